What follows belongs to an exercise in optimizing a design on an open flow for a short achievable clock period and few clock cycles per item; a production flow would make more cautious choices.
In this exercise RTL edits were held to simulation tests only and were not proved equivalent to the original.
Runs are listed by start time; runs that overlapped did not see each other's results, and the first one shown may already differ from the original design.
Some runs may be left out. An edit can pass the tests and still lose a function that they never use.
Power is estimated from default activity; no workload was simulated.

--- run.sh ---
#!/bin/bash
# synth_recipe.tcl (not shown) runs the flow's synth.tcl, then flattens the netlist and writes it again
# the make line also repeats each setting of config.mk as NAME=value (left out here)
make -C /OpenROAD-flow-scripts/flow DESIGN_CONFIG=/design/flow/config.mk WORK_HOME=/design/flow/orfs CLKGATE_MAP_FILE= SYNTH_SCRIPT=/design/flow/synth_recipe.tcl finish
--- config.mk ---
export PLATFORM = sky130hd
export DESIGN_NAME = divider_top
export DESIGN_NICKNAME = divider_top
export VERILOG_FILES = /design/flow/design.v
export SDC_FILE = /design/flow/constraint.sdc
export NUM_CORES = 4
export LEC_CHECK = 0
export CAP_MARGIN = 20
export CORE_MARGIN = 2
export CORE_UTILIZATION = 50
export CTS_BUF_LIST = sky130_fd_sc_hd__clkbuf_8 sky130_fd_sc_hd__clkbuf_16
export SLEW_MARGIN = 20
--- constraint.sdc ---
create_clock -name core_clock -period 170.0 [get_ports {clk}]
set_input_delay 34.0000 -clock core_clock [delete_from_list [all_inputs] [get_ports {clk}]]
set_output_delay 34.0000 -clock core_clock [all_outputs]
set_load 0.01 [all_outputs]
--- design.v ---
module divider (input wire [31:0] dividend, divisor, output reg [31:0] quotient);
  reg [32:0] temp;
  integer i;
  always @ (*) begin
    quotient = 0;
    temp = 0;
    for (i=31; i>=0; i=i-1) begin
      temp = {temp[31:0], dividend[i]};
      if (temp >= {1'b0, divisor}) begin
        temp = temp - {1'b0, divisor};
        quotient[i] = 1'b1;
      end else
        quotient[i] = 1'b0;
    end
  end
endmodule
module divider_top (
  input  wire        clk,
  input  wire        rst,
  input  wire        start,
  input  wire [31:0] dividend,
  input  wire [31:0] divisor,
  output wire        ready,
  output reg         done,
  output reg  [31:0] quotient
);
  reg [31:0] dividend_r;
  reg [31:0] divisor_r;
  reg        valid_r;
  wire [31:0] q;
  always @(posedge clk) begin
    if (rst) begin
      valid_r <= 1'b0;
      done    <= 1'b0;
    end else begin
      valid_r <= start;
      done    <= valid_r;
    end
  end
  always @(posedge clk) begin
    if (start) begin
      dividend_r <= dividend;
      divisor_r  <= divisor;
    end
    if (valid_r)
      quotient <= q;
  end
  divider u_div (.dividend(dividend_r), .divisor(divisor_r), .quotient(q));
  assign ready = 1'b1;
endmodule
==> impl_metrics.csv, run 1 <==
group,metric,value,unit
status,status,"no timing/DRC/antenna violations",
timing,fin_crit_sh,90.6,%
detailed_routing,ant_nets,0,
critical_path,cp-startpoint,"divisor_r[7]",
timing,period_needed,153.97,ns
synth,synth_warnings,2,
timing,tightestPinTransition,1.27,ns
finish,final-instance-count-excl-fill,10100,
hold_path,worstHoldEndpoint,"quotient[31]",
synth,yosysUniqueCellTypes,120,
critical_path,crit_family,"compound AO/OA/AOI/OAI gates",
global_route,antenna_found_initial,3,
power,switching_share,53.4,%
global_route,overflow,0,
floorplanning,start_util,50.2,%
floorplanning,dieArea,125000,um^2
synth,synth_area_leaders,"ha_1, mux2_2, o21ai_0",
placement,io_buffers,99,
hold_path,hp-class,"reg2reg",
placement,dp.cells,10000,
power,p_seq_share,1.8,%
critical_path,worst_path_largest_cell_delay,0.68,ns
power,p_seq,0.0000360,W
synth,ys_ff_latch,98,
detailed_routing,num_vias,64700,
detailed_routing,drt_pre_antenna_iters,8,
clock_tree,clockBufferDepth,2,
power,peakVddDrop,149,uV
critical_path,worstSetupStartpointType,"flip-flop",
power,top_power_group,"combinational logic",
clock_tree,insertion_delay,0.50,ns
clock_tree,cts_hold_buffers,0,
timing,setup_viol_count_final,0,
placement,gp_congestion,0.988,
critical_path,r2r-start,"divisor_r[7]",
finish,syn2layout_area_growth,6.73,%
timing,hold_ws,1.03,ns
timing,hold_viol,0,
finish,nNetsFinal,9553,
detailed_routing,viasPerCell,6.40,
job,maxCapViolations,0,
global_route,grt_pass1_wl,359000,um
timing,slew_viol_final,0,
critical_path,cp.required,170.22,ns
synth,ys_seq_area_share,4.79,%
power,powerDensity,30.1,nW/um^2
power,intPower,0.000915,W
power,p_clk_share,1.5,%
finish,drive_above_1_share,11.2,%
critical_path,endpoint,"quotient[0]",
synth,synth_edf_count,96,
clock_tree,numCtsBuffers,9,
clock_tree,htreeDepth,3,
critical_path,cp-end-kind,"flip-flop",
power,combPwrFrac,96.7,%
critical_path,cp_num_buf_inv,59,
finish,multi_input_area,55400,um^2
timing,skew,0.0551,ns
floorplanning,fp.dieW,353,um
synth,synth_top_area_cell,"ha_1",
hold_path,whs_path_depth,3,
floorplanning,rows,128,
timing,maxSlewHeadroom,15.6,%
detailed_routing,drc,0,
global_route,grt_start_max_net_pins,75,
synth,synth_nets,9496,
placement,dpl_cell_area,63900,um^2
critical_path,worstSetupPathType,"reg2reg",
finish,nFillCells,12100,
clock_tree,cts.sink_count,98,
hold_path,hp-start,"divisor_r[19]",
synth,postSynthCellCount,8406,
global_route,first_global_vias,59600,
critical_path,crit_cells,940,
timing,fmax,6.49,MHz
critical_path,critPathArrivalTime,154.20,ns
synth,avgSynthCellArea,7.25,um^2
critical_path,rr_endpoint,"quotient[0]",
detailed_routing,drt_wl_total,242000,um
power,switchingPower,0.00105,W
synth,async_flop_share,0,%
power,comb_power,0.00190,W
critical_path,rrSetupSlack,16.03,ns
synth,synth_ff_type,"edfxtp_1",
clock_tree,path_clk_slew,0.09,ns
placement,place_hpwl,190000,um
clock_tree,cts_tree,"yes",
critical_path,r2r.worst_path.cells,737,
power,power.leakage,31.0,nW
finish,register_area,2920,um^2
finish,final_util,53.6,%
synth,synth_top_area_share,20.4,%
floorplanning,die_h,353,um
global_route,grt_usage,36.9,%
floorplanning,core-area,121000,um^2
power,powerClk,0.0000286,W
detailed_routing,drt-initial-drc-count,6206,
critical_path,cp_max_fo,50,
clock_tree,cts_root_buf,"clkbuf_16",
detailed_routing,wl_per_cell,24.0,um
floorplanning,ioPinCount,101,
synth,syn-cell-area,61000,um^2
critical_path,cp_slowest_cell,"edfxtp_1",
finish,fin_area,65100,um^2
critical_path,cpMostUsedCell,"o21ai_0",
[cells in the mapped netlist (all sizes together), types with 13 or more instances]
| cell | count |
|---|---|
| buf | 76 |
| and3 | 70 |
| nand2b | 111 |
| o31ai | 39 |
| inv | 619 |
| a221oi | 17 |
| or3 | 52 |
| ha | 993 |
| a21boi | 252 |
| o2111ai | 14 |
| o41ai | 14 |
| nor4 | 70 |
| fa | 30 |
| a221o | 23 |
| edfxtp | 96 |
| mux2 | 587 |
| a211o | 16 |
| o21ai | 757 |
| or2 | 44 |
| o21a | 116 |
| o221ai | 37 |
| and2 | 43 |
| nand4 | 194 |
| nand3 | 161 |
| a21o | 290 |
| a2111oi | 38 |
| mux2i | 130 |
| a21oi | 590 |
| a31oi | 60 |
| xnor2 | 374 |
| clkbuf | 102 |
| nor2 | 846 |
| o21bai | 57 |
| a211oi | 54 |
| nor2b | 127 |
| a31o | 18 |
| o211ai | 48 |
| and4 | 16 |
| o31a | 18 |
| xor2 | 192 |
| o311ai | 13 |
| nor3 | 144 |
| nand2 | 699 |
[cell usage in the layout, fill, tap and decap left out, types with 31 or more instances in the layout]
cell	n
ha_1	992
nor2_1	834
o21ai_0	711
nand2_1	696
a21oi_1	574
inv_1	567
mux2_2	549
xnor2_1	374
a21o_1	288
a21boi_0	247
nand4_1	194
xor2_1	192
nand3_1	161
nor3_1	142
nor2b_1	126
mux2i_1	125
o21a_1	114
nand2b_1	110
buf_4	110
clkdlybuf4s50_1	98
edfxtp_1	96
and3_1	69
nor4_1	63
a31oi_1	57
o21bai_1	56
a211oi_1	50
or3_1	49
o211ai_1	47
or2_2	41
inv_2	40
and2_1	39
o221ai_1	36
o21ai_1	34
o31ai_1	34
a2111oi_0	31
[registers in the layout, indices dropped and copies added (netlist names)]
signal	cells
valid_r	1
dividend_r	32
quotient	32
done	1
divisor_r	32
[cell families (layout without fill, tap and decap cells)]
kind of cell | Yosys count | count (layout) | share of synthesized area [%]
xor+xnor | 566 | 566 | 8.13
compound gates | 2578 | 2579 | 27.2
mux | 717 | 717 | 13.1
other cells | 1 | 4 | 0.00615
fa+ha+maj | 1023 | 1023 | 21.4
simple gates | 2625 | 2628 | 20.3
flops | 98 | 98 | 4.79
buf+inv | 798 | 856 | 5.05
[metal layers]
| layer | wire length [um] | track usage, % | up-vias | part of all wire, % |
|---|---|---|---|---|
| met5 | 0 | 0 | - | 0 |
| met4 | 9230 | 12.5 | 0 | 3.8 |
| met3 | 19400 | 4.49 | 413 | 8.0 |
| met2 | 105000 | 58.6 | 2589 | 43 |
| met1 | 109000 | 51.3 | 30500 | 45 |
| li1 | - | - | 31200 | - |
[repair_timing]
action / in CTS / in global routing
endpoints found under the setup margin: 0 / 3
buffers inserted: 0 / 42
hold endpoints to repair: 0 / 0
resized for setup: 0 / 143
[layout make-up]
type / instances / share of cell area, %
diodes: 3 / 0.0115
flip-flops and latches: 98 / 4.49
clock buffers: 9 / 0.346
multi-input cells: 7514 / 85.2
clock inverters: 7 / 0.142
inverters: 620 / 3.65
repair buffers: 220 / 3.02
well taps: 1625 / 3.13
[per-stage QoR]
step / power, W / TNS (ns) / setup WS [ns]
after global placement: 0.00188 / 0 / 12.64
final: 0.00196 / 0 / 16.03
after CTS: 0.00193 / 0 / 7.30
after global routing: 0.00218 / -0.116 / -0.116
after detailed placement: 0.00189 / 0 / 8.15
after floorplan: 0.00151 / 0 / 24.06
Testbench counts, summed over its fixed seeds: cycles 3,200, items 1,600.
==> run 2, diff against run 1 <==
==> design.v (replaced) <==
module divider (input wire [31:0] dividend, divisor, output wire [31:0] quotient);
  wire [32:0] a = {1'd0, dividend};
  wire [34:0] d = {3'd0, divisor};
  wire [34:0] m1 = d * 35'd1;
  wire [34:0] m2 = d * 35'd2;
  wire [34:0] m3 = d * 35'd3;
  wire [34:0] m4 = d * 35'd4;
  wire [34:0] m5 = d * 35'd5;
  wire [34:0] m6 = d * 35'd6;
  wire [34:0] m7 = d * 35'd7;
  wire [32:0] q;
  wire [2:0] t0 = a[32:30];
  wire [3:0] s0_1 = {1'b0, t0} - {1'b0, m1[2:0]};
  wire c0_1 = ~s0_1[3] & (divisor <= 32'd7);
  wire [3:0] s0_2 = {1'b0, t0} - {1'b0, m2[2:0]};
  wire c0_2 = ~s0_2[3] & (divisor <= 32'd3);
  wire [3:0] s0_3 = {1'b0, t0} - {1'b0, m3[2:0]};
  wire c0_3 = ~s0_3[3] & (divisor <= 32'd2);
  wire [3:0] s0_4 = {1'b0, t0} - {1'b0, m4[2:0]};
  wire c0_4 = ~s0_4[3] & (divisor <= 32'd1);
  wire [3:0] s0_5 = {1'b0, t0} - {1'b0, m5[2:0]};
  wire c0_5 = ~s0_5[3] & (divisor <= 32'd1);
  wire [3:0] s0_6 = {1'b0, t0} - {1'b0, m6[2:0]};
  wire c0_6 = ~s0_6[3] & (divisor <= 32'd1);
  wire [3:0] s0_7 = {1'b0, t0} - {1'b0, m7[2:0]};
  wire c0_7 = ~s0_7[3] & (divisor <= 32'd1);
  wire [2:0] r0;
  assign r0 = ({3{~c0_1}} & t0) |
    ({3{c0_1 & ~c0_2}} & s0_1[2:0]) |
    ({3{c0_2 & ~c0_3}} & s0_2[2:0]) |
    ({3{c0_3 & ~c0_4}} & s0_3[2:0]) |
    ({3{c0_4 & ~c0_5}} & s0_4[2:0]) |
    ({3{c0_5 & ~c0_6}} & s0_5[2:0]) |
    ({3{c0_6 & ~c0_7}} & s0_6[2:0]) |
    ({3{c0_7}} & s0_7[2:0]);
  assign q[30] = (c0_1 & ~c0_2) | (c0_3 & ~c0_4) | (c0_5 & ~c0_6) | (c0_7);
  assign q[31] = (c0_2 & ~c0_3) | (c0_3 & ~c0_4) | (c0_6 & ~c0_7) | (c0_7);
  assign q[32] = (c0_4 & ~c0_5) | (c0_5 & ~c0_6) | (c0_6 & ~c0_7) | (c0_7);
  wire [5:0] t1 = {r0[2:0], a[29:27]};
  wire [6:0] s1_1 = {1'b0, t1} - {1'b0, m1[5:0]};
  wire c1_1 = ~s1_1[6] & (divisor <= 32'd63);
  wire [6:0] s1_2 = {1'b0, t1} - {1'b0, m2[5:0]};
  wire c1_2 = ~s1_2[6] & (divisor <= 32'd31);
  wire [6:0] s1_3 = {1'b0, t1} - {1'b0, m3[5:0]};
  wire c1_3 = ~s1_3[6] & (divisor <= 32'd21);
  wire [6:0] s1_4 = {1'b0, t1} - {1'b0, m4[5:0]};
  wire c1_4 = ~s1_4[6] & (divisor <= 32'd15);
  wire [6:0] s1_5 = {1'b0, t1} - {1'b0, m5[5:0]};
  wire c1_5 = ~s1_5[6] & (divisor <= 32'd12);
  wire [6:0] s1_6 = {1'b0, t1} - {1'b0, m6[5:0]};
  wire c1_6 = ~s1_6[6] & (divisor <= 32'd10);
  wire [6:0] s1_7 = {1'b0, t1} - {1'b0, m7[5:0]};
  wire c1_7 = ~s1_7[6] & (divisor <= 32'd9);
  wire [5:0] r1;
  assign r1 = ({6{~c1_1}} & t1) |
    ({6{c1_1 & ~c1_2}} & s1_1[5:0]) |
    ({6{c1_2 & ~c1_3}} & s1_2[5:0]) |
    ({6{c1_3 & ~c1_4}} & s1_3[5:0]) |
    ({6{c1_4 & ~c1_5}} & s1_4[5:0]) |
    ({6{c1_5 & ~c1_6}} & s1_5[5:0]) |
    ({6{c1_6 & ~c1_7}} & s1_6[5:0]) |
    ({6{c1_7}} & s1_7[5:0]);
  assign q[27] = (c1_1 & ~c1_2) | (c1_3 & ~c1_4) | (c1_5 & ~c1_6) | (c1_7);
  assign q[28] = (c1_2 & ~c1_3) | (c1_3 & ~c1_4) | (c1_6 & ~c1_7) | (c1_7);
  assign q[29] = (c1_4 & ~c1_5) | (c1_5 & ~c1_6) | (c1_6 & ~c1_7) | (c1_7);
  wire [8:0] t2 = {r1[5:0], a[26:24]};
  wire [9:0] s2_1 = {1'b0, t2} - {1'b0, m1[8:0]};
  wire c2_1 = ~s2_1[9] & (divisor <= 32'd511);
  wire [9:0] s2_2 = {1'b0, t2} - {1'b0, m2[8:0]};
  wire c2_2 = ~s2_2[9] & (divisor <= 32'd255);
  wire [9:0] s2_3 = {1'b0, t2} - {1'b0, m3[8:0]};
  wire c2_3 = ~s2_3[9] & (divisor <= 32'd170);
  wire [9:0] s2_4 = {1'b0, t2} - {1'b0, m4[8:0]};
  wire c2_4 = ~s2_4[9] & (divisor <= 32'd127);
  wire [9:0] s2_5 = {1'b0, t2} - {1'b0, m5[8:0]};
  wire c2_5 = ~s2_5[9] & (divisor <= 32'd102);
  wire [9:0] s2_6 = {1'b0, t2} - {1'b0, m6[8:0]};
  wire c2_6 = ~s2_6[9] & (divisor <= 32'd85);
  wire [9:0] s2_7 = {1'b0, t2} - {1'b0, m7[8:0]};
  wire c2_7 = ~s2_7[9] & (divisor <= 32'd73);
  wire [8:0] r2;
  assign r2 = ({9{~c2_1}} & t2) |
    ({9{c2_1 & ~c2_2}} & s2_1[8:0]) |
    ({9{c2_2 & ~c2_3}} & s2_2[8:0]) |
    ({9{c2_3 & ~c2_4}} & s2_3[8:0]) |
    ({9{c2_4 & ~c2_5}} & s2_4[8:0]) |
    ({9{c2_5 & ~c2_6}} & s2_5[8:0]) |
    ({9{c2_6 & ~c2_7}} & s2_6[8:0]) |
    ({9{c2_7}} & s2_7[8:0]);
  assign q[24] = (c2_1 & ~c2_2) | (c2_3 & ~c2_4) | (c2_5 & ~c2_6) | (c2_7);
  assign q[25] = (c2_2 & ~c2_3) | (c2_3 & ~c2_4) | (c2_6 & ~c2_7) | (c2_7);
  assign q[26] = (c2_4 & ~c2_5) | (c2_5 & ~c2_6) | (c2_6 & ~c2_7) | (c2_7);
  wire [11:0] t3 = {r2[8:0], a[23:21]};
  wire [12:0] s3_1 = {1'b0, t3} - {1'b0, m1[11:0]};
  wire c3_1 = ~s3_1[12] & (divisor <= 32'd4095);
  wire [12:0] s3_2 = {1'b0, t3} - {1'b0, m2[11:0]};
  wire c3_2 = ~s3_2[12] & (divisor <= 32'd2047);
  wire [12:0] s3_3 = {1'b0, t3} - {1'b0, m3[11:0]};
  wire c3_3 = ~s3_3[12] & (divisor <= 32'd1365);
  wire [12:0] s3_4 = {1'b0, t3} - {1'b0, m4[11:0]};
  wire c3_4 = ~s3_4[12] & (divisor <= 32'd1023);
  wire [12:0] s3_5 = {1'b0, t3} - {1'b0, m5[11:0]};
  wire c3_5 = ~s3_5[12] & (divisor <= 32'd819);
  wire [12:0] s3_6 = {1'b0, t3} - {1'b0, m6[11:0]};
  wire c3_6 = ~s3_6[12] & (divisor <= 32'd682);
  wire [12:0] s3_7 = {1'b0, t3} - {1'b0, m7[11:0]};
  wire c3_7 = ~s3_7[12] & (divisor <= 32'd585);
  wire [11:0] r3;
  assign r3 = ({12{~c3_1}} & t3) |
    ({12{c3_1 & ~c3_2}} & s3_1[11:0]) |
    ({12{c3_2 & ~c3_3}} & s3_2[11:0]) |
    ({12{c3_3 & ~c3_4}} & s3_3[11:0]) |
    ({12{c3_4 & ~c3_5}} & s3_4[11:0]) |
    ({12{c3_5 & ~c3_6}} & s3_5[11:0]) |
    ({12{c3_6 & ~c3_7}} & s3_6[11:0]) |
    ({12{c3_7}} & s3_7[11:0]);
  assign q[21] = (c3_1 & ~c3_2) | (c3_3 & ~c3_4) | (c3_5 & ~c3_6) | (c3_7);
  assign q[22] = (c3_2 & ~c3_3) | (c3_3 & ~c3_4) | (c3_6 & ~c3_7) | (c3_7);
  assign q[23] = (c3_4 & ~c3_5) | (c3_5 & ~c3_6) | (c3_6 & ~c3_7) | (c3_7);
  wire [14:0] t4 = {r3[11:0], a[20:18]};
  wire [15:0] s4_1 = {1'b0, t4} - {1'b0, m1[14:0]};
  wire c4_1 = ~s4_1[15] & (divisor <= 32'd32767);
  wire [15:0] s4_2 = {1'b0, t4} - {1'b0, m2[14:0]};
  wire c4_2 = ~s4_2[15] & (divisor <= 32'd16383);
  wire [15:0] s4_3 = {1'b0, t4} - {1'b0, m3[14:0]};
  wire c4_3 = ~s4_3[15] & (divisor <= 32'd10922);
  wire [15:0] s4_4 = {1'b0, t4} - {1'b0, m4[14:0]};
  wire c4_4 = ~s4_4[15] & (divisor <= 32'd8191);
  wire [15:0] s4_5 = {1'b0, t4} - {1'b0, m5[14:0]};
  wire c4_5 = ~s4_5[15] & (divisor <= 32'd6553);
  wire [15:0] s4_6 = {1'b0, t4} - {1'b0, m6[14:0]};
  wire c4_6 = ~s4_6[15] & (divisor <= 32'd5461);
  wire [15:0] s4_7 = {1'b0, t4} - {1'b0, m7[14:0]};
  wire c4_7 = ~s4_7[15] & (divisor <= 32'd4681);
  wire [14:0] r4;
  assign r4 = ({15{~c4_1}} & t4) |
    ({15{c4_1 & ~c4_2}} & s4_1[14:0]) |
    ({15{c4_2 & ~c4_3}} & s4_2[14:0]) |
    ({15{c4_3 & ~c4_4}} & s4_3[14:0]) |
    ({15{c4_4 & ~c4_5}} & s4_4[14:0]) |
    ({15{c4_5 & ~c4_6}} & s4_5[14:0]) |
    ({15{c4_6 & ~c4_7}} & s4_6[14:0]) |
    ({15{c4_7}} & s4_7[14:0]);
  assign q[18] = (c4_1 & ~c4_2) | (c4_3 & ~c4_4) | (c4_5 & ~c4_6) | (c4_7);
  assign q[19] = (c4_2 & ~c4_3) | (c4_3 & ~c4_4) | (c4_6 & ~c4_7) | (c4_7);
  assign q[20] = (c4_4 & ~c4_5) | (c4_5 & ~c4_6) | (c4_6 & ~c4_7) | (c4_7);
  wire [17:0] t5 = {r4[14:0], a[17:15]};
  wire [18:0] s5_1 = {1'b0, t5} - {1'b0, m1[17:0]};
  wire c5_1 = ~s5_1[18] & (divisor <= 32'd262143);
  wire [18:0] s5_2 = {1'b0, t5} - {1'b0, m2[17:0]};
  wire c5_2 = ~s5_2[18] & (divisor <= 32'd131071);
  wire [18:0] s5_3 = {1'b0, t5} - {1'b0, m3[17:0]};
  wire c5_3 = ~s5_3[18] & (divisor <= 32'd87381);
  wire [18:0] s5_4 = {1'b0, t5} - {1'b0, m4[17:0]};
  wire c5_4 = ~s5_4[18] & (divisor <= 32'd65535);
  wire [18:0] s5_5 = {1'b0, t5} - {1'b0, m5[17:0]};
  wire c5_5 = ~s5_5[18] & (divisor <= 32'd52428);
  wire [18:0] s5_6 = {1'b0, t5} - {1'b0, m6[17:0]};
  wire c5_6 = ~s5_6[18] & (divisor <= 32'd43690);
  wire [18:0] s5_7 = {1'b0, t5} - {1'b0, m7[17:0]};
  wire c5_7 = ~s5_7[18] & (divisor <= 32'd37449);
  wire [17:0] r5;
  assign r5 = ({18{~c5_1}} & t5) |
    ({18{c5_1 & ~c5_2}} & s5_1[17:0]) |
    ({18{c5_2 & ~c5_3}} & s5_2[17:0]) |
    ({18{c5_3 & ~c5_4}} & s5_3[17:0]) |
    ({18{c5_4 & ~c5_5}} & s5_4[17:0]) |
    ({18{c5_5 & ~c5_6}} & s5_5[17:0]) |
    ({18{c5_6 & ~c5_7}} & s5_6[17:0]) |
    ({18{c5_7}} & s5_7[17:0]);
  assign q[15] = (c5_1 & ~c5_2) | (c5_3 & ~c5_4) | (c5_5 & ~c5_6) | (c5_7);
  assign q[16] = (c5_2 & ~c5_3) | (c5_3 & ~c5_4) | (c5_6 & ~c5_7) | (c5_7);
  assign q[17] = (c5_4 & ~c5_5) | (c5_5 & ~c5_6) | (c5_6 & ~c5_7) | (c5_7);
  wire [20:0] t6 = {r5[17:0], a[14:12]};
  wire [21:0] s6_1 = {1'b0, t6} - {1'b0, m1[20:0]};
  wire c6_1 = ~s6_1[21] & (divisor <= 32'd2097151);
  wire [21:0] s6_2 = {1'b0, t6} - {1'b0, m2[20:0]};
  wire c6_2 = ~s6_2[21] & (divisor <= 32'd1048575);
  wire [21:0] s6_3 = {1'b0, t6} - {1'b0, m3[20:0]};
  wire c6_3 = ~s6_3[21] & (divisor <= 32'd699050);
  wire [21:0] s6_4 = {1'b0, t6} - {1'b0, m4[20:0]};
  wire c6_4 = ~s6_4[21] & (divisor <= 32'd524287);
  wire [21:0] s6_5 = {1'b0, t6} - {1'b0, m5[20:0]};
  wire c6_5 = ~s6_5[21] & (divisor <= 32'd419430);
  wire [21:0] s6_6 = {1'b0, t6} - {1'b0, m6[20:0]};
  wire c6_6 = ~s6_6[21] & (divisor <= 32'd349525);
  wire [21:0] s6_7 = {1'b0, t6} - {1'b0, m7[20:0]};
  wire c6_7 = ~s6_7[21] & (divisor <= 32'd299593);
  wire [20:0] r6;
  assign r6 = ({21{~c6_1}} & t6) |
    ({21{c6_1 & ~c6_2}} & s6_1[20:0]) |
    ({21{c6_2 & ~c6_3}} & s6_2[20:0]) |
    ({21{c6_3 & ~c6_4}} & s6_3[20:0]) |
    ({21{c6_4 & ~c6_5}} & s6_4[20:0]) |
    ({21{c6_5 & ~c6_6}} & s6_5[20:0]) |
    ({21{c6_6 & ~c6_7}} & s6_6[20:0]) |
    ({21{c6_7}} & s6_7[20:0]);
  assign q[12] = (c6_1 & ~c6_2) | (c6_3 & ~c6_4) | (c6_5 & ~c6_6) | (c6_7);
  assign q[13] = (c6_2 & ~c6_3) | (c6_3 & ~c6_4) | (c6_6 & ~c6_7) | (c6_7);
  assign q[14] = (c6_4 & ~c6_5) | (c6_5 & ~c6_6) | (c6_6 & ~c6_7) | (c6_7);
  wire [23:0] t7 = {r6[20:0], a[11:9]};
  wire [24:0] s7_1 = {1'b0, t7} - {1'b0, m1[23:0]};
  wire c7_1 = ~s7_1[24] & (divisor <= 32'd16777215);
  wire [24:0] s7_2 = {1'b0, t7} - {1'b0, m2[23:0]};
  wire c7_2 = ~s7_2[24] & (divisor <= 32'd8388607);
  wire [24:0] s7_3 = {1'b0, t7} - {1'b0, m3[23:0]};
  wire c7_3 = ~s7_3[24] & (divisor <= 32'd5592405);
  wire [24:0] s7_4 = {1'b0, t7} - {1'b0, m4[23:0]};
  wire c7_4 = ~s7_4[24] & (divisor <= 32'd4194303);
  wire [24:0] s7_5 = {1'b0, t7} - {1'b0, m5[23:0]};
  wire c7_5 = ~s7_5[24] & (divisor <= 32'd3355443);
  wire [24:0] s7_6 = {1'b0, t7} - {1'b0, m6[23:0]};
  wire c7_6 = ~s7_6[24] & (divisor <= 32'd2796202);
  wire [24:0] s7_7 = {1'b0, t7} - {1'b0, m7[23:0]};
  wire c7_7 = ~s7_7[24] & (divisor <= 32'd2396745);
  wire [23:0] r7;
  assign r7 = ({24{~c7_1}} & t7) |
    ({24{c7_1 & ~c7_2}} & s7_1[23:0]) |
    ({24{c7_2 & ~c7_3}} & s7_2[23:0]) |
    ({24{c7_3 & ~c7_4}} & s7_3[23:0]) |
    ({24{c7_4 & ~c7_5}} & s7_4[23:0]) |
    ({24{c7_5 & ~c7_6}} & s7_5[23:0]) |
    ({24{c7_6 & ~c7_7}} & s7_6[23:0]) |
    ({24{c7_7}} & s7_7[23:0]);
  assign q[9] = (c7_1 & ~c7_2) | (c7_3 & ~c7_4) | (c7_5 & ~c7_6) | (c7_7);
  assign q[10] = (c7_2 & ~c7_3) | (c7_3 & ~c7_4) | (c7_6 & ~c7_7) | (c7_7);
  assign q[11] = (c7_4 & ~c7_5) | (c7_5 & ~c7_6) | (c7_6 & ~c7_7) | (c7_7);
  wire [26:0] t8 = {r7[23:0], a[8:6]};
  wire [27:0] s8_1 = {1'b0, t8} - {1'b0, m1[26:0]};
  wire c8_1 = ~s8_1[27] & (divisor <= 32'd134217727);
  wire [27:0] s8_2 = {1'b0, t8} - {1'b0, m2[26:0]};
  wire c8_2 = ~s8_2[27] & (divisor <= 32'd67108863);
  wire [27:0] s8_3 = {1'b0, t8} - {1'b0, m3[26:0]};
  wire c8_3 = ~s8_3[27] & (divisor <= 32'd44739242);
  wire [27:0] s8_4 = {1'b0, t8} - {1'b0, m4[26:0]};
  wire c8_4 = ~s8_4[27] & (divisor <= 32'd33554431);
  wire [27:0] s8_5 = {1'b0, t8} - {1'b0, m5[26:0]};
  wire c8_5 = ~s8_5[27] & (divisor <= 32'd26843545);
  wire [27:0] s8_6 = {1'b0, t8} - {1'b0, m6[26:0]};
  wire c8_6 = ~s8_6[27] & (divisor <= 32'd22369621);
  wire [27:0] s8_7 = {1'b0, t8} - {1'b0, m7[26:0]};
  wire c8_7 = ~s8_7[27] & (divisor <= 32'd19173961);
  wire [26:0] r8;
  assign r8 = ({27{~c8_1}} & t8) |
    ({27{c8_1 & ~c8_2}} & s8_1[26:0]) |
    ({27{c8_2 & ~c8_3}} & s8_2[26:0]) |
    ({27{c8_3 & ~c8_4}} & s8_3[26:0]) |
    ({27{c8_4 & ~c8_5}} & s8_4[26:0]) |
    ({27{c8_5 & ~c8_6}} & s8_5[26:0]) |
    ({27{c8_6 & ~c8_7}} & s8_6[26:0]) |
    ({27{c8_7}} & s8_7[26:0]);
  assign q[6] = (c8_1 & ~c8_2) | (c8_3 & ~c8_4) | (c8_5 & ~c8_6) | (c8_7);
  assign q[7] = (c8_2 & ~c8_3) | (c8_3 & ~c8_4) | (c8_6 & ~c8_7) | (c8_7);
  assign q[8] = (c8_4 & ~c8_5) | (c8_5 & ~c8_6) | (c8_6 & ~c8_7) | (c8_7);
  wire [29:0] t9 = {r8[26:0], a[5:3]};
  wire [30:0] s9_1 = {1'b0, t9} - {1'b0, m1[29:0]};
  wire c9_1 = ~s9_1[30] & (divisor <= 32'd1073741823);
  wire [30:0] s9_2 = {1'b0, t9} - {1'b0, m2[29:0]};
  wire c9_2 = ~s9_2[30] & (divisor <= 32'd536870911);
  wire [30:0] s9_3 = {1'b0, t9} - {1'b0, m3[29:0]};
  wire c9_3 = ~s9_3[30] & (divisor <= 32'd357913941);
  wire [30:0] s9_4 = {1'b0, t9} - {1'b0, m4[29:0]};
  wire c9_4 = ~s9_4[30] & (divisor <= 32'd268435455);
  wire [30:0] s9_5 = {1'b0, t9} - {1'b0, m5[29:0]};
  wire c9_5 = ~s9_5[30] & (divisor <= 32'd214748364);
  wire [30:0] s9_6 = {1'b0, t9} - {1'b0, m6[29:0]};
  wire c9_6 = ~s9_6[30] & (divisor <= 32'd178956970);
  wire [30:0] s9_7 = {1'b0, t9} - {1'b0, m7[29:0]};
  wire c9_7 = ~s9_7[30] & (divisor <= 32'd153391689);
  wire [29:0] r9;
  assign r9 = ({30{~c9_1}} & t9) |
    ({30{c9_1 & ~c9_2}} & s9_1[29:0]) |
    ({30{c9_2 & ~c9_3}} & s9_2[29:0]) |
    ({30{c9_3 & ~c9_4}} & s9_3[29:0]) |
    ({30{c9_4 & ~c9_5}} & s9_4[29:0]) |
    ({30{c9_5 & ~c9_6}} & s9_5[29:0]) |
    ({30{c9_6 & ~c9_7}} & s9_6[29:0]) |
    ({30{c9_7}} & s9_7[29:0]);
  assign q[3] = (c9_1 & ~c9_2) | (c9_3 & ~c9_4) | (c9_5 & ~c9_6) | (c9_7);
  assign q[4] = (c9_2 & ~c9_3) | (c9_3 & ~c9_4) | (c9_6 & ~c9_7) | (c9_7);
  assign q[5] = (c9_4 & ~c9_5) | (c9_5 & ~c9_6) | (c9_6 & ~c9_7) | (c9_7);
  wire [32:0] t10 = {r9[29:0], a[2:0]};
  wire [33:0] s10_1 = {1'b0, t10} - {1'b0, m1[32:0]};
  wire c10_1 = ~s10_1[33] & (divisor <= 32'd4294967295);
  wire [33:0] s10_2 = {1'b0, t10} - {1'b0, m2[32:0]};
  wire c10_2 = ~s10_2[33] & (divisor <= 32'd4294967295);
  wire [33:0] s10_3 = {1'b0, t10} - {1'b0, m3[32:0]};
  wire c10_3 = ~s10_3[33] & (divisor <= 32'd2863311530);
  wire [33:0] s10_4 = {1'b0, t10} - {1'b0, m4[32:0]};
  wire c10_4 = ~s10_4[33] & (divisor <= 32'd2147483647);
  wire [33:0] s10_5 = {1'b0, t10} - {1'b0, m5[32:0]};
  wire c10_5 = ~s10_5[33] & (divisor <= 32'd1717986918);
  wire [33:0] s10_6 = {1'b0, t10} - {1'b0, m6[32:0]};
  wire c10_6 = ~s10_6[33] & (divisor <= 32'd1431655765);
  wire [33:0] s10_7 = {1'b0, t10} - {1'b0, m7[32:0]};
  wire c10_7 = ~s10_7[33] & (divisor <= 32'd1227133513);
  wire [32:0] r10;
  assign r10 = ({33{~c10_1}} & t10) |
    ({33{c10_1 & ~c10_2}} & s10_1[32:0]) |
    ({33{c10_2 & ~c10_3}} & s10_2[32:0]) |
    ({33{c10_3 & ~c10_4}} & s10_3[32:0]) |
    ({33{c10_4 & ~c10_5}} & s10_4[32:0]) |
    ({33{c10_5 & ~c10_6}} & s10_5[32:0]) |
    ({33{c10_6 & ~c10_7}} & s10_6[32:0]) |
    ({33{c10_7}} & s10_7[32:0]);
  assign q[0] = (c10_1 & ~c10_2) | (c10_3 & ~c10_4) | (c10_5 & ~c10_6) | (c10_7);
  assign q[1] = (c10_2 & ~c10_3) | (c10_3 & ~c10_4) | (c10_6 & ~c10_7) | (c10_7);
  assign q[2] = (c10_4 & ~c10_5) | (c10_5 & ~c10_6) | (c10_6 & ~c10_7) | (c10_7);
  assign quotient = q[31:0];
endmodule
module divider_top (
  input  wire        clk,
  input  wire        rst,
  input  wire        start,
  input  wire [31:0] dividend,
  input  wire [31:0] divisor,
  output wire        ready,
  output reg         done,
  output reg  [31:0] quotient
);
  wire [31:0] q;
  divider u_div (.dividend(dividend), .divisor(divisor), .quotient(q));
  always @(posedge clk) begin
    if (rst)
      done <= 1'b0;
    else
      done <= start;
    quotient <= q;
  end
  assign ready = 1'b1;
endmodule
==> run 2 against run 1 <==
Net effect:
- critical endpoint is now quotient[0]
- count of clock-buffer cells in the layout fell by 3
- wire length increased by 42%
- total power decreased by 16%
==> impl_metrics.csv, run 2 <==
group,metric,value,unit
status,status,"no timing/DRC/antenna violations",
synth,async_flop_share,0,%
floorplanning,start_util,50.3,%
finish,final_common_cell,"ha_1",
synth,synth_top_area_share,27.3,%
critical_path,cp_slowest_cell,"a21oi_1",
detailed_routing,num_vias,79400,
timing,fin_tns_setup,0,ns
clock_tree,cts_hold_buffers,0,
power,power.leakage,32.7,nW
synth,synth_top_area_cell,"ha_1",
synth,netlist_top_cells_count,"ha_1, a21oi_1, o21ai_0",
timing,fin_crit_sh,46.1,%
detailed_routing,drt-initial-drc-count,11500,
global_route,overflow,0,
floorplanning,ioPinCount,101,
timing,rsz0062_at_grt,"no",
clock_tree,cts_resized,0,
critical_path,cpMostUsedCell,"o21ai_0",
clock_tree,path_clk_slew,0.12,ns
detailed_routing,ant_nets,0,
placement,io_buffers,99,
detailed_routing,drt_pre_antenna_iters,8,
synth,synth-simple-area-share,19.6,%
finish,final_util,53.8,%
clock_tree,htreeDepth,2,
finish,largest_register_ff_count,32,
timing,fmax,12.8,MHz
timing,maxSlewHeadroom,14.9,%
synth,synth_nets,10800,
clock_tree,numCtsBuffers,5,
finish,drive_above_1_share,4.47,%
detailed_routing,drt_wl_total,344000,um
synth,ys_ff_latch,33,
timing,setup_viol_count_final,0,
critical_path,cp_max_fo,16,
floorplanning,dieArea,139000,um^2
synth,synth_xor_area_share,11.5,%
finish,largest-register,"quotient",
synth,synth_ff_type,"dfxtp_1",
synth,synth_area_leaders,"ha_1, xnor2_1, a21oi_1",
floorplanning,rows,135,
critical_path,critPathArrivalTime,78.58,ns
synth,synth_fa_ha_area_share,29.7,%
global_route,antenna_found_initial,26,
hold_path,hp-class,"in2reg",
critical_path,cp.required,170.26,ns
timing,hold_viol,0,
placement,gp_congestion,1.08,
detailed_routing,viasPerCell,7.10,
critical_path,worstSetupStartpointType,"primary input",
floorplanning,core-area,135000,um^2
clock_tree,clockBufferDepth,2,
clock_tree,cts.sink_count,33,
timing,tightestPinTransition,1.28,ns
synth,synth_compound_area_share,35.2,%
power,peakVddDrop,12.2,uV
synth,yosysUniqueCellTypes,107,
floorplanning,fp.dieW,373,um
global_route,grt_usage,47.0,%
job,maxCapViolations,0,
finish,syn2layout_area_growth,7.09,%
global_route,grt_pass1_wl,491000,um
global_route,first_global_vias,72600,
critical_path,worstSetupPathType,"in2reg",
clock_tree,post_cts.repair.setup_buffers,0,
finish,nNetsFinal,11000,
synth,ys_seq_area_share,0.972,%
finish,mostFrequentLayoutCells,"ha_1, a21oi_1, nor2_1, o21ai_0, nand2_1",
detailed_routing,drc,0,
floorplanning,die_h,373,um
clock_tree,cts_tree,"yes",
global_route,grt_start_max_net_pins,33,
power,powerDensity,22.6,nW/um^2
placement,place_hpwl,270000,um
synth,syn-cell-area,67900,um^2
synth,synth_warnings,1,
synth,avgSynthCellArea,7.38,um^2
clock_tree,cts_root_buf,"clkbuf_16",
detailed_routing,wl_per_cell,30.8,um
synth,synth_mux_area_share,0.241,%
synth,synth_edf_count,0,
critical_path,worst_path_largest_cell_delay,0.99,ns
critical_path,cp-end-kind,"flip-flop",
synth,postSynthCellCount,9211,
synth,synth_top_family_by_area,"compound AO/OA/AOI/OAI gates",
finish,reg_top3,"quotient (32), done (1)",
timing,period_needed,78.32,ns
timing,slew_viol_final,0,
synth,yosysMostFrequentCell,"ha_1",
==> run 2: stage by stage <==
stage	worst slack [ns]	std cells	instance area, um^2	power, W	hold WS [ns]
2_1_floorplan	103.72	9211	67900	0.00109	34.07
3_3_place_gp	93.94	11100	72500	0.00154	34.54
3_5_place_dp	93.67	11100	72500	0.00155	34.55
4_1_cts	94.00	11200	72700	0.00158	34.15
5_1_grt	90.68	11200	72700	0.00175	34.18
6_report	91.68	11200	72700	0.00164	34.16
==> run 2: path summary, 6_finish.rpt <==
kind | start | end | slack, ns | cells past startpoint
worst max-delay path | divisor[31] | quotient[0] | 91.68 | 125
worst min-delay path | rst | done | 34.16 | 2
==> run 2: logic make-up after synthesis <==
kind of cell	Yosys count
AO/OA/AOI/OAI	3547
multiplexers	16
buffers and inverters	504
other	1
XOR/XNOR	894
flip-flops	33
AND/OR/NAND/NOR	2654
adder cells (fa/ha/maj)	1562
==> run 2: layer usage <==
layer | share of wire (%) | up-vias | global-route usage, %
li1 | - | 35800 | -
met1 | 40 | 37300 | 61.0
met2 | 40 | 5121 | 67.6
met3 | 12 | 1194 | 11.9
met4 | 8.2 | 10 | 32.2
met5 | 0.020 | - | 0
==> run 2: final cells by class <==
class | instances | area, um^2
fill | 13300 | 62400
sequential | 33 | 661
timing repair buffer | 297 | 2470
antenna | 31 | 77.6
clock buffer | 6 | 139
inverter | 361 | 1360
multi-input combinational | 8674 | 65800
tap | 1781 | 2230
clock inverter | 1 | 3.75
==> run 2: critical path, delay by kind of cell <==
| kind | cells | cell delay [ns] |
|---|---|---|
| simple gates | 29 | 9.09 |
| fa+ha+maj | 11 | 5.36 |
| buf+inv | 11 | 3.92 |
| compound gates | 74 | 26.10 |
==> run 2: power breakdown <==
part | switching, W | total [W] | internal, W | leakage, nW
registers | 0.00000106 | 0.0000109 | 0.00000982 | 0.269
clock network | 0.00000829 | 0.0000141 | 0.00000585 | 0.0743
logic | 0.00101 | 0.00162 | 0.000611 | 32.3
Testbench counts for the RTL of run 2, summed over its fixed seeds: cycles 1,600, items 1,600.
==> run 3, diff against run 2 <==
==> design.v (replaced) <==
module divider (
  input  wire        clk,
  input  wire [31:0] dividend,
  input  wire [31:0] divisor,
  output wire [31:0] quotient
);
  wire [34:0] a = {3'd0, dividend};
  wire [36:0] d = {5'd0, divisor};
  wire [36:0] m1 = d * 37'd1;
  wire [36:0] m2 = d * 37'd2;
  wire [36:0] m3 = d * 37'd3;
  wire [36:0] m4 = d * 37'd4;
  wire [36:0] m5 = d * 37'd5;
  wire [36:0] m6 = d * 37'd6;
  wire [36:0] m7 = d * 37'd7;
  wire [36:0] m8 = d * 37'd8;
  wire [36:0] m9 = d * 37'd9;
  wire [36:0] m10 = d * 37'd10;
  wire [36:0] m11 = d * 37'd11;
  wire [36:0] m12 = d * 37'd12;
  wire [36:0] m13 = d * 37'd13;
  wire [36:0] m14 = d * 37'd14;
  wire [36:0] m15 = d * 37'd15;
  wire [36:0] m16 = d * 37'd16;
  wire [36:0] m17 = d * 37'd17;
  wire [36:0] m18 = d * 37'd18;
  wire [36:0] m19 = d * 37'd19;
  wire [36:0] m20 = d * 37'd20;
  wire [36:0] m21 = d * 37'd21;
  wire [36:0] m22 = d * 37'd22;
  wire [36:0] m23 = d * 37'd23;
  wire [36:0] m24 = d * 37'd24;
  wire [36:0] m25 = d * 37'd25;
  wire [36:0] m26 = d * 37'd26;
  wire [36:0] m27 = d * 37'd27;
  wire [36:0] m28 = d * 37'd28;
  wire [36:0] m29 = d * 37'd29;
  wire [36:0] m30 = d * 37'd30;
  wire [36:0] m31 = d * 37'd31;
  wire [34:0] q;
  wire [4:0] t0 = a[34:30];
  wire [5:0] s0_1 = {1'b0, t0} - {1'b0, m1[4:0]};
  wire c0_1 = ~s0_1[5] & (divisor <= 32'd31);
  wire [5:0] s0_2 = {1'b0, t0} - {1'b0, m2[4:0]};
  wire c0_2 = ~s0_2[5] & (divisor <= 32'd15);
  wire [5:0] s0_3 = {1'b0, t0} - {1'b0, m3[4:0]};
  wire c0_3 = ~s0_3[5] & (divisor <= 32'd10);
  wire [5:0] s0_4 = {1'b0, t0} - {1'b0, m4[4:0]};
  wire c0_4 = ~s0_4[5] & (divisor <= 32'd7);
  wire [5:0] s0_5 = {1'b0, t0} - {1'b0, m5[4:0]};
  wire c0_5 = ~s0_5[5] & (divisor <= 32'd6);
  wire [5:0] s0_6 = {1'b0, t0} - {1'b0, m6[4:0]};
  wire c0_6 = ~s0_6[5] & (divisor <= 32'd5);
  wire [5:0] s0_7 = {1'b0, t0} - {1'b0, m7[4:0]};
  wire c0_7 = ~s0_7[5] & (divisor <= 32'd4);
  wire [5:0] s0_8 = {1'b0, t0} - {1'b0, m8[4:0]};
  wire c0_8 = ~s0_8[5] & (divisor <= 32'd3);
  wire [5:0] s0_9 = {1'b0, t0} - {1'b0, m9[4:0]};
  wire c0_9 = ~s0_9[5] & (divisor <= 32'd3);
  wire [5:0] s0_10 = {1'b0, t0} - {1'b0, m10[4:0]};
  wire c0_10 = ~s0_10[5] & (divisor <= 32'd3);
  wire [5:0] s0_11 = {1'b0, t0} - {1'b0, m11[4:0]};
  wire c0_11 = ~s0_11[5] & (divisor <= 32'd2);
  wire [5:0] s0_12 = {1'b0, t0} - {1'b0, m12[4:0]};
  wire c0_12 = ~s0_12[5] & (divisor <= 32'd2);
  wire [5:0] s0_13 = {1'b0, t0} - {1'b0, m13[4:0]};
  wire c0_13 = ~s0_13[5] & (divisor <= 32'd2);
  wire [5:0] s0_14 = {1'b0, t0} - {1'b0, m14[4:0]};
  wire c0_14 = ~s0_14[5] & (divisor <= 32'd2);
  wire [5:0] s0_15 = {1'b0, t0} - {1'b0, m15[4:0]};
  wire c0_15 = ~s0_15[5] & (divisor <= 32'd2);
  wire [5:0] s0_16 = {1'b0, t0} - {1'b0, m16[4:0]};
  wire c0_16 = ~s0_16[5] & (divisor <= 32'd1);
  wire [5:0] s0_17 = {1'b0, t0} - {1'b0, m17[4:0]};
  wire c0_17 = ~s0_17[5] & (divisor <= 32'd1);
  wire [5:0] s0_18 = {1'b0, t0} - {1'b0, m18[4:0]};
  wire c0_18 = ~s0_18[5] & (divisor <= 32'd1);
  wire [5:0] s0_19 = {1'b0, t0} - {1'b0, m19[4:0]};
  wire c0_19 = ~s0_19[5] & (divisor <= 32'd1);
  wire [5:0] s0_20 = {1'b0, t0} - {1'b0, m20[4:0]};
  wire c0_20 = ~s0_20[5] & (divisor <= 32'd1);
  wire [5:0] s0_21 = {1'b0, t0} - {1'b0, m21[4:0]};
  wire c0_21 = ~s0_21[5] & (divisor <= 32'd1);
  wire [5:0] s0_22 = {1'b0, t0} - {1'b0, m22[4:0]};
  wire c0_22 = ~s0_22[5] & (divisor <= 32'd1);
  wire [5:0] s0_23 = {1'b0, t0} - {1'b0, m23[4:0]};
  wire c0_23 = ~s0_23[5] & (divisor <= 32'd1);
  wire [5:0] s0_24 = {1'b0, t0} - {1'b0, m24[4:0]};
  wire c0_24 = ~s0_24[5] & (divisor <= 32'd1);
  wire [5:0] s0_25 = {1'b0, t0} - {1'b0, m25[4:0]};
  wire c0_25 = ~s0_25[5] & (divisor <= 32'd1);
  wire [5:0] s0_26 = {1'b0, t0} - {1'b0, m26[4:0]};
  wire c0_26 = ~s0_26[5] & (divisor <= 32'd1);
  wire [5:0] s0_27 = {1'b0, t0} - {1'b0, m27[4:0]};
  wire c0_27 = ~s0_27[5] & (divisor <= 32'd1);
  wire [5:0] s0_28 = {1'b0, t0} - {1'b0, m28[4:0]};
  wire c0_28 = ~s0_28[5] & (divisor <= 32'd1);
  wire [5:0] s0_29 = {1'b0, t0} - {1'b0, m29[4:0]};
  wire c0_29 = ~s0_29[5] & (divisor <= 32'd1);
  wire [5:0] s0_30 = {1'b0, t0} - {1'b0, m30[4:0]};
  wire c0_30 = ~s0_30[5] & (divisor <= 32'd1);
  wire [5:0] s0_31 = {1'b0, t0} - {1'b0, m31[4:0]};
  wire c0_31 = ~s0_31[5] & (divisor <= 32'd1);
  wire [4:0] r0 = ({5{~c0_1}} & t0) |
    ({5{c0_1 & ~c0_2}} & s0_1[4:0]) |
    ({5{c0_2 & ~c0_3}} & s0_2[4:0]) |
    ({5{c0_3 & ~c0_4}} & s0_3[4:0]) |
    ({5{c0_4 & ~c0_5}} & s0_4[4:0]) |
    ({5{c0_5 & ~c0_6}} & s0_5[4:0]) |
    ({5{c0_6 & ~c0_7}} & s0_6[4:0]) |
    ({5{c0_7 & ~c0_8}} & s0_7[4:0]) |
    ({5{c0_8 & ~c0_9}} & s0_8[4:0]) |
    ({5{c0_9 & ~c0_10}} & s0_9[4:0]) |
    ({5{c0_10 & ~c0_11}} & s0_10[4:0]) |
    ({5{c0_11 & ~c0_12}} & s0_11[4:0]) |
    ({5{c0_12 & ~c0_13}} & s0_12[4:0]) |
    ({5{c0_13 & ~c0_14}} & s0_13[4:0]) |
    ({5{c0_14 & ~c0_15}} & s0_14[4:0]) |
    ({5{c0_15 & ~c0_16}} & s0_15[4:0]) |
    ({5{c0_16 & ~c0_17}} & s0_16[4:0]) |
    ({5{c0_17 & ~c0_18}} & s0_17[4:0]) |
    ({5{c0_18 & ~c0_19}} & s0_18[4:0]) |
    ({5{c0_19 & ~c0_20}} & s0_19[4:0]) |
    ({5{c0_20 & ~c0_21}} & s0_20[4:0]) |
    ({5{c0_21 & ~c0_22}} & s0_21[4:0]) |
    ({5{c0_22 & ~c0_23}} & s0_22[4:0]) |
    ({5{c0_23 & ~c0_24}} & s0_23[4:0]) |
    ({5{c0_24 & ~c0_25}} & s0_24[4:0]) |
    ({5{c0_25 & ~c0_26}} & s0_25[4:0]) |
    ({5{c0_26 & ~c0_27}} & s0_26[4:0]) |
    ({5{c0_27 & ~c0_28}} & s0_27[4:0]) |
    ({5{c0_28 & ~c0_29}} & s0_28[4:0]) |
    ({5{c0_29 & ~c0_30}} & s0_29[4:0]) |
    ({5{c0_30 & ~c0_31}} & s0_30[4:0]) |
    ({5{c0_31}} & s0_31[4:0]);
  assign q[30] = (c0_1 & ~c0_2) | (c0_3 & ~c0_4) | (c0_5 & ~c0_6) | (c0_7 & ~c0_8) | (c0_9 & ~c0_10) | (c0_11 & ~c0_12) | (c0_13 & ~c0_14) | (c0_15 & ~c0_16) | (c0_17 & ~c0_18) | (c0_19 & ~c0_20) | (c0_21 & ~c0_22) | (c0_23 & ~c0_24) | (c0_25 & ~c0_26) | (c0_27 & ~c0_28) | (c0_29 & ~c0_30) | (c0_31);
  assign q[31] = (c0_2 & ~c0_3) | (c0_3 & ~c0_4) | (c0_6 & ~c0_7) | (c0_7 & ~c0_8) | (c0_10 & ~c0_11) | (c0_11 & ~c0_12) | (c0_14 & ~c0_15) | (c0_15 & ~c0_16) | (c0_18 & ~c0_19) | (c0_19 & ~c0_20) | (c0_22 & ~c0_23) | (c0_23 & ~c0_24) | (c0_26 & ~c0_27) | (c0_27 & ~c0_28) | (c0_30 & ~c0_31) | (c0_31);
  assign q[32] = (c0_4 & ~c0_5) | (c0_5 & ~c0_6) | (c0_6 & ~c0_7) | (c0_7 & ~c0_8) | (c0_12 & ~c0_13) | (c0_13 & ~c0_14) | (c0_14 & ~c0_15) | (c0_15 & ~c0_16) | (c0_20 & ~c0_21) | (c0_21 & ~c0_22) | (c0_22 & ~c0_23) | (c0_23 & ~c0_24) | (c0_28 & ~c0_29) | (c0_29 & ~c0_30) | (c0_30 & ~c0_31) | (c0_31);
  assign q[33] = (c0_8 & ~c0_9) | (c0_9 & ~c0_10) | (c0_10 & ~c0_11) | (c0_11 & ~c0_12) | (c0_12 & ~c0_13) | (c0_13 & ~c0_14) | (c0_14 & ~c0_15) | (c0_15 & ~c0_16) | (c0_24 & ~c0_25) | (c0_25 & ~c0_26) | (c0_26 & ~c0_27) | (c0_27 & ~c0_28) | (c0_28 & ~c0_29) | (c0_29 & ~c0_30) | (c0_30 & ~c0_31) | (c0_31);
  assign q[34] = (c0_16 & ~c0_17) | (c0_17 & ~c0_18) | (c0_18 & ~c0_19) | (c0_19 & ~c0_20) | (c0_20 & ~c0_21) | (c0_21 & ~c0_22) | (c0_22 & ~c0_23) | (c0_23 & ~c0_24) | (c0_24 & ~c0_25) | (c0_25 & ~c0_26) | (c0_26 & ~c0_27) | (c0_27 & ~c0_28) | (c0_28 & ~c0_29) | (c0_29 & ~c0_30) | (c0_30 & ~c0_31) | (c0_31);
  wire [9:0] t1 = {r0[4:0], a[29:25]};
  wire [10:0] s1_1 = {1'b0, t1} - {1'b0, m1[9:0]};
  wire c1_1 = ~s1_1[10] & (divisor <= 32'd1023);
  wire [10:0] s1_2 = {1'b0, t1} - {1'b0, m2[9:0]};
  wire c1_2 = ~s1_2[10] & (divisor <= 32'd511);
  wire [10:0] s1_3 = {1'b0, t1} - {1'b0, m3[9:0]};
  wire c1_3 = ~s1_3[10] & (divisor <= 32'd341);
  wire [10:0] s1_4 = {1'b0, t1} - {1'b0, m4[9:0]};
  wire c1_4 = ~s1_4[10] & (divisor <= 32'd255);
  wire [10:0] s1_5 = {1'b0, t1} - {1'b0, m5[9:0]};
  wire c1_5 = ~s1_5[10] & (divisor <= 32'd204);
  wire [10:0] s1_6 = {1'b0, t1} - {1'b0, m6[9:0]};
  wire c1_6 = ~s1_6[10] & (divisor <= 32'd170);
  wire [10:0] s1_7 = {1'b0, t1} - {1'b0, m7[9:0]};
  wire c1_7 = ~s1_7[10] & (divisor <= 32'd146);
  wire [10:0] s1_8 = {1'b0, t1} - {1'b0, m8[9:0]};
  wire c1_8 = ~s1_8[10] & (divisor <= 32'd127);
  wire [10:0] s1_9 = {1'b0, t1} - {1'b0, m9[9:0]};
  wire c1_9 = ~s1_9[10] & (divisor <= 32'd113);
  wire [10:0] s1_10 = {1'b0, t1} - {1'b0, m10[9:0]};
  wire c1_10 = ~s1_10[10] & (divisor <= 32'd102);
  wire [10:0] s1_11 = {1'b0, t1} - {1'b0, m11[9:0]};
  wire c1_11 = ~s1_11[10] & (divisor <= 32'd93);
  wire [10:0] s1_12 = {1'b0, t1} - {1'b0, m12[9:0]};
  wire c1_12 = ~s1_12[10] & (divisor <= 32'd85);
  wire [10:0] s1_13 = {1'b0, t1} - {1'b0, m13[9:0]};
  wire c1_13 = ~s1_13[10] & (divisor <= 32'd78);
  wire [10:0] s1_14 = {1'b0, t1} - {1'b0, m14[9:0]};
  wire c1_14 = ~s1_14[10] & (divisor <= 32'd73);
  wire [10:0] s1_15 = {1'b0, t1} - {1'b0, m15[9:0]};
  wire c1_15 = ~s1_15[10] & (divisor <= 32'd68);
  wire [10:0] s1_16 = {1'b0, t1} - {1'b0, m16[9:0]};
  wire c1_16 = ~s1_16[10] & (divisor <= 32'd63);
  wire [10:0] s1_17 = {1'b0, t1} - {1'b0, m17[9:0]};
  wire c1_17 = ~s1_17[10] & (divisor <= 32'd60);
  wire [10:0] s1_18 = {1'b0, t1} - {1'b0, m18[9:0]};
  wire c1_18 = ~s1_18[10] & (divisor <= 32'd56);
  wire [10:0] s1_19 = {1'b0, t1} - {1'b0, m19[9:0]};
  wire c1_19 = ~s1_19[10] & (divisor <= 32'd53);
  wire [10:0] s1_20 = {1'b0, t1} - {1'b0, m20[9:0]};
  wire c1_20 = ~s1_20[10] & (divisor <= 32'd51);
  wire [10:0] s1_21 = {1'b0, t1} - {1'b0, m21[9:0]};
  wire c1_21 = ~s1_21[10] & (divisor <= 32'd48);
  wire [10:0] s1_22 = {1'b0, t1} - {1'b0, m22[9:0]};
  wire c1_22 = ~s1_22[10] & (divisor <= 32'd46);
  wire [10:0] s1_23 = {1'b0, t1} - {1'b0, m23[9:0]};
  wire c1_23 = ~s1_23[10] & (divisor <= 32'd44);
  wire [10:0] s1_24 = {1'b0, t1} - {1'b0, m24[9:0]};
  wire c1_24 = ~s1_24[10] & (divisor <= 32'd42);
  wire [10:0] s1_25 = {1'b0, t1} - {1'b0, m25[9:0]};
  wire c1_25 = ~s1_25[10] & (divisor <= 32'd40);
  wire [10:0] s1_26 = {1'b0, t1} - {1'b0, m26[9:0]};
  wire c1_26 = ~s1_26[10] & (divisor <= 32'd39);
  wire [10:0] s1_27 = {1'b0, t1} - {1'b0, m27[9:0]};
  wire c1_27 = ~s1_27[10] & (divisor <= 32'd37);
  wire [10:0] s1_28 = {1'b0, t1} - {1'b0, m28[9:0]};
  wire c1_28 = ~s1_28[10] & (divisor <= 32'd36);
  wire [10:0] s1_29 = {1'b0, t1} - {1'b0, m29[9:0]};
  wire c1_29 = ~s1_29[10] & (divisor <= 32'd35);
  wire [10:0] s1_30 = {1'b0, t1} - {1'b0, m30[9:0]};
  wire c1_30 = ~s1_30[10] & (divisor <= 32'd34);
  wire [10:0] s1_31 = {1'b0, t1} - {1'b0, m31[9:0]};
  wire c1_31 = ~s1_31[10] & (divisor <= 32'd33);
  wire [9:0] r1 = ({10{~c1_1}} & t1) |
    ({10{c1_1 & ~c1_2}} & s1_1[9:0]) |
    ({10{c1_2 & ~c1_3}} & s1_2[9:0]) |
    ({10{c1_3 & ~c1_4}} & s1_3[9:0]) |
    ({10{c1_4 & ~c1_5}} & s1_4[9:0]) |
    ({10{c1_5 & ~c1_6}} & s1_5[9:0]) |
    ({10{c1_6 & ~c1_7}} & s1_6[9:0]) |
    ({10{c1_7 & ~c1_8}} & s1_7[9:0]) |
    ({10{c1_8 & ~c1_9}} & s1_8[9:0]) |
    ({10{c1_9 & ~c1_10}} & s1_9[9:0]) |
    ({10{c1_10 & ~c1_11}} & s1_10[9:0]) |
    ({10{c1_11 & ~c1_12}} & s1_11[9:0]) |
    ({10{c1_12 & ~c1_13}} & s1_12[9:0]) |
    ({10{c1_13 & ~c1_14}} & s1_13[9:0]) |
    ({10{c1_14 & ~c1_15}} & s1_14[9:0]) |
    ({10{c1_15 & ~c1_16}} & s1_15[9:0]) |
    ({10{c1_16 & ~c1_17}} & s1_16[9:0]) |
    ({10{c1_17 & ~c1_18}} & s1_17[9:0]) |
    ({10{c1_18 & ~c1_19}} & s1_18[9:0]) |
    ({10{c1_19 & ~c1_20}} & s1_19[9:0]) |
    ({10{c1_20 & ~c1_21}} & s1_20[9:0]) |
    ({10{c1_21 & ~c1_22}} & s1_21[9:0]) |
    ({10{c1_22 & ~c1_23}} & s1_22[9:0]) |
    ({10{c1_23 & ~c1_24}} & s1_23[9:0]) |
    ({10{c1_24 & ~c1_25}} & s1_24[9:0]) |
    ({10{c1_25 & ~c1_26}} & s1_25[9:0]) |
    ({10{c1_26 & ~c1_27}} & s1_26[9:0]) |
    ({10{c1_27 & ~c1_28}} & s1_27[9:0]) |
    ({10{c1_28 & ~c1_29}} & s1_28[9:0]) |
    ({10{c1_29 & ~c1_30}} & s1_29[9:0]) |
    ({10{c1_30 & ~c1_31}} & s1_30[9:0]) |
    ({10{c1_31}} & s1_31[9:0]);
  assign q[25] = (c1_1 & ~c1_2) | (c1_3 & ~c1_4) | (c1_5 & ~c1_6) | (c1_7 & ~c1_8) | (c1_9 & ~c1_10) | (c1_11 & ~c1_12) | (c1_13 & ~c1_14) | (c1_15 & ~c1_16) | (c1_17 & ~c1_18) | (c1_19 & ~c1_20) | (c1_21 & ~c1_22) | (c1_23 & ~c1_24) | (c1_25 & ~c1_26) | (c1_27 & ~c1_28) | (c1_29 & ~c1_30) | (c1_31);
  assign q[26] = (c1_2 & ~c1_3) | (c1_3 & ~c1_4) | (c1_6 & ~c1_7) | (c1_7 & ~c1_8) | (c1_10 & ~c1_11) | (c1_11 & ~c1_12) | (c1_14 & ~c1_15) | (c1_15 & ~c1_16) | (c1_18 & ~c1_19) | (c1_19 & ~c1_20) | (c1_22 & ~c1_23) | (c1_23 & ~c1_24) | (c1_26 & ~c1_27) | (c1_27 & ~c1_28) | (c1_30 & ~c1_31) | (c1_31);
  assign q[27] = (c1_4 & ~c1_5) | (c1_5 & ~c1_6) | (c1_6 & ~c1_7) | (c1_7 & ~c1_8) | (c1_12 & ~c1_13) | (c1_13 & ~c1_14) | (c1_14 & ~c1_15) | (c1_15 & ~c1_16) | (c1_20 & ~c1_21) | (c1_21 & ~c1_22) | (c1_22 & ~c1_23) | (c1_23 & ~c1_24) | (c1_28 & ~c1_29) | (c1_29 & ~c1_30) | (c1_30 & ~c1_31) | (c1_31);
  assign q[28] = (c1_8 & ~c1_9) | (c1_9 & ~c1_10) | (c1_10 & ~c1_11) | (c1_11 & ~c1_12) | (c1_12 & ~c1_13) | (c1_13 & ~c1_14) | (c1_14 & ~c1_15) | (c1_15 & ~c1_16) | (c1_24 & ~c1_25) | (c1_25 & ~c1_26) | (c1_26 & ~c1_27) | (c1_27 & ~c1_28) | (c1_28 & ~c1_29) | (c1_29 & ~c1_30) | (c1_30 & ~c1_31) | (c1_31);
  assign q[29] = (c1_16 & ~c1_17) | (c1_17 & ~c1_18) | (c1_18 & ~c1_19) | (c1_19 & ~c1_20) | (c1_20 & ~c1_21) | (c1_21 & ~c1_22) | (c1_22 & ~c1_23) | (c1_23 & ~c1_24) | (c1_24 & ~c1_25) | (c1_25 & ~c1_26) | (c1_26 & ~c1_27) | (c1_27 & ~c1_28) | (c1_28 & ~c1_29) | (c1_29 & ~c1_30) | (c1_30 & ~c1_31) | (c1_31);
  wire [14:0] t2 = {r1[9:0], a[24:20]};
  wire [15:0] s2_1 = {1'b0, t2} - {1'b0, m1[14:0]};
  wire c2_1 = ~s2_1[15] & (divisor <= 32'd32767);
  wire [15:0] s2_2 = {1'b0, t2} - {1'b0, m2[14:0]};
  wire c2_2 = ~s2_2[15] & (divisor <= 32'd16383);
  wire [15:0] s2_3 = {1'b0, t2} - {1'b0, m3[14:0]};
  wire c2_3 = ~s2_3[15] & (divisor <= 32'd10922);
  wire [15:0] s2_4 = {1'b0, t2} - {1'b0, m4[14:0]};
  wire c2_4 = ~s2_4[15] & (divisor <= 32'd8191);
  wire [15:0] s2_5 = {1'b0, t2} - {1'b0, m5[14:0]};
  wire c2_5 = ~s2_5[15] & (divisor <= 32'd6553);
  wire [15:0] s2_6 = {1'b0, t2} - {1'b0, m6[14:0]};
  wire c2_6 = ~s2_6[15] & (divisor <= 32'd5461);
  wire [15:0] s2_7 = {1'b0, t2} - {1'b0, m7[14:0]};
  wire c2_7 = ~s2_7[15] & (divisor <= 32'd4681);
  wire [15:0] s2_8 = {1'b0, t2} - {1'b0, m8[14:0]};
  wire c2_8 = ~s2_8[15] & (divisor <= 32'd4095);
  wire [15:0] s2_9 = {1'b0, t2} - {1'b0, m9[14:0]};
  wire c2_9 = ~s2_9[15] & (divisor <= 32'd3640);
  wire [15:0] s2_10 = {1'b0, t2} - {1'b0, m10[14:0]};
  wire c2_10 = ~s2_10[15] & (divisor <= 32'd3276);
  wire [15:0] s2_11 = {1'b0, t2} - {1'b0, m11[14:0]};
  wire c2_11 = ~s2_11[15] & (divisor <= 32'd2978);
  wire [15:0] s2_12 = {1'b0, t2} - {1'b0, m12[14:0]};
  wire c2_12 = ~s2_12[15] & (divisor <= 32'd2730);
  wire [15:0] s2_13 = {1'b0, t2} - {1'b0, m13[14:0]};
  wire c2_13 = ~s2_13[15] & (divisor <= 32'd2520);
  wire [15:0] s2_14 = {1'b0, t2} - {1'b0, m14[14:0]};
  wire c2_14 = ~s2_14[15] & (divisor <= 32'd2340);
  wire [15:0] s2_15 = {1'b0, t2} - {1'b0, m15[14:0]};
  wire c2_15 = ~s2_15[15] & (divisor <= 32'd2184);
  wire [15:0] s2_16 = {1'b0, t2} - {1'b0, m16[14:0]};
  wire c2_16 = ~s2_16[15] & (divisor <= 32'd2047);
  wire [15:0] s2_17 = {1'b0, t2} - {1'b0, m17[14:0]};
  wire c2_17 = ~s2_17[15] & (divisor <= 32'd1927);
  wire [15:0] s2_18 = {1'b0, t2} - {1'b0, m18[14:0]};
  wire c2_18 = ~s2_18[15] & (divisor <= 32'd1820);
  wire [15:0] s2_19 = {1'b0, t2} - {1'b0, m19[14:0]};
  wire c2_19 = ~s2_19[15] & (divisor <= 32'd1724);
  wire [15:0] s2_20 = {1'b0, t2} - {1'b0, m20[14:0]};
  wire c2_20 = ~s2_20[15] & (divisor <= 32'd1638);
  wire [15:0] s2_21 = {1'b0, t2} - {1'b0, m21[14:0]};
  wire c2_21 = ~s2_21[15] & (divisor <= 32'd1560);
  wire [15:0] s2_22 = {1'b0, t2} - {1'b0, m22[14:0]};
  wire c2_22 = ~s2_22[15] & (divisor <= 32'd1489);
  wire [15:0] s2_23 = {1'b0, t2} - {1'b0, m23[14:0]};
  wire c2_23 = ~s2_23[15] & (divisor <= 32'd1424);
  wire [15:0] s2_24 = {1'b0, t2} - {1'b0, m24[14:0]};
  wire c2_24 = ~s2_24[15] & (divisor <= 32'd1365);
  wire [15:0] s2_25 = {1'b0, t2} - {1'b0, m25[14:0]};
  wire c2_25 = ~s2_25[15] & (divisor <= 32'd1310);
  wire [15:0] s2_26 = {1'b0, t2} - {1'b0, m26[14:0]};
  wire c2_26 = ~s2_26[15] & (divisor <= 32'd1260);
  wire [15:0] s2_27 = {1'b0, t2} - {1'b0, m27[14:0]};
  wire c2_27 = ~s2_27[15] & (divisor <= 32'd1213);
  wire [15:0] s2_28 = {1'b0, t2} - {1'b0, m28[14:0]};
  wire c2_28 = ~s2_28[15] & (divisor <= 32'd1170);
  wire [15:0] s2_29 = {1'b0, t2} - {1'b0, m29[14:0]};
  wire c2_29 = ~s2_29[15] & (divisor <= 32'd1129);
  wire [15:0] s2_30 = {1'b0, t2} - {1'b0, m30[14:0]};
  wire c2_30 = ~s2_30[15] & (divisor <= 32'd1092);
  wire [15:0] s2_31 = {1'b0, t2} - {1'b0, m31[14:0]};
  wire c2_31 = ~s2_31[15] & (divisor <= 32'd1057);
  wire [14:0] r2 = ({15{~c2_1}} & t2) |
    ({15{c2_1 & ~c2_2}} & s2_1[14:0]) |
    ({15{c2_2 & ~c2_3}} & s2_2[14:0]) |
    ({15{c2_3 & ~c2_4}} & s2_3[14:0]) |
    ({15{c2_4 & ~c2_5}} & s2_4[14:0]) |
    ({15{c2_5 & ~c2_6}} & s2_5[14:0]) |
    ({15{c2_6 & ~c2_7}} & s2_6[14:0]) |
    ({15{c2_7 & ~c2_8}} & s2_7[14:0]) |
    ({15{c2_8 & ~c2_9}} & s2_8[14:0]) |
    ({15{c2_9 & ~c2_10}} & s2_9[14:0]) |
    ({15{c2_10 & ~c2_11}} & s2_10[14:0]) |
    ({15{c2_11 & ~c2_12}} & s2_11[14:0]) |
    ({15{c2_12 & ~c2_13}} & s2_12[14:0]) |
    ({15{c2_13 & ~c2_14}} & s2_13[14:0]) |
    ({15{c2_14 & ~c2_15}} & s2_14[14:0]) |
    ({15{c2_15 & ~c2_16}} & s2_15[14:0]) |
    ({15{c2_16 & ~c2_17}} & s2_16[14:0]) |
    ({15{c2_17 & ~c2_18}} & s2_17[14:0]) |
    ({15{c2_18 & ~c2_19}} & s2_18[14:0]) |
    ({15{c2_19 & ~c2_20}} & s2_19[14:0]) |
    ({15{c2_20 & ~c2_21}} & s2_20[14:0]) |
    ({15{c2_21 & ~c2_22}} & s2_21[14:0]) |
    ({15{c2_22 & ~c2_23}} & s2_22[14:0]) |
    ({15{c2_23 & ~c2_24}} & s2_23[14:0]) |
    ({15{c2_24 & ~c2_25}} & s2_24[14:0]) |
    ({15{c2_25 & ~c2_26}} & s2_25[14:0]) |
    ({15{c2_26 & ~c2_27}} & s2_26[14:0]) |
    ({15{c2_27 & ~c2_28}} & s2_27[14:0]) |
    ({15{c2_28 & ~c2_29}} & s2_28[14:0]) |
    ({15{c2_29 & ~c2_30}} & s2_29[14:0]) |
    ({15{c2_30 & ~c2_31}} & s2_30[14:0]) |
    ({15{c2_31}} & s2_31[14:0]);
  assign q[20] = (c2_1 & ~c2_2) | (c2_3 & ~c2_4) | (c2_5 & ~c2_6) | (c2_7 & ~c2_8) | (c2_9 & ~c2_10) | (c2_11 & ~c2_12) | (c2_13 & ~c2_14) | (c2_15 & ~c2_16) | (c2_17 & ~c2_18) | (c2_19 & ~c2_20) | (c2_21 & ~c2_22) | (c2_23 & ~c2_24) | (c2_25 & ~c2_26) | (c2_27 & ~c2_28) | (c2_29 & ~c2_30) | (c2_31);
  assign q[21] = (c2_2 & ~c2_3) | (c2_3 & ~c2_4) | (c2_6 & ~c2_7) | (c2_7 & ~c2_8) | (c2_10 & ~c2_11) | (c2_11 & ~c2_12) | (c2_14 & ~c2_15) | (c2_15 & ~c2_16) | (c2_18 & ~c2_19) | (c2_19 & ~c2_20) | (c2_22 & ~c2_23) | (c2_23 & ~c2_24) | (c2_26 & ~c2_27) | (c2_27 & ~c2_28) | (c2_30 & ~c2_31) | (c2_31);
  assign q[22] = (c2_4 & ~c2_5) | (c2_5 & ~c2_6) | (c2_6 & ~c2_7) | (c2_7 & ~c2_8) | (c2_12 & ~c2_13) | (c2_13 & ~c2_14) | (c2_14 & ~c2_15) | (c2_15 & ~c2_16) | (c2_20 & ~c2_21) | (c2_21 & ~c2_22) | (c2_22 & ~c2_23) | (c2_23 & ~c2_24) | (c2_28 & ~c2_29) | (c2_29 & ~c2_30) | (c2_30 & ~c2_31) | (c2_31);
  assign q[23] = (c2_8 & ~c2_9) | (c2_9 & ~c2_10) | (c2_10 & ~c2_11) | (c2_11 & ~c2_12) | (c2_12 & ~c2_13) | (c2_13 & ~c2_14) | (c2_14 & ~c2_15) | (c2_15 & ~c2_16) | (c2_24 & ~c2_25) | (c2_25 & ~c2_26) | (c2_26 & ~c2_27) | (c2_27 & ~c2_28) | (c2_28 & ~c2_29) | (c2_29 & ~c2_30) | (c2_30 & ~c2_31) | (c2_31);
  assign q[24] = (c2_16 & ~c2_17) | (c2_17 & ~c2_18) | (c2_18 & ~c2_19) | (c2_19 & ~c2_20) | (c2_20 & ~c2_21) | (c2_21 & ~c2_22) | (c2_22 & ~c2_23) | (c2_23 & ~c2_24) | (c2_24 & ~c2_25) | (c2_25 & ~c2_26) | (c2_26 & ~c2_27) | (c2_27 & ~c2_28) | (c2_28 & ~c2_29) | (c2_29 & ~c2_30) | (c2_30 & ~c2_31) | (c2_31);
  wire [19:0] t3 = {r2[14:0], a[19:15]};
  wire [20:0] s3_1 = {1'b0, t3} - {1'b0, m1[19:0]};
  wire c3_1 = ~s3_1[20] & (divisor <= 32'd1048575);
  wire [20:0] s3_2 = {1'b0, t3} - {1'b0, m2[19:0]};
  wire c3_2 = ~s3_2[20] & (divisor <= 32'd524287);
  wire [20:0] s3_3 = {1'b0, t3} - {1'b0, m3[19:0]};
  wire c3_3 = ~s3_3[20] & (divisor <= 32'd349525);
  wire [20:0] s3_4 = {1'b0, t3} - {1'b0, m4[19:0]};
  wire c3_4 = ~s3_4[20] & (divisor <= 32'd262143);
  wire [20:0] s3_5 = {1'b0, t3} - {1'b0, m5[19:0]};
  wire c3_5 = ~s3_5[20] & (divisor <= 32'd209715);
  wire [20:0] s3_6 = {1'b0, t3} - {1'b0, m6[19:0]};
  wire c3_6 = ~s3_6[20] & (divisor <= 32'd174762);
  wire [20:0] s3_7 = {1'b0, t3} - {1'b0, m7[19:0]};
  wire c3_7 = ~s3_7[20] & (divisor <= 32'd149796);
  wire [20:0] s3_8 = {1'b0, t3} - {1'b0, m8[19:0]};
  wire c3_8 = ~s3_8[20] & (divisor <= 32'd131071);
  wire [20:0] s3_9 = {1'b0, t3} - {1'b0, m9[19:0]};
  wire c3_9 = ~s3_9[20] & (divisor <= 32'd116508);
  wire [20:0] s3_10 = {1'b0, t3} - {1'b0, m10[19:0]};
  wire c3_10 = ~s3_10[20] & (divisor <= 32'd104857);
  wire [20:0] s3_11 = {1'b0, t3} - {1'b0, m11[19:0]};
  wire c3_11 = ~s3_11[20] & (divisor <= 32'd95325);
  wire [20:0] s3_12 = {1'b0, t3} - {1'b0, m12[19:0]};
  wire c3_12 = ~s3_12[20] & (divisor <= 32'd87381);
  wire [20:0] s3_13 = {1'b0, t3} - {1'b0, m13[19:0]};
  wire c3_13 = ~s3_13[20] & (divisor <= 32'd80659);
  wire [20:0] s3_14 = {1'b0, t3} - {1'b0, m14[19:0]};
  wire c3_14 = ~s3_14[20] & (divisor <= 32'd74898);
  wire [20:0] s3_15 = {1'b0, t3} - {1'b0, m15[19:0]};
  wire c3_15 = ~s3_15[20] & (divisor <= 32'd69905);
  wire [20:0] s3_16 = {1'b0, t3} - {1'b0, m16[19:0]};
  wire c3_16 = ~s3_16[20] & (divisor <= 32'd65535);
  wire [20:0] s3_17 = {1'b0, t3} - {1'b0, m17[19:0]};
  wire c3_17 = ~s3_17[20] & (divisor <= 32'd61680);
  wire [20:0] s3_18 = {1'b0, t3} - {1'b0, m18[19:0]};
  wire c3_18 = ~s3_18[20] & (divisor <= 32'd58254);
  wire [20:0] s3_19 = {1'b0, t3} - {1'b0, m19[19:0]};
  wire c3_19 = ~s3_19[20] & (divisor <= 32'd55188);
  wire [20:0] s3_20 = {1'b0, t3} - {1'b0, m20[19:0]};
  wire c3_20 = ~s3_20[20] & (divisor <= 32'd52428);
  wire [20:0] s3_21 = {1'b0, t3} - {1'b0, m21[19:0]};
  wire c3_21 = ~s3_21[20] & (divisor <= 32'd49932);
  wire [20:0] s3_22 = {1'b0, t3} - {1'b0, m22[19:0]};
  wire c3_22 = ~s3_22[20] & (divisor <= 32'd47662);
  wire [20:0] s3_23 = {1'b0, t3} - {1'b0, m23[19:0]};
  wire c3_23 = ~s3_23[20] & (divisor <= 32'd45590);
  wire [20:0] s3_24 = {1'b0, t3} - {1'b0, m24[19:0]};
  wire c3_24 = ~s3_24[20] & (divisor <= 32'd43690);
  wire [20:0] s3_25 = {1'b0, t3} - {1'b0, m25[19:0]};
  wire c3_25 = ~s3_25[20] & (divisor <= 32'd41943);
  wire [20:0] s3_26 = {1'b0, t3} - {1'b0, m26[19:0]};
  wire c3_26 = ~s3_26[20] & (divisor <= 32'd40329);
  wire [20:0] s3_27 = {1'b0, t3} - {1'b0, m27[19:0]};
  wire c3_27 = ~s3_27[20] & (divisor <= 32'd38836);
  wire [20:0] s3_28 = {1'b0, t3} - {1'b0, m28[19:0]};
  wire c3_28 = ~s3_28[20] & (divisor <= 32'd37449);
  wire [20:0] s3_29 = {1'b0, t3} - {1'b0, m29[19:0]};
  wire c3_29 = ~s3_29[20] & (divisor <= 32'd36157);
  wire [20:0] s3_30 = {1'b0, t3} - {1'b0, m30[19:0]};
  wire c3_30 = ~s3_30[20] & (divisor <= 32'd34952);
  wire [20:0] s3_31 = {1'b0, t3} - {1'b0, m31[19:0]};
  wire c3_31 = ~s3_31[20] & (divisor <= 32'd33825);
  wire [19:0] r3 = ({20{~c3_1}} & t3) |
    ({20{c3_1 & ~c3_2}} & s3_1[19:0]) |
    ({20{c3_2 & ~c3_3}} & s3_2[19:0]) |
    ({20{c3_3 & ~c3_4}} & s3_3[19:0]) |
    ({20{c3_4 & ~c3_5}} & s3_4[19:0]) |
    ({20{c3_5 & ~c3_6}} & s3_5[19:0]) |
    ({20{c3_6 & ~c3_7}} & s3_6[19:0]) |
    ({20{c3_7 & ~c3_8}} & s3_7[19:0]) |
    ({20{c3_8 & ~c3_9}} & s3_8[19:0]) |
    ({20{c3_9 & ~c3_10}} & s3_9[19:0]) |
    ({20{c3_10 & ~c3_11}} & s3_10[19:0]) |
    ({20{c3_11 & ~c3_12}} & s3_11[19:0]) |
    ({20{c3_12 & ~c3_13}} & s3_12[19:0]) |
    ({20{c3_13 & ~c3_14}} & s3_13[19:0]) |
    ({20{c3_14 & ~c3_15}} & s3_14[19:0]) |
    ({20{c3_15 & ~c3_16}} & s3_15[19:0]) |
    ({20{c3_16 & ~c3_17}} & s3_16[19:0]) |
    ({20{c3_17 & ~c3_18}} & s3_17[19:0]) |
    ({20{c3_18 & ~c3_19}} & s3_18[19:0]) |
    ({20{c3_19 & ~c3_20}} & s3_19[19:0]) |
    ({20{c3_20 & ~c3_21}} & s3_20[19:0]) |
    ({20{c3_21 & ~c3_22}} & s3_21[19:0]) |
    ({20{c3_22 & ~c3_23}} & s3_22[19:0]) |
    ({20{c3_23 & ~c3_24}} & s3_23[19:0]) |
    ({20{c3_24 & ~c3_25}} & s3_24[19:0]) |
    ({20{c3_25 & ~c3_26}} & s3_25[19:0]) |
    ({20{c3_26 & ~c3_27}} & s3_26[19:0]) |
    ({20{c3_27 & ~c3_28}} & s3_27[19:0]) |
    ({20{c3_28 & ~c3_29}} & s3_28[19:0]) |
    ({20{c3_29 & ~c3_30}} & s3_29[19:0]) |
    ({20{c3_30 & ~c3_31}} & s3_30[19:0]) |
    ({20{c3_31}} & s3_31[19:0]);
  assign q[15] = (c3_1 & ~c3_2) | (c3_3 & ~c3_4) | (c3_5 & ~c3_6) | (c3_7 & ~c3_8) | (c3_9 & ~c3_10) | (c3_11 & ~c3_12) | (c3_13 & ~c3_14) | (c3_15 & ~c3_16) | (c3_17 & ~c3_18) | (c3_19 & ~c3_20) | (c3_21 & ~c3_22) | (c3_23 & ~c3_24) | (c3_25 & ~c3_26) | (c3_27 & ~c3_28) | (c3_29 & ~c3_30) | (c3_31);
  assign q[16] = (c3_2 & ~c3_3) | (c3_3 & ~c3_4) | (c3_6 & ~c3_7) | (c3_7 & ~c3_8) | (c3_10 & ~c3_11) | (c3_11 & ~c3_12) | (c3_14 & ~c3_15) | (c3_15 & ~c3_16) | (c3_18 & ~c3_19) | (c3_19 & ~c3_20) | (c3_22 & ~c3_23) | (c3_23 & ~c3_24) | (c3_26 & ~c3_27) | (c3_27 & ~c3_28) | (c3_30 & ~c3_31) | (c3_31);
  assign q[17] = (c3_4 & ~c3_5) | (c3_5 & ~c3_6) | (c3_6 & ~c3_7) | (c3_7 & ~c3_8) | (c3_12 & ~c3_13) | (c3_13 & ~c3_14) | (c3_14 & ~c3_15) | (c3_15 & ~c3_16) | (c3_20 & ~c3_21) | (c3_21 & ~c3_22) | (c3_22 & ~c3_23) | (c3_23 & ~c3_24) | (c3_28 & ~c3_29) | (c3_29 & ~c3_30) | (c3_30 & ~c3_31) | (c3_31);
  assign q[18] = (c3_8 & ~c3_9) | (c3_9 & ~c3_10) | (c3_10 & ~c3_11) | (c3_11 & ~c3_12) | (c3_12 & ~c3_13) | (c3_13 & ~c3_14) | (c3_14 & ~c3_15) | (c3_15 & ~c3_16) | (c3_24 & ~c3_25) | (c3_25 & ~c3_26) | (c3_26 & ~c3_27) | (c3_27 & ~c3_28) | (c3_28 & ~c3_29) | (c3_29 & ~c3_30) | (c3_30 & ~c3_31) | (c3_31);
  assign q[19] = (c3_16 & ~c3_17) | (c3_17 & ~c3_18) | (c3_18 & ~c3_19) | (c3_19 & ~c3_20) | (c3_20 & ~c3_21) | (c3_21 & ~c3_22) | (c3_22 & ~c3_23) | (c3_23 & ~c3_24) | (c3_24 & ~c3_25) | (c3_25 & ~c3_26) | (c3_26 & ~c3_27) | (c3_27 & ~c3_28) | (c3_28 & ~c3_29) | (c3_29 & ~c3_30) | (c3_30 & ~c3_31) | (c3_31);
  reg [19:0] rem_r;
  reg [14:0] a_r;
  reg [34:15] qh_r;
  reg [34:0] m1_r;
  reg [34:0] m2_r;
  reg [34:0] m3_r;
  reg [34:0] m4_r;
  reg [34:0] m5_r;
  reg [34:0] m6_r;
  reg [34:0] m7_r;
  reg [34:0] m8_r;
  reg [34:0] m9_r;
  reg [34:0] m10_r;
  reg [34:0] m11_r;
  reg [34:0] m12_r;
  reg [34:0] m13_r;
  reg [34:0] m14_r;
  reg [34:0] m15_r;
  reg [34:0] m16_r;
  reg [34:0] m17_r;
  reg [34:0] m18_r;
  reg [34:0] m19_r;
  reg [34:0] m20_r;
  reg [34:0] m21_r;
  reg [34:0] m22_r;
  reg [34:0] m23_r;
  reg [34:0] m24_r;
  reg [34:0] m25_r;
  reg [34:0] m26_r;
  reg [34:0] m27_r;
  reg [34:0] m28_r;
  reg [34:0] m29_r;
  reg [34:0] m30_r;
  reg [34:0] m31_r;
  reg f4_1_r;
  reg f4_2_r;
  reg f4_3_r;
  reg f4_4_r;
  reg f4_5_r;
  reg f4_6_r;
  reg f4_7_r;
  reg f4_8_r;
  reg f4_9_r;
  reg f4_10_r;
  reg f4_11_r;
  reg f4_12_r;
  reg f4_13_r;
  reg f4_14_r;
  reg f4_15_r;
  reg f4_16_r;
  reg f4_17_r;
  reg f4_18_r;
  reg f4_19_r;
  reg f4_20_r;
  reg f4_21_r;
  reg f4_22_r;
  reg f4_23_r;
  reg f4_24_r;
  reg f4_25_r;
  reg f4_26_r;
  reg f4_27_r;
  reg f4_28_r;
  reg f4_29_r;
  reg f4_30_r;
  reg f4_31_r;
  reg f5_1_r;
  reg f5_2_r;
  reg f5_3_r;
  reg f5_4_r;
  reg f5_5_r;
  reg f5_6_r;
  reg f5_7_r;
  reg f5_8_r;
  reg f5_9_r;
  reg f5_10_r;
  reg f5_11_r;
  reg f5_12_r;
  reg f5_13_r;
  reg f5_14_r;
  reg f5_15_r;
  reg f5_16_r;
  reg f5_17_r;
  reg f5_18_r;
  reg f5_19_r;
  reg f5_20_r;
  reg f5_21_r;
  reg f5_22_r;
  reg f5_23_r;
  reg f5_24_r;
  reg f5_25_r;
  reg f5_26_r;
  reg f5_27_r;
  reg f5_28_r;
  reg f5_29_r;
  reg f5_30_r;
  reg f5_31_r;
  reg f6_1_r;
  reg f6_2_r;
  reg f6_3_r;
  reg f6_4_r;
  reg f6_5_r;
  reg f6_6_r;
  reg f6_7_r;
  reg f6_8_r;
  reg f6_9_r;
  reg f6_10_r;
  reg f6_11_r;
  reg f6_12_r;
  reg f6_13_r;
  reg f6_14_r;
  reg f6_15_r;
  reg f6_16_r;
  reg f6_17_r;
  reg f6_18_r;
  reg f6_19_r;
  reg f6_20_r;
  reg f6_21_r;
  reg f6_22_r;
  reg f6_23_r;
  reg f6_24_r;
  reg f6_25_r;
  reg f6_26_r;
  reg f6_27_r;
  reg f6_28_r;
  reg f6_29_r;
  reg f6_30_r;
  reg f6_31_r;
  always @(posedge clk) begin
    rem_r <= r3[19:0];
    a_r <= a[14:0];
    qh_r <= q[34:15];
    m1_r <= m1[34:0];
    m2_r <= m2[34:0];
    m3_r <= m3[34:0];
    m4_r <= m4[34:0];
    m5_r <= m5[34:0];
    m6_r <= m6[34:0];
    m7_r <= m7[34:0];
    m8_r <= m8[34:0];
    m9_r <= m9[34:0];
    m10_r <= m10[34:0];
    m11_r <= m11[34:0];
    m12_r <= m12[34:0];
    m13_r <= m13[34:0];
    m14_r <= m14[34:0];
    m15_r <= m15[34:0];
    m16_r <= m16[34:0];
    m17_r <= m17[34:0];
    m18_r <= m18[34:0];
    m19_r <= m19[34:0];
    m20_r <= m20[34:0];
    m21_r <= m21[34:0];
    m22_r <= m22[34:0];
    m23_r <= m23[34:0];
    m24_r <= m24[34:0];
    m25_r <= m25[34:0];
    m26_r <= m26[34:0];
    m27_r <= m27[34:0];
    m28_r <= m28[34:0];
    m29_r <= m29[34:0];
    m30_r <= m30[34:0];
    m31_r <= m31[34:0];
    f4_1_r <= (divisor <= 32'd33554431);
    f4_2_r <= (divisor <= 32'd16777215);
    f4_3_r <= (divisor <= 32'd11184810);
    f4_4_r <= (divisor <= 32'd8388607);
    f4_5_r <= (divisor <= 32'd6710886);
    f4_6_r <= (divisor <= 32'd5592405);
    f4_7_r <= (divisor <= 32'd4793490);
    f4_8_r <= (divisor <= 32'd4194303);
    f4_9_r <= (divisor <= 32'd3728270);
    f4_10_r <= (divisor <= 32'd3355443);
    f4_11_r <= (divisor <= 32'd3050402);
    f4_12_r <= (divisor <= 32'd2796202);
    f4_13_r <= (divisor <= 32'd2581110);
    f4_14_r <= (divisor <= 32'd2396745);
    f4_15_r <= (divisor <= 32'd2236962);
    f4_16_r <= (divisor <= 32'd2097151);
    f4_17_r <= (divisor <= 32'd1973790);
    f4_18_r <= (divisor <= 32'd1864135);
    f4_19_r <= (divisor <= 32'd1766022);
    f4_20_r <= (divisor <= 32'd1677721);
    f4_21_r <= (divisor <= 32'd1597830);
    f4_22_r <= (divisor <= 32'd1525201);
    f4_23_r <= (divisor <= 32'd1458888);
    f4_24_r <= (divisor <= 32'd1398101);
    f4_25_r <= (divisor <= 32'd1342177);
    f4_26_r <= (divisor <= 32'd1290555);
    f4_27_r <= (divisor <= 32'd1242756);
    f4_28_r <= (divisor <= 32'd1198372);
    f4_29_r <= (divisor <= 32'd1157049);
    f4_30_r <= (divisor <= 32'd1118481);
    f4_31_r <= (divisor <= 32'd1082401);
    f5_1_r <= (divisor <= 32'd1073741823);
    f5_2_r <= (divisor <= 32'd536870911);
    f5_3_r <= (divisor <= 32'd357913941);
    f5_4_r <= (divisor <= 32'd268435455);
    f5_5_r <= (divisor <= 32'd214748364);
    f5_6_r <= (divisor <= 32'd178956970);
    f5_7_r <= (divisor <= 32'd153391689);
    f5_8_r <= (divisor <= 32'd134217727);
    f5_9_r <= (divisor <= 32'd119304647);
    f5_10_r <= (divisor <= 32'd107374182);
    f5_11_r <= (divisor <= 32'd97612893);
    f5_12_r <= (divisor <= 32'd89478485);
    f5_13_r <= (divisor <= 32'd82595524);
    f5_14_r <= (divisor <= 32'd76695844);
    f5_15_r <= (divisor <= 32'd71582788);
    f5_16_r <= (divisor <= 32'd67108863);
    f5_17_r <= (divisor <= 32'd63161283);
    f5_18_r <= (divisor <= 32'd59652323);
    f5_19_r <= (divisor <= 32'd56512727);
    f5_20_r <= (divisor <= 32'd53687091);
    f5_21_r <= (divisor <= 32'd51130563);
    f5_22_r <= (divisor <= 32'd48806446);
    f5_23_r <= (divisor <= 32'd46684427);
    f5_24_r <= (divisor <= 32'd44739242);
    f5_25_r <= (divisor <= 32'd42949672);
    f5_26_r <= (divisor <= 32'd41297762);
    f5_27_r <= (divisor <= 32'd39768215);
    f5_28_r <= (divisor <= 32'd38347922);
    f5_29_r <= (divisor <= 32'd37025580);
    f5_30_r <= (divisor <= 32'd35791394);
    f5_31_r <= (divisor <= 32'd34636833);
    f6_1_r <= (divisor <= 32'd4294967295);
    f6_2_r <= (divisor <= 32'd4294967295);
    f6_3_r <= (divisor <= 32'd4294967295);
    f6_4_r <= (divisor <= 32'd4294967295);
    f6_5_r <= (divisor <= 32'd4294967295);
    f6_6_r <= (divisor <= 32'd4294967295);
    f6_7_r <= (divisor <= 32'd4294967295);
    f6_8_r <= (divisor <= 32'd4294967295);
    f6_9_r <= (divisor <= 32'd3817748707);
    f6_10_r <= (divisor <= 32'd3435973836);
    f6_11_r <= (divisor <= 32'd3123612578);
    f6_12_r <= (divisor <= 32'd2863311530);
    f6_13_r <= (divisor <= 32'd2643056797);
    f6_14_r <= (divisor <= 32'd2454267026);
    f6_15_r <= (divisor <= 32'd2290649224);
    f6_16_r <= (divisor <= 32'd2147483647);
    f6_17_r <= (divisor <= 32'd2021161080);
    f6_18_r <= (divisor <= 32'd1908874353);
    f6_19_r <= (divisor <= 32'd1808407282);
    f6_20_r <= (divisor <= 32'd1717986918);
    f6_21_r <= (divisor <= 32'd1636178017);
    f6_22_r <= (divisor <= 32'd1561806289);
    f6_23_r <= (divisor <= 32'd1493901668);
    f6_24_r <= (divisor <= 32'd1431655765);
    f6_25_r <= (divisor <= 32'd1374389534);
    f6_26_r <= (divisor <= 32'd1321528398);
    f6_27_r <= (divisor <= 32'd1272582902);
    f6_28_r <= (divisor <= 32'd1227133513);
    f6_29_r <= (divisor <= 32'd1184818564);
    f6_30_r <= (divisor <= 32'd1145324612);
    f6_31_r <= (divisor <= 32'd1108378657);
  end
  wire [24:0] t4 = {rem_r, a_r[14:10]};
  wire [25:0] s4_1 = {1'b0, t4} - {1'b0, m1_r[24:0]};
  wire c4_1 = ~s4_1[25] & f4_1_r;
  wire [25:0] s4_2 = {1'b0, t4} - {1'b0, m2_r[24:0]};
  wire c4_2 = ~s4_2[25] & f4_2_r;
  wire [25:0] s4_3 = {1'b0, t4} - {1'b0, m3_r[24:0]};
  wire c4_3 = ~s4_3[25] & f4_3_r;
  wire [25:0] s4_4 = {1'b0, t4} - {1'b0, m4_r[24:0]};
  wire c4_4 = ~s4_4[25] & f4_4_r;
  wire [25:0] s4_5 = {1'b0, t4} - {1'b0, m5_r[24:0]};
  wire c4_5 = ~s4_5[25] & f4_5_r;
  wire [25:0] s4_6 = {1'b0, t4} - {1'b0, m6_r[24:0]};
  wire c4_6 = ~s4_6[25] & f4_6_r;
  wire [25:0] s4_7 = {1'b0, t4} - {1'b0, m7_r[24:0]};
  wire c4_7 = ~s4_7[25] & f4_7_r;
  wire [25:0] s4_8 = {1'b0, t4} - {1'b0, m8_r[24:0]};
  wire c4_8 = ~s4_8[25] & f4_8_r;
  wire [25:0] s4_9 = {1'b0, t4} - {1'b0, m9_r[24:0]};
  wire c4_9 = ~s4_9[25] & f4_9_r;
  wire [25:0] s4_10 = {1'b0, t4} - {1'b0, m10_r[24:0]};
  wire c4_10 = ~s4_10[25] & f4_10_r;
  wire [25:0] s4_11 = {1'b0, t4} - {1'b0, m11_r[24:0]};
  wire c4_11 = ~s4_11[25] & f4_11_r;
  wire [25:0] s4_12 = {1'b0, t4} - {1'b0, m12_r[24:0]};
  wire c4_12 = ~s4_12[25] & f4_12_r;
  wire [25:0] s4_13 = {1'b0, t4} - {1'b0, m13_r[24:0]};
  wire c4_13 = ~s4_13[25] & f4_13_r;
  wire [25:0] s4_14 = {1'b0, t4} - {1'b0, m14_r[24:0]};
  wire c4_14 = ~s4_14[25] & f4_14_r;
  wire [25:0] s4_15 = {1'b0, t4} - {1'b0, m15_r[24:0]};
  wire c4_15 = ~s4_15[25] & f4_15_r;
  wire [25:0] s4_16 = {1'b0, t4} - {1'b0, m16_r[24:0]};
  wire c4_16 = ~s4_16[25] & f4_16_r;
  wire [25:0] s4_17 = {1'b0, t4} - {1'b0, m17_r[24:0]};
  wire c4_17 = ~s4_17[25] & f4_17_r;
  wire [25:0] s4_18 = {1'b0, t4} - {1'b0, m18_r[24:0]};
  wire c4_18 = ~s4_18[25] & f4_18_r;
  wire [25:0] s4_19 = {1'b0, t4} - {1'b0, m19_r[24:0]};
  wire c4_19 = ~s4_19[25] & f4_19_r;
  wire [25:0] s4_20 = {1'b0, t4} - {1'b0, m20_r[24:0]};
  wire c4_20 = ~s4_20[25] & f4_20_r;
  wire [25:0] s4_21 = {1'b0, t4} - {1'b0, m21_r[24:0]};
  wire c4_21 = ~s4_21[25] & f4_21_r;
  wire [25:0] s4_22 = {1'b0, t4} - {1'b0, m22_r[24:0]};
  wire c4_22 = ~s4_22[25] & f4_22_r;
  wire [25:0] s4_23 = {1'b0, t4} - {1'b0, m23_r[24:0]};
  wire c4_23 = ~s4_23[25] & f4_23_r;
  wire [25:0] s4_24 = {1'b0, t4} - {1'b0, m24_r[24:0]};
  wire c4_24 = ~s4_24[25] & f4_24_r;
  wire [25:0] s4_25 = {1'b0, t4} - {1'b0, m25_r[24:0]};
  wire c4_25 = ~s4_25[25] & f4_25_r;
  wire [25:0] s4_26 = {1'b0, t4} - {1'b0, m26_r[24:0]};
  wire c4_26 = ~s4_26[25] & f4_26_r;
  wire [25:0] s4_27 = {1'b0, t4} - {1'b0, m27_r[24:0]};
  wire c4_27 = ~s4_27[25] & f4_27_r;
  wire [25:0] s4_28 = {1'b0, t4} - {1'b0, m28_r[24:0]};
  wire c4_28 = ~s4_28[25] & f4_28_r;
  wire [25:0] s4_29 = {1'b0, t4} - {1'b0, m29_r[24:0]};
  wire c4_29 = ~s4_29[25] & f4_29_r;
  wire [25:0] s4_30 = {1'b0, t4} - {1'b0, m30_r[24:0]};
  wire c4_30 = ~s4_30[25] & f4_30_r;
  wire [25:0] s4_31 = {1'b0, t4} - {1'b0, m31_r[24:0]};
  wire c4_31 = ~s4_31[25] & f4_31_r;
  wire [24:0] r4 = ({25{~c4_1}} & t4) |
    ({25{c4_1 & ~c4_2}} & s4_1[24:0]) |
    ({25{c4_2 & ~c4_3}} & s4_2[24:0]) |
    ({25{c4_3 & ~c4_4}} & s4_3[24:0]) |
    ({25{c4_4 & ~c4_5}} & s4_4[24:0]) |
    ({25{c4_5 & ~c4_6}} & s4_5[24:0]) |
    ({25{c4_6 & ~c4_7}} & s4_6[24:0]) |
    ({25{c4_7 & ~c4_8}} & s4_7[24:0]) |
    ({25{c4_8 & ~c4_9}} & s4_8[24:0]) |
    ({25{c4_9 & ~c4_10}} & s4_9[24:0]) |
    ({25{c4_10 & ~c4_11}} & s4_10[24:0]) |
    ({25{c4_11 & ~c4_12}} & s4_11[24:0]) |
    ({25{c4_12 & ~c4_13}} & s4_12[24:0]) |
    ({25{c4_13 & ~c4_14}} & s4_13[24:0]) |
    ({25{c4_14 & ~c4_15}} & s4_14[24:0]) |
    ({25{c4_15 & ~c4_16}} & s4_15[24:0]) |
    ({25{c4_16 & ~c4_17}} & s4_16[24:0]) |
    ({25{c4_17 & ~c4_18}} & s4_17[24:0]) |
    ({25{c4_18 & ~c4_19}} & s4_18[24:0]) |
    ({25{c4_19 & ~c4_20}} & s4_19[24:0]) |
    ({25{c4_20 & ~c4_21}} & s4_20[24:0]) |
    ({25{c4_21 & ~c4_22}} & s4_21[24:0]) |
    ({25{c4_22 & ~c4_23}} & s4_22[24:0]) |
    ({25{c4_23 & ~c4_24}} & s4_23[24:0]) |
    ({25{c4_24 & ~c4_25}} & s4_24[24:0]) |
    ({25{c4_25 & ~c4_26}} & s4_25[24:0]) |
    ({25{c4_26 & ~c4_27}} & s4_26[24:0]) |
    ({25{c4_27 & ~c4_28}} & s4_27[24:0]) |
    ({25{c4_28 & ~c4_29}} & s4_28[24:0]) |
    ({25{c4_29 & ~c4_30}} & s4_29[24:0]) |
    ({25{c4_30 & ~c4_31}} & s4_30[24:0]) |
    ({25{c4_31}} & s4_31[24:0]);
  assign q[10] = (c4_1 & ~c4_2) | (c4_3 & ~c4_4) | (c4_5 & ~c4_6) | (c4_7 & ~c4_8) | (c4_9 & ~c4_10) | (c4_11 & ~c4_12) | (c4_13 & ~c4_14) | (c4_15 & ~c4_16) | (c4_17 & ~c4_18) | (c4_19 & ~c4_20) | (c4_21 & ~c4_22) | (c4_23 & ~c4_24) | (c4_25 & ~c4_26) | (c4_27 & ~c4_28) | (c4_29 & ~c4_30) | (c4_31);
  assign q[11] = (c4_2 & ~c4_3) | (c4_3 & ~c4_4) | (c4_6 & ~c4_7) | (c4_7 & ~c4_8) | (c4_10 & ~c4_11) | (c4_11 & ~c4_12) | (c4_14 & ~c4_15) | (c4_15 & ~c4_16) | (c4_18 & ~c4_19) | (c4_19 & ~c4_20) | (c4_22 & ~c4_23) | (c4_23 & ~c4_24) | (c4_26 & ~c4_27) | (c4_27 & ~c4_28) | (c4_30 & ~c4_31) | (c4_31);
  assign q[12] = (c4_4 & ~c4_5) | (c4_5 & ~c4_6) | (c4_6 & ~c4_7) | (c4_7 & ~c4_8) | (c4_12 & ~c4_13) | (c4_13 & ~c4_14) | (c4_14 & ~c4_15) | (c4_15 & ~c4_16) | (c4_20 & ~c4_21) | (c4_21 & ~c4_22) | (c4_22 & ~c4_23) | (c4_23 & ~c4_24) | (c4_28 & ~c4_29) | (c4_29 & ~c4_30) | (c4_30 & ~c4_31) | (c4_31);
  assign q[13] = (c4_8 & ~c4_9) | (c4_9 & ~c4_10) | (c4_10 & ~c4_11) | (c4_11 & ~c4_12) | (c4_12 & ~c4_13) | (c4_13 & ~c4_14) | (c4_14 & ~c4_15) | (c4_15 & ~c4_16) | (c4_24 & ~c4_25) | (c4_25 & ~c4_26) | (c4_26 & ~c4_27) | (c4_27 & ~c4_28) | (c4_28 & ~c4_29) | (c4_29 & ~c4_30) | (c4_30 & ~c4_31) | (c4_31);
  assign q[14] = (c4_16 & ~c4_17) | (c4_17 & ~c4_18) | (c4_18 & ~c4_19) | (c4_19 & ~c4_20) | (c4_20 & ~c4_21) | (c4_21 & ~c4_22) | (c4_22 & ~c4_23) | (c4_23 & ~c4_24) | (c4_24 & ~c4_25) | (c4_25 & ~c4_26) | (c4_26 & ~c4_27) | (c4_27 & ~c4_28) | (c4_28 & ~c4_29) | (c4_29 & ~c4_30) | (c4_30 & ~c4_31) | (c4_31);
  wire [29:0] t5 = {r4[24:0], a_r[9:5]};
  wire [30:0] s5_1 = {1'b0, t5} - {1'b0, m1_r[29:0]};
  wire c5_1 = ~s5_1[30] & f5_1_r;
  wire [30:0] s5_2 = {1'b0, t5} - {1'b0, m2_r[29:0]};
  wire c5_2 = ~s5_2[30] & f5_2_r;
  wire [30:0] s5_3 = {1'b0, t5} - {1'b0, m3_r[29:0]};
  wire c5_3 = ~s5_3[30] & f5_3_r;
  wire [30:0] s5_4 = {1'b0, t5} - {1'b0, m4_r[29:0]};
  wire c5_4 = ~s5_4[30] & f5_4_r;
  wire [30:0] s5_5 = {1'b0, t5} - {1'b0, m5_r[29:0]};
  wire c5_5 = ~s5_5[30] & f5_5_r;
  wire [30:0] s5_6 = {1'b0, t5} - {1'b0, m6_r[29:0]};
  wire c5_6 = ~s5_6[30] & f5_6_r;
  wire [30:0] s5_7 = {1'b0, t5} - {1'b0, m7_r[29:0]};
  wire c5_7 = ~s5_7[30] & f5_7_r;
  wire [30:0] s5_8 = {1'b0, t5} - {1'b0, m8_r[29:0]};
  wire c5_8 = ~s5_8[30] & f5_8_r;
  wire [30:0] s5_9 = {1'b0, t5} - {1'b0, m9_r[29:0]};
  wire c5_9 = ~s5_9[30] & f5_9_r;
  wire [30:0] s5_10 = {1'b0, t5} - {1'b0, m10_r[29:0]};
  wire c5_10 = ~s5_10[30] & f5_10_r;
  wire [30:0] s5_11 = {1'b0, t5} - {1'b0, m11_r[29:0]};
  wire c5_11 = ~s5_11[30] & f5_11_r;
  wire [30:0] s5_12 = {1'b0, t5} - {1'b0, m12_r[29:0]};
  wire c5_12 = ~s5_12[30] & f5_12_r;
  wire [30:0] s5_13 = {1'b0, t5} - {1'b0, m13_r[29:0]};
  wire c5_13 = ~s5_13[30] & f5_13_r;
  wire [30:0] s5_14 = {1'b0, t5} - {1'b0, m14_r[29:0]};
  wire c5_14 = ~s5_14[30] & f5_14_r;
  wire [30:0] s5_15 = {1'b0, t5} - {1'b0, m15_r[29:0]};
  wire c5_15 = ~s5_15[30] & f5_15_r;
  wire [30:0] s5_16 = {1'b0, t5} - {1'b0, m16_r[29:0]};
  wire c5_16 = ~s5_16[30] & f5_16_r;
  wire [30:0] s5_17 = {1'b0, t5} - {1'b0, m17_r[29:0]};
  wire c5_17 = ~s5_17[30] & f5_17_r;
  wire [30:0] s5_18 = {1'b0, t5} - {1'b0, m18_r[29:0]};
  wire c5_18 = ~s5_18[30] & f5_18_r;
  wire [30:0] s5_19 = {1'b0, t5} - {1'b0, m19_r[29:0]};
  wire c5_19 = ~s5_19[30] & f5_19_r;
  wire [30:0] s5_20 = {1'b0, t5} - {1'b0, m20_r[29:0]};
  wire c5_20 = ~s5_20[30] & f5_20_r;
  wire [30:0] s5_21 = {1'b0, t5} - {1'b0, m21_r[29:0]};
  wire c5_21 = ~s5_21[30] & f5_21_r;
  wire [30:0] s5_22 = {1'b0, t5} - {1'b0, m22_r[29:0]};
  wire c5_22 = ~s5_22[30] & f5_22_r;
  wire [30:0] s5_23 = {1'b0, t5} - {1'b0, m23_r[29:0]};
  wire c5_23 = ~s5_23[30] & f5_23_r;
  wire [30:0] s5_24 = {1'b0, t5} - {1'b0, m24_r[29:0]};
  wire c5_24 = ~s5_24[30] & f5_24_r;
  wire [30:0] s5_25 = {1'b0, t5} - {1'b0, m25_r[29:0]};
  wire c5_25 = ~s5_25[30] & f5_25_r;
  wire [30:0] s5_26 = {1'b0, t5} - {1'b0, m26_r[29:0]};
  wire c5_26 = ~s5_26[30] & f5_26_r;
  wire [30:0] s5_27 = {1'b0, t5} - {1'b0, m27_r[29:0]};
  wire c5_27 = ~s5_27[30] & f5_27_r;
  wire [30:0] s5_28 = {1'b0, t5} - {1'b0, m28_r[29:0]};
  wire c5_28 = ~s5_28[30] & f5_28_r;
  wire [30:0] s5_29 = {1'b0, t5} - {1'b0, m29_r[29:0]};
  wire c5_29 = ~s5_29[30] & f5_29_r;
  wire [30:0] s5_30 = {1'b0, t5} - {1'b0, m30_r[29:0]};
  wire c5_30 = ~s5_30[30] & f5_30_r;
  wire [30:0] s5_31 = {1'b0, t5} - {1'b0, m31_r[29:0]};
  wire c5_31 = ~s5_31[30] & f5_31_r;
  wire [29:0] r5 = ({30{~c5_1}} & t5) |
    ({30{c5_1 & ~c5_2}} & s5_1[29:0]) |
    ({30{c5_2 & ~c5_3}} & s5_2[29:0]) |
    ({30{c5_3 & ~c5_4}} & s5_3[29:0]) |
    ({30{c5_4 & ~c5_5}} & s5_4[29:0]) |
    ({30{c5_5 & ~c5_6}} & s5_5[29:0]) |
    ({30{c5_6 & ~c5_7}} & s5_6[29:0]) |
    ({30{c5_7 & ~c5_8}} & s5_7[29:0]) |
    ({30{c5_8 & ~c5_9}} & s5_8[29:0]) |
    ({30{c5_9 & ~c5_10}} & s5_9[29:0]) |
    ({30{c5_10 & ~c5_11}} & s5_10[29:0]) |
    ({30{c5_11 & ~c5_12}} & s5_11[29:0]) |
    ({30{c5_12 & ~c5_13}} & s5_12[29:0]) |
    ({30{c5_13 & ~c5_14}} & s5_13[29:0]) |
    ({30{c5_14 & ~c5_15}} & s5_14[29:0]) |
    ({30{c5_15 & ~c5_16}} & s5_15[29:0]) |
    ({30{c5_16 & ~c5_17}} & s5_16[29:0]) |
    ({30{c5_17 & ~c5_18}} & s5_17[29:0]) |
    ({30{c5_18 & ~c5_19}} & s5_18[29:0]) |
    ({30{c5_19 & ~c5_20}} & s5_19[29:0]) |
    ({30{c5_20 & ~c5_21}} & s5_20[29:0]) |
    ({30{c5_21 & ~c5_22}} & s5_21[29:0]) |
    ({30{c5_22 & ~c5_23}} & s5_22[29:0]) |
    ({30{c5_23 & ~c5_24}} & s5_23[29:0]) |
    ({30{c5_24 & ~c5_25}} & s5_24[29:0]) |
    ({30{c5_25 & ~c5_26}} & s5_25[29:0]) |
    ({30{c5_26 & ~c5_27}} & s5_26[29:0]) |
    ({30{c5_27 & ~c5_28}} & s5_27[29:0]) |
    ({30{c5_28 & ~c5_29}} & s5_28[29:0]) |
    ({30{c5_29 & ~c5_30}} & s5_29[29:0]) |
    ({30{c5_30 & ~c5_31}} & s5_30[29:0]) |
    ({30{c5_31}} & s5_31[29:0]);
  assign q[5] = (c5_1 & ~c5_2) | (c5_3 & ~c5_4) | (c5_5 & ~c5_6) | (c5_7 & ~c5_8) | (c5_9 & ~c5_10) | (c5_11 & ~c5_12) | (c5_13 & ~c5_14) | (c5_15 & ~c5_16) | (c5_17 & ~c5_18) | (c5_19 & ~c5_20) | (c5_21 & ~c5_22) | (c5_23 & ~c5_24) | (c5_25 & ~c5_26) | (c5_27 & ~c5_28) | (c5_29 & ~c5_30) | (c5_31);
  assign q[6] = (c5_2 & ~c5_3) | (c5_3 & ~c5_4) | (c5_6 & ~c5_7) | (c5_7 & ~c5_8) | (c5_10 & ~c5_11) | (c5_11 & ~c5_12) | (c5_14 & ~c5_15) | (c5_15 & ~c5_16) | (c5_18 & ~c5_19) | (c5_19 & ~c5_20) | (c5_22 & ~c5_23) | (c5_23 & ~c5_24) | (c5_26 & ~c5_27) | (c5_27 & ~c5_28) | (c5_30 & ~c5_31) | (c5_31);
  assign q[7] = (c5_4 & ~c5_5) | (c5_5 & ~c5_6) | (c5_6 & ~c5_7) | (c5_7 & ~c5_8) | (c5_12 & ~c5_13) | (c5_13 & ~c5_14) | (c5_14 & ~c5_15) | (c5_15 & ~c5_16) | (c5_20 & ~c5_21) | (c5_21 & ~c5_22) | (c5_22 & ~c5_23) | (c5_23 & ~c5_24) | (c5_28 & ~c5_29) | (c5_29 & ~c5_30) | (c5_30 & ~c5_31) | (c5_31);
  assign q[8] = (c5_8 & ~c5_9) | (c5_9 & ~c5_10) | (c5_10 & ~c5_11) | (c5_11 & ~c5_12) | (c5_12 & ~c5_13) | (c5_13 & ~c5_14) | (c5_14 & ~c5_15) | (c5_15 & ~c5_16) | (c5_24 & ~c5_25) | (c5_25 & ~c5_26) | (c5_26 & ~c5_27) | (c5_27 & ~c5_28) | (c5_28 & ~c5_29) | (c5_29 & ~c5_30) | (c5_30 & ~c5_31) | (c5_31);
  assign q[9] = (c5_16 & ~c5_17) | (c5_17 & ~c5_18) | (c5_18 & ~c5_19) | (c5_19 & ~c5_20) | (c5_20 & ~c5_21) | (c5_21 & ~c5_22) | (c5_22 & ~c5_23) | (c5_23 & ~c5_24) | (c5_24 & ~c5_25) | (c5_25 & ~c5_26) | (c5_26 & ~c5_27) | (c5_27 & ~c5_28) | (c5_28 & ~c5_29) | (c5_29 & ~c5_30) | (c5_30 & ~c5_31) | (c5_31);
  wire [34:0] t6 = {r5[29:0], a_r[4:0]};
  wire [35:0] s6_1 = {1'b0, t6} - {1'b0, m1_r[34:0]};
  wire c6_1 = ~s6_1[35] & f6_1_r;
  wire [35:0] s6_2 = {1'b0, t6} - {1'b0, m2_r[34:0]};
  wire c6_2 = ~s6_2[35] & f6_2_r;
  wire [35:0] s6_3 = {1'b0, t6} - {1'b0, m3_r[34:0]};
  wire c6_3 = ~s6_3[35] & f6_3_r;
  wire [35:0] s6_4 = {1'b0, t6} - {1'b0, m4_r[34:0]};
  wire c6_4 = ~s6_4[35] & f6_4_r;
  wire [35:0] s6_5 = {1'b0, t6} - {1'b0, m5_r[34:0]};
  wire c6_5 = ~s6_5[35] & f6_5_r;
  wire [35:0] s6_6 = {1'b0, t6} - {1'b0, m6_r[34:0]};
  wire c6_6 = ~s6_6[35] & f6_6_r;
  wire [35:0] s6_7 = {1'b0, t6} - {1'b0, m7_r[34:0]};
  wire c6_7 = ~s6_7[35] & f6_7_r;
  wire [35:0] s6_8 = {1'b0, t6} - {1'b0, m8_r[34:0]};
  wire c6_8 = ~s6_8[35] & f6_8_r;
  wire [35:0] s6_9 = {1'b0, t6} - {1'b0, m9_r[34:0]};
  wire c6_9 = ~s6_9[35] & f6_9_r;
  wire [35:0] s6_10 = {1'b0, t6} - {1'b0, m10_r[34:0]};
  wire c6_10 = ~s6_10[35] & f6_10_r;
  wire [35:0] s6_11 = {1'b0, t6} - {1'b0, m11_r[34:0]};
  wire c6_11 = ~s6_11[35] & f6_11_r;
  wire [35:0] s6_12 = {1'b0, t6} - {1'b0, m12_r[34:0]};
  wire c6_12 = ~s6_12[35] & f6_12_r;
  wire [35:0] s6_13 = {1'b0, t6} - {1'b0, m13_r[34:0]};
  wire c6_13 = ~s6_13[35] & f6_13_r;
  wire [35:0] s6_14 = {1'b0, t6} - {1'b0, m14_r[34:0]};
  wire c6_14 = ~s6_14[35] & f6_14_r;
  wire [35:0] s6_15 = {1'b0, t6} - {1'b0, m15_r[34:0]};
  wire c6_15 = ~s6_15[35] & f6_15_r;
  wire [35:0] s6_16 = {1'b0, t6} - {1'b0, m16_r[34:0]};
  wire c6_16 = ~s6_16[35] & f6_16_r;
  wire [35:0] s6_17 = {1'b0, t6} - {1'b0, m17_r[34:0]};
  wire c6_17 = ~s6_17[35] & f6_17_r;
  wire [35:0] s6_18 = {1'b0, t6} - {1'b0, m18_r[34:0]};
  wire c6_18 = ~s6_18[35] & f6_18_r;
  wire [35:0] s6_19 = {1'b0, t6} - {1'b0, m19_r[34:0]};
  wire c6_19 = ~s6_19[35] & f6_19_r;
  wire [35:0] s6_20 = {1'b0, t6} - {1'b0, m20_r[34:0]};
  wire c6_20 = ~s6_20[35] & f6_20_r;
  wire [35:0] s6_21 = {1'b0, t6} - {1'b0, m21_r[34:0]};
  wire c6_21 = ~s6_21[35] & f6_21_r;
  wire [35:0] s6_22 = {1'b0, t6} - {1'b0, m22_r[34:0]};
  wire c6_22 = ~s6_22[35] & f6_22_r;
  wire [35:0] s6_23 = {1'b0, t6} - {1'b0, m23_r[34:0]};
  wire c6_23 = ~s6_23[35] & f6_23_r;
  wire [35:0] s6_24 = {1'b0, t6} - {1'b0, m24_r[34:0]};
  wire c6_24 = ~s6_24[35] & f6_24_r;
  wire [35:0] s6_25 = {1'b0, t6} - {1'b0, m25_r[34:0]};
  wire c6_25 = ~s6_25[35] & f6_25_r;
  wire [35:0] s6_26 = {1'b0, t6} - {1'b0, m26_r[34:0]};
  wire c6_26 = ~s6_26[35] & f6_26_r;
  wire [35:0] s6_27 = {1'b0, t6} - {1'b0, m27_r[34:0]};
  wire c6_27 = ~s6_27[35] & f6_27_r;
  wire [35:0] s6_28 = {1'b0, t6} - {1'b0, m28_r[34:0]};
  wire c6_28 = ~s6_28[35] & f6_28_r;
  wire [35:0] s6_29 = {1'b0, t6} - {1'b0, m29_r[34:0]};
  wire c6_29 = ~s6_29[35] & f6_29_r;
  wire [35:0] s6_30 = {1'b0, t6} - {1'b0, m30_r[34:0]};
  wire c6_30 = ~s6_30[35] & f6_30_r;
  wire [35:0] s6_31 = {1'b0, t6} - {1'b0, m31_r[34:0]};
  wire c6_31 = ~s6_31[35] & f6_31_r;
  wire [34:0] r6 = ({35{~c6_1}} & t6) |
    ({35{c6_1 & ~c6_2}} & s6_1[34:0]) |
    ({35{c6_2 & ~c6_3}} & s6_2[34:0]) |
    ({35{c6_3 & ~c6_4}} & s6_3[34:0]) |
    ({35{c6_4 & ~c6_5}} & s6_4[34:0]) |
    ({35{c6_5 & ~c6_6}} & s6_5[34:0]) |
    ({35{c6_6 & ~c6_7}} & s6_6[34:0]) |
    ({35{c6_7 & ~c6_8}} & s6_7[34:0]) |
    ({35{c6_8 & ~c6_9}} & s6_8[34:0]) |
    ({35{c6_9 & ~c6_10}} & s6_9[34:0]) |
    ({35{c6_10 & ~c6_11}} & s6_10[34:0]) |
    ({35{c6_11 & ~c6_12}} & s6_11[34:0]) |
    ({35{c6_12 & ~c6_13}} & s6_12[34:0]) |
    ({35{c6_13 & ~c6_14}} & s6_13[34:0]) |
    ({35{c6_14 & ~c6_15}} & s6_14[34:0]) |
    ({35{c6_15 & ~c6_16}} & s6_15[34:0]) |
    ({35{c6_16 & ~c6_17}} & s6_16[34:0]) |
    ({35{c6_17 & ~c6_18}} & s6_17[34:0]) |
    ({35{c6_18 & ~c6_19}} & s6_18[34:0]) |
    ({35{c6_19 & ~c6_20}} & s6_19[34:0]) |
    ({35{c6_20 & ~c6_21}} & s6_20[34:0]) |
    ({35{c6_21 & ~c6_22}} & s6_21[34:0]) |
    ({35{c6_22 & ~c6_23}} & s6_22[34:0]) |
    ({35{c6_23 & ~c6_24}} & s6_23[34:0]) |
    ({35{c6_24 & ~c6_25}} & s6_24[34:0]) |
    ({35{c6_25 & ~c6_26}} & s6_25[34:0]) |
    ({35{c6_26 & ~c6_27}} & s6_26[34:0]) |
    ({35{c6_27 & ~c6_28}} & s6_27[34:0]) |
    ({35{c6_28 & ~c6_29}} & s6_28[34:0]) |
    ({35{c6_29 & ~c6_30}} & s6_29[34:0]) |
    ({35{c6_30 & ~c6_31}} & s6_30[34:0]) |
    ({35{c6_31}} & s6_31[34:0]);
  assign q[0] = (c6_1 & ~c6_2) | (c6_3 & ~c6_4) | (c6_5 & ~c6_6) | (c6_7 & ~c6_8) | (c6_9 & ~c6_10) | (c6_11 & ~c6_12) | (c6_13 & ~c6_14) | (c6_15 & ~c6_16) | (c6_17 & ~c6_18) | (c6_19 & ~c6_20) | (c6_21 & ~c6_22) | (c6_23 & ~c6_24) | (c6_25 & ~c6_26) | (c6_27 & ~c6_28) | (c6_29 & ~c6_30) | (c6_31);
  assign q[1] = (c6_2 & ~c6_3) | (c6_3 & ~c6_4) | (c6_6 & ~c6_7) | (c6_7 & ~c6_8) | (c6_10 & ~c6_11) | (c6_11 & ~c6_12) | (c6_14 & ~c6_15) | (c6_15 & ~c6_16) | (c6_18 & ~c6_19) | (c6_19 & ~c6_20) | (c6_22 & ~c6_23) | (c6_23 & ~c6_24) | (c6_26 & ~c6_27) | (c6_27 & ~c6_28) | (c6_30 & ~c6_31) | (c6_31);
  assign q[2] = (c6_4 & ~c6_5) | (c6_5 & ~c6_6) | (c6_6 & ~c6_7) | (c6_7 & ~c6_8) | (c6_12 & ~c6_13) | (c6_13 & ~c6_14) | (c6_14 & ~c6_15) | (c6_15 & ~c6_16) | (c6_20 & ~c6_21) | (c6_21 & ~c6_22) | (c6_22 & ~c6_23) | (c6_23 & ~c6_24) | (c6_28 & ~c6_29) | (c6_29 & ~c6_30) | (c6_30 & ~c6_31) | (c6_31);
  assign q[3] = (c6_8 & ~c6_9) | (c6_9 & ~c6_10) | (c6_10 & ~c6_11) | (c6_11 & ~c6_12) | (c6_12 & ~c6_13) | (c6_13 & ~c6_14) | (c6_14 & ~c6_15) | (c6_15 & ~c6_16) | (c6_24 & ~c6_25) | (c6_25 & ~c6_26) | (c6_26 & ~c6_27) | (c6_27 & ~c6_28) | (c6_28 & ~c6_29) | (c6_29 & ~c6_30) | (c6_30 & ~c6_31) | (c6_31);
  assign q[4] = (c6_16 & ~c6_17) | (c6_17 & ~c6_18) | (c6_18 & ~c6_19) | (c6_19 & ~c6_20) | (c6_20 & ~c6_21) | (c6_21 & ~c6_22) | (c6_22 & ~c6_23) | (c6_23 & ~c6_24) | (c6_24 & ~c6_25) | (c6_25 & ~c6_26) | (c6_26 & ~c6_27) | (c6_27 & ~c6_28) | (c6_28 & ~c6_29) | (c6_29 & ~c6_30) | (c6_30 & ~c6_31) | (c6_31);
  wire [34:0] qf = {qh_r, q[14:0]};
  assign quotient = qf[31:0];
endmodule
module divider_top (
  input  wire        clk,
  input  wire        rst,
  input  wire        start,
  input  wire [31:0] dividend,
  input  wire [31:0] divisor,
  output wire        ready,
  output reg         done,
  output wire [31:0] quotient
);
  divider u_div (.clk(clk), .dividend(dividend), .divisor(divisor), .quotient(quotient));
  always @(posedge clk) begin
    if (rst)
      done <= 1'b0;
    else
      done <= start;
  end
  assign ready = 1'b1;
endmodule
==> flow/run.sh (new file) <==
#!/bin/bash
# Standard ORFS layout, but with a setup-slack margin so that the resizer keeps
# improving the critical path well past the (loose) clock period. The SDC and
# the clock period are left unchanged; only how hard repair_timing works differs.
set -euo pipefail
MARGIN=$(cat "$(dirname "$0")/margin.txt")
bash standard.sh SETUP_SLACK_MARGIN=$MARGIN finish > standard.log 2>&1
==> flow/margin.txt (new file) <==
128
==> standard.sh (new file) <==
#!/bin/bash
# synth_recipe.tcl (not shown) runs the flow's synth.tcl, then flattens the netlist and writes it again
# the make line also repeats each setting of config.mk as NAME=value (left out here)
make -C /OpenROAD-flow-scripts/flow DESIGN_CONFIG=/design/flow/config.mk WORK_HOME=/design/flow/orfs CLKGATE_MAP_FILE= SYNTH_SCRIPT=/design/flow/synth_recipe.tcl "${@:-finish}"
removed: run.sh
==> run 3 against run 2 <==
Net effect:
- the flow now stops in global routing
- synthesized area grew to 3.1 times the previous value
- synthesized cell count rose to 3.0 times the previous value
==> impl_metrics.csv, run 3 <==
group,metric,value,unit
global_route,grt_usage,83.5,%
synth,syn-cell-area,211000,um^2
floorplanning,rows,238,
synth,synth_warnings,2,
synth,postSynthCellCount,27900,
floorplanning,fp.dieW,653,um
synth,synth_ff_type,"dfxtp_1",
floorplanning,ioPinCount,101,
clock_tree,clockBufferDepth,4,
synth,synth_compound_area_share,31.0,%
synth,netlist_top_cells_count,"ha_1, a21oi_1, inv_1",
placement,place_hpwl,1210000,um
clock_tree,cts_hold_buffers,0,
synth,yosysMostFrequentCell,"ha_1",
status,haltStage,"global routing",
synth,ys_ff_latch,647,
synth,synth_edf_count,0,
clock_tree,htreeDepth,3,
clock_tree,cts_root_buf,"clkbuf_16",
synth,async_flop_share,0,%
global_route,grt_pass1_wl,2610000,um
global_route,overflow,3435,
synth,synth_xor_area_share,10.7,%
synth,synth_top_area_cell,"ha_1",
synth,synth_top_family_by_area,"compound AO/OA/AOI/OAI gates",
status,status,"aborted with a tool error",
global_route,first_global_vias,290000,
global_route,grt_start_max_net_pins,35,
placement,dp.cells,34100,
synth,avgSynthCellArea,7.56,um^2
synth,synth_top_area_share,25.5,%
synth,synth_area_leaders,"ha_1, xnor2_1, dfxtp_1",
placement,io_buffers,99,
placement,dpl_cell_area,227000,um^2
placement,gp_congestion,1.22,
status,error_line,"[ERROR GRT-0116] Global routing finished with congestion. Check the congestion regions in the DRC Viewer.",
synth,yosysUniqueCellTypes,107,
synth,synth_nets,32700,
synth,ys_seq_area_share,6.14,%
clock_tree,numCtsBuffers,93,
clock_tree,cts.sink_count,647,
synth,synth_mux_area_share,0.125,%
floorplanning,start_util,50.2,%
synth,synth-simple-area-share,17.3,%
floorplanning,die_h,653,um
synth,synth_fa_ha_area_share,29.8,%
-- run 3: worst max-delay path by stage --
stage	start	end	slack, ns
after CTS	u_div.m5_r[1]	quotient[0]	122.13
after floorplan	divisor[1]	u_div.rem_r[12]	121.46
after global placement	divisor[26]	u_div.rem_r[19]	116.24
after detailed placement	divisor[26]	u_div.rem_r[4]	115.98
-- run 3: cell families after synthesis --
group,after synthesis
AO/OA/AOI/OAI,9837
AND/OR/NAND/NOR,7301
adder cells (fa/ha/maj),4751
buffers and inverters,2751
XOR/XNOR,2565
flip-flops,647
multiplexers,26
other,1
-- run 3: timing repair --
action                     4_1_cts
gates cloned                    48
buffers inserted               988
setup endpoints to repair       45
pin swaps                      702
resized for setup             2879
-- run 3: power groups by stage --
| stage | registers, W | clock network (W) | logic (W) |
|---|---|---|---|
| after detailed placement | 0.000239 | 0 | 0.00699 |
| after global placement | 0.000236 | 0 | 0.00696 |
| after floorplan | 0.000228 | 0 | 0.00422 |
| after CTS | 0.000236 | 0.000222 | 0.00789 |
-- run 3: routing by layer --
| metal | global-route usage (%) | GRT overflow |
|---|---|---|
| met3 | 72.1 | 54 |
| met1 | 83.6 | 31 |
| met4 | 82.2 | 1192 |
| met2 | 96.5 | 2143 |
| met5 | 45.4 | 15 |
-- run 3: per-stage QoR --
stage	power [W]	setup slack, ns	utilization [%]
after detailed placement	0.00723	115.98	54.0
after global placement	0.00719	116.24	54.0
after CTS	0.00835	122.13	60.4
after floorplan	0.00445	121.46	-
Testbench counts for the RTL of run 3, summed over its fixed seeds: cycles 1,600, items 1,600.
--- run 4: outline of the changes from run 3 ---
design.v: 1018 -> 2140 lines; modules unchanged: 1
  divider: edited, 999 -> 2121 lines, shown in part
==> module divider as of run 4, first 50 of 2121 lines <==
module divider (
  input  wire        clk,
  input  wire [31:0] dividend,
  input  wire [31:0] divisor,
  output wire [31:0] quotient
);
  wire [31:0] a = dividend;
  wire [36:0] d = {5'd0, divisor};
  wire [36:0] m1 = d * 37'd1;
  wire [36:0] m2 = d * 37'd2;
  wire [36:0] m3 = d * 37'd3;
  wire [36:0] m4 = d * 37'd4;
  wire [36:0] m5 = d * 37'd5;
  wire [36:0] m6 = d * 37'd6;
  wire [36:0] m7 = d * 37'd7;
  wire [36:0] m8 = d * 37'd8;
  wire [36:0] m9 = d * 37'd9;
  wire [36:0] m10 = d * 37'd10;
  wire [36:0] m11 = d * 37'd11;
  wire [36:0] m12 = d * 37'd12;
  wire [36:0] m13 = d * 37'd13;
  wire [36:0] m14 = d * 37'd14;
  wire [36:0] m15 = d * 37'd15;
  wire [36:0] m16 = d * 37'd16;
  wire [36:0] m17 = d * 37'd17;
  wire [36:0] m18 = d * 37'd18;
  wire [36:0] m19 = d * 37'd19;
  wire [36:0] m20 = d * 37'd20;
  wire [36:0] m21 = d * 37'd21;
  wire [36:0] m22 = d * 37'd22;
  wire [36:0] m23 = d * 37'd23;
  wire [36:0] m24 = d * 37'd24;
  wire [36:0] m25 = d * 37'd25;
  wire [36:0] m26 = d * 37'd26;
  wire [36:0] m27 = d * 37'd27;
  wire [36:0] m28 = d * 37'd28;
  wire [36:0] m29 = d * 37'd29;
  wire [36:0] m30 = d * 37'd30;
  wire [36:0] m31 = d * 37'd31;
  wire [31:0] q;
  wire [3:0] t0 = a[31:28];
  wire [3:0] s0_1_p = t0 ^ ~m1[3:0];
  wire [3:0] s0_1_g0 = (t0 & ~m1[3:0]) | ({3'd0, 1'b1} & s0_1_p);
  wire [3:0] s0_1_a0 = s0_1_p;
  wire [3:0] s0_1_g1 = {s0_1_g0[3:1] | (s0_1_a0[3:1] & s0_1_g0[2:0]), s0_1_g0[0:0]};
  wire [3:0] s0_1_a1 = {s0_1_a0[3:1] & s0_1_a0[2:0], s0_1_a0[0:0]};
  wire [3:0] s0_1_g2 = {s0_1_g1[3:2] | (s0_1_a1[3:2] & s0_1_g1[1:0]), s0_1_g1[1:0]};
  wire [3:0] s0_1_a2 = {s0_1_a1[3:2] & s0_1_a1[1:0], s0_1_a1[1:0]};
  wire [4:0] s0_1 = {~s0_1_g2[3], s0_1_p ^ {s0_1_g2[2:0], 1'b1}};
  wire c0_1 = ~s0_1[4] & (divisor <= 32'd15);
--- a/config.mk
+++ b/config.mk
@@ -7,6 +7,6 @@
 export LEC_CHECK = 0
 export CAP_MARGIN = 20
 export CORE_MARGIN = 2
-export CORE_UTILIZATION = 50
+export CORE_UTILIZATION = 40
 export CTS_BUF_LIST = sky130_fd_sc_hd__clkbuf_8 sky130_fd_sc_hd__clkbuf_16
 export SLEW_MARGIN = 20
==> run 4 against run 3 <==
Net effect:
- synthesized area fell by 38%
- synthesized cell count fell by 41%
- now clean on timing, DRC and antenna
==> impl_metrics.csv, run 4 <==
group,metric,value,unit
global_route,grt_pass1_wl,1030000,um
timing,tightestPinTransition,1.38,ns
detailed_routing,viasPerCell,6.49,
power,combPwrFrac,89.1,%
synth,synth_top_area_cell,"ha_1",
synth,synth_ff_type,"dfxtp_1",
hold_path,hp-class,"in2reg",
global_route,grt_start_max_net_pins,27,
critical_path,worst_path_largest_cell_delay,0.60,ns
power,switching_share,57.6,%
clock_tree,cts_root_buf,"clkbuf_16",
placement,place_hpwl,586000,um
power,p_total,0.00388,W
critical_path,cp.required,170.76,ns
finish,nFillCells,31800,
timing,setup_viol_count_final,0,
power,p_seq_share,5.7,%
placement,io_buffers,99,
critical_path,worstSetupPathType,"in2reg",
timing,setup_ws,121.71,ns
synth,netlist_top_cells_count,"ha_1, inv_1, a21oi_1",
timing,maxSlewHeadroom,7.57,%
global_route,first_global_vias,135000,
power,intPower,0.00164,W
power,p_clk_share,5.3,%
clock_tree,numCtsBuffers,88,
floorplanning,rows,209,
timing,fin_crit_sh,28.4,%
power,power.leakage,73.5,nW
clock_tree,cts_tree,"yes",
detailed_routing,drt_wl_total,765000,um
synth,synth_top_area_share,26.9,%
placement,gp_congestion,1.09,
clock_tree,path_clk_slew,0.07,ns
detailed_routing,drt-initial-drc-count,17000,
critical_path,critPathArrivalTime,49.04,ns
power,peakVddDrop,13.6,uV
critical_path,cp_slowest_cell,"o221ai_2",
synth,synth_nets,19800,
detailed_routing,ant_nets,0,
finish,final_common_cell,"ha_1",
synth,syn-cell-area,131000,um^2
synth,synth_edf_count,0,
synth,yosysUniqueCellTypes,105,
floorplanning,fp.dieW,575,um
detailed_routing,wl_per_cell,34.4,um
finish,nNetsFinal,21000,
floorplanning,die_h,575,um
detailed_routing,num_vias,144000,
finish,reg_top3,"u_div.m31_r (32), u_div.m29_r (31)",
detailed_routing,drt_pre_antenna_iters,10,
finish,syn2layout_area_growth,22.8,%
clock_tree,clockBufferDepth,4,
power,switchingPower,0.00223,W
synth,avgSynthCellArea,7.91,um^2
timing,period_needed,48.29,ns
floorplanning,core-area,325000,um^2
timing,rsz0062_at_grt,"yes",
power,powerDensity,24.2,nW/um^2
timing,fin_tns_setup,0,ns
global_route,overflow,0,
finish,largest_register_ff_count,32,
synth,ys_seq_area_share,8.85,%
timing,hold_ws,33.49,ns
placement,place_ws,116.59,ns
critical_path,worstSetupStartpointType,"primary input",
finish,drive_above_1_share,15.6,%
critical_path,cp-end-kind,"flip-flop",
critical_path,cpMostUsedCell,"buf_4",
timing,slew_viol_final,0,
clock_tree,cts.sink_count,577,
timing,fmax,20.7,MHz
finish,mostFrequentLayoutCells,"ha_1, inv_1, a21oi_1, buf_4, xnor2_1",
synth,ys_ff_latch,577,
detailed_routing,drc,0,
synth,yosysMostFrequentCell,"ha_1",
floorplanning,ioPinCount,101,
synth,synth_warnings,2,
clock_tree,cts_hold_buffers,0,
finish,largest-register,"u_div.m31_r",
synth,postSynthCellCount,16500,
timing,hold_viol,0,
job,maxCapViolations,0,
synth,async_flop_share,0,%
critical_path,cp_max_fo,11,
global_route,antenna_found_initial,108,
floorplanning,dieArea,331000,um^2
global_route,grt_usage,43.7,%
status,status,"no timing/DRC/antenna violations",
clock_tree,htreeDepth,3,
floorplanning,start_util,40.2,%
synth,synth_area_leaders,"ha_1, dfxtp_1, xnor2_1",
-- run 4: cell types whose count changed after synthesis, sizes merged, moves of 662 or more --
cell	delta
ha	-1483
a21oi	-1061
nand2	-834
o21ai	-793
inv	-675
xnor2	-669
nor2	-662
-- run 4: kinds of logic after synthesis --
logic type / synth area share, %
compound gates: 27.6
xor+xnor: 9.63
fa+ha+maj: 33.1
buf+inv: 5.39
flops: 8.85
mux: 0.0614
other cells: 0.00287
simple gates: 15.4
-- run 4: timing repair --
action                                  in CTS  in global routing
endpoints found under the setup margin      39                 39
buffers inserted                           488                304
pin swaps                                  301                364
cloned                                      23                 15
gates resized for setup                   1195                621
-- run 4: per-stage QoR --
step | instance area [um^2] | std cells | util (%)
after floorplan | 132000 | 16500 | -
after global placement | 141000 | 21200 | 43.4
after detailed placement | 141000 | 21200 | 43.4
after CTS | 154000 | 21800 | 47.5
after global routing | 160000 | 22200 | 49.3
final | 160000 | 22200 | 49.4
-- run 4: final cells by class --
cell class | instances | area (um^2) | area share (%)
Timing Repair Buffer | 1351 | 13000 | 8.09
Clock buffer | 100 | 2370 | 1.48
Tap cell | 4325 | 5410 | 3.38
Multi-Input combinational cell | 14100 | 121000 | 75.3
Inverter | 1655 | 6430 | 4.01
Clock inverter | 55 | 683 | 0.426
Sequential cell | 577 | 11600 | 7.25
Timing Repair inverter | 1 | 6.26 | 0.00390
Antenna cell | 56 | 140 | 0.0874
-- run 4: metal layers --
| layer | vias to the layer above | global-route usage (%) | part of all wire (%) |
|---|---|---|---|
| met5 | - | 0 | 0.041 |
| met3 | 2671 | 11.8 | 11 |
| met4 | 44 | 33.6 | 9.6 |
| met1 | 69500 | 54.1 | 39 |
| li1 | 63400 | - | - |
| met2 | 8702 | 64.4 | 40 |
-- run 4: worst max-delay path, delay by kind of cell --
family / cells / cell delay [ns]
AOI/OAI and AO/OA: 29 / 6.96
and+or+nand+nor: 18 / 4.08
buffers and inverters: 14 / 2.42
adders and majority gates: 5 / 1.46
-- run 4: path summary, 6_finish.rpt --
kind / from / end / slack [ns] / cells past startpoint
max: divisor[5] / u_div.rem_r[17] / 121.71 / 66
min: divisor[30] / u_div.m1_r[30] / 33.49 / 2
-- run 4: power by group through the flow --
stage	registers [W]	clock network [W]	logic, W
after detailed placement	0.000221	0	0.00291
after CTS	0.000217	0.000207	0.00318
after global placement	0.000220	0	0.00291
after floorplan	0.000208	0	0.00193
final	0.000219	0.000205	0.00346
after global routing	0.000222	0.000211	0.00364
Testbench counts for the RTL of run 4, summed over its fixed seeds: cycles 1,600, items 1,600.
--- run 5: outline of the changes from run 4 ---
design.v: 2140 -> 2364 lines; modules unchanged: 1
  divider: edited, 2121 -> 2345 lines, shown in part
==> module divider, changes in run 5, first 34 of 1687 lines <==
@@ -47,7 +47,7 @@
   wire [3:0] s0_1_g2 = {s0_1_g1[3:2] | (s0_1_a1[3:2] & s0_1_g1[1:0]), s0_1_g1[1:0]};
   wire [3:0] s0_1_a2 = {s0_1_a1[3:2] & s0_1_a1[1:0], s0_1_a1[1:0]};
   wire [4:0] s0_1 = {~s0_1_g2[3], s0_1_p ^ {s0_1_g2[2:0], 1'b1}};
-  wire c0_1 = ~s0_1[4] & (divisor <= 32'd15);
+  wire c0_1 = ~s0_1[4] & (~|divisor[31:4]);
   wire [3:0] s0_2_p = t0 ^ ~m2[3:0];
   wire [3:0] s0_2_g0 = (t0 & ~m2[3:0]) | ({3'd0, 1'b1} & s0_2_p);
   wire [3:0] s0_2_a0 = s0_2_p;
@@ -56,7 +56,7 @@
   wire [3:0] s0_2_g2 = {s0_2_g1[3:2] | (s0_2_a1[3:2] & s0_2_g1[1:0]), s0_2_g1[1:0]};
   wire [3:0] s0_2_a2 = {s0_2_a1[3:2] & s0_2_a1[1:0], s0_2_a1[1:0]};
   wire [4:0] s0_2 = {~s0_2_g2[3], s0_2_p ^ {s0_2_g2[2:0], 1'b1}};
-  wire c0_2 = ~s0_2[4] & (divisor <= 32'd7);
+  wire c0_2 = ~s0_2[4] & (~|divisor[31:3]);
   wire [3:0] s0_3_p = t0 ^ ~m3[3:0];
   wire [3:0] s0_3_g0 = (t0 & ~m3[3:0]) | ({3'd0, 1'b1} & s0_3_p);
   wire [3:0] s0_3_a0 = s0_3_p;
@@ -65,7 +65,7 @@
   wire [3:0] s0_3_g2 = {s0_3_g1[3:2] | (s0_3_a1[3:2] & s0_3_g1[1:0]), s0_3_g1[1:0]};
   wire [3:0] s0_3_a2 = {s0_3_a1[3:2] & s0_3_a1[1:0], s0_3_a1[1:0]};
   wire [4:0] s0_3 = {~s0_3_g2[3], s0_3_p ^ {s0_3_g2[2:0], 1'b1}};
-  wire c0_3 = ~s0_3[4] & (divisor <= 32'd5);
+  wire c0_3 = ~s0_3[4] & (~|divisor[31:3] & (divisor[2:0] <= 3'd5));
   wire [3:0] s0_4_p = t0 ^ ~m4[3:0];
   wire [3:0] s0_4_g0 = (t0 & ~m4[3:0]) | ({3'd0, 1'b1} & s0_4_p);
   wire [3:0] s0_4_a0 = s0_4_p;
@@ -74,7 +74,7 @@
   wire [3:0] s0_4_g2 = {s0_4_g1[3:2] | (s0_4_a1[3:2] & s0_4_g1[1:0]), s0_4_g1[1:0]};
   wire [3:0] s0_4_a2 = {s0_4_a1[3:2] & s0_4_a1[1:0], s0_4_a1[1:0]};
   wire [4:0] s0_4 = {~s0_4_g2[3], s0_4_p ^ {s0_4_g2[2:0], 1'b1}};
-  wire c0_4 = ~s0_4[4] & (divisor <= 32'd3);
+  wire c0_4 = ~s0_4[4] & (~|divisor[31:2]);
   wire [3:0] s0_5_p = t0 ^ ~m5[3:0];
==> flow/run.sh (replaced) <==
#!/bin/bash
# Standard ORFS layout with two changes to how hard it optimises timing; the SDC,
# the clock period and the synthesis are unchanged:
#  - a setup-slack margin (flow/margin.txt, ns), so that repair_timing keeps
#    improving the critical path well past the loose clock period;
#  - the port buffers are buf_4 cells instead of the default delay-buffer
#    cell that the footprint-matched resizer never swaps out.
set -euo pipefail
MARGIN=$(cat "$(dirname "$0")/margin.txt")
bash standard.sh SETUP_SLACK_MARGIN=$MARGIN \
  "BUFFER_PORTS_ARGS=-buffer_cell sky130_fd_sc_hd__buf_4" finish > standard.log 2>&1
--- a/config.mk
+++ b/config.mk
@@ -7,6 +7,6 @@
 export LEC_CHECK = 0
 export CAP_MARGIN = 20
 export CORE_MARGIN = 2
-export CORE_UTILIZATION = 40
+export CORE_UTILIZATION = 35
 export CTS_BUF_LIST = sky130_fd_sc_hd__clkbuf_8 sky130_fd_sc_hd__clkbuf_16
 export SLEW_MARGIN = 20
==> run 5 against run 4 <==
Net effect:
- via count grew 11%
- count of clock-buffer cells in the layout increased by 6
- highest routed layer unchanged
- sequential cell count is 15 higher
- non-clock buffer count is 104 lower
- sequential power fell by 5%
- critical endpoint is now u_div.rem_r[15]
- critical path depth up 2
- synthesized area increased by 9.8%
- still clean on timing, DRC and antenna
- worst hold slack got worse by 0.30 ns
- total power shrank 35%
- maximum frequency increased by 0.66%
==> impl_metrics.csv, run 5 <==
group,metric,value,unit
critical_path,worstSetupStartpointType,"primary input",
synth,syn-cell-area,143000,um^2
synth,synth_area_leaders,"ha_1, dfxtp_1, xnor2_1",
critical_path,cp.required,170.79,ns
clock_tree,cts.sink_count,592,
clock_tree,cts_root_buf,"clkbuf_16",
timing,period_needed,47.97,ns
global_route,grt_usage,39.2,%
floorplanning,fp.dieW,644,um
detailed_routing,num_vias,160000,
clock_tree,cts_hold_buffers,0,
critical_path,cp-end-kind,"flip-flop",
synth,ys_seq_area_share,8.27,%
synth,postSynthCellCount,18400,
timing,fmax,20.8,MHz
synth,yosysMostFrequentCell,"ha_1",
timing,fin_tns_setup,0,ns
power,power.leakage,79.5,nW
power,combPwrFrac,83.0,%
global_route,grt_pass1_wl,1160000,um
placement,gp_congestion,1.10,
timing,rsz0062_at_grt,"yes",
timing,slew_viol_final,0,
hold_path,hp-class,"in2reg",
synth,avgSynthCellArea,7.79,um^2
finish,reg_top3,"u_div.m31_r (32), u_div.m29_r (31)",
power,peakVddDrop,9.92,uV
placement,place_ws,116.95,ns
status,status,"no timing/DRC/antenna violations",
synth,yosysUniqueCellTypes,110,
finish,nFillCells,41600,
floorplanning,ioPinCount,101,
finish,mostFrequentLayoutCells,"ha_1, inv_1, a21oi_1, xnor2_1, nand2_1",
clock_tree,numCtsBuffers,91,
detailed_routing,wl_per_cell,34.0,um
synth,synth_nets,22000,
finish,syn2layout_area_growth,20.7,%
floorplanning,die_h,644,um
synth,synth_ff_type,"dfxtp_1",
timing,hold_viol,0,
clock_tree,path_clk_slew,0.07,ns
finish,largest_register_ff_count,32,
placement,io_buffers,99,
finish,final_common_cell,"ha_1",
detailed_routing,drt-initial-drc-count,19400,
timing,fin_crit_sh,28.2,%
finish,register_area,11900,um^2
global_route,first_global_vias,152000,
global_route,overflow,0,
critical_path,cpMostUsedCell,"a21o_1",
detailed_routing,drt_wl_total,852000,um
synth,synth_top_area_cell,"ha_1",
synth,synth_edf_count,0,
power,p_clk_share,8.7,%
synth,synth_warnings,2,
clock_tree,htreeDepth,3,
power,p_seq_share,8.3,%
finish,nNetsFinal,23100,
detailed_routing,ant_nets,0,
job,maxCapViolations,0,
floorplanning,start_util,35.1,%
finish,largest-register,"u_div.m31_r",
timing,setup_viol_count_final,0,
global_route,grt_start_max_net_pins,33,
critical_path,cp_slowest_cell,"a222oi_1",
finish,multi_input_area,133000,um^2
critical_path,worstSetupPathType,"in2reg",
synth,synth_top_area_share,27.1,%
synth,netlist_top_cells_count,"ha_1, inv_1, a21oi_1",
power,switchingPower,0.00144,W
power,intPower,0.00108,W
detailed_routing,drc,0,
floorplanning,rows,235,
critical_path,critPathArrivalTime,48.76,ns
critical_path,cp_max_fo,28,
finish,final_util,42.3,%
detailed_routing,drt_pre_antenna_iters,9,
floorplanning,core-area,409000,um^2
placement,place_hpwl,667000,um
floorplanning,dieArea,415000,um^2
finish,drive_above_1_share,14.2,%
synth,async_flop_share,0,%
critical_path,worst_path_largest_cell_delay,0.55,ns
clock_tree,clockBufferDepth,4,
timing,setup_ws,122.03,ns
global_route,antenna_found_initial,100,
power,switching_share,57.2,%
timing,maxSlewHeadroom,7.80,%
detailed_routing,viasPerCell,6.36,
clock_tree,cts_tree,"yes",
synth,ys_ff_latch,592,
timing,tightestPinTransition,1.37,ns
power,powerDensity,14.6,nW/um^2
run 5: cell count changes after synthesis, sizes merged, moves of 46 or more:
cell	previous run	this run
nor2	929	1023
xnor2	993	1167
nor3	304	381
nand2b	282	408
a21o	816	716
o21ai	945	1146
nor2b	287	424
inv	1654	1758
a21oi	1437	1722
nand2	870	1045
o21bai	165	211
clkbuf	154	211
ha	2810	3109
run 5: worst max-delay path: cells and delay by family:
family,cells,cell delay [ns]
adder cells (fa/ha/maj),5,1.36
buffers and inverters,9,1.76
AND/OR/NAND/NOR,17,3.22
AO/OA/AOI/OAI,37,8.19
run 5: what timing repair did:
action | in CTS | in global routing
gates cloned | 21 | 7
resized for setup | 1358 | 427
setup buffers | 488 | 148
pin swaps | 408 | 317
endpoints found under the setup margin | 38 | 36
run 5: worst paths after layout:
| kind | startpoint | end | slack (ns) | depth (start not counted) |
|---|---|---|---|---|
| worst max-delay path | divisor[22] | u_div.rem_r[15] | 122.03 | 68 |
| worst min-delay path | dividend[4] | u_div.a_r[4] | 33.19 | 1 |
run 5: final cells by class:
type	instances	share of cell area, %
Multi-Input combinational cell	15800	76.6
Clock buffer	106	1.45
Tap cell	5451	3.94
Timing Repair Buffer	1247	6.78
Antenna cell	79	0.114
Inverter	1759	3.85
Sequential cell	592	6.87
Clock inverter	55	0.413
run 5: kinds of logic (layout without fill, tap and decap cells):
kind of cell,Yosys count,after routing,synth area share (%)
other,1,80,0.00262
DFF,592,592,8.27
buffers and inverters,2005,3167,5.30
adders and majority gates,3512,3512,32.7
muxes,10,10,0.0707
AOI/OAI and AO/OA,5960,5961,27.1
and+or+nand+nor,4679,4683,16.4
xor gates and xnor gates,1647,1647,10.1
run 5: power groups by stage:
stage	clock network (W)	logic, W	registers, W
6_report	0.000218	0.00209	0.000209
5_1_grt	0.000223	0.00219	0.000212
4_1_cts	0.000219	0.00196	0.000208
3_5_place_dp	0	0.00184	0.000211
3_3_place_gp	0	0.00184	0.000209
2_1_floorplan	0	0.00118	0.000201
run 5: through the flow:
stage | instance area, um^2 | cells | total power [W] | hold WS [ns]
final | 173000 | 25100 | 0.00252 | 33.19
after global placement | 155000 | 24200 | 0.00204 | 34.11
after CTS | 169000 | 24900 | 0.00239 | 33.15
after floorplan | 144000 | 18400 | 0.00139 | 34.03
after global routing | 173000 | 25000 | 0.00263 | 33.18
after detailed placement | 155000 | 24200 | 0.00205 | 34.11
run 5: per-layer routing:
metal | vias to the layer above | share of wire, % | global-route usage, %
li1 | 69900 | - | -
met1 | 76300 | 37 | 46.3
met2 | 10300 | 41 | 58.5
met3 | 3107 | 11 | 10.5
met4 | 30 | 11 | 34.3
met5 | - | 0.025 | 0.0925
Testbench counts for the RTL of run 5, summed over its fixed seeds: cycles 1,600, items 1,600.
==> run 6, diff against run 5 <==
--- a/config.mk
+++ b/config.mk
@@ -7,6 +7,6 @@
 export LEC_CHECK = 0
 export CAP_MARGIN = 20
 export CORE_MARGIN = 2
-export CORE_UTILIZATION = 35
+export CORE_UTILIZATION = 45
 export CTS_BUF_LIST = sky130_fd_sc_hd__clkbuf_8 sky130_fd_sc_hd__clkbuf_16
 export SLEW_MARGIN = 20
==> run 6 against run 5 <==
Net effect:
- still clean on timing, DRC and antenna
- cell count fell by 5.3%
- setup slack got worse by 0.062 ns
- die area fell by 22%
- utilization rose by 11 points
- critical endpoint is now quotient[3]
- total power rose by 0.82%
- highest routed layer unchanged
- global-route usage rose by 13 points
- largest power group unchanged
==> impl_metrics.csv, run 6 <==
group,metric,value,unit
status,status,"no timing/DRC/antenna violations",
detailed_routing,ant_nets,0,
critical_path,cp_max_fo,22,
synth,ys_seq_area_share,8.27,%
floorplanning,ioPinCount,101,
synth,syn-cell-area,143000,um^2
floorplanning,die_h,568,um
synth,async_flop_share,0,%
finish,drive_above_1_share,13.3,%
finish,fin_area,170000,um^2
clock_tree,clockBufferDepth,4,
detailed_routing,drt-initial-drc-count,21500,
synth,synth_fa_ha_area_share,32.7,%
detailed_routing,drc,0,
detailed_routing,drt_pre_antenna_iters,13,
finish,nFillCells,30800,
synth,synth_edf_count,0,
clock_tree,cts_hold_buffers,0,
clock_tree,cts.sink_count,592,
power,p_clk_share,8.4,%
power,power.leakage,79.1,nW
synth,synth_area_leaders,"ha_1, dfxtp_1, xnor2_1",
finish,reg_top3,"u_div.m31_r (32), u_div.m29_r (31)",
placement,place_hpwl,690000,um
power,switchingPower,0.00147,W
finish,nNetsFinal,23000,
timing,period_needed,48.03,ns
synth,yosysUniqueCellTypes,110,
timing,rsz0062_at_grt,"yes",
critical_path,worstSetupPathType,"reg2out",
critical_path,cpMostUsedCell,"buf_6",
timing,maxSlewHeadroom,14.0,%
timing,setup_viol_count_final,0,
power,powerDensity,14.9,nW/um^2
synth,postSynthCellCount,18400,
detailed_routing,wl_per_cell,36.8,um
placement,gp_congestion,1.11,
timing,tightestPinTransition,1.28,ns
synth,synth_top_area_cell,"ha_1",
synth,synth_mux_area_share,0.0707,%
synth,synth_top_family_by_area,"adder cells",
timing,fin_tns_setup,0,ns
timing,slew_viol_final,0,
finish,mostFrequentLayoutCells,"ha_1, inv_1, a21oi_1, xnor2_1, nand2_1",
floorplanning,start_util,45.1,%
power,intPower,0.00107,W
finish,largest_register_ff_count,32,
critical_path,worstSetupStartpointType,"flip-flop",
clock_tree,htreeDepth,3,
power,p_seq_share,8.3,%
clock_tree,cts_root_buf,"clkbuf_16",
timing,fin_crit_sh,28.3,%
placement,dpl_cell_area,154000,um^2
synth,netlist_top_cells_count,"ha_1, inv_1, a21oi_1",
global_route,grt_usage,51.8,%
synth,synth_top_area_share,27.1,%
synth,synth_compound_area_share,27.1,%
synth,yosysMostFrequentCell,"ha_1",
floorplanning,rows,207,
synth,synth_nets,22000,
timing,fmax,20.8,MHz
finish,final_common_cell,"ha_1",
synth,synth_warnings,2,
critical_path,cp_num_buf_inv,12,
detailed_routing,num_vias,161000,
detailed_routing,viasPerCell,6.78,
job,maxCapViolations,0,
synth,avgSynthCellArea,7.79,um^2
placement,io_buffers,99,
detailed_routing,drt_wl_total,876000,um
clock_tree,path_clk_slew,0.06,ns
global_route,overflow,0,
synth,ys_ff_latch,592,
critical_path,cp_slowest_cell,"nor2_4",
floorplanning,dieArea,323000,um^2
clock_tree,cts_tree,"yes",
synth,synth-simple-area-share,16.4,%
critical_path,crit_family,"compound AO/OA/AOI/OAI gates",
critical_path,worst_path_largest_cell_delay,0.74,ns
power,combPwrFrac,83.3,%
floorplanning,fp.dieW,568,um
global_route,grt_pass1_wl,1180000,um
critical_path,cp.required,136.00,ns
timing,hold_viol,0,
hold_path,hp-class,"in2reg",
clock_tree,numCtsBuffers,90,
finish,largest-register,"u_div.m31_r",
global_route,first_global_vias,151000,
critical_path,critPathArrivalTime,14.03,ns
critical_path,cp-end-kind,"primary output",
global_route,grt_start_max_net_pins,33,
synth,synth_ff_type,"dfxtp_1",
power,peakVddDrop,12.1,uV
finish,syn2layout_area_growth,18.8,%
power,switching_share,58.0,%
floorplanning,core-area,318000,um^2
synth,synth_xor_area_share,10.1,%
global_route,antenna_found_initial,107,
==> run 6: changes by cell type in the layout (fill, tap and decap cells not counted), sizes merged, moves of 4 or more <==
cell      delta
bufbuf       -5
diode       +14
clkinvlp     +4
buf         -53
inv          +4
clkbuf      -13
==> run 6: cell families after synthesis <==
family | after synthesis
AO/OA/AOI/OAI | 5960
AND/OR/NAND/NOR | 4679
adder cells (fa/ha/maj) | 3512
buffers and inverters | 2005
XOR/XNOR | 1647
flip-flops | 592
multiplexers | 10
other | 1
==> run 6: stage by stage <==
step	hold WS [ns]	util (%)	worst slack [ns]	cells	power, W
floorplan	34.03	-	121.89	18400	0.00139
finish	33.24	53.6	121.97	23800	0.00254
detailed placement	34.11	48.4	117.00	22900	0.00207
global placement	34.10	48.3	117.27	22900	0.00207
CTS	33.22	52.4	122.29	23500	0.00239
global route	33.27	53.6	121.57	23700	0.00263
==> run 6: power groups by stage <==
| stage | clock network (W) | registers (W) | logic [W] |
|---|---|---|---|
| final | 0.000213 | 0.000211 | 0.00212 |
| after global routing | 0.000217 | 0.000213 | 0.00220 |
| after CTS | 0.000213 | 0.000209 | 0.00197 |
| after detailed placement | 0 | 0.000212 | 0.00186 |
| after global placement | 0 | 0.000210 | 0.00186 |
| after floorplan | 0 | 0.000201 | 0.00118 |
==> run 6: final timing paths <==
path,start,end,slack [ns],depth (start not counted)
worst min-delay path,rst,done,33.24,2
worst max-delay path,u_div.m25_r[2],quotient[3],121.97,55
==> run 6: area by class of cell <==
type                    count  area, um^2  area share (%)
diodes                     93         233           0.137
clock buffers              96        2330            1.37
clock inverters            63         820           0.481
inverters                1759        6670            3.92
multi-input cells       15800      132000            77.5
flip-flops and latches    592       11900            6.97
well taps                4180        5230            3.07
repair buffers           1186       11200            6.57
==> run 6: what timing repair did <==
| action | 4_1_cts | 5_1_grt |
|---|---|---|
| resized for setup | 1188 | 456 |
| setup buffers | 390 | 168 |
| setup endpoints to repair | 38 | 37 |
| gates cloned | 15 | 3 |
| pin swaps | 283 | 285 |
==> run 6: routing by layer <==
| metal | global-route usage [%] | vias up | part of all wire [%] |
|---|---|---|---|
| met1 | 60.2 | 76700 | 36 |
| met2 | 73.8 | 11100 | 39 |
| met4 | 46.5 | 44 | 11 |
| li1 | - | 69900 | - |
| met5 | 0.402 | - | 0.051 |
| met3 | 19.4 | 3603 | 13 |
## Run 7: large edit since run 6, in outline
design.v: 2364 -> 2140 lines; modules unchanged: 1
  divider: edited, 2345 -> 2121 lines, shown in part
==> module divider, changes in run 7, first 23 of 1068 lines <==
@@ -812,61 +812,126 @@
   assign q[17] = (c3_2 & ~c3_3) | (c3_3 & ~c3_4) | (c3_6 & ~c3_7) | (c3_7 & ~c3_8) | (c3_10 & ~c3_11) | (c3_11 & ~c3_12) | (c3_14 & ~c3_15) | (c3_15);
   assign q[18] = (c3_4 & ~c3_5) | (c3_5 & ~c3_6) | (c3_6 & ~c3_7) | (c3_7 & ~c3_8) | (c3_12 & ~c3_13) | (c3_13 & ~c3_14) | (c3_14 & ~c3_15) | (c3_15);
   assign q[19] = (c3_8 & ~c3_9) | (c3_9 & ~c3_10) | (c3_10 & ~c3_11) | (c3_11 & ~c3_12) | (c3_12 & ~c3_13) | (c3_13 & ~c3_14) | (c3_14 & ~c3_15) | (c3_15);
-  wire [17:0] t4 = {r3[15:0], a[15:14]};
-  wire [17:0] s4_1_p = t4 ^ ~m1[17:0];
-  wire [17:0] s4_1_g0 = (t4 & ~m1[17:0]) | ({17'd0, 1'b1} & s4_1_p);
-  wire [17:0] s4_1_a0 = s4_1_p;
-  wire [17:0] s4_1_g1 = {s4_1_g0[17:1] | (s4_1_a0[17:1] & s4_1_g0[16:0]), s4_1_g0[0:0]};
-  wire [17:0] s4_1_a1 = {s4_1_a0[17:1] & s4_1_a0[16:0], s4_1_a0[0:0]};
-  wire [17:0] s4_1_g2 = {s4_1_g1[17:2] | (s4_1_a1[17:2] & s4_1_g1[15:0]), s4_1_g1[1:0]};
-  wire [17:0] s4_1_a2 = {s4_1_a1[17:2] & s4_1_a1[15:0], s4_1_a1[1:0]};
-  wire [17:0] s4_1_g3 = {s4_1_g2[17:4] | (s4_1_a2[17:4] & s4_1_g2[13:0]), s4_1_g2[3:0]};
-  wire [17:0] s4_1_a3 = {s4_1_a2[17:4] & s4_1_a2[13:0], s4_1_a2[3:0]};
-  wire [17:0] s4_1_g4 = {s4_1_g3[17:8] | (s4_1_a3[17:8] & s4_1_g3[9:0]), s4_1_g3[7:0]};
-  wire [17:0] s4_1_a4 = {s4_1_a3[17:8] & s4_1_a3[9:0], s4_1_a3[7:0]};
-  wire [17:0] s4_1_g5 = {s4_1_g4[17:16] | (s4_1_a4[17:16] & s4_1_g4[1:0]), s4_1_g4[15:0]};
-  wire [17:0] s4_1_a5 = {s4_1_a4[17:16] & s4_1_a4[1:0], s4_1_a4[15:0]};
-  wire [18:0] s4_1 = {~s4_1_g5[17], s4_1_p ^ {s4_1_g5[16:0], 1'b1}};
-  wire c4_1 = ~s4_1[18] & (~|divisor[31:18]);
-  wire [17:0] s4_2_p = t4 ^ ~m2[17:0];
-  wire [17:0] s4_2_g0 = (t4 & ~m2[17:0]) | ({17'd0, 1'b1} & s4_2_p);
-  wire [17:0] s4_2_a0 = s4_2_p;
--- a/config.mk
+++ b/config.mk
@@ -7,6 +7,6 @@
 export LEC_CHECK = 0
 export CAP_MARGIN = 20
 export CORE_MARGIN = 2
-export CORE_UTILIZATION = 45
+export CORE_UTILIZATION = 40
 export CTS_BUF_LIST = sky130_fd_sc_hd__clkbuf_8 sky130_fd_sc_hd__clkbuf_16
 export SLEW_MARGIN = 20
==> run 7 against run 6 <==
Net effect:
- clock power fell by 5%
- global-route usage fell by 9.4 points
- sequential cell count fell by 15
- wire length fell by 16%
- setup slack got worse by 0.065 ns
- maximum frequency fell by 0.13%
- sequential share of layout area rose by 0.35 points
- non-clock buffer count fell by 41
- die area rose by 3.0%
- cell area fell by 7.0%
- sequential power fell by 4%
- still clean on timing, DRC and antenna
- count of clock-buffer cells in the layout rose by 8
- largest power group unchanged
==> impl_metrics.csv, run 7 <==
group,metric,value,unit
status,status,"no timing/DRC/antenna violations",
power,peakVddDrop,9.20,uV
synth,async_flop_share,0,%
timing,hold_viol,0,
critical_path,critPathArrivalTime,48.83,ns
placement,dp.cells,21300,
timing,slew_viol_final,0,
critical_path,cpMostUsedCell,"buf_6",
critical_path,worstSetupPathType,"in2reg",
global_route,overflow,0,
hold_path,hp-class,"in2reg",
detailed_routing,wl_per_cell,33.2,um
clock_tree,htreeDepth,3,
global_route,first_global_vias,136000,
critical_path,worstSetupStartpointType,"primary input",
timing,setup_ws,121.90,ns
critical_path,worst_path_largest_cell_delay,0.44,ns
placement,gp_congestion,1.10,
power,power.leakage,73.9,nW
timing,maxSlewHeadroom,8.16,%
placement,place_hpwl,567000,um
synth,ys_seq_area_share,8.80,%
timing,hold_ws,33.23,ns
finish,final-instance-count-excl-fill,22200,
synth,avgSynthCellArea,7.87,um^2
hold_path,whs_path_depth,1,
detailed_routing,drc,0,
floorplanning,ioPinCount,101,
finish,nFillCells,32200,
hold_path,worstHoldEndpoint,"u_div.a_r[10]",
placement,io_buffers,99,
timing,fmax,20.8,MHz
critical_path,cp_max_fo,23,
timing,tightestPinTransition,1.37,ns
finish,reg_top3,"u_div.m31_r (32), u_div.m29_r (31)",
finish,largest_register_ff_count,32,
clock_tree,cts_root_buf,"clkbuf_16",
timing,fin_tns_setup,0,ns
clock_tree,numCtsBuffers,87,
critical_path,cp-end-kind,"flip-flop",
floorplanning,fp.dieW,577,um
clock_tree,path_clk_slew,0.06,ns
clock_tree,clockBufferDepth,4,
placement,place_ws,116.90,ns
synth,ys_ff_latch,577,
clock_tree,cts_tree,"yes",
clock_tree,cts.sink_count,577,
timing,period_needed,48.10,ns
power,powerDensity,13.6,nW/um^2
synth,synth_ff_type,"dfxtp_1",
synth,synth_top_area_share,26.9,%
detailed_routing,drt-initial-drc-count,17400,
floorplanning,rows,210,
hold_path,hp-start,"dividend[10]",
floorplanning,dieArea,333000,um^2
synth,synth_edf_count,0,
detailed_routing,drt_wl_total,736000,um
global_route,grt_start_max_net_pins,32,
synth,postSynthCellCount,16700,
finish,largest-register,"u_div.m31_r",
synth,synth_top_area_cell,"ha_1",
detailed_routing,ant_nets,0,
floorplanning,start_util,40.2,%
critical_path,cp.required,170.73,ns
detailed_routing,viasPerCell,6.47,
finish,mostFrequentLayoutCells,"ha_1, inv_1, a21oi_1, xnor2_1, nand2_1",
floorplanning,die_h,577,um
critical_path,cp_slowest_cell,"a2111oi_2",
global_route,grt_pass1_wl,1010000,um
timing,setup_viol_count_final,0,
global_route,grt_usage,42.4,%
detailed_routing,drt_pre_antenna_iters,10,
detailed_routing,num_vias,144000,
finish,final_common_cell,"ha_1",
synth,yosysMostFrequentCell,"ha_1",
finish,syn2layout_area_growth,20.6,%
finish,drive_above_1_share,14.4,%
synth,synth_nets,20000,
timing,rsz0062_at_grt,"yes",
global_route,antenna_found_initial,79,
timing,fin_crit_sh,28.3,%
floorplanning,core-area,327000,um^2
job,maxCapViolations,0,
synth,syn-cell-area,131000,um^2
synth,synth_area_leaders,"ha_1, dfxtp_1, xnor2_1",
clock_tree,cts_hold_buffers,0,
synth,yosysUniqueCellTypes,99,
synth,netlist_top_cells_count,"ha_1, inv_1, a21oi_1",
finish,nNetsFinal,21000,
synth,synth_warnings,2,
==> run 7: cell types whose count changed in the layout (fill, tap and decap cells not counted), moves of 53 or more <==
cell / before / now
nand4_1: 340 / 287
nand2_1: 1019 / 914
diode_2: 93 / 36
inv_1: 1742 / 1659
xnor2_1: 1151 / 989
a21oi_1: 1614 / 1351
nor2b_1: 390 / 282
a22oi_1: 161 / 105
o21ai_0: 953 / 802
nor2_1: 969 / 861
a21o_1: 711 / 766
nand2b_1: 395 / 269
xor2_1: 475 / 420
ha_1: 2967 / 2637
==> run 7: power breakdown <==
part	internal, W	total, W	leakage, nW	switching, W
logic	0.000649	0.00175	67.5	0.00110
registers	0.000186	0.000203	4.84	0.0000171
clock network	0.000118	0.000202	1.52	0.0000842
==> run 7: through the flow <==
stage          power, W  area (um^2)  utilization [%]
2_1_floorplan   0.00121       133000                -
3_3_place_gp    0.00174       141000             43.3
3_5_place_dp    0.00174       141000             43.3
4_1_cts         0.00205       155000             47.6
5_1_grt         0.00226       158000             48.4
6_report        0.00215       158000             48.4
==> run 7: timing repair <==
action	4_1_cts	5_1_grt
endpoints found under the setup margin	39	36
cloned	22	4
buffers inserted	503	113
pin swaps	410	232
gates resized for setup	1269	323
==> run 7: area by class of cell <==
cell class                 count  area [um^2]  area share, %
sequential                   577        11600           7.32
clock buffer                 104         2440           1.54
tap                         4346         5440           3.43
antenna                       36         90.1         0.0569
timing repair buffer        1145        10800           6.85
clock inverter                52          594          0.375
inverter                    1700         6520           4.12
multi-input combinational  14200       121000           76.3
==> run 7: logic make-up after synthesis <==
family	synth area share (%)
buf+inv	5.45
simple gates	15.6
mux	0.0305
fa+ha+maj	33.1
flops	8.80
other cells	0.00286
xor+xnor	9.65
compound gates	27.4
==> run 7: routing by layer <==
metal / GRT usage [%] / part of all wire (%) / vias to the layer above
met5: 0.172 / 0.034 / -
met4: 38.3 / 11 / 36
met3: 11.6 / 12 / 2859
met2: 62.7 / 40 / 8773
met1: 50.0 / 37 / 68400
li1: - / - / 63500
==> run 7: worst max-delay path by stage <==
stage / end / start / depth (start not counted) / slack (ns)
2_1_floorplan: u_div.rem_r[14] / divisor[1] / 60 / 122.14
3_3_place_gp: u_div.rem_r[16] / divisor[1] / 61 / 117.27
3_5_place_dp: u_div.rem_r[16] / divisor[1] / 60 / 116.90
4_1_cts: u_div.rem_r[14] / divisor[0] / 62 / 122.27
5_1_grt: u_div.rem_r[11] / divisor[1] / 68 / 121.71
6_report: u_div.rem_r[16] / divisor[28] / 63 / 121.90
==> run 7: worst max-delay path, delay by kind of cell <==
family	cells	cell delay (ns)
buf+inv	13	2.78
compound gates	31	7.65
simple gates	14	2.79
fa+ha+maj	5	1.50
Testbench counts for the RTL of run 7, summed over its fixed seeds: cycles 1,600, items 1,600.
==> run 8, diff against run 7 <==
==> design.v: back to that of run 5 <==
==> run.sh (new file) <==
#!/bin/bash
# synth_recipe.tcl (not shown) runs the flow's synth.tcl, then flattens the netlist and writes it again
# the make line also repeats each setting of config.mk as NAME=value (left out here)
make -C /OpenROAD-flow-scripts/flow DESIGN_CONFIG=/design/flow/config.mk WORK_HOME=/design/flow/orfs CLKGATE_MAP_FILE= SYNTH_SCRIPT=/design/flow/synth_recipe.tcl finish
removed: flow/run.sh
removed: flow/margin.txt
removed: standard.sh
==> run 8 against run 7 <==
Net effect:
- wire length grew 18%
- maximum frequency shrank 10%
- setup slack lost 5.5 ns
- the layout now fails its checks (max-capacitance violations, max-slew violations)
- critical path type unchanged
- sequential power grew 3%
- critical endpoint is now u_div.rem_r[6]
==> impl_metrics.csv, run 8 <==
group,metric,value,unit
status,status,"complete, but fails checks",
status,so_faults,"max-capacitance violations, max-slew violations",
power,power.leakage,74.4,nW
timing,fin_tns_setup,0,ns
finish,mostFrequentLayoutCells,"ha_1, inv_1, a21oi_1, xnor2_1, o21ai_0",
detailed_routing,ant_nets,0,
finish,syn2layout_area_growth,10.0,%
timing,setup_ws,116.43,ns
critical_path,cp_max_fo,19,
detailed_routing,drt_wl_total,869000,um
timing,fin_crit_sh,31.5,%
clock_tree,cts_root_buf,"clkbuf_16",
detailed_routing,num_vias,156000,
synth,synth_area_leaders,"ha_1, dfxtp_1, xnor2_1",
clock_tree,numCtsBuffers,91,
timing,maxSlewHeadroom,-1.85,%
synth,syn-cell-area,143000,um^2
placement,gp_congestion,1.08,
finish,nNetsFinal,22500,
synth,synth_ff_type,"dfxtp_1",
floorplanning,start_util,40.2,%
critical_path,worst_path_largest_cell_delay,1.03,ns
synth,synth_edf_count,0,
synth,async_flop_share,0,%
clock_tree,cts_hold_buffers,0,
global_route,grt_usage,46.0,%
global_route,grt_start_max_net_pins,33,
critical_path,cp.required,170.77,ns
power,peakVddDrop,8.91,uV
power,powerDensity,15.2,nW/um^2
timing,tightestPinTransition,1.53,ns
timing,hold_ws,33.52,ns
finish,fin_area,158000,um^2
synth,synth_top_area_cell,"ha_1",
power,p_seq_share,8.8,%
placement,place_ws,116.22,ns
power,combPwrFrac,82.2,%
synth,ys_ff_latch,592,
floorplanning,rows,219,
clock_tree,htreeDepth,3,
finish,drive_above_1_share,5.76,%
power,intPower,0.000992,W
synth,synth_top_area_share,27.1,%
critical_path,worstSetupPathType,"in2reg",
timing,rsz0062_at_grt,"no",
clock_tree,cts.sink_count,592,
finish,largest_register_ff_count,32,
floorplanning,fp.dieW,603,um
global_route,overflow,0,
floorplanning,core-area,356000,um^2
detailed_routing,drt_pre_antenna_iters,10,
timing,hold_viol,0,
synth,ys_seq_area_share,8.27,%
job,maxCapViolations,1,
global_route,grt_pass1_wl,1170000,um
global_route,antenna_found_initial,131,
global_route,first_global_vias,148000,
floorplanning,ioPinCount,101,
detailed_routing,drt-initial-drc-count,19600,
detailed_routing,drc,0,
critical_path,critPathArrivalTime,54.34,ns
synth,postSynthCellCount,18400,
critical_path,worstSetupStartpointType,"primary input",
floorplanning,dieArea,363000,um^2
critical_path,cp_slowest_cell,"ha_1",
power,switching_share,58.5,%
synth,yosysUniqueCellTypes,110,
timing,fmax,18.7,MHz
placement,dpl_cell_area,154000,um^2
clock_tree,clockBufferDepth,4,
placement,io_buffers,99,
timing,setup_viol_count_final,0,
finish,reg_top3,"u_div.m31_r (32), u_div.m29_r (31)",
finish,final_util,44.3,%
finish,largest-register,"u_div.m31_r",
detailed_routing,viasPerCell,6.55,
timing,slew_viol_final,2,
critical_path,cpMostUsedCell,"o21a_1",
floorplanning,die_h,603,um
synth,avgSynthCellArea,7.79,um^2
finish,final_common_cell,"ha_1",
synth,synth_warnings,2,
synth,netlist_top_cells_count,"ha_1, inv_1, a21oi_1",
synth,synth_nets,22000,
clock_tree,post_cts.repair.setup_buffers,0,
power,switchingPower,0.00140,W
timing,period_needed,53.57,ns
clock_tree,cts_resized,0,
clock_tree,path_clk_slew,0.07,ns
power,p_clk_share,9.0,%
hold_path,hp-class,"in2reg",
placement,place_hpwl,714000,um
detailed_routing,wl_per_cell,36.4,um
clock_tree,cts_tree,"yes",
critical_path,cp-end-kind,"flip-flop",
synth,yosysMostFrequentCell,"ha_1",
run 8: cell types whose count changed after synthesis, sizes merged, moves of 102 or more:
| cell | change |
|---|---|
| ha | +283 |
| a21oi | +252 |
| o21ai | +184 |
| xnor2 | +151 |
| nand2b | +132 |
| nor2b | +124 |
| nor2 | +111 |
| nand2 | +102 |
run 8: power by group through the flow:
stage          Sequential, W  Combinational [W]  Clock, W
4_1_cts             0.000209            0.00188  0.000217
3_5_place_dp        0.000212            0.00187         0
2_1_floorplan       0.000201            0.00117         0
3_3_place_gp        0.000210            0.00188         0
5_1_grt             0.000213            0.00207  0.000221
6_report            0.000210            0.00196  0.000216
run 8: cell families after synthesis:
| kind of cell | Yosys count | share of synthesized area [%] |
|---|---|---|
| flip-flops | 592 | 8.27 |
| XOR/XNOR | 1647 | 10.1 |
| buffers and inverters | 2005 | 5.30 |
| other | 1 | 0.00262 |
| multiplexers | 10 | 0.0707 |
| AND/OR/NAND/NOR | 4679 | 16.4 |
| adder cells (fa/ha/maj) | 3512 | 32.7 |
| AO/OA/AOI/OAI | 5960 | 27.1 |
run 8: critical path: cells and delay by family:
family                     cells  cell delay (ns)
adders and majority gates      5             2.59
muxes                          1             0.06
buffers and inverters          9             2.94
AOI/OAI and AO/OA             32             9.09
and+or+nand+nor               17             5.56
run 8: final timing paths:
| kind | from | to | slack, ns | cells after the start |
|---|---|---|---|---|
| max | divisor[13] | u_div.rem_r[6] | 116.43 | 64 |
| min | divisor[27] | u_div.m1_r[27] | 33.52 | 1 |
run 8: per-layer routing:
metal	global-route usage, %	vias to the layer above	share of wire [%]
met4	36.8	64	9.6
met3	13.5	2603	11
li1	-	68800	-
met5	0	-	0.10
met2	67.8	9535	41
met1	55.7	75300	38
run 8: area by class of cell:
class	instances	area (um^2)
antenna	109	273
clock buffer	104	2480
clock inverter	60	771
fill	36500	198000
inverter	1759	6600
multi-input combinational	15800	125000
sequential	592	11900
tap	4751	5940
timing repair buffer	688	5280
run 8: metrics by stage:
| step | total power (W) | std cells |
|---|---|---|
| 6_report | 0.00239 | 23900 |
| 5_1_grt | 0.00250 | 23800 |
| 4_1_cts | 0.00231 | 23800 |
| 3_5_place_dp | 0.00208 | 23600 |
| 3_3_place_gp | 0.00209 | 23600 |
| 2_1_floorplan | 0.00138 | 18400 |
Testbench counts for the RTL of run 8, summed over its fixed seeds: cycles 1,600, items 1,600.
==> run 9, diff against run 8 <==
--- a/config.mk
+++ b/config.mk
@@ -5,8 +5,8 @@
 export SDC_FILE = /design/flow/constraint.sdc
 export NUM_CORES = 4
 export LEC_CHECK = 0
-export CAP_MARGIN = 20
+export CAP_MARGIN = 40
 export CORE_MARGIN = 2
-export CORE_UTILIZATION = 40
+export CORE_UTILIZATION = 35
 export CTS_BUF_LIST = sky130_fd_sc_hd__clkbuf_8 sky130_fd_sc_hd__clkbuf_16
-export SLEW_MARGIN = 20
+export SLEW_MARGIN = 40
==> run 9 against run 8 <==
Net effect:
- now clean on timing, DRC and antenna
- utilization down 5.5 points
- die area up 14%
- synthesized cell count unchanged
- maximum frequency up 1.4%
- synthesized area unchanged
- critical path type is now reg2out
- sequential share of layout area about the same
- largest power group unchanged
- via count down 1.0%
==> impl_metrics.csv, run 9 <==
group,metric,value,unit
synth,synth_edf_count,0,
power,power.leakage,74.4,nW
synth,synth_compound_area_share,27.1,%
detailed_routing,drt_wl_total,846000,um
synth,synth_nets,22000,
timing,maxSlewHeadroom,26.5,%
finish,nFillCells,42700,
hold_path,hp-start,"divisor[21]",
hold_path,hp-class,"in2reg",
synth,synth_xor_area_share,10.1,%
finish,mostFrequentLayoutCells,"ha_1, inv_1, a21oi_1, xnor2_1, o21ai_0",
global_route,grt_start_max_net_pins,33,
global_route,antenna_found_initial,110,
floorplanning,dieArea,415000,um^2
detailed_routing,num_vias,155000,
finish,nNetsFinal,22500,
synth,synth_mux_area_share,0.0707,%
synth,synth_top_area_share,27.1,%
clock_tree,numCtsBuffers,91,
timing,rsz0062_at_grt,"no",
synth,synth_top_area_cell,"ha_1",
clock_tree,htreeDepth,3,
floorplanning,start_util,35.1,%
critical_path,worst_path_largest_cell_delay,0.76,ns
critical_path,worstSetupStartpointType,"flip-flop",
finish,reg_top3,"u_div.m31_r (32), u_div.m29_r (31)",
clock_tree,cts_tree,"yes",
placement,dp.cells,24300,
synth,syn-cell-area,143000,um^2
finish,final_util,38.8,%
synth,ys_ff_latch,592,
finish,final-instance-count-excl-fill,24500,
synth,avgSynthCellArea,7.79,um^2
timing,fin_crit_sh,31.1,%
global_route,grt_pass1_wl,1140000,um
global_route,grt_usage,39.1,%
timing,fin_tns_setup,0,ns
timing,tightestPinTransition,1.09,ns
clock_tree,cts_resized,0,
synth,async_flop_share,0,%
floorplanning,core-area,409000,um^2
detailed_routing,wl_per_cell,34.6,um
clock_tree,cts_root_buf,"clkbuf_16",
synth,synth-simple-area-share,16.4,%
floorplanning,rows,235,
synth,synth_fa_ha_area_share,32.7,%
clock_tree,cts.sink_count,592,
power,peakVddDrop,11.0,uV
critical_path,cp_slowest_cell,"nor3_1",
placement,io_buffers,99,
status,status,"no timing/DRC/antenna violations",
critical_path,cpMostUsedCell,"buf_4",
global_route,overflow,0,
detailed_routing,drt-initial-drc-count,18300,
finish,syn2layout_area_growth,10.6,%
detailed_routing,viasPerCell,6.32,
finish,register_area,11900,um^2
clock_tree,path_clk_slew,0.07,ns
finish,final_common_cell,"ha_1",
floorplanning,ioPinCount,101,
timing,setup_viol_count_final,0,
timing,period_needed,52.81,ns
finish,largest-register,"u_div.m31_r",
detailed_routing,drt_pre_antenna_iters,10,
synth,synth_warnings,2,
timing,fmax,18.9,MHz
synth,ys_seq_area_share,8.27,%
detailed_routing,drc,0,
clock_tree,clockBufferDepth,4,
critical_path,cp_max_fo,31,
hold_path,worstHoldEndpoint,"u_div.m1_r[21]",
synth,synth_ff_type,"dfxtp_1",
finish,multi_input_area,125000,um^2
clock_tree,post_cts.repair.setup_buffers,0,
floorplanning,die_h,644,um
critical_path,cp.required,136.00,ns
timing,slew_viol_final,0,
synth,netlist_top_cells_count,"ha_1, inv_1, a21oi_1",
hold_path,whs_path_depth,1,
clock_tree,cts_hold_buffers,0,
synth,synth_top_family_by_area,"adder cells",
critical_path,critPathArrivalTime,18.81,ns
synth,yosysUniqueCellTypes,110,
finish,drive_above_1_share,5.90,%
detailed_routing,ant_nets,0,
placement,place_hpwl,693000,um
placement,gp_congestion,1.10,
floorplanning,fp.dieW,644,um
critical_path,cp-end-kind,"primary output",
job,maxCapViolations,0,
synth,yosysMostFrequentCell,"ha_1",
global_route,first_global_vias,147000,
synth,synth_area_leaders,"ha_1, dfxtp_1, xnor2_1",
critical_path,worstSetupPathType,"reg2out",
power,powerDensity,14.9,nW/um^2
synth,postSynthCellCount,18400,
timing,hold_viol,0,
finish,largest_register_ff_count,32,
[run 9: cell counts after synthesis]
Identical to the previous run, type by type.
[run 9: cell families (layout without fill, tap and decap cells)]
logic type | count (synthesis) | after routing
AO/OA/AOI/OAI | 5960 | 5960
flip-flops | 592 | 592
multiplexers | 10 | 10
adder cells (fa/ha/maj) | 3512 | 3512
AND/OR/NAND/NOR | 4679 | 4679
XOR/XNOR | 1647 | 1647
buffers and inverters | 2005 | 2561
other | 1 | 61
[run 9: per-layer routing]
metal	routed length, um	track usage [%]	part of all wire (%)	up-vias
met5	277	0	0.033	-
met4	84400	32.3	10	40
met3	88100	9.81	10	2577
met2	351000	59.3	42	8959
met1	322000	46.6	38	74500
li1	-	-	-	68600
[run 9: worst max-delay path, delay by kind of cell (launching register included)]
family	cells	cell delay (ns)
flip-flops	1	0.31
adder cells (fa/ha/maj)	4	1.84
AND/OR/NAND/NOR	16	4.31
AO/OA/AOI/OAI	23	8.75
buffers and inverters	9	2.51
[run 9: final cells by class]
type	count	area share, %
multi-input cells	15800	78.9
repair buffers	641	3.11
well taps	5451	4.30
clock buffers	103	1.54
diodes	60	0.0947
clock inverters	58	0.394
inverters	1759	4.16
flip-flops and latches	592	7.48
[run 9: worst max path at each step]
stage	startpoint	to	slack (ns)	cells past startpoint
finish	u_div.m31_r[0]	quotient[4]	117.19	52
global route	divisor[2]	u_div.rem_r[6]	116.35	67
CTS	divisor[2]	u_div.rem_r[6]	117.64	64
detailed placement	divisor[2]	u_div.rem_r[6]	116.75	64
global placement	divisor[2]	u_div.rem_r[6]	116.88	67
floorplan	divisor[1]	u_div.rem_r[6]	119.50	66
[run 9: power breakdown]
group	internal [W]	total, W	switching (W)
Combinational	0.000676	0.00194	0.00127
Clock	0.000117	0.000209	0.0000920
Sequential	0.000189	0.000209	0.0000203
Total	0.000982	0.00236	0.00138
[run 9: through the flow]
stage	setup WS [ns]	power, W	hold slack (ns)	cell area (um^2)
finish	117.19	0.00236	33.40	159000
global route	116.35	0.00247	33.39	158000
CTS	117.64	0.00228	33.35	158000
detailed placement	116.75	0.00207	34.34	155000
global placement	116.88	0.00205	34.33	155000
floorplan	119.50	0.00138	34.03	143000

==> re-timing with driven ports <==
The flow's constraints put no driver on any port. The routed layouts listed below were extracted and timed again, unchanged, in two steps. Step 1 (the two cells are an assumption about what drives the block):
set clk [get_ports {clk}]
set_driving_cell -lib_cell sky130_fd_sc_hd__clkbuf_16 $clk
set_driving_cell -lib_cell sky130_fd_sc_hd__buf_2 [delete_from_list [all_inputs] $clk]
Step 2 moves the port delays by t, midway between the first and last clock arrival at a register: inputs arrive t later, outputs are due t later. That takes back most of the time a late clock gives input paths. Three values: ideal, step 1, step 2; two values: the first two.
run | shift t [ns] | setup slack, ns | worst hold slack (ns) | worst register clock-pin slew, ns
run 1 | 0.544 | 16.026 / 16.026 / 16.026 | 1.032 / 1.032 / 1.032 | 0.12 / 0.12
run 2 | 0.484 | 91.680 / 91.744 / 91.260 | 34.162 / 34.098 / 34.582 | 0.12 / 0.12
run 4 | 0.934 | 121.714 / 121.800 / 120.866 | 33.490 / 33.410 / 34.344 | 0.08 / 0.08
run 5 | 1.007 | 122.030 / 122.008 / 121.075 | 33.186 / 33.100 / 34.108 | 0.09 / 0.09
run 6 | 0.958 | 121.968 / 121.836 / 121.104 | 33.241 / 33.136 / 34.094 | 0.08 / 0.08
run 7 | 0.954 | 121.903 / 121.706 / 120.752 | 33.232 / 33.140 / 34.094 | 0.08 / 0.08
run 8 | 0.968 | 116.434 / 116.436 / 115.558 | 33.519 / 33.431 / 34.399 | 0.07 / 0.07
run 9 | 1.020 | 117.190 / 117.079 / 116.548 | 33.399 / 33.307 / 34.327 | 0.09 / 0.09
The setup slack of run 7, which loses most, moves by -0.197 ns with the drivers and by -1.151 ns with both steps.
